From an optimization exercise on the open Yosys and OpenROAD flow, aimed at small area and few clock cycles per item; shortcuts taken in it are not production practice. In this exercise RTL edits were held to simulation tests only and were not proved equivalent to the original. Runs are listed by start time; runs that overlapped did not see each other's results, and the first one shown may already differ from the original design. Not every run is shown, and edits may drop behaviour that the tests do not exercise. The flow treats the clock pin as an ideal source, which a real chip does not have. No activity file was given, so power comes from the tool's default toggle rates.

==> flow/design.v <==
module MUX16 (in0, in1, select, out);
    input[15:0] in0;
    input[15:0] in1;
    input select;
    output reg[15:0] out;
    always @(in0 or in1 or select)
        begin
        case(select)
        0 : out = in0;
        1 : out = in1;
        default: out = in0;
        endcase
        end
endmodule
module MUX4 (in0, in1, select, out);
    input[3:0] in0;
    input[3:0] in1;
    input select;
    output reg[3:0] out;
    always @(in0 or in1 or select)
        begin
        case(select)
        0 : out = in0;
        1 : out = in1;
        default: out = in0;
        endcase
        end
endmodule
module MUX16_3_input (in0, in1, in2, select, out);
    input[15:0] in0;
    input[15:0] in1;
    input [15:0] in2;
    input [1:0] select;
    output reg[15:0] out;
    always @(in0 or in1 or in2 or select)
        begin
        case(select)
        2'b00 : out = in0;
        2'b01 : out = in1;
        2'b10 : out = in2;
        default: out = in0;
        endcase
        end
endmodule
module adder( pc_add, imm, shiftout);
  input [15:0] pc_add;
  input [15:0] imm;
  output [15:0] shiftout;
  assign shiftout = pc_add + imm;
endmodule
module sign_ext_4_16(
  imm_4, imm_16);
  input [3:0] imm_4;
  output[15:0] imm_16;
  assign imm_16 = {{12{imm_4[3]}}, imm_4};
endmodule  
module sign_ext_8_16(
  imm_8, imm_16);
  input [7:0] imm_8;
  output[15:0] imm_16;
  assign imm_16 = {{8{imm_8[7]}}, imm_8};
endmodule  
module sign_ext_12_16(
  imm_12, imm_16);
  input [11:0] imm_12;
  output[15:0] imm_16;
  assign imm_16 = {{4{imm_12[11]}}, imm_12};
endmodule  
module control(
    opcode,
    dmem_wen,
    rf_wen,
    alu_op,
    alusrc,
    regdest,
    branch,
    mem2reg,
    lhb_llb_con1,
    s5,
    s6,
    s7,
    jal,
    jr,
    exec, 
    lw
  );
 input[3:0] opcode;
 output reg dmem_wen;
 output reg rf_wen;
 output reg[2:0] alu_op;
 output reg alusrc;
 output reg regdest;
 output reg branch;
 output reg mem2reg;
 output reg lhb_llb_con1;
 output reg s5;
 output reg s6;
 output reg s7;
 output reg jal;
 output reg jr;
 output reg exec;
 output reg lw; 
always @ (*)
begin
  dmem_wen=1;
  rf_wen=0;
  alu_op=3'b000;
  alusrc=0;
  regdest=1;
  branch=0;
  mem2reg=0;
  lhb_llb_con1 = 0;
  s5 = 0;
  s6 = 1;
  s7 = 0;
  jal = 0;
  jr = 0;
  exec = 0;
  lw = 0;
  if ( (opcode==4'b0000) || (opcode==4'b0001) || (opcode==4'b0010) || (opcode==4'b0011) )
  begin
    dmem_wen=1;
    rf_wen=1;
    alu_op=opcode[2:0];
    alusrc=0;
    regdest=1;
    branch=0;
    mem2reg=0;
    lhb_llb_con1 = 0;
    s5 = 0;
    s6 = 1;
    s7 = 0; 
    jal = 0; 
    jr = 0;
    exec = 0;
    lw=0;
  end
  if ( (opcode==4'b0100) || (opcode==4'b0101) || (opcode==4'b0110) || (opcode==4'b0111) )
  begin
    dmem_wen=1;
    rf_wen=1;
    alu_op=opcode[2:0];
    alusrc=1;
    regdest=1;
    branch=0;
    mem2reg=0;
    lhb_llb_con1 = 0;
    s5 = 0;
    s6 = 1;
    s7 = 0;
    jal=0;
    jr = 0;
    exec = 0;
    lw=0;
  end
  if (opcode==4'b1000)
  begin
    dmem_wen=1;
    rf_wen=1;
    alu_op=3'b000;
    alusrc=1;
    regdest=1;
    branch=0;
    mem2reg=1;
    lhb_llb_con1 = 0;
    s5 = 0;
    s6 = 1;
    s7 = 0;
    jal=0;
    jr = 0;
    exec =0;
    lw=1;
  end
  if (opcode==4'b1001)
  begin
    dmem_wen=0;
    rf_wen=0;
    alu_op=3'b000;
    alusrc=1;
    regdest=0;
    branch=0;
    lhb_llb_con1 = 1;
    s5 = 0;
    s6 = 1;
    jal=0;
    jr = 0;
    exec = 0;
    lw=0;
    mem2reg=0;
  end
  if((opcode == 4'b1010)) 
  begin
    dmem_wen = 1;
    alu_op = 3'b010;
    rf_wen = 1;
    regdest = 1;
    branch = 0;
    lhb_llb_con1 = 1;
    mem2reg=0;
    alusrc = 0;
    s5 = 1;
    s6 = 0;
    s7 = 0;
    jal=0;
    jr = 0;
    exec = 0;
    lw=0;
  end
  if(opcode == 4'b1011)
  begin
    dmem_wen = 1;
    rf_wen = 1;
    regdest = 1;
    mem2reg=0;
    s7 = 1;
    branch = 0;
    jal=0;
    jr = 0;
    exec = 0;
    lw=0;
  end 
  if(opcode == 4'b1101)
  begin
    dmem_wen=1;
    rf_wen=1;
    alu_op=3'b000;  
    branch=0;
    jal = 1;
    mem2reg=0;
    lhb_llb_con1 = 0;
    s5 = 0;
    s6 = 1;
    s7 = 0;
    jr = 0;
    exec = 0;
    lw=0;
  end
  if(opcode == 4'b1110)
  begin
    dmem_wen = 1;
    rf_wen = 0;
    branch = 0;
    lhb_llb_con1 = 1;
    mem2reg=0;
    jal = 0;
    s5 = 0;
    s6 = 1;
    s7 = 0;
    jr = 1;
    exec = 0;
    lw=0;
  end
  if(opcode == 4'b1111)
  begin
    dmem_wen = 1;
    rf_wen = 0;
    branch = 0;
    mem2reg=0;
    lhb_llb_con1 = 1;
    jal = 0;
    s5 = 0;
    s6 = 1;
    s7 = 0;
    jr = 0;
    exec = 1;
    lw=0;
  end
  if((opcode == 4'b1100))
  begin
    s7 = 0;
    dmem_wen=1;
    rf_wen=0;
    branch=1;
    jal=0;
    jr = 0;
    mem2reg=0;
  end
end
endmodule
module alu(
   a,    
   b,    
   op,    
   imm,    
   flag_in,  
   flag_out,  
   out    
   );
   parameter DSIZE = 16;
   input [DSIZE-1:0] a, b;
   input [2:0] op;
   input [3:0] imm;
   input [2:0] flag_in;
   output reg[DSIZE-1:0] out;
   output reg [2:0] flag_out;
always @(*)
  begin
   flag_out = flag_in;
   flag_out[1] = 1'b0;
   case(op)
      3'd0: 
        begin
          out = a + b;
          flag_out[1] = ((a[15] == b[15])&&(b[15] != out[15]))? 1'b1 : 1'b0;
          if (flag_out[1] == 0) 
            flag_out[0] = out[15];
        end
      3'd1: 
        begin
          out = a - b;
          flag_out[1] = ((a[15] != b[15])&&(a[15] != out[15]))? 1'b1 : 1'b0;
          if (flag_out[1] == 0)
            flag_out[0] = out[15];
        end
      3'd2:             
          out = a & b;
      3'd3:           
          out = a | b;
      3'd4: out = a << imm;
      3'd5: out = a >> imm;
      3'd6: out = $signed(a) >>> imm;
      3'd7: out = (a << imm) | (a >> (5'd16-{1'b0,imm}));
      default: out = 0;
  endcase
  flag_out[2] = (out == 16'h0000)? 1'b1 : 1'b0;
end
endmodule
module regfile (
	clk,
	rst,
	wen,
	raddr1, 
	raddr2, 
	waddr, 
	wdata, 
  	rdata1,
	rdata2
	);
        parameter DSIZE=16;
        parameter NREG=16;
        localparam RSIZE=4;
  	input clk;
	input rst;
	input wen;
	input [RSIZE-1:0] raddr1;
	input [RSIZE-1:0] raddr2; 
	input [RSIZE-1:0] waddr;
	input [DSIZE-1:0] wdata;
 	output [DSIZE-1:0] rdata1;
	output [DSIZE-1:0] rdata2;
	reg [DSIZE-1:0] regdata [0:NREG-1];
	reg wen_temp;
	always@(posedge clk)
		begin
			if(rst)
				begin
					regdata[0] <=0;
                                        regdata[1] <=0;
                                        regdata[2] <=0;
                                        regdata[3] <=0;
                                        regdata[4] <=0;
                                        regdata[5] <=0;
                                        regdata[6] <=0;
                                        regdata[7] <=0;
                                        regdata[8] <=0;
                                        regdata[9] <=0;
                                        regdata[10] <=0;
                                        regdata[11] <=0;
                                        regdata[12] <=0;
                                        regdata[13] <=0;
                                        regdata[14] <=0;
                                        regdata[15] <=0;
				end
			else
				regdata[waddr] <= ((wen == 1) && (waddr != 0)) ? wdata : regdata[waddr];
		end
  assign rdata1 = ((wen===1) && (waddr == raddr1) && (waddr != 0))? wdata : regdata[raddr1];
  assign rdata2 = ((wen===1) && (waddr == raddr2) && (waddr != 0)) ? wdata : regdata[raddr2];
endmodule 
module phase1_top(
    input clk,
    input rst,
    output [15:0] imem_addr,
    input  [15:0] imem_rdata,
    output [15:0] dmem_addr,
    output [15:0] dmem_wdata,
    output        dmem_we,
    input  [15:0] dmem_rdata
);
reg  [15:0] pc_curr;
reg         valid_ifid;
reg  [15:0] inst_curr_IDIF;
reg  [15:0] pc_added_IDIF;
reg         valid_idex;
reg  [15:0] inst_curr_IDEX;
reg  [15:0] pc_added_IDEX;
reg  [15:0] rdata1_idex, rdata2_idex;
reg  [3:0]  raddr2_idex;
reg         dmem_wen_idex, rf_wen_idex, alusrc_idex, branch_idex, mem2reg_idex;
reg  [2:0]  alu_op_idex;
reg         s5_idex, s6_idex, s7_idex, jal_idex, jr_idex, exec_idex, lw_idex;
reg         valid_exmem;
reg         branch2_exmem;
reg  [15:0] branch_target_exmem;
reg  [15:0] aluout_exmem;
reg  [15:0] rdata2_exmem;
reg  [3:0]  rf_waddr_exmem;
reg         rf_wen_exmem, mem2reg_exmem, sw_exmem;
reg         valid_memwb;
reg  [15:0] aluout_memwb;
reg  [3:0]  rf_waddr_memwb;
reg         rf_wen_memwb, mem2reg_memwb;
reg  [2:0]  flag;
reg         exec_pending;
reg  [15:0] execPCadded;
wire stall;
wire [15:0] pc_added = pc_curr + 16'd1;
wire [15:0] pc_seq, pc_mux_out;
MUX16 pcStallMUX (.in0(pc_added), .in1(pc_curr), .select(stall), .out(pc_seq));
MUX16 S9 (.in0(pc_seq), .in1(branch_target_exmem), .select(branch2_exmem), .out(pc_mux_out));
assign imem_addr = rst ? 16'h0000 : pc_mux_out;
always @(posedge clk) begin
  if (rst) pc_curr <= 16'h0000;
  else     pc_curr <= pc_mux_out;
end
always @(posedge clk) begin
  if (rst || branch2_exmem) valid_ifid <= 1'b0;
  else if (!stall) valid_ifid <= 1'b1;
  if (!stall) begin
    inst_curr_IDIF <= imem_rdata;
    pc_added_IDIF  <= pc_added;
  end
end
wire [3:0] opcode = inst_curr_IDIF[15:12];
wire dmem_wen, rf_wen, alusrc, regdest, branch, mem2reg, lhb_llb_regcon;
wire s5, s6, s7, jal, jr, exec, lw;
wire [2:0] alu_op;
control Ctrl(
    .opcode(opcode),
    .dmem_wen(dmem_wen),
    .rf_wen(rf_wen),
    .alu_op(alu_op),
    .alusrc(alusrc),
    .regdest(regdest),
    .branch(branch),
    .mem2reg(mem2reg),
    .lhb_llb_con1(lhb_llb_regcon),
    .s5(s5),
    .s6(s6),
    .s7(s7),
    .jal(jal),
    .jr(jr),
    .exec(exec),
    .lw(lw)
);
wire [3:0] inst_raddr1 = inst_curr_IDIF[7:4];
wire [3:0] inst_raddr2;
MUX4 S4 (.in0(inst_curr_IDIF[3:0]), .in1(inst_curr_IDIF[11:8]),
  .select(lhb_llb_regcon), .out(inst_raddr2));
wire [15:0] rdata1, rdata2;
wire [15:0] rf_wdata;
regfile RF(
  .clk(clk),
  .rst(rst),
  .wen(valid_memwb & rf_wen_memwb),
  .raddr1(inst_raddr1),
  .raddr2(inst_raddr2),
  .waddr(rf_waddr_memwb),
  .wdata(rf_wdata),
  .rdata1(rdata1),
  .rdata2(rdata2)
);
wire uses_r1 = ~opcode[3] | (opcode == 4'b1000) | (opcode == 4'b1001);
wire uses_r2 = (opcode == 4'b0000) | (opcode == 4'b0001) | (opcode == 4'b0010) | (opcode == 4'b0011) |
               (opcode == 4'b1001) | (opcode == 4'b1010) | (opcode == 4'b1110) | (opcode == 4'b1111);
wire [3:0] rd_idex = inst_curr_IDEX[11:8];
assign stall = valid_ifid & valid_idex & lw_idex & (rd_idex != 4'd0) &
               ((uses_r1 & (inst_raddr1 == rd_idex)) | (uses_r2 & (inst_raddr2 == rd_idex)));
always @(posedge clk) begin
  if (rst || branch2_exmem || stall) valid_idex <= 1'b0;
  else valid_idex <= valid_ifid;
  inst_curr_IDEX <= inst_curr_IDIF;
  pc_added_IDEX  <= pc_added_IDIF;
  rdata1_idex    <= rdata1;
  rdata2_idex    <= rdata2;
  raddr2_idex    <= inst_raddr2;
  dmem_wen_idex  <= dmem_wen;
  rf_wen_idex    <= rf_wen;
  alu_op_idex    <= alu_op;
  alusrc_idex    <= alusrc;
  branch_idex    <= branch;
  mem2reg_idex   <= mem2reg;
  s5_idex        <= s5;
  s6_idex        <= s6;
  s7_idex        <= s7;
  jal_idex       <= jal;
  jr_idex        <= jr;
  exec_idex      <= exec;
  lw_idex        <= lw;
end
wire valid_ex = valid_idex & ~branch2_exmem;
wire [3:0] rs_idex = inst_curr_IDEX[7:4];
wire fwd_em_ok = valid_exmem & rf_wen_exmem & ~mem2reg_exmem & (rf_waddr_exmem != 4'd0);
wire fwd_mw_ok = valid_memwb & rf_wen_memwb & (rf_waddr_memwb != 4'd0);
wire [1:0] forwardA = (fwd_em_ok & (rf_waddr_exmem == rs_idex)) ? 2'b10 :
                      (fwd_mw_ok & (rf_waddr_memwb == rs_idex)) ? 2'b01 : 2'b00;
wire [1:0] forwardB = (fwd_em_ok & (rf_waddr_exmem == raddr2_idex)) ? 2'b10 :
                      (fwd_mw_ok & (rf_waddr_memwb == raddr2_idex)) ? 2'b01 : 2'b00;
wire [15:0] rdata1_idex_final, rdata2_idex_final;
MUX16_3_input forward_a_alu(.in0(rdata1_idex), .in1(rf_wdata), .in2(aluout_exmem),
  .select(forwardA), .out(rdata1_idex_final));
MUX16_3_input forward_b_alu(.in0(rdata2_idex), .in1(rf_wdata), .in2(aluout_exmem),
  .select(forwardB), .out(rdata2_idex_final));
wire [15:0] extended_idex, imm_16_0_idex, imm_12_to_16_idex;
sign_ext_4_16  signext4_16 (.imm_4(inst_curr_IDEX[3:0]),   .imm_16(extended_idex));
sign_ext_8_16  signext8_16 (.imm_8(inst_curr_IDEX[7:0]),   .imm_16(imm_16_0_idex));
sign_ext_12_16 signext12_16(.imm_12(inst_curr_IDEX[11:0]), .imm_16(imm_12_to_16_idex));
wire [15:0] shifted81  = {inst_curr_IDEX[7:0], 8'hFF};
wire [15:0] changed8_1 = {8'hFF, rdata2_idex_final[7:0]};
wire [15:0] alu_first_input, alu_second_input, alu_second_input_final;
MUX16 S6(.in0(shifted81), .in1(rdata1_idex_final), .select(s6_idex), .out(alu_first_input));
MUX16 S5(.in0(rdata2_idex_final), .in1(changed8_1), .select(s5_idex), .out(alu_second_input));
MUX16 S1(.in0(alu_second_input), .in1(extended_idex), .select(alusrc_idex), .out(alu_second_input_final));
wire [15:0] aluout;
wire [2:0]  flag_next;
alu ALU(
  .a(alu_first_input),
  .b(alu_second_input_final),
  .op(alu_op_idex),
  .imm(inst_curr_IDEX[3:0]),
  .flag_in(flag),
  .flag_out(flag_next),
  .out(aluout)
);
wire is_alu_idex = ~inst_curr_IDEX[15];
always @(posedge clk) begin
  if (rst) flag <= 3'b000;
  else if (valid_ex & is_alu_idex) flag <= flag_next;
end
wire [3:0] cond_IDEX = inst_curr_IDEX[11:8];
reg canBranch;
always @(*) begin
  case (cond_IDEX)
    4'b0000: canBranch = flag[2];
    4'b0001: canBranch = ~flag[2];
    4'b0010: canBranch = ~flag[2] & ~flag[0];
    4'b0011: canBranch = flag[0];
    4'b0100: canBranch = flag[2] | ~flag[0];
    4'b0101: canBranch = flag[0] | flag[2];
    4'b0110: canBranch = flag[1];
    4'b0111: canBranch = 1'b1;
    default: canBranch = 1'b0;
  endcase
end
wire [15:0] adderToAdd = jal_idex ? imm_12_to_16_idex : imm_16_0_idex;
wire [15:0] branch_target_idex;
adder branch_adder(.pc_add(pc_added_IDEX), .imm(adderToAdd), .shiftout(branch_target_idex));
wire is_ctrl_idex = branch_idex | jal_idex | jr_idex | exec_idex;
wire [15:0] branch_target_final = (jr_idex | exec_idex) ? rdata2_idex_final : branch_target_idex;
wire [15:0] branch_target_final_muxout;
MUX16 branch_target_final_or_exec(.in0(branch_target_final), .in1(execPCadded),
  .select(exec_pending), .out(branch_target_final_muxout));
wire branch2_idex = valid_ex & (exec_pending |
                    (branch_idex & canBranch) | jal_idex | jr_idex | exec_idex);
always @(posedge clk) begin
  if (rst) exec_pending <= 1'b0;
  else if (valid_ex) exec_pending <= ~exec_pending & exec_idex;
  if (valid_ex & ~exec_pending & exec_idex) execPCadded <= pc_added_IDEX;
end
wire [15:0] ex_result = jal_idex ? pc_added_IDEX : (s7_idex ? imm_16_0_idex : aluout);
wire [3:0]  rf_waddr  = jal_idex ? 4'b1111 : inst_curr_IDEX[11:8];
wire        rf_wen_ex = rf_wen_idex & ~(exec_pending & is_ctrl_idex);
always @(posedge clk) begin
  if (rst) begin
    valid_exmem   <= 1'b0;
    branch2_exmem <= 1'b0;
  end else begin
    valid_exmem   <= valid_ex;
    branch2_exmem <= branch2_idex;
  end
  branch_target_exmem <= branch_target_final_muxout;
  aluout_exmem   <= ex_result;
  rdata2_exmem   <= rdata2_idex_final;
  rf_waddr_exmem <= rf_waddr;
  rf_wen_exmem   <= rf_wen_ex;
  mem2reg_exmem  <= mem2reg_idex;
  sw_exmem       <= ~dmem_wen_idex;
end
assign dmem_addr  = aluout_exmem;
assign dmem_wdata = rdata2_exmem;
assign dmem_we    = valid_exmem & sw_exmem & ~rst;
always @(posedge clk) begin
  if (rst) valid_memwb <= 1'b0;
  else     valid_memwb <= valid_exmem;
  aluout_memwb   <= aluout_exmem;
  rf_waddr_memwb <= rf_waddr_exmem;
  rf_wen_memwb   <= rf_wen_exmem;
  mem2reg_memwb  <= mem2reg_exmem;
end
MUX16 mem2regMUX(.in0(aluout_memwb), .in1(dmem_rdata), .select(mem2reg_memwb), .out(rf_wdata));
endmodule
==> flow/run.sh <==
#!/bin/bash
# synth_recipe.tcl (not shown) runs the flow's synth.tcl, then flattens the netlist and writes it again
# the make line also repeats each setting of config.mk as NAME=value (left out here)
make -C /OpenROAD-flow-scripts/flow DESIGN_CONFIG=/design/flow/config.mk WORK_HOME=/design/flow/orfs CLKGATE_MAP_FILE= SYNTH_SCRIPT=/design/flow/synth_recipe.tcl finish
==> flow/config.mk <==
export PLATFORM = sky130hd
export DESIGN_NAME = phase1_top
export DESIGN_NICKNAME = phase1_top
export VERILOG_FILES = /design/flow/design.v
export SDC_FILE = /design/flow/constraint.sdc
export NUM_CORES = 4
export LEC_CHECK = 0
export CAP_MARGIN = 20
export CORE_MARGIN = 2
export CORE_UTILIZATION = 40
export SLEW_MARGIN = 20
==> flow/constraint.sdc <==
create_clock -name core_clock -period 8.0 [get_ports {clk}]
set_input_delay 1.6000 -clock core_clock [delete_from_list [all_inputs] [get_ports {clk}]]
set_output_delay 1.6000 -clock core_clock [all_outputs]
set_load 0.01 [all_outputs]
==> results of run 1 <==
## synthesized netlist by cell type, types with 6 or more instances
cell type and count:
o21a_1 11, inv_1 74, o22ai_1 18, a211oi_1 26
mux4_2 105, dfxtp_1 186, a32o_1 9, o311ai_0 6
a21oi_1 88, xnor2_1 47, o22a_1 6, a32oi_1 7
a221oi_1 20, and2_1 15, buf_2 8, a21o_1 11
and3_1 51, nand3_1 52, buf_1 23, edfxtp_1 304
mux2_2 28, o21ai_0 137, a22oi_1 9, a311oi_1 34
buf_6 7, nand3b_1 7, or2_2 15, or3_1 7
xor2_1 46, mux2i_1 133, a2111oi_0 7, nor2_1 395
nor3b_1 8, nand2b_1 36, o211ai_1 13, ha_1 64
nor2b_1 22, nand2_1 335, o31ai_1 24, a31oi_1 17
nor4_1 8, clkbuf_1 162, nor3_1 32
## area by class of cell
type | count | area [sq um] | area share [%]
multi-input cells | 1954 | 13800 | 43.9
repair buffers | 181 | 1560 | 4.96
inverters | 76 | 288 | 0.915
well taps | 882 | 1100 | 3.51
flip-flops and latches | 490 | 12900 | 40.9
clock inverters | 33 | 353 | 1.12
clock buffers | 67 | 1480 | 4.71
## cell families (layout without fill, tap and decap cells)
group	Yosys count	count (layout)	synth area share (%)
AOI/OAI and AO/OA	513	513	12.7
xor gates and xnor gates	94	94	3.01
adders and majority gates	67	67	3.12
buffers and inverters	277	357	4.01
DFF	490	490	46.6
muxes	266	266	14.5
other	1	16	0.0136
and+or+nand+nor	998	998	15.9
## placed cells by master (no fill, tap or decap), types with 18 or more instances in the layout
cell / netlist / layout
nand2_1: 335 / 335
xor2_1: 46 / 46
edfxtp_1: 304 / 304
o21ai_0: 137 / 137
nand3_1: 52 / 52
nor2_1: 395 / 394
mux2i_1: 133 / 113
ha_1: 64 / 64
nor2b_1: 22 / 22
and3_1: 51 / 51
inv_1: 74 / 74
mux4_2: 105 / 105
o22ai_1: 18 / 18
mux2_2: 28 / 28
a211oi_1: 26 / 26
clkbuf_16: 0 / 56
a311oi_1: 34 / 34
clkdlybuf4s50_1: 0 / 81
nor3_1: 32 / 32
xnor2_1: 47 / 47
a21oi_1: 88 / 88
buf_4: 1 / 99
o31ai_1: 24 / 24
dfxtp_1: 186 / 183
a221oi_1: 20 / 20
nand2b_1: 36 / 34
## final timing paths
kind | startpoint | to | slack [ns] | cells past startpoint
worst min register to register | mem2reg_idex$_SDFF_PP0_ | mem2reg_exmem$_DFF_P_ | 0.33 | 0
worst max-delay path | inst_curr_IDEX[7]$_DFF_P_ | flag[2]$_SDFFE_PP0P_ | 1.16 | 18
worst max register to register | inst_curr_IDEX[7]$_DFF_P_ | flag[2]$_SDFFE_PP0P_ | 1.16 | 18
worst min-delay path | mem2reg_idex$_SDFF_PP0_ | mem2reg_exmem$_DFF_P_ | 0.33 | 0
## critical path: cells and delay by family (launching register included)
family                   cells  cell delay [ns]
AND/OR/NAND/NOR              8             3.10
AO/OA/AOI/OAI                7             2.16
flip-flops                   1             0.66
adder cells (fa/ha/maj)      1             0.45
XOR/XNOR                     2             0.35
## report_power, final
part	leakage, nW	switching (mW)	total (mW)	internal, mW
registers	4.69	0.198	3.07	2.87
logic	6.35	1.20	1.88	0.679
clock network	0.909	1.09	2.58	1.49
## metal layers
| layer | track usage [%] | up-vias | wire length (microns) |
|---|---|---|---|
| li1 | - | 9954 | - |
| met3 | 6.26 | 232 | 10500 |
| met1 | 40.5 | 11300 | 43400 |
| met2 | 43.4 | 1312 | 44900 |
| met4 | 11.6 | 2 | 4600 |
| met5 | 0 | - | 17 |
## flip-flops by register name, summed over array words and instances, names as in the netlist, 13 cells and up, named ones only
signal               flops
RF.regdata             256
aluout_exmem            16
aluout_memwb            16
branch_target_exmem     16
execPCadded             16
inst_curr_IDEX          13
inst_curr_IDIF          16
pc_added_IDEX           16
pc_added_IDIF           16
pc_curr                 16
rdata1_idex             16
rdata2_exmem            16
rdata2_idex             16
## metrics by stage
stage                     util (%)  hold slack (ns)  area (sq um)  std cells  setup WS [ns]
after floorplan                  -            0.310         27600       2721           1.97
after global placement        43.2            0.316         29600       3583          0.912
after detailed placement      43.2            0.315         29600       3583          0.919
after CTS                     45.9            0.326         31400       3683           1.18
after global routing          45.9            0.332         31400       3683          0.896
final                         45.9            0.325         31400       3683           1.16
==> results.txt, run 1 <==
Total die area = 0.0710 sq mm
Post-synth EDFFs = 304
Yosys warns = 7
Nets = 2857
Total grt overflow = 0
Share of Yosys cell area claimed by the top area cell type = 33.1%
Pwr per Cell Area = 239 mW/mm^2
Run status = timing/DRC/antenna clean
Final setup viols = 0
CORE AREA = 0.0685 sq mm
Synth area leader = edfxtp_1
Initial antenna violation count = 3
Setup Skew = 0.0419 ns
Pre-antenna DRT Iters = 8
Share of layout cells above drive strength 1 = 13.5%
Min-Delay Path Class = flip-flop to flip-flop
Post-CTS Setup Bufs = 0
Iteration-0 DRC Markers = 2916
Total GRT Usage = 28.9%
First-pass GRT wire length = 150 mm
Max Root-Sink Buffers = 3
Worst setup EP type = flip-flop
Post-synthesis sequential area ratio = 46.6%
Final worst path period share = 85.5%
ANT nets after route = 0
Cts hold-fix bufs = 0
Crit Path Max Fanout = 15
Total Power = 7.53 mW
Root Driver = clkbuf_16
Vias in the first global route = 22100
CP Class = flip-flop to flip-flop
Die width = 267 microns
Final Hold Fails = 0
Critical Path RT = 8.50 ns
Post-synth ARST share = 0%
Die Height = 267 microns
IO Count = 83
IO Port Bufs = 82
Worst-margin pin slew = 1.14 ns
Max Slew Vio Count = 0
Fillcell total = 6342
GPL Wtd Cong = 1.04
Clk slew on worst S/H paths = 0.06 ns
Wire per inst = 28.1 microns
Routed WL = 103 mm
N_diodes = 0
VDD IR max = 163 uV
Type of origin of the critical path = flip-flop
Max Fclk = 146 MHz
Fin Setup TNS = 0 ns
Static leakage = 11.9 nW
Slowest library cell on the worst path = nor4_4
Total CTS buffers = 53
Final HPWL DP = 71.6 mm
Dominant synthesized flop cell = edfxtp_1
Critical path, cell by cell = xor2_2 -> nor4_4 -> and2_1 -> o31a_1 -> nand2_1 -> ha_1 -> or2_2 -> a221oi_1 -> nor4_1 -> nor2_1 -> nand3_1 -> a31oi_1 -> a2111oi_0 -> a2111oi_0 -> xnor2_1 -> o21ai_0 -> or4_1 -> o41ai_2
Ranking of synthesized cells by area = edfxtp_1, dfxtp_1, mux4_2
# rows = 96
CTS tree = built
Critical Path AT = 7.34 ns
Initial core utilization = 40.3%
Drc violations = 0
Clk latency of the worst-skew pair = 0.65 ns
CP dominant cell by count = a2111oi_0
Max cap viols = 0
RSZ-0062 raised after global routing = false
Largest net degree at the start of global routing = 67
Via count = 22800
Resized cells post-CTS = 0
Cell variety after synth = 81
Syn avg cell area = 10.2 sq um
Slowest cell delay on critical path = 0.92 ns
Synth-to-Final Area Change = 14.0%
Via density = 6.19
H-Tree Depth = 2
Cells after Synth = 2706
Clock sink count = 490
Synthesized cell area = 0.0276 sq mm
Synth Register Bits = 490
Tmin final = 6.84 ns
Worst rel slew slack = 24.3%
Testbench counts, summed over its fixed seeds: cycles 15,020, instructions 10,191.
==> run 2: changes to the inputs <==
==> flow/design.v (replaced) <==
module MUX16 (in0, in1, select, out);
    input[15:0] in0;
    input[15:0] in1;
    input select;
    output reg[15:0] out;
    always @(in0 or in1 or select)
        begin
        case(select)
        0 : out = in0;
        1 : out = in1;
        default: out = in0;
        endcase
        end
endmodule
module MUX4 (in0, in1, select, out);
    input[3:0] in0;
    input[3:0] in1;
    input select;
    output reg[3:0] out;
    always @(in0 or in1 or select)
        begin
        case(select)
        0 : out = in0;
        1 : out = in1;
        default: out = in0;
        endcase
        end
endmodule
module MUX16_3_input (in0, in1, in2, select, out);
    input[15:0] in0;
    input[15:0] in1;
    input [15:0] in2;
    input [1:0] select;
    output reg[15:0] out;
    always @(in0 or in1 or in2 or select)
        begin
        case(select)
        2'b00 : out = in0;
        2'b01 : out = in1;
        2'b10 : out = in2;
        default: out = in0;
        endcase
        end
endmodule
module adder( pc_add, imm, shiftout);
  input [15:0] pc_add;
  input [15:0] imm;
  output [15:0] shiftout;
  assign shiftout = pc_add + imm;
endmodule
module sign_ext_4_16(
  imm_4, imm_16);
  input [3:0] imm_4;
  output[15:0] imm_16;
  assign imm_16 = {{12{imm_4[3]}}, imm_4};
endmodule  
module sign_ext_8_16(
  imm_8, imm_16);
  input [7:0] imm_8;
  output[15:0] imm_16;
  assign imm_16 = {{8{imm_8[7]}}, imm_8};
endmodule  
module sign_ext_12_16(
  imm_12, imm_16);
  input [11:0] imm_12;
  output[15:0] imm_16;
  assign imm_16 = {{4{imm_12[11]}}, imm_12};
endmodule  
module control(
    opcode,
    dmem_wen,
    rf_wen,
    alu_op,
    alusrc,
    regdest,
    branch,
    mem2reg,
    lhb_llb_con1,
    s5,
    s6,
    s7,
    jal,
    jr,
    exec, 
    lw
  );
 input[3:0] opcode;
 output reg dmem_wen;
 output reg rf_wen;
 output reg[2:0] alu_op;
 output reg alusrc;
 output reg regdest;
 output reg branch;
 output reg mem2reg;
 output reg lhb_llb_con1;
 output reg s5;
 output reg s6;
 output reg s7;
 output reg jal;
 output reg jr;
 output reg exec;
 output reg lw; 
always @ (*)
begin
  dmem_wen=1;
  rf_wen=0;
  alu_op=3'b000;
  alusrc=0;
  regdest=1;
  branch=0;
  mem2reg=0;
  lhb_llb_con1 = 0;
  s5 = 0;
  s6 = 1;
  s7 = 0;
  jal = 0;
  jr = 0;
  exec = 0;
  lw = 0;
  if ( (opcode==4'b0000) || (opcode==4'b0001) || (opcode==4'b0010) || (opcode==4'b0011) )
  begin
    dmem_wen=1;
    rf_wen=1;
    alu_op=opcode[2:0];
    alusrc=0;
    regdest=1;
    branch=0;
    mem2reg=0;
    lhb_llb_con1 = 0;
    s5 = 0;
    s6 = 1;
    s7 = 0; 
    jal = 0; 
    jr = 0;
    exec = 0;
    lw=0;
  end
  if ( (opcode==4'b0100) || (opcode==4'b0101) || (opcode==4'b0110) || (opcode==4'b0111) )
  begin
    dmem_wen=1;
    rf_wen=1;
    alu_op=opcode[2:0];
    alusrc=1;
    regdest=1;
    branch=0;
    mem2reg=0;
    lhb_llb_con1 = 0;
    s5 = 0;
    s6 = 1;
    s7 = 0;
    jal=0;
    jr = 0;
    exec = 0;
    lw=0;
  end
  if (opcode==4'b1000)
  begin
    dmem_wen=1;
    rf_wen=1;
    alu_op=3'b000;
    alusrc=1;
    regdest=1;
    branch=0;
    mem2reg=1;
    lhb_llb_con1 = 0;
    s5 = 0;
    s6 = 1;
    s7 = 0;
    jal=0;
    jr = 0;
    exec =0;
    lw=1;
  end
  if (opcode==4'b1001)
  begin
    dmem_wen=0;
    rf_wen=0;
    alu_op=3'b000;
    alusrc=1;
    regdest=0;
    branch=0;
    lhb_llb_con1 = 1;
    s5 = 0;
    s6 = 1;
    jal=0;
    jr = 0;
    exec = 0;
    lw=0;
    mem2reg=0;
  end
  if((opcode == 4'b1010)) 
  begin
    dmem_wen = 1;
    alu_op = 3'b010;
    rf_wen = 1;
    regdest = 1;
    branch = 0;
    lhb_llb_con1 = 1;
    mem2reg=0;
    alusrc = 0;
    s5 = 1;
    s6 = 0;
    s7 = 0;
    jal=0;
    jr = 0;
    exec = 0;
    lw=0;
  end
  if(opcode == 4'b1011)
  begin
    dmem_wen = 1;
    rf_wen = 1;
    regdest = 1;
    mem2reg=0;
    s7 = 1;
    branch = 0;
    jal=0;
    jr = 0;
    exec = 0;
    lw=0;
  end 
  if(opcode == 4'b1101)
  begin
    dmem_wen=1;
    rf_wen=1;
    alu_op=3'b000;  
    branch=0;
    jal = 1;
    mem2reg=0;
    lhb_llb_con1 = 0;
    s5 = 0;
    s6 = 1;
    s7 = 0;
    jr = 0;
    exec = 0;
    lw=0;
  end
  if(opcode == 4'b1110)
  begin
    dmem_wen = 1;
    rf_wen = 0;
    branch = 0;
    lhb_llb_con1 = 1;
    mem2reg=0;
    jal = 0;
    s5 = 0;
    s6 = 1;
    s7 = 0;
    jr = 1;
    exec = 0;
    lw=0;
  end
  if(opcode == 4'b1111)
  begin
    dmem_wen = 1;
    rf_wen = 0;
    branch = 0;
    mem2reg=0;
    lhb_llb_con1 = 1;
    jal = 0;
    s5 = 0;
    s6 = 1;
    s7 = 0;
    jr = 0;
    exec = 1;
    lw=0;
  end
  if((opcode == 4'b1100))
  begin
    s7 = 0;
    dmem_wen=1;
    rf_wen=0;
    branch=1;
    jal=0;
    jr = 0;
    mem2reg=0;
  end
end
endmodule
module alu(
   a,    
   b,    
   op,    
   imm,    
   flag_in,  
   flag_out,  
   out    
   );
   parameter DSIZE = 16;
   input [DSIZE-1:0] a, b;
   input [2:0] op;
   input [3:0] imm;
   input [2:0] flag_in;
   output reg[DSIZE-1:0] out;
   output reg [2:0] flag_out;
always @(*)
  begin
   flag_out = flag_in;
   flag_out[1] = 1'b0;
   case(op)
      3'd0: 
        begin
          out = a + b;
          flag_out[1] = ((a[15] == b[15])&&(b[15] != out[15]))? 1'b1 : 1'b0;
          if (flag_out[1] == 0) 
            flag_out[0] = out[15];
        end
      3'd1: 
        begin
          out = a - b;
          flag_out[1] = ((a[15] != b[15])&&(a[15] != out[15]))? 1'b1 : 1'b0;
          if (flag_out[1] == 0)
            flag_out[0] = out[15];
        end
      3'd2:             
          out = a & b;
      3'd3:           
          out = a | b;
      3'd4: out = a << imm;
      3'd5: out = a >> imm;
      3'd6: out = $signed(a) >>> imm;
      3'd7: out = (a << imm) | (a >> (5'd16-{1'b0,imm}));
      default: out = 0;
  endcase
  flag_out[2] = (out == 16'h0000)? 1'b1 : 1'b0;
end
endmodule
module regfile (
	clk,
	rst,
	wen,
	raddr1, 
	raddr2, 
	waddr, 
	wdata, 
  	rdata1,
	rdata2
	);
        parameter DSIZE=16;
        parameter NREG=16;
        localparam RSIZE=4;
  	input clk;
	input rst;
	input wen;
	input [RSIZE-1:0] raddr1;
	input [RSIZE-1:0] raddr2; 
	input [RSIZE-1:0] waddr;
	input [DSIZE-1:0] wdata;
 	output [DSIZE-1:0] rdata1;
	output [DSIZE-1:0] rdata2;
	reg [DSIZE-1:0] regdata [0:NREG-1];
	reg wen_temp;
	always@(posedge clk)
		begin
			if(rst)
				begin
					regdata[0] <=0;
                                        regdata[1] <=0;
                                        regdata[2] <=0;
                                        regdata[3] <=0;
                                        regdata[4] <=0;
                                        regdata[5] <=0;
                                        regdata[6] <=0;
                                        regdata[7] <=0;
                                        regdata[8] <=0;
                                        regdata[9] <=0;
                                        regdata[10] <=0;
                                        regdata[11] <=0;
                                        regdata[12] <=0;
                                        regdata[13] <=0;
                                        regdata[14] <=0;
                                        regdata[15] <=0;
				end
			else
				regdata[waddr] <= ((wen == 1) && (waddr != 0)) ? wdata : regdata[waddr];
		end
  assign rdata1 = ((wen===1) && (waddr == raddr1) && (waddr != 0))? wdata : regdata[raddr1];
  assign rdata2 = ((wen===1) && (waddr == raddr2) && (waddr != 0)) ? wdata : regdata[raddr2];
endmodule 
module phase1_top(
    input clk,
    input rst,
    output [15:0] imem_addr,
    input  [15:0] imem_rdata,
    output [15:0] dmem_addr,
    output [15:0] dmem_wdata,
    output        dmem_we,
    input  [15:0] dmem_rdata
);
reg  [15:0] pc;     
reg         xm;     
reg         lwb;    
reg  [3:0]  lrd;    
reg         fz, fv, fn;
wire [15:0] ir = imem_rdata;
wire [3:0]  op = ir[15:12];
wire [3:0]  ra = ir[11:8];
wire [3:0]  rb = ir[7:4];
wire [3:0]  rc = ir[3:0];
wire exe    = ~lwb;                      
wire is_alu = ~op[3];
wire is_lw  = op == 4'b1000;
wire is_sw  = op == 4'b1001;
wire is_lhb = op == 4'b1010;
wire is_llb = op == 4'b1011;
wire is_br  = op == 4'b1100;
wire is_jal = op == 4'b1101;
wire is_jr  = op == 4'b1110;
wire is_ex  = op == 4'b1111;
wire [3:0]  addr_b = (op[3] | op[2]) ? ra : rc;
reg  [15:0] R [1:15];
reg  [15:0] rda, rdb;
integer i;
always @(*) begin
  rda = 16'h0000;
  rdb = 16'h0000;
  for (i = 1; i < 16; i = i + 1) begin
    if (rb == i)     rda = rda | R[i];
    if (addr_b == i) rdb = rdb | R[i];
  end
end
wire [15:0] sext4 = {{12{rc[3]}}, rc};
wire        sub   = op == 4'b0001;
wire [15:0] add_b = op[3] ? sext4 : (sub ? ~rdb : rdb);
wire [15:0] sum   = rda + add_b + {15'd0, sub};
reg  [15:0] shres;
always @(*) begin
  case (op[1:0])
    2'd0: shres = rda << rc;
    2'd1: shres = rda >> rc;
    2'd2: shres = $signed(rda) >>> rc;
    default: shres = (rda << rc) | (rda >> (5'd16 - {1'b0, rc}));
  endcase
end
wire [15:0] pc_inc = pc + 16'd1;
reg [15:0] res;
always @(*) begin
  case (op)
    4'd0, 4'd1: res = sum;
    4'd2:       res = rda & rdb;
    4'd3:       res = rda | rdb;
    4'b1010:       res = {ir[7:0], rdb[7:0]};
    4'b1011:       res = {{8{ir[7]}}, ir[7:0]};
    4'b1101:       res = pc_inc;
    default:    res = shres;
  endcase
end
wire v_new = ~op[2] & ~op[1] & (rda[15] == add_b[15]) & (sum[15] != rda[15]);
wire z_new = res == 16'h0000;
wire n_new = (~op[2] & ~op[1] & ~v_new) ? sum[15] : fn;
reg cond;
always @(*) begin
  case (ra)
    4'd0: cond = fz;
    4'd1: cond = ~fz;
    4'd2: cond = ~fz & ~fn;
    4'd3: cond = fn;
    4'd4: cond = fz | ~fn;
    4'd5: cond = fn | fz;
    4'd6: cond = fv;
    4'd7: cond = 1'b1;
    default: cond = 1'b0;
  endcase
end
wire ctl     = exe & ~xm;                  
wire taken   = ctl & ((is_br & cond) | is_jal);
wire [15:0] off = is_jal ? {{4{ir[11]}}, ir[11:0]} : {{8{ir[7]}}, ir[7:0]};
wire [15:0] tgt = pc_inc + (taken ? off : 16'd0);
wire to_reg  = ctl & (is_jr | is_ex);
wire [15:0] npc = lwb ? pc : (to_reg ? rdb : tgt);
assign imem_addr = rst ? 16'h0000 : npc;
wire lw_go = exe & is_lw & (ra != 4'd0);
always @(posedge clk) begin
  if (rst) begin
    pc  <= 16'h0000;
    xm  <= 1'b0;
    lwb <= 1'b0;
    fz  <= 1'b0;
    fv  <= 1'b0;
    fn  <= 1'b0;
  end else begin
    if (!(ctl & is_ex)) pc <= npc;
    xm  <= ctl & is_ex;
    lwb <= lw_go;
    if (exe & is_alu) begin
      fz <= z_new;
      fv <= v_new;
      fn <= n_new;
    end
  end
  if (lw_go) lrd <= ra;
end
wire        wen   = lwb | (exe & (is_alu | is_lhb | is_llb | (is_jal & ~xm)));
wire [3:0]  waddr = lwb ? lrd : ((is_jal & ~xm) ? 4'd15 : ra);
wire [15:0] wdata = lwb ? dmem_rdata : res;
wire [15:0] wd    = rst ? 16'h0000 : wdata;
integer k;
always @(posedge clk) begin
  for (k = 1; k < 16; k = k + 1)
    if (rst | (wen & (waddr == k))) R[k] <= wd;
end
assign dmem_addr  = sum;
assign dmem_wdata = rdb;
assign dmem_we    = ~rst & exe & is_sw;
endmodule
==> results.txt, run 2 <==
Critical Path AT = 6.27 ns (-1.07 ns)
Initial antenna violation count = 2 (-1)
Yosys warns = 2 (-5)
Post-synth ARST share = 0% (unchanged)
Pwr per Cell Area = 209 mW/mm^2 (-13%)
Slowest cell delay on critical path = 0.60 ns (-0.32 ns)
Via count = 18700 (-18%)
IO Port Bufs = 82 (unchanged)
Max cap viols = 0 (unchanged)
CP dominant cell by count = buf_4
Largest net degree at the start of global routing = 50 (-25%)
Slowest library cell on the worst path = clkdlybuf4s50_1
Buf+Inv Stages, Crit Path = 7 (+7)
Post-route insts no fill = 2762 (-25%)
Pre-antenna DRT Iters = 9 (+1)
Synthesized cell area = 0.0183 sq mm (-34%)
Worst-margin pin slew = 1.17 ns (+0.0393 ns)
Post-synth EDFFs = 244 (-20%)
Setup Skew = 0.0217 ns (-0.0202 ns)
Static leakage = 9.02 nW (-25%)
CTS tree = built
Max Slew Vio Count = 0 (unchanged)
CORE AREA = 0.0453 sq mm (-34%)
Cell variety after synth = 100 (+23%)
Cells after Synth = 1837 (-32%)
Final Hold Fails = 0 (unchanged)
First-pass GRT wire length = 128 mm (-15%)
Share of Yosys cell area claimed by the top area cell type = 40.1% (+7.0 points)
IO Count = 83 (unchanged)
GPL Wtd Cong = 1.03 (-0.47%)
Layout Utilization = 51.1% (+5.1 points)
Die width = 218 microns (-18%)
Post-synthesis sequential area ratio = 42.4% (-4.3 points)
Max Root-Sink Buffers = 3 (unchanged)
Tmin final = 7.87 ns (+1.04 ns)
Final WS setup = 0.125 ns (-1.04 ns)
Post-DP Area = 0.0217 sq mm (-27%)
Total GRT Usage = 37.5% (+8.6 points)
Final worst path period share = 98.4% (+13 points)
Syn avg cell area = 9.96 sq um (-2.3%)
Critical path, cell by cell = clkdlybuf4s50_1 -> buf_4 -> nand2b_1 -> mux2i_2 -> and2_1 -> buf_4 -> a222oi_1 -> nand2_1 -> a2111o_1 -> xnor2_1 -> o21ai_0 -> ha_1 -> buf_4 -> a211oi_2 -> nor2_2 -> o21ai_1 -> buf_4 -> a311oi_2 -> buf_4 -> xor2_2 -> dlygate4sd2_1
Vias in the first global route = 17700 (-20%)
Worst rel slew slack = 21.4% (-2.9 points)
Fin Setup TNS = 0 ns (unchanged)
Clock sink count = 265 (-46%)
Routed WL = 91.7 mm (-11%)
Run status = timing/DRC/antenna clean
Setup WS pre-CTS = -0.677 ns (-1.60 ns)
Final HPWL DP = 67.1 mm (-6.3%)
Most frequent cell after synthesis = edfxtp_1
Top cells by count, synth = edfxtp_1, nor2_1, nand2_1, mux2i_1, clkbuf_1
Die Height = 218 microns (-18%)
Cts hold-fix bufs = 0 (unchanged)
Commonest non-fill, non-tap cell in the layout = buf_4
H-Tree Depth = 1 (-1)
Max Fclk = 127 MHz (-13%)
Root Driver = clkbuf_16
Synth-to-Final Area Change = 26.4%
Delay-heaviest family, CP = buffers and inverters
Total die area = 0.0474 sq mm (-33%)
Cell count after placement = 2682 (-25%)
Total grt overflow = 0 (unchanged)
Top reg by flops = R
Final setup viols = 0 (unchanged)
Initial core utilization = 40.4% (+0.12 points)
CP Class = primary input to primary output
Dominant synthesized flop cell = edfxtp_1
Commonest cells after routing, fill and taps aside = buf_4, edfxtp_1, nand2_1
Iteration-0 DRC Markers = 3021 (+3.6%)
Ranking of synthesized cells by area = edfxtp_1, mux2i_1, a22oi_1
ANT nets after route = 0 (unchanged)
Wire per inst = 33.2 microns (+18%)
Min-Delay Path Class = flip-flop to flip-flop
Total CTS buffers = 29 (-45%)
Crit Path Max Fanout = 4 (-11)
Fin area = 0.0231 sq mm (-26%)
Fillcell total = 4198 (-34%)
# rows = 78 (-19%)
Via density = 6.76 (+9.2%)
Max reg flops = 240 (-6.3%)
Critical Path RT = 6.40 ns (-2.10 ns)
Synth Register Bits = 265 (-46%)
Hold WS = 0.516 ns (+0.191 ns)
Drc violations = 0 (unchanged)
Clk slew on worst S/H paths = 0.06 ns (about the same)
Type of origin of the critical path = primary input
Total Power = 4.84 mW (-36%)
Worst setup EP type = primary output
Clk latency of the worst-skew pair = 0.58 ns (-0.07 ns)
Largest regs = R x240, pc x16, lrd x4
Synth area leader = edfxtp_1
Share of layout cells above drive strength 1 = 24.0% (+10 points)
VDD IR max = 203 uV (+25%)
Nets = 2207 (-23%)
-- run 2: changes by cell type in the layout (fill, tap and decap cells not counted), sizes merged, moves of 32 or more --
cell    change
nor2      -250
a22oi      +73
clkbuf     -32
edfxtp     -60
mux4       -91
dfxtp     -165
nand2     -192
ha         -33
a222oi     +36
and3       -44
inv        -35
o21ai      -57
buf       +233
o22ai      +32
-- run 2: path summary, 6_finish.rpt --
check / startpoint / to / slack [ns] / cells past startpoint
max: imem_rdata[2] / dmem_addr[12] / 0.13 / 21
min: pc[10]$_SDFFE_PP0N_ / pc[10]$_SDFFE_PP0N_ / 0.52 / 1
min reg2reg: pc[10]$_SDFFE_PP0N_ / pc[10]$_SDFFE_PP0N_ / 0.52 / 1
max reg2reg: R[4][0]$_DFFE_PP_ / fz$_SDFFE_PP0P_ / 2.44 / 23
-- run 2: final cells by class --
cell class                      count  area [sq um]  share of cell area, %
Clock inverter                     21           178                  0.768
Inverter                           45           169                  0.731
Multi-Input combinational cell   1388         10100                   43.8
Antenna cell                        1          2.50                 0.0108
Tap cell                          600           751                   3.25
Timing Repair Buffer              410          3400                   14.7
Clock buffer                       32           737                   3.19
Sequential cell                   265          7750                   33.5
-- run 2: logic make-up (layout without fill, tap and decap cells) --
family                     count (synthesis)  count (layout)  synth area share, %
muxes                                    127             127                 8.01
and+or+nand+nor                          541             541                 14.8
buffers and inverters                    184             508                 4.28
DFF                                      265             265                 42.4
adders and majority gates                 34              34                 2.45
other                                      0               1                    0
AOI/OAI and AO/OA                        627             627                 25.2
xor gates and xnor gates                  59              59                 2.91
-- run 2: metal layers --
layer	share of wire (%)	up-vias	routed length (microns)	GRT usage, %
li1	-	7879	-	-
met1	39	9137	35600	49.7
met2	44	1356	40300	58.5
met3	11	298	9920	6.67
met4	6.4	0	5850	20.2
met5	0	-	0	0
-- run 2: power by group --
part	leakage (nW)	total [mW]	internal, mW	switching (mW)
registers	2.68	1.80	1.70	0.0941
clock network	0.439	1.30	0.732	0.572
logic	5.90	1.74	0.710	1.03
-- run 2: repair_timing --
action	4_1_cts	5_1_grt
setup buffers	6	19
pin swaps	12	30
endpoints found under the setup margin	19	17
resized for setup	54	57
cloned	0	1
Testbench counts for the RTL of run 2, summed over its fixed seeds: cycles 11,209, instructions 10,191.
==> run 3: changes to the inputs <==
==> flow/design.v (replaced) <==
module MUX16 (in0, in1, select, out);
    input[15:0] in0;
    input[15:0] in1;
    input select;
    output reg[15:0] out;
    always @(in0 or in1 or select)
        begin
        case(select)
        0 : out = in0;
        1 : out = in1;
        default: out = in0;
        endcase
        end
endmodule
module MUX4 (in0, in1, select, out);
    input[3:0] in0;
    input[3:0] in1;
    input select;
    output reg[3:0] out;
    always @(in0 or in1 or select)
        begin
        case(select)
        0 : out = in0;
        1 : out = in1;
        default: out = in0;
        endcase
        end
endmodule
module MUX16_3_input (in0, in1, in2, select, out);
    input[15:0] in0;
    input[15:0] in1;
    input [15:0] in2;
    input [1:0] select;
    output reg[15:0] out;
    always @(in0 or in1 or in2 or select)
        begin
        case(select)
        2'b00 : out = in0;
        2'b01 : out = in1;
        2'b10 : out = in2;
        default: out = in0;
        endcase
        end
endmodule
module adder( pc_add, imm, shiftout);
  input [15:0] pc_add;
  input [15:0] imm;
  output [15:0] shiftout;
  assign shiftout = pc_add + imm;
endmodule
module sign_ext_4_16(
  imm_4, imm_16);
  input [3:0] imm_4;
  output[15:0] imm_16;
  assign imm_16 = {{12{imm_4[3]}}, imm_4};
endmodule  
module sign_ext_8_16(
  imm_8, imm_16);
  input [7:0] imm_8;
  output[15:0] imm_16;
  assign imm_16 = {{8{imm_8[7]}}, imm_8};
endmodule  
module sign_ext_12_16(
  imm_12, imm_16);
  input [11:0] imm_12;
  output[15:0] imm_16;
  assign imm_16 = {{4{imm_12[11]}}, imm_12};
endmodule  
module control(
    opcode,
    dmem_wen,
    rf_wen,
    alu_op,
    alusrc,
    regdest,
    branch,
    mem2reg,
    lhb_llb_con1,
    s5,
    s6,
    s7,
    jal,
    jr,
    exec, 
    lw
  );
 input[3:0] opcode;
 output reg dmem_wen;
 output reg rf_wen;
 output reg[2:0] alu_op;
 output reg alusrc;
 output reg regdest;
 output reg branch;
 output reg mem2reg;
 output reg lhb_llb_con1;
 output reg s5;
 output reg s6;
 output reg s7;
 output reg jal;
 output reg jr;
 output reg exec;
 output reg lw; 
always @ (*)
begin
  dmem_wen=1;
  rf_wen=0;
  alu_op=3'b000;
  alusrc=0;
  regdest=1;
  branch=0;
  mem2reg=0;
  lhb_llb_con1 = 0;
  s5 = 0;
  s6 = 1;
  s7 = 0;
  jal = 0;
  jr = 0;
  exec = 0;
  lw = 0;
  if ( (opcode==4'b0000) || (opcode==4'b0001) || (opcode==4'b0010) || (opcode==4'b0011) )
  begin
    dmem_wen=1;
    rf_wen=1;
    alu_op=opcode[2:0];
    alusrc=0;
    regdest=1;
    branch=0;
    mem2reg=0;
    lhb_llb_con1 = 0;
    s5 = 0;
    s6 = 1;
    s7 = 0; 
    jal = 0; 
    jr = 0;
    exec = 0;
    lw=0;
  end
  if ( (opcode==4'b0100) || (opcode==4'b0101) || (opcode==4'b0110) || (opcode==4'b0111) )
  begin
    dmem_wen=1;
    rf_wen=1;
    alu_op=opcode[2:0];
    alusrc=1;
    regdest=1;
    branch=0;
    mem2reg=0;
    lhb_llb_con1 = 0;
    s5 = 0;
    s6 = 1;
    s7 = 0;
    jal=0;
    jr = 0;
    exec = 0;
    lw=0;
  end
  if (opcode==4'b1000)
  begin
    dmem_wen=1;
    rf_wen=1;
    alu_op=3'b000;
    alusrc=1;
    regdest=1;
    branch=0;
    mem2reg=1;
    lhb_llb_con1 = 0;
    s5 = 0;
    s6 = 1;
    s7 = 0;
    jal=0;
    jr = 0;
    exec =0;
    lw=1;
  end
  if (opcode==4'b1001)
  begin
    dmem_wen=0;
    rf_wen=0;
    alu_op=3'b000;
    alusrc=1;
    regdest=0;
    branch=0;
    lhb_llb_con1 = 1;
    s5 = 0;
    s6 = 1;
    jal=0;
    jr = 0;
    exec = 0;
    lw=0;
    mem2reg=0;
  end
  if((opcode == 4'b1010)) 
  begin
    dmem_wen = 1;
    alu_op = 3'b010;
    rf_wen = 1;
    regdest = 1;
    branch = 0;
    lhb_llb_con1 = 1;
    mem2reg=0;
    alusrc = 0;
    s5 = 1;
    s6 = 0;
    s7 = 0;
    jal=0;
    jr = 0;
    exec = 0;
    lw=0;
  end
  if(opcode == 4'b1011)
  begin
    dmem_wen = 1;
    rf_wen = 1;
    regdest = 1;
    mem2reg=0;
    s7 = 1;
    branch = 0;
    jal=0;
    jr = 0;
    exec = 0;
    lw=0;
  end 
  if(opcode == 4'b1101)
  begin
    dmem_wen=1;
    rf_wen=1;
    alu_op=3'b000;  
    branch=0;
    jal = 1;
    mem2reg=0;
    lhb_llb_con1 = 0;
    s5 = 0;
    s6 = 1;
    s7 = 0;
    jr = 0;
    exec = 0;
    lw=0;
  end
  if(opcode == 4'b1110)
  begin
    dmem_wen = 1;
    rf_wen = 0;
    branch = 0;
    lhb_llb_con1 = 1;
    mem2reg=0;
    jal = 0;
    s5 = 0;
    s6 = 1;
    s7 = 0;
    jr = 1;
    exec = 0;
    lw=0;
  end
  if(opcode == 4'b1111)
  begin
    dmem_wen = 1;
    rf_wen = 0;
    branch = 0;
    mem2reg=0;
    lhb_llb_con1 = 1;
    jal = 0;
    s5 = 0;
    s6 = 1;
    s7 = 0;
    jr = 0;
    exec = 1;
    lw=0;
  end
  if((opcode == 4'b1100))
  begin
    s7 = 0;
    dmem_wen=1;
    rf_wen=0;
    branch=1;
    jal=0;
    jr = 0;
    mem2reg=0;
  end
end
endmodule
module dp_mux2i(input a, input b, input s, output y);
  assign y = ~(s ? b : a);
endmodule
module dp_mux2(input a, input b, input s, output y);
  assign y = s ? b : a;
endmodule
module alu_shift(
  input         en,       
  input  [1:0]  op,       
  input  [3:0]  k,
  input  [15:0] a,
  output [15:0] rot,
  output [15:0] sk,
  output [15:0] sfn
);
  wire        right = op[0] ^ op[1];          
  wire        rl    = op[0] & op[1];
  wire [3:1]  m     = k[3:1] ^ {3{right}};
  wire        sel0  = ~right & ~k[0];
  wire        sel1  = k[0];
  wire        sel2  = right & ~k[0];
  wire [15:0] s1, s2, s3;
  genvar i;
  generate for (i = 0; i < 16; i = i + 1) begin : st
    c_aoi222  m1(.a1(sel0), .a2(a[i]), .b1(sel1), .b2(a[(i+15)%16]), .c1(sel2), .c2(a[(i+14)%16]),
                 .y(s1[i]));                                                
    dp_mux2i  m2(.a(s1[i]), .b(s1[(i+14)%16]), .s(m[1]), .y(s2[i]));        
    dp_mux2i  m3(.a(s2[i]), .b(s2[(i+12)%16]), .s(m[2]), .y(s3[i]));        
    dp_mux2i  m4(.a(s3[i]), .b(s3[(i+8)%16]),  .s(m[3]), .y(rot[i]));       
  end endgenerate
  wire [15:0] lo;
  dp_therm th(.force1(rl), .k(k), .lo(lo));
  wire el = en & ~right;
  wire er = en & right;
  wire ef = en & op[1] & ~op[0] & a[15];
  generate for (i = 0; i < 16; i = i + 1) begin : mk
    dp_ao2  u(.s1(el), .d1(lo[i]), .s2(er), .d2(lo[15-i]), .y(sk[i]));
    dp_ornot f(.a(lo[15-i]), .b(ef), .y(sfn[i]));
  end endgenerate
endmodule
module dp_therm(input force1, input [3:0] k, output [15:0] lo);
  assign lo = {16{force1}} | (16'hFFFF << k);
endmodule
module dp_ao2(input s1, d1, s2, d2, output y);
  assign y = (s1 & d1) | (s2 & d2);
endmodule
module dp_ornot(input a, b, output y);
  assign y = a | ~b;
endmodule
module c_aoi222(input a1, a2, b1, b2, c1, c2, output y);
  assign y = ~((a1 & a2) | (b1 & b2) | (c1 & c2));
endmodule
module c_aoi21(input a1, a2, b, output y);
  assign y = ~((a1 & a2) | b);
endmodule
module c_nand2(input a, b, output y);
  assign y = ~(a & b);
endmodule
module c_nand3(input a, b, c, output y);
  assign y = ~(a & b & c);
endmodule
module c_nand4(input a, b, c, d, output y);
  assign y = ~(a & b & c & d);
endmodule
module c_nand5(input a, b, c, d, e, output y);
  assign y = ~(a & b & c & d & e);
endmodule
module c_nand6(input a, b, c, d, e, f, output y);
  assign y = ~(a & b & c & d & e & f);
endmodule
module c_inv(input a, output y);
  assign y = ~a;
endmodule
module dp_ao7(input s1, d1, s2, d2, s3, d3, s4, d4, s5, d5, s6, d6, s7, d7, output y);
  wire n1, n2, n3;
  c_aoi222 u1(.a1(s1), .a2(d1), .b1(s2), .b2(d2), .c1(s3), .c2(d3), .y(n1));
  c_aoi222 u2(.a1(s4), .a2(d4), .b1(s5), .b2(d5), .c1(s6), .c2(d6), .y(n2));
  c_nand2  u3(.a(s7), .b(d7), .y(n3));
  c_nand3  o(.a(n1), .b(n2), .c(n3), .y(y));
endmodule
module dp_ao8(input s1, d1, s2, d2, s3, d3, s4, d4, s5, d5, s6, d6, s7, d7, s8n, output y);
  wire n1, n2, n3;
  c_aoi222 u1(.a1(s1), .a2(d1), .b1(s2), .b2(d2), .c1(s3), .c2(d3), .y(n1));
  c_aoi222 u2(.a1(s4), .a2(d4), .b1(s5), .b2(d5), .c1(s6), .c2(d6), .y(n2));
  c_nand2  u3(.a(s7), .b(d7), .y(n3));
  c_nand4  o(.a(n1), .b(n2), .c(n3), .d(s8n), .y(y));
endmodule
module dp_ao4(input s1, d1, s2, d2, s3, d3, s4, d4, output y);
  wire n1, n2;
  c_aoi222 u1(.a1(s1), .a2(d1), .b1(s2), .b2(d2), .c1(s3), .c2(d3), .y(n1));
  c_nand2  u2(.a(s4), .b(d4), .y(n2));
  c_nand2  o(.a(n1), .b(n2), .y(y));
endmodule
module dp_ao3(input s1, d1, s2, d2, s3, d3, output y);
  wire n1;
  c_aoi222 u1(.a1(s1), .a2(d1), .b1(s2), .b2(d2), .c1(s3), .c2(d3), .y(n1));
  c_inv    o(.a(n1), .y(y));
endmodule
module dp_add(input [15:0] a, input [15:0] b, input cin,
              output [15:0] s, output [15:0] g, output [15:0] p);
  assign s = a + b + {15'd0, cin};
  assign g = a & b;
  assign p = a ^ b;
endmodule
module rf_bit(input [15:1] s, input [15:1] r, output y);
  wire [4:0] n;
  genvar g;
  generate for (g = 0; g < 5; g = g + 1) begin : grp
    c_aoi222 u(.a1(s[3*g+1]), .a2(r[3*g+1]), .b1(s[3*g+2]), .b2(r[3*g+2]),
               .c1(s[3*g+3]), .c2(r[3*g+3]), .y(n[g]));
  end endgenerate
  c_nand5 o(.a(n[0]), .b(n[1]), .c(n[2]), .d(n[3]), .e(n[4]), .y(y));
endmodule
module rf_bit_x(input [15:1] s, input [15:1] r, input xs, input x, output y);
  wire [5:0] n;
  genvar g;
  generate for (g = 0; g < 5; g = g + 1) begin : grp
    c_aoi222 u(.a1(s[3*g+1]), .a2(r[3*g+1]), .b1(s[3*g+2]), .b2(r[3*g+2]),
               .c1(s[3*g+3]), .c2(r[3*g+3]), .y(n[g]));
  end endgenerate
  c_nand2 x5(.a(xs), .b(x), .y(n[5]));
  c_nand6 o(.a(n[0]), .b(n[1]), .c(n[2]), .d(n[3]), .e(n[4]), .f(n[5]), .y(y));
endmodule
module rf_read(
  input  [3:0]  addr,
  input  [15:0] r1, r2, r3, r4, r5, r6, r7, r8, r9, r10, r11, r12, r13, r14, r15,
  output [15:0] q
);
  wire [15:1] s;
  genvar g, b;
  generate for (g = 1; g < 16; g = g + 1) begin : dec
    assign s[g] = addr == g;
  end endgenerate
  wire [16*15-1:0] all = {r15, r14, r13, r12, r11, r10, r9, r8, r7, r6, r5, r4, r3, r2, r1};
  generate for (b = 0; b < 16; b = b + 1) begin : bits
    wire [15:1] col;
    for (g = 1; g < 16; g = g + 1) begin : c
      assign col[g] = all[16*(g-1) + b];
    end
    rf_bit u(.s(s), .r(col), .y(q[b]));
  end endgenerate
endmodule
module rf_read_x(
  input         en,
  input  [3:0]  addr,
  input         xs,
  input  [15:0] x,
  input  [15:0] r1, r2, r3, r4, r5, r6, r7, r8, r9, r10, r11, r12, r13, r14, r15,
  output [15:0] q
);
  wire [15:1] s;
  genvar g, b;
  generate for (g = 1; g < 16; g = g + 1) begin : dec
    assign s[g] = en & (addr == g);
  end endgenerate
  wire [16*15-1:0] all = {r15, r14, r13, r12, r11, r10, r9, r8, r7, r6, r5, r4, r3, r2, r1};
  generate for (b = 0; b < 16; b = b + 1) begin : bits
    wire [15:1] col;
    for (g = 1; g < 16; g = g + 1) begin : c
      assign col[g] = all[16*(g-1) + b];
    end
    rf_bit_x u(.s(s), .r(col), .xs(xs), .x(x[b]), .y(q[b]));
  end endgenerate
endmodule
module phase1_top(
    input clk,
    input rst,
    output [15:0] imem_addr,
    input  [15:0] imem_rdata,
    output [15:0] dmem_addr,
    output [15:0] dmem_wdata,
    output        dmem_we,
    input  [15:0] dmem_rdata
);
reg  [15:0] pc;     
reg         xm;     
reg         boot;   
reg         pend;   
reg         lwb;    
reg  [3:0]  pr;
reg  [15:0] lb;
reg         fz, fv, fn;
reg  [15:0] R [1:15];
wire [15:0] ir = imem_rdata;
wire [3:0]  op = ir[15:12];
wire [3:0]  ra = ir[11:8];
wire [3:0]  rb = ir[7:4];
wire [3:0]  rc = ir[3:0];
wire is_alu = ~op[3];
wire is_lw  = op == 4'b1000;
wire is_sw  = op == 4'b1001;
wire is_lhb = op == 4'b1010;
wire is_llb = op == 4'b1011;
wire is_br  = op == 4'b1100;
wire is_jal = op == 4'b1101;
wire is_jr  = op == 4'b1110;
wire is_ex  = op == 4'b1111;
wire is_rel = is_br | is_jal;              
wire is_as  = ~op[3] & ~op[2] & ~op[1];    
wire sub    = op == 4'b0001;
wire [3:0]  addr_b = (op[3] | op[2]) ? ra : rc;
wire use_a = is_alu | is_lw | is_sw;
wire use_b = (~op[3] & ~op[2]) | is_sw | is_lhb | ((is_jr | is_ex) & ~xm);
wire hazard = pend & ((use_a & (rb == pr)) | (use_b & (addr_b == pr)) | (is_ex & ~xm));
wire hold   = boot | hazard;
wire exe    = ~hold;                       
wire ctl    = exe & ~xm;                   
wire [15:0] pc_inc = pc + 16'd1;
wire [15:0] rda, rdb;
rf_read_x RA(.en(~is_rel), .addr(rb), .xs(is_rel), .x(pc_inc),
           .r1(R[1]), .r2(R[2]), .r3(R[3]), .r4(R[4]), .r5(R[5]),
           .r6(R[6]), .r7(R[7]), .r8(R[8]), .r9(R[9]), .r10(R[10]), .r11(R[11]),
           .r12(R[12]), .r13(R[13]), .r14(R[14]), .r15(R[15]), .q(rda));
rf_read RB(.addr(addr_b),
           .r1(R[1]), .r2(R[2]), .r3(R[3]), .r4(R[4]), .r5(R[5]),
           .r6(R[6]), .r7(R[7]), .r8(R[8]), .r9(R[9]), .r10(R[10]), .r11(R[11]),
           .r12(R[12]), .r13(R[13]), .r14(R[14]), .r15(R[15]), .q(rdb));
wire s_sh   = ~op[3] & op[2];            
wire [15:0] imm = is_jal ? {{4{ir[11]}}, ir[11:0]} :
                  is_br  ? {{8{ir[7]}}, ir[7:0]} : {{12{rc[3]}}, rc};
wire [15:0] add_b = op[3] ? imm : (rdb ^ {16{sub}});
wire [15:0] sum, g, p;
dp_add ADD(.a(rda), .b(add_b), .cin(sub), .s(sum), .g(g), .p(p));
wire [15:0] rot, sk, sfn;
alu_shift SH(.en(s_sh), .op(op[1:0]), .k(rc), .a(rda), .rot(rot), .sk(sk), .sfn(sfn));
wire s_sum  = is_as;
wire s_g    = op[3:1] == 3'b001;           
wire s_p    = op == 4'b0011;
wire s_lo   = is_lhb;                       
wire s_llb_lo = is_llb;                     
wire s_lhb_hi = is_lhb;                     
wire s_sx   = is_llb;                       
wire s_link = is_jal;
wire [15:0] res;
genvar gi;
generate for (gi = 0; gi < 16; gi = gi + 1) begin : rs
  if (gi < 8) begin : lo
    dp_ao8 u(.s1(s_sum), .d1(sum[gi]), .s2(s_g), .d2(g[gi]), .s3(s_p), .d3(p[gi]),
             .s4(sk[gi]), .d4(rot[gi]), .s5(s_lo), .d5(rdb[gi]), .s6(s_llb_lo), .d6(ir[gi]),
             .s7(s_link), .d7(pc_inc[gi]), .s8n(sfn[gi]), .y(res[gi]));
  end else begin : hi
    dp_ao8 u(.s1(s_sum), .d1(sum[gi]), .s2(s_g), .d2(g[gi]), .s3(s_p), .d3(p[gi]),
             .s4(sk[gi]), .d4(rot[gi]), .s5(s_lhb_hi), .d5(ir[gi-8]), .s6(s_sx), .d6(ir[7]),
             .s7(s_link), .d7(pc_inc[gi]), .s8n(sfn[gi]), .y(res[gi]));
  end
end endgenerate
wire v_new = is_as & (rda[15] == add_b[15]) & (sum[15] != rda[15]);
wire z_new = res == 16'h0000;
wire n_new = (is_as & ~v_new) ? sum[15] : fn;
reg cond;
always @(*) begin
  case (ra)
    4'd0: cond = fz;
    4'd1: cond = ~fz;
    4'd2: cond = ~fz & ~fn;
    4'd3: cond = fn;
    4'd4: cond = fz | ~fn;
    4'd5: cond = fn | fz;
    4'd6: cond = fv;
    4'd7: cond = 1'b1;
    default: cond = 1'b0;
  endcase
end
wire taken  = ctl & ((is_br & cond) | is_jal);
wire to_reg = ctl & (is_jr | is_ex);
wire n_hold = hold;
wire n_reg  = to_reg;
wire n_tk   = taken;
wire n_inc  = exe & ~to_reg & ~taken;
wire [15:0] npc;
generate for (gi = 0; gi < 16; gi = gi + 1) begin : np
  dp_ao4 u(.s1(n_hold), .d1(pc[gi]), .s2(n_reg), .d2(rdb[gi]), .s3(n_tk), .d3(sum[gi]),
           .s4(n_inc), .d4(pc_inc[gi]), .y(npc[gi]));
end endgenerate
assign imem_addr = npc;
wire        iwen  = exe & (is_alu | is_lhb | is_llb | (is_jal & ~xm));
wire [3:0]  iwa   = (is_jal & ~xm) ? 4'd15 : ra;
wire        pwr   = pend & ~iwen;          
wire        wen   = iwen | pwr;
wire [3:0]  waddr = pwr ? pr : iwa;
wire        w_res = ~rst & ~pwr;
wire        w_dm  = ~rst & pwr & lwb;
wire        w_lb  = ~rst & pwr & ~lwb;
wire [15:0] wd;
generate for (gi = 0; gi < 16; gi = gi + 1) begin : wb
  dp_ao3 u(.s1(w_res), .d1(res[gi]), .s2(w_dm), .d2(dmem_rdata[gi]), .s3(w_lb), .d3(lb[gi]),
           .y(wd[gi]));
end endgenerate
integer k;
always @(posedge clk) begin
  for (k = 1; k < 16; k = k + 1)
    if (rst | (wen & (waddr == k))) R[k] <= wd;
end
wire lw_go = exe & is_lw & (ra != 4'd0);
always @(posedge clk) begin
  if (rst) begin
    pc   <= 16'h0000;
    xm   <= 1'b0;
    boot <= 1'b1;
    pend <= 1'b0;
    fz   <= 1'b0;
    fv   <= 1'b0;
    fn   <= 1'b0;
  end else begin
    if (!(ctl & is_ex)) pc <= npc;
    if (exe) xm <= ~xm & is_ex;
    boot <= 1'b0;
    pend <= lw_go | (pend & iwen & (iwa != pr));
    if (exe & is_alu) begin
      fz <= z_new;
      fv <= v_new;
      fn <= n_new;
    end
  end
  lwb <= lw_go;
  if (lw_go) pr <= ra;
  if (lwb) lb <= dmem_rdata;
end
assign dmem_addr  = sum;
assign dmem_wdata = rdb;
assign dmem_we    = ~rst & exe & is_sw;
endmodule
==> flow/flow/run.sh (new file) <==
#!/bin/bash
# Layout flow: the standard flow (standard.sh, unchanged synthesis and
# steps) with the port buffers made from sky130_fd_sc_hd__buf_2 instead of
# the cell buffer_ports picks by default. Each tool's output goes to
# orfs/logs (ORFS's own logs); make's output to flow.log here.
set -euo pipefail
export BUFFER_PORTS_ARGS="-buffer_cell sky130_fd_sc_hd__buf_2"
bash standard.sh finish > flow.log 2>&1
==> flow/standard.sh (new file) <==
#!/bin/bash
# synth_recipe.tcl (not shown) runs the flow's synth.tcl, then flattens the netlist and writes it again
# the make line also repeats each setting of config.mk as NAME=value (left out here)
make -C /OpenROAD-flow-scripts/flow DESIGN_CONFIG=/design/flow/config.mk WORK_HOME=/design/flow/orfs CLKGATE_MAP_FILE= SYNTH_SCRIPT=/design/flow/synth_recipe.tcl "${@:-finish}"
--- a/flow/config.mk
+++ b/flow/config.mk
@@ -7,5 +7,7 @@
 export LEC_CHECK = 0
 export CAP_MARGIN = 20
 export CORE_MARGIN = 2
-export CORE_UTILIZATION = 40
+export CORE_UTILIZATION = 60
+export SETUP_SLACK_MARGIN = 0.2
 export SLEW_MARGIN = 20
+export SYNTH_HIERARCHICAL = 1
removed: flow/run.sh
==> results.txt, run 3 <==
Commonest cells after routing, fill and taps aside = edfxtp_1, a222oi_1, buf_4
Vias in the first global route = 13200 (-26%)
Die Height = 165 microns (-24%)
Synth Register Bits = 283 (+6.8%)
Root Driver = clkbuf_16
# rows = 59 (-24%)
Cts hold-fix bufs = 0 (unchanged)
Yosys warns = 9 (+7)
Dominant synthesized flop cell = edfxtp_1
Post-synth ARST share = 0% (unchanged)
Worst rel slew slack = 23.9% (+2.5 points)
Max Fclk = 129 MHz (+1.5%)
Final WS setup = 0.240 ns (+0.115 ns)
Min-Delay Path Class = flip-flop to flip-flop
Nets = 1586 (-28%)
Total grt overflow = 0 (unchanged)
IO Count = 83 (unchanged)
Type of origin of the critical path = primary input
Max Slew Vio Count = 0 (unchanged)
Final worst path period share = 97.0% (-1.4 points)
Pre-antenna DRT Iters = 12 (+3)
Largest regs = R x240, lb x16, pc x16
Setup Skew = 0.0405 ns (+0.0188 ns)
Initial antenna violation count = 4 (+2)
ANT nets after route = 0 (unchanged)
RSZ-0062 raised after global routing = false
Top cells by count, synth = edfxtp_1, a222oi_1, nand2_1, mux2i_1, nor2_1
Final Hold Fails = 0 (unchanged)
CTS tree = built
Max cap viols = 0 (unchanged)
Critical Path RT = 6.40 ns (about the same)
Total CTS buffers = 29 (unchanged)
GPL Wtd Cong = 1.15 (+11%)
Commonest non-fill, non-tap cell in the layout = edfxtp_1
Top reg by flops = R
Via count = 15000 (-20%)
Final setup viols = 0 (unchanged)
Synthesized cell area = 0.0156 sq mm (-15%)
Cell variety after synth = 75 (-25%)
Worst-margin pin slew = 1.14 ns (-0.0384 ns)
Max Root-Sink Buffers = 3 (unchanged)
Via density = 7.92 (+17%)
Largest net degree at the start of global routing = 45 (-10%)
Most frequent cell after synthesis = edfxtp_1
Critical Path AT = 6.16 ns (-0.11 ns)
Share of Yosys cell area claimed by the top area cell type = 50.0% (+9.9 points)
CORE AREA = 0.0258 sq mm (-43%)
Share of layout cells above drive strength 1 = 25.4% (+1.4 points)
Max reg flops = 240 (unchanged)
Setup WS pre-CTS = -0.0902 ns (+0.587 ns)
Post-synthesis sequential area ratio = 52.9% (+11 points)
First-pass GRT wire length = 86.9 mm (-32%)
Synth area leader = edfxtp_1
VDD IR max = 231 uV (+14%)
Total die area = 0.0274 sq mm (-42%)
Routed WL = 63.7 mm (-31%)
Total Power = 4.51 mW (-6.8%)
Run status = timing/DRC/antenna clean
Ranking of synthesized cells by area = edfxtp_1, a222oi_1, mux2i_1
Post-synth EDFFs = 260 (+6.6%)
Iteration-0 DRC Markers = 4013 (+33%)
Pwr per Cell Area = 236 mW/mm^2 (+13%)
Synth-to-Final Area Change = 22.3%
Clock sink count = 283 (+6.8%)
Clk latency of the worst-skew pair = 0.61 ns (+0.03 ns)
Wire per inst = 33.7 microns (+1.4%)
IO Port Bufs = 82 (unchanged)
Crit Path Max Fanout = 10 (+6)
H-Tree Depth = 1 (unchanged)
Total GRT Usage = 44.5% (+7.0 points)
Cells after Synth = 1270 (-31%)
Clk slew on worst S/H paths = 0.06 ns (about the same)
Die width = 165 microns (-24%)
Tmin final = 7.76 ns (-0.115 ns)
Worst setup EP type = primary output
Syn avg cell area = 12.3 sq um (+24%)
Final HPWL DP = 43.8 mm (-35%)
Drc violations = 0 (unchanged)
CP Class = primary input to primary output
Static leakage = 7.43 nW (-18%)
Initial core utilization = 60.5% (+20 points)
-- run 3: area by class of cell --
cell class | count | area (sq um)
fillers | 1754 | 6720
well taps | 335 | 419
repair buffers | 266 | 1970
inverters | 34 | 128
flip-flops and latches | 283 | 8270
clock inverters | 21 | 168
clock buffers | 33 | 741
diodes | 2 | 5.00
multi-input cells | 918 | 7410
-- run 3: final timing paths --
check	slack, ns	to	start	cells past startpoint
setup / recovery	0.24	imem_addr[12]	imem_rdata[14]	21
hold / removal	0.49	fv$_SDFFE_PP0P_	fv$_SDFFE_PP0P_	2
setup reg to reg	2.11	R[14][14]$_DFFE_PP_	pc[0]$_SDFFE_PP0N_	25
hold reg to reg	0.49	fv$_SDFFE_PP0P_	fv$_SDFFE_PP0P_	2
-- run 3: kinds of logic after synthesis --
group | after synthesis | share of synthesized area, %
and+or+nand+nor | 396 | 14.2
AOI/OAI and AO/OA | 379 | 21.8
DFF | 283 | 52.9
buffers and inverters | 71 | 2.07
muxes | 68 | 4.36
xor gates and xnor gates | 52 | 2.91
adders and majority gates | 20 | 1.70
other | 1 | 0.0240
-- run 3: per-module statistics from Yosys (local to each module, per instance), excerpt --
| module | cells inside | flops+latches | times used | cell area, sq um |
|---|---|---|---|---|
| c_nand2 | 1 | 0 | 64 | 3.75 |
| c_nand5 | 2 | 0 | 16 | 11.3 |
| dp_ornot | 1 | 0 | 16 | 6.26 |
| rf_read | 19 | 0 | 1 | 264 |
| dp_ao2 | 1 | 0 | 16 | 8.76 |
| c_inv | 1 | 0 | 16 | 3.75 |
| dp_therm | 25 | 0 | 1 | 165 |
| rf_read_x | 22 | 0 | 1 | 105 |
| dp_add | 90 | 0 | 1 | 712 |
-- run 3: timing repair --
action,CTS,global route
cloned,0,5
buffers inserted,9,35
pin swaps,7,73
gates resized for setup,23,65
setup endpoints to repair,12,15
-- run 3: metal layers --
metal | track usage [%] | routed length (microns) | share of wire, %
met1 | 55.4 | 20200 | 32
met2 | 66.5 | 27300 | 43
met3 | 14.6 | 10400 | 16
met4 | 29.3 | 5860 | 9.2
met5 | 0 | 0 | 0
-- run 3: where the power goes --
group | internal (mW) | total (mW) | switching, mW
Sequential | 1.80 | 1.88 | 0.0805
Combinational | 0.500 | 1.31 | 0.807
Clock | 0.709 | 1.32 | 0.614
-- run 3: critical path: stages --
cell      delay [ns]
buf_6           0.13
o21a_1          0.21
or2_4           0.28
buf_6           0.14
and4bb_4        0.23
buf_12          0.16
a222oi_1        0.59
and3_1          0.35
nand3_2         0.16
xor2_1          0.19
nor2_1          0.11
a31oi_1         0.05
ha_1            0.34
buf_6           0.14
a221oi_4        0.32
o21ai_4         0.12
a311oi_2        0.25
xnor2_1         0.14
a222oi_1        0.31
nand2_1         0.14
buf_2           0.17
-- run 3: through the flow --
step | utilization, % | cells | cell area [sq um] | TNS (ns) | hold WS [ns]
after floorplan | - | 1270 | 15600 | 0 | 0.445
after global placement | 67.5 | 1786 | 17400 | -0.0610 | 0.467
after detailed placement | 67.5 | 1786 | 17400 | -0.186 | 0.474
after CTS | 71.6 | 1849 | 18500 | 0 | 0.488
after global routing | 74.0 | 1890 | 19100 | 0 | 0.516
final | 74.0 | 1892 | 19100 | 0 | 0.488
Testbench counts for the RTL of run 3, summed over its fixed seeds: cycles 10,347, instructions 10,191.
==> run 4: changes to the inputs <==
--- a/flow/config.mk
+++ b/flow/config.mk
@@ -8,6 +8,7 @@
 export CAP_MARGIN = 20
 export CORE_MARGIN = 2
 export CORE_UTILIZATION = 60
+export CTS_BUF_LIST = sky130_fd_sc_hd__clkbuf_4
 export SETUP_SLACK_MARGIN = 0.2
 export SLEW_MARGIN = 20
 export SYNTH_HIERARCHICAL = 1
==> results.txt, run 4 <==
Critical path, cell by cell = buf_6 -> buf_4 -> nor2b_2 -> nand2_2 -> nand3b_1 -> buf_4 -> nor2_1 -> a222oi_1 -> nand3_1 -> inv_1 -> fa_2 -> inv_1 -> fa_2 -> a21o_1 -> a221oi_4 -> o21ai_4 -> a311oi_2 -> xnor2_1 -> a222oi_1 -> nand2_1 -> buf_2
First-pass GRT wire length = 87.4 mm (+0.52%)
Crit Path Max Fanout = 11 (+1)
RSZ-0062 raised after global routing = true
Setup Skew = 0.0823 ns (+0.0418 ns)
Post-DP Area = 0.0174 sq mm (unchanged)
Slowest library cell on the worst path = nor2_1
Slowest cell delay on critical path = 0.87 ns (+0.28 ns)
Synth Register Bits = 283 (unchanged)
Pre-antenna DRT Iters = 14 (+2)
IO Count = 83 (unchanged)
Total die area = 0.0274 sq mm (unchanged)
Worst-margin pin slew = 1.23 ns (+0.0919 ns)
Top reg by flops = R
Max cap viols = 0 (unchanged)
ANT nets after route = 0 (unchanged)
Dominant synthesized flop cell = edfxtp_1
Commonest cells after routing, fill and taps aside = edfxtp_1, a222oi_1, buf_4
Synth area leader = edfxtp_1
Die Height = 165 microns (unchanged)
Initial antenna violation count = 1 (-3)
Final Hold Fails = 0 (unchanged)
Ranking of synthesized cells by area = edfxtp_1, a222oi_1, mux2i_1
Hold WS = 0.487 ns (-0.000740 ns)
IO Port Bufs = 82 (unchanged)
GPL Wtd Cong = 1.15 (unchanged)
Final worst path period share = 97.8% (+0.78 points)
Synth-to-Final Area Change = 21.4%
Syn avg cell area = 12.3 sq um (unchanged)
Critical Path RT = 6.40 ns (about the same)
Worst setup EP type = primary output
Total GRT Usage = 44.8% (+0.33 points)
Pwr per Cell Area = 233 mW/mm^2 (-1.2%)
Largest net degree at the start of global routing = 45 (unchanged)
Clock sink count = 283 (unchanged)
Vias in the first global route = 13600 (+3.0%)
CORE AREA = 0.0258 sq mm (unchanged)
H-Tree Depth = 3 (+2)
Post-synthesis sequential area ratio = 52.9% (unchanged)
Type of origin of the critical path = primary input
Post-synth EDFFs = 260 (unchanged)
Total CTS buffers = 73 (+150%)
Min-Delay Path Class = flip-flop to flip-flop
CTS tree = built
Worst reg-to-reg setup slack = 2.17 ns (+0.06 ns)
Static leakage = 7.43 nW (about the same)
CP Class = primary input to primary output
Via density = 7.75 (-2.1%)
Top cells by count, synth = edfxtp_1, a222oi_1, nand2_1, mux2i_1, nor2_1
Max reg flops = 240 (unchanged)
Clk slew on worst S/H paths = 0.06 ns (about the same)
Max Slew Vio Count = 0 (unchanged)
Most frequent cell after synthesis = edfxtp_1
Root Driver = clkbuf_4
Largest regs = R x240, lb x16, pc x16
Final HPWL DP = 43.8 mm (unchanged)
Via count = 15100 (+0.56%)
Share of Yosys cell area claimed by the top area cell type = 50.0% (unchanged)
Cts hold-fix bufs = 0 (unchanged)
Clk latency of the worst-skew pair = 0.76 ns (+0.15 ns)
Fin area = 0.0190 sq mm (-0.71%)
Nets = 1612 (+1.6%)
Post-route insts no fill = 1944 (+2.7%)
Post-synth ARST share = 0% (unchanged)
Max Fclk = 128 MHz (-0.80%)
Yosys warns = 9 (unchanged)
Cell variety after synth = 75 (unchanged)
Initial core utilization = 60.5% (unchanged)
Total grt overflow = 0 (unchanged)
Synthesized cell area = 0.0156 sq mm (unchanged)
Critical Path AT = 6.22 ns (+0.06 ns)
Cells after Synth = 1270 (unchanged)
VDD IR max = 179 uV (-23%)
Tmin final = 7.82 ns (+0.0622 ns)
Wire per inst = 32.4 microns (-3.9%)
Max Root-Sink Buffers = 3 (unchanged)
# rows = 59 (unchanged)
Cell count after placement = 1786 (unchanged)
Iteration-0 DRC Markers = 3822 (-4.8%)
Run status = timing/DRC/antenna clean
Die width = 165 microns (unchanged)
Worst rel slew slack = 17.8% (-6.1 points)
Routed WL = 62.9 mm (-1.2%)
Share of layout cells above drive strength 1 = 27.2% (+1.8 points)
Final setup viols = 0 (unchanged)
Drc violations = 0 (unchanged)
Commonest non-fill, non-tap cell in the layout = edfxtp_1
run 4: layout make-up:
type | instances | area (sq um)
flip-flops and latches | 283 | 8270
multi-input cells | 916 | 7400
fillers | 1803 | 6860
repair buffers | 250 | 1840
clock buffers | 100 | 751
well taps | 335 | 419
clock inverters | 25 | 174
inverters | 34 | 128
diodes | 1 | 2.50
run 4: cell families (layout without fill, tap and decap cells):
family	count (synthesis)	in the layout	synth area share (%)
flip-flops	283	283	52.9
adder cells (fa/ha/maj)	20	20	1.70
buffers and inverters	71	409	2.07
AND/OR/NAND/NOR	396	396	14.2
other	1	2	0.0240
AO/OA/AOI/OAI	379	379	21.8
XOR/XNOR	52	52	2.91
multiplexers	68	68	4.36
run 4: what timing repair did:
action                                  in CTS  in global routing
hold endpoints to repair                     0                  0
setup buffers                               10                 19
pin swaps                                   12                 65
cloned                                       0                  2
endpoints found under the setup margin      12                 16
gates resized for setup                     22                 64
run 4: path summary, 6_finish.rpt:
kind	startpoint	to	cells past startpoint
min	fv$_SDFFE_PP0P_	fv$_SDFFE_PP0P_	2
max	imem_rdata[14]	imem_addr[12]	21
min reg2reg	fv$_SDFFE_PP0P_	fv$_SDFFE_PP0P_	2
max reg2reg	pc[4]$_SDFFE_PP0N_	R[11][14]$_DFFE_PP_	22
run 4: per-layer routing:
layer / routed length [microns] / global-route usage [%] / up-vias / part of all wire [%]
met4: 5550 / 32.1 / 0 / 8.8
met2: 27200 / 66.9 / 1472 / 43
li1: - / - / 6198 / -
met1: 20200 / 54.4 / 7103 / 32
met3: 9980 / 15.4 / 296 / 16
met5: 0 / 0 / - / 0
run 4: critical path: cells and delay by family:
kind | cells | cell delay (ns)
AND/OR/NAND/NOR | 6 | 1.77
XOR/XNOR | 1 | 0.17
AO/OA/AOI/OAI | 6 | 1.19
buffers and inverters | 6 | 0.87
adder cells (fa/ha/maj) | 2 | 0.61
run 4: per-module statistics from Yosys (local to each module, per instance), excerpt:
module      flops+latches  area, sq um  cells  times used
dp_therm                0          165     25           1
dp_ornot                0         6.26      1          16
dp_add                  0          712     90           1
c_nand5                 0         11.3      2          16
dp_ao2                  0         8.76      1          16
phase1_top            283        10400    624           1
c_nand4                 0         6.26      1          16
c_nand2                 0         3.75      1          64
c_aoi222                0         10.0      1         240
c_inv                   0         3.75      1          16
rf_read_x               0          105     22           1
rf_read                 0          264     19           1
alu_shift               0         82.6     10           1
dp_mux2i                0         10.0      1          48
c_nand6                 0         13.8      2          16
run 4: stage by stage:
step / power (mW) / worst slack (ns) / TNS [ns] / util, %
5_1_grt: 4.55 / 0.116 / 0 / 73.5
6_report: 4.42 / 0.178 / 0 / 73.5
3_3_place_gp: 3.03 / -0.0500 / -0.0610 / 67.5
3_5_place_dp: 3.04 / -0.0902 / -0.186 / 67.5
4_1_cts: 4.29 / 0.190 / 0 / 71.7
2_1_floorplan: 2.49 / 0.413 / 0 / -
run 4: power breakdown:
group          total, mW  switching, mW  internal (mW)
sequential          1.88         0.0798           1.80
clock               1.27          0.618          0.650
combinational       1.27          0.791          0.484
==> run 5: changes to the inputs <==
--- a/flow/config.mk
+++ b/flow/config.mk
@@ -9,6 +9,7 @@
 export CORE_MARGIN = 2
 export CORE_UTILIZATION = 60
 export CTS_BUF_LIST = sky130_fd_sc_hd__clkbuf_4
+export GPL_TIMING_DRIVEN = 0
 export SETUP_SLACK_MARGIN = 0.2
 export SLEW_MARGIN = 20
 export SYNTH_HIERARCHICAL = 1
==> results.txt, run 5 <==
Tmin final = 8.31 ns (+0.492 ns)
Top reg by flops = R
Pwr per Cell Area = 232 mW/mm^2 (-0.26%)
Static leakage = 7.23 nW (-2.7%)
IO Count = 83 (unchanged)
Max Fclk = 120 MHz (-5.9%)
Critical Path RT = 6.40 ns (about the same)
Cell count after placement = 1701 (-4.8%)
Nets = 1573 (-2.4%)
Top cells by count, synth = edfxtp_1, a222oi_1, nand2_1, mux2i_1, nor2_1
Levels on crit path = 26 (+24%)
Max cap viols = 0 (unchanged)
Critical path launch point = imem_rdata[14]
Comb pwr share = 29.2% (+0.3 points)
Setup WS pre-CTS = -1.36 ns (-1.27 ns)
Register share of total power = 42.7% (+0.3 points)
Worst rel slew slack = 21.6% (+3.8 points)
Max reg flops = 240 (unchanged)
Final WS setup = -0.314 ns (-0.492 ns)
Yosys warns = 9 (unchanged)
RSZ-0062 raised after global routing = true
Crit Path Max Fanout = 6 (-5)
Synthesized cell area = 0.0156 sq mm (unchanged)
Worst reg-to-reg setup slack = 1.69 ns (-0.48 ns)
Clk latency of the worst-skew pair = 0.73 ns (-0.03 ns)
Hold Path Stages = 2 (unchanged)
Initial core utilization = 60.5% (unchanged)
Total GRT Usage = 45.4% (+0.59 points)
Final HPWL DP = 42.5 mm (-3.0%)
GPL Wtd Cong = 0.998 (-13%)
Initial antenna violation count = 1 (unchanged)
Most frequent cell after synthesis = edfxtp_1
Die width = 165 microns (unchanged)
Worst-margin pin slew = 1.17 ns (-0.0563 ns)
Total CTS buffers = 73 (unchanged)
Cell internal pwr = 2.91 mW (-0.84%)
Iteration-0 DRC Markers = 3762 (-1.6%)
Cell variety after synth = 75 (unchanged)
Largest regs = R x240, lb x16, pc x16
Type of origin of the critical path = primary input
Worst-case reg-to-reg path depth = 20 (-9.1%)
Reg2reg start = pc[0]$_SDFFE_PP0N_
Synth Register Bits = 283 (unchanged)
Buf+Inv Stages, Crit Path = 9 (+3)
Max Slew Vio Count = 0 (unchanged)
Worst setup path end = imem_addr[12]
Fail Reasons = negative setup slack
VDD IR max = 208 uV (+16%)
Syn avg cell area = 12.3 sq um (unchanged)
Share of layout cells above drive strength 1 = 27.1% (-0.056 points)
CP dominant cell by count = buf_6
CORE AREA = 0.0258 sq mm (unchanged)
Final setup viols = 8 (+8)
Pre-antenna DRT Iters = 22 (+8)
Via density = 7.96 (+2.7%)
H-Tree Depth = 3 (unchanged)
Commonest non-fill, non-tap cell in the layout = edfxtp_1
Run status = failed layout checks
CTS tree = built
Setup Skew = 0.0739 ns (-0.00841 ns)
Dominant synthesized flop cell = edfxtp_1
Commonest cells after routing, fill and taps aside = edfxtp_1, a222oi_1, clkbuf_4
Largest net degree at the start of global routing = 30 (-33%)
Slowest library cell on the worst path = ha_1
Critical Path AT = 6.71 ns (+0.49 ns)
Share of Yosys cell area claimed by the top area cell type = 50.0% (unchanged)
Post-synth ARST share = 0% (unchanged)
Synth-to-Final Area Change = 20.9%
Vias in the first global route = 13700 (+1.1%)
CP Class = primary input to primary output
Worst R2R End = R[3][15]$_DFFE_PP_
Clock power share = 28.0% (-0.7 points)
Total grt overflow = 0 (unchanged)
Delay-heaviest family, CP = compound AO/OA/AOI/OAI gates
Synth area leader = edfxtp_1
Final Hold Fails = 0 (unchanged)
Post-synth EDFFs = 260 (unchanged)
Slowest cell delay on critical path = 0.42 ns (-0.45 ns)
Via count = 15100 (-0.060%)
First-pass GRT wire length = 88.1 mm (+0.90%)
Root Driver = clkbuf_4
Drc violations = 0 (unchanged)
ANT nets after route = 0 (unchanged)
Min-Delay Path Class = flip-flop to flip-flop
Post-synthesis sequential area ratio = 52.9% (unchanged)
Cts hold-fix bufs = 0 (unchanged)
Worst setup EP type = primary output
Clk slew on worst S/H paths = 0.06 ns (about the same)
Routed WL = 63.3 mm (+0.59%)
Max Root-Sink Buffers = 3 (unchanged)
Hold WS = 0.483 ns (-0.00342 ns)
IO Port Bufs = 82 (unchanged)
Clock sink count = 283 (unchanged)
Wire per inst = 33.4 microns (+3.4%)
Total die area = 0.0274 sq mm (unchanged)
Final worst path period share = 104% (+6.1 points)
Fin Setup TNS = -1.31 ns (-1.31 ns)
Die Height = 165 microns (unchanged)
Cells after Synth = 1270 (unchanged)
Switch Pwr = 1.48 mW (-0.53%)
Ranking of synthesized cells by area = edfxtp_1, a222oi_1, mux2i_1
Switching Share = 33.8% (+0.069 points)
Post-route insts no fill = 1892 (-2.7%)
Layout Utilization = 73.1% (-0.35 points)
# rows = 59 (unchanged)
## run 5: cell counts after synthesis
No cell type changed its count.
## run 5: cell families (layout without fill, tap and decap cells)
logic type / count (synthesis) / after routing / synth area share, %
DFF: 283 / 283 / 52.9
xor gates and xnor gates: 52 / 52 / 2.91
adders and majority gates: 20 / 20 / 1.70
muxes: 68 / 68 / 4.36
AOI/OAI and AO/OA: 379 / 379 / 21.8
and+or+nand+nor: 396 / 396 / 14.2
other: 1 / 2 / 0.0240
buffers and inverters: 71 / 357 / 2.07
## run 5: cell type report
class,instances,area (sq um)
fill,1827,6950
clock inverter,17,156
sequential,283,8270
antenna,1,2.50
inverter,34,128
tap,335,419
multi-input combinational,916,7700
clock buffer,95,713
buffer,37,229
timing repair buffer,174,1270
## run 5: repair_timing
item	in CTS	in global routing
setup buffers	58	20
setup endpoints to repair	161	81
cloned	0	0
gates resized for setup	116	53
pin swaps	37	35
## run 5: per-stage QoR
stage	total power [mW]	cell area, sq um
after floorplan	2.49	15600
after global placement	2.90	16500
final	4.39	18900
after CTS	4.24	18500
after detailed placement	2.93	16700
after global routing	4.51	18900
## run 5: Yosys stat by module (local to each module, per instance), a selection
module,cells,times used,flip-flops and latches
rf_read_x,22,1,0
dp_ornot,1,16,0
c_nand5,2,16,0
c_inv,1,16,0
dp_mux2i,1,48,0
dp_therm,25,1,0
rf_read,19,1,0
## run 5: power by group through the flow
stage          Combinational (mW)  Clock, mW  Sequential, mW
2_1_floorplan               0.621          0            1.87
3_3_place_gp                 1.02          0            1.89
3_5_place_dp                 1.04          0            1.90
4_1_cts                      1.14       1.23            1.87
5_1_grt                      1.31       1.31            1.88
6_report                     1.28       1.23            1.87
## run 5: per-layer routing
metal	vias up	share of wire, %	GRT usage (%)
li1	6113	-	-
met1	7056	32	55.1
met2	1560	44	69.4
met3	331	15	13.5
met4	0	8.9	32.3
met5	-	0	0
## run 5: worst min path at each step
stage | endpoint | start | slack, ns
after CTS | fv$_SDFFE_PP0P_ | fv$_SDFFE_PP0P_ | 0.48
final | fv$_SDFFE_PP0P_ | fv$_SDFFE_PP0P_ | 0.48
after global placement | fv$_SDFFE_PP0P_ | fv$_SDFFE_PP0P_ | 0.46
after detailed placement | fv$_SDFFE_PP0P_ | fv$_SDFFE_PP0P_ | 0.46
after floorplan | fv$_SDFFE_PP0P_ | fv$_SDFFE_PP0P_ | 0.44
after global routing | fv$_SDFFE_PP0P_ | fv$_SDFFE_PP0P_ | 0.51
## run 5: worst min-delay path: cells and delay by family, from the launching register on
kind	cells	cell delay, ns
flip-flops	1	0.32
multiplexers	1	0.05
AND/OR/NAND/NOR	1	0.06
==> run 6: changes to the inputs <==
--- a/flow/design.v
+++ b/flow/design.v
@@ -375,12 +375,86 @@
   c_aoi222 u1(.a1(s1), .a2(d1), .b1(s2), .b2(d2), .c1(s3), .c2(d3), .y(n1));
   c_inv    o(.a(n1), .y(y));
 endmodule
-module dp_add(input [15:0] a, input [15:0] b, input cin,
-              output [15:0] s, output [15:0] g, output [15:0] p);
-  assign s = a + b + {15'd0, cin};
+module dp_gp(input a, b, output g, p);
   assign g = a & b;
   assign p = a ^ b;
 endmodule
+module dp_pfx(input gh, ph, gl, pl, output g, p);
+  assign g = gh | (ph & gl);
+  assign p = ph & pl;
+endmodule
+module dp_xor(input a, b, output y);
+  assign y = a ^ b;
+endmodule
+module dp_add(input [15:0] a, input [15:0] b, input cin,
+              output [15:0] s, output [15:0] g, output [15:0] p);
+  genvar i, l;
+  generate for (i = 0; i < 16; i = i + 1) begin : gp
+    dp_gp u(.a(a[i]), .b(b[i]), .g(g[i]), .p(p[i]));
+  end endgenerate
+  wire [15:0] G [0:4];
+  wire [15:0] P [0:4];
+  dp_a21o c0(.a1(p[0]), .a2(cin), .b(g[0]), .y(G[0][0]));
+  assign P[0][0] = 1'b0;                       
+  generate for (i = 1; i < 16; i = i + 1) begin : l0
+    assign G[0][i] = g[i];
+    assign P[0][i] = p[i];
+  end endgenerate
+  generate for (l = 0; l < 4; l = l + 1) begin : lv
+    for (i = 0; i < 16; i = i + 1) begin : n
+      if (i & (1 << l)) begin : c
+        localparam integer J = ((i >> l) << l) - 1;
+        if (J < (1 << l)) begin : grey            
+          dp_a21o u(.a1(P[l][i]), .a2(G[l][J]), .b(G[l][i]), .y(G[l+1][i]));
+          assign P[l+1][i] = 1'b0;
+        end else begin : black
+          dp_pfx u(.gh(G[l][i]), .ph(P[l][i]), .gl(G[l][J]), .pl(P[l][J]),
+                   .g(G[l+1][i]), .p(P[l+1][i]));
+        end
+      end else begin : w
+        assign G[l+1][i] = G[l][i];
+        assign P[l+1][i] = P[l][i];
+      end
+    end
+  end endgenerate
+  dp_xor x0(.a(p[0]), .b(cin), .y(s[0]));
+  generate for (i = 1; i < 16; i = i + 1) begin : sm
+    dp_xor x(.a(p[i]), .b(G[4][i-1]), .y(s[i]));
+  end endgenerate
+endmodule
+module dp_ha(input a, b, output s, c);
+  assign s = a ^ b;
+  assign c = a & b;
+endmodule
+module dp_inc(input [15:0] a, output [15:0] y);
+  wire [3:0] gc;                        
+  assign gc[0] = 1'b1;
+  assign gc[1] = &a[3:0];
+  assign gc[2] = gc[1] & (&a[7:4]);
+  assign gc[3] = gc[2] & (&a[11:8]);
+  genvar g, i;
+  generate for (g = 0; g < 4; g = g + 1) begin : grp
+    wire [4:0] c;
+    assign c[0] = gc[g];
+    for (i = 0; i < 4; i = i + 1) begin : b
+      dp_ha h(.a(a[4*g+i]), .b(c[i]), .s(y[4*g+i]), .c(c[i+1]));
+    end
+  end endgenerate
+endmodule
+module dp_wdec(input rst, input wen, input [3:0] waddr, output [15:1] we);
+  wire [3:0] hi, lo;
+  genvar k;
+  generate for (k = 0; k < 4; k = k + 1) begin : pd
+    assign hi[k] = wen & (waddr[3:2] == k);
+    assign lo[k] = waddr[1:0] == k;
+  end endgenerate
+  generate for (k = 1; k < 16; k = k + 1) begin : d
+    dp_a21o u(.a1(hi[k/4]), .a2(lo[k%4]), .b(rst), .y(we[k]));
+  end endgenerate
+endmodule
+module dp_a21o(input a1, a2, b, output y);
+  assign y = (a1 & a2) | b;
+endmodule
 module rf_bit(input [15:1] s, input [15:1] r, output y);
   wire [4:0] n;
   genvar g;
@@ -484,9 +558,10 @@
 wire hold   = boot | hazard;
 wire exe    = ~hold;                       
 wire ctl    = exe & ~xm;                   
-wire [15:0] pc_inc = pc + 16'd1;
+wire [15:0] pc_inc;
+dp_inc INC(.a(pc), .y(pc_inc));
 wire [15:0] rda, rdb;
-rf_read_x RA(.en(~is_rel), .addr(rb), .xs(is_rel), .x(pc_inc),
+rf_read_x RA(.en(~is_rel), .addr(rb), .xs(is_rel), .x(pc),
            .r1(R[1]), .r2(R[2]), .r3(R[3]), .r4(R[4]), .r5(R[5]),
            .r6(R[6]), .r7(R[7]), .r8(R[8]), .r9(R[9]), .r10(R[10]), .r11(R[11]),
            .r12(R[12]), .r13(R[13]), .r14(R[14]), .r15(R[15]), .q(rda));
@@ -499,7 +574,7 @@
                   is_br  ? {{8{ir[7]}}, ir[7:0]} : {{12{rc[3]}}, rc};
 wire [15:0] add_b = op[3] ? imm : (rdb ^ {16{sub}});
 wire [15:0] sum, g, p;
-dp_add ADD(.a(rda), .b(add_b), .cin(sub), .s(sum), .g(g), .p(p));
+dp_add ADD(.a(rda), .b(add_b), .cin(sub | is_rel), .s(sum), .g(g), .p(p));
 wire [15:0] rot, sk, sfn;
 alu_shift SH(.en(s_sh), .op(op[1:0]), .k(rc), .a(rda), .rot(rot), .sk(sk), .sfn(sfn));
 wire s_sum  = is_as;
@@ -548,8 +623,8 @@
 wire n_inc  = exe & ~to_reg & ~taken;
 wire [15:0] npc;
 generate for (gi = 0; gi < 16; gi = gi + 1) begin : np
-  dp_ao4 u(.s1(n_hold), .d1(pc[gi]), .s2(n_reg), .d2(rdb[gi]), .s3(n_tk), .d3(sum[gi]),
-           .s4(n_inc), .d4(pc_inc[gi]), .y(npc[gi]));
+  dp_ao4 u(.s1(n_hold), .d1(pc[gi]), .s2(n_reg), .d2(rdb[gi]), .s3(n_inc), .d3(pc_inc[gi]),
+           .s4(n_tk), .d4(sum[gi]), .y(npc[gi]));      
 end endgenerate
 assign imem_addr = npc;
 wire        iwen  = exe & (is_alu | is_lhb | is_llb | (is_jal & ~xm));
@@ -565,10 +640,12 @@
   dp_ao3 u(.s1(w_res), .d1(res[gi]), .s2(w_dm), .d2(dmem_rdata[gi]), .s3(w_lb), .d3(lb[gi]),
            .y(wd[gi]));
 end endgenerate
+wire [15:1] wek;
+dp_wdec WDEC(.rst(rst), .wen(wen), .waddr(waddr), .we(wek));
 integer k;
 always @(posedge clk) begin
   for (k = 1; k < 16; k = k + 1)
-    if (rst | (wen & (waddr == k))) R[k] <= wd;
+    if (wek[k]) R[k] <= wd;
 end
 wire lw_go = exe & is_lw & (ra != 4'd0);
 always @(posedge clk) begin
--- a/flow/config.mk
+++ b/flow/config.mk
@@ -9,7 +9,6 @@
 export CORE_MARGIN = 2
 export CORE_UTILIZATION = 60
 export CTS_BUF_LIST = sky130_fd_sc_hd__clkbuf_4
-export GPL_TIMING_DRIVEN = 0
 export SETUP_SLACK_MARGIN = 0.2
 export SLEW_MARGIN = 20
 export SYNTH_HIERARCHICAL = 1
==> results.txt, run 6 <==
Cts hold-fix bufs = 0 (unchanged)
Final setup viols = 0 (-8)
VDD IR max = 185 uV (-11%)
Setup Skew = 0.0865 ns (+0.0126 ns)
Pre-antenna DRT Iters = 12 (-45%)
Iteration-0 DRC Markers = 3241 (-14%)
Synth area leader = edfxtp_1
CORE AREA = 0.0258 sq mm (-0.29%)
Max reg flops = 240 (unchanged)
Post-synth ARST share = 0% (unchanged)
Run status = timing/DRC/antenna clean
First-pass GRT wire length = 81.1 mm (-7.9%)
CTS tree = built
ANT nets after route = 0 (unchanged)
CP Class = primary input to primary output
Crit Path Max Fanout = 12 (+6)
Clock sink count = 283 (unchanged)
Type of origin of the critical path = primary input
Static leakage = 7.21 nW (-0.23%)
Worst R2R End = R[14][9]$_DFFE_PP_
Worst rel slew slack = 23.9% (+2.4 points)
Total grt overflow = 0 (unchanged)
WHS Endpoint = fv$_SDFFE_PP0P_
GPL Wtd Cong = 1.08 (+8.3%)
Clk latency of the worst-skew pair = 0.76 ns (+0.03 ns)
Min-Delay Path Class = flip-flop to flip-flop
RSZ-0062 raised after global routing = false
Nets = 1525 (-3.1%)
Synth-to-Final Area Change = 15.4%
Gr busiest metal = met2
Clk slew on worst S/H paths = 0.06 ns (about the same)
Hold wc startpoint = fv$_SDFFE_PP0P_
Hold Path Stages = 2 (unchanged)
Total GRT Usage = 41.2% (-4.2 points)
Die Height = 165 microns (about the same)
Worst reg-to-reg setup slack = 2.83 ns (+1.14 ns)
# rows = 59 (unchanged)
Drc violations = 0 (unchanged)
Post-synth EDFFs = 260 (unchanged)
Synthesized cell area = 0.0156 sq mm (-0.14%)
Initial antenna violation count = 2 (+1)
Routed WL = 57.2 mm (-9.6%)
Max Slew Vio Count = 0 (unchanged)
IO Port Bufs = 82 (unchanged)
M3 GR Usage = 12.2% (-1.3 points)
Hold WS = 0.490 ns (+0.00660 ns)
Final HPWL DP = 41.5 mm (-2.2%)
Largest net degree at the start of global routing = 32 (+6.7%)
Max Root-Sink Buffers = 3 (unchanged)
H-Tree Depth = 3 (unchanged)
GRT met2 Usage = 61.6% (-7.8 points)
Total CTS buffers = 74 (+1.4%)
Share of layout cells above drive strength 1 = 23.7% (-3.4 points)
Met1 usage = 54.5% (-0.61 points)
Via density = 7.70 (-3.2%)
Die width = 165 microns (about the same)
Critical Path AT = 6.09 ns (-0.62 ns)
Fillcell total = 1913 (+4.7%)
Top reg by flops = R
Commonest cells after routing, fill and taps aside = edfxtp_1, a222oi_1, nand2_1
Syn avg cell area = 12.5 sq um (+1.7%)
Yosys warns = 10 (+1)
Vias in the first global route = 12600 (-7.9%)
Worst setup EP type = primary output
Wire per inst = 31.0 microns (-7.2%)
Commonest non-fill, non-tap cell in the layout = edfxtp_1
Max cap viols = 0 (unchanged)
Reg2reg start = R[10][5]$_DFFE_PP_
Ranking of synthesized cells by area = edfxtp_1, a222oi_1, mux2i_1
Tmin final = 7.69 ns (-0.621 ns)
Fin Setup TNS = 0 ns (+1.31 ns)
Worst-case reg-to-reg path depth = 17 (-15%)
Cells after Synth = 1247 (-1.8%)
Post-synthesis sequential area ratio = 53.0% (+0.076 points)
Via count = 14200 (-5.7%)
Total Power = 4.21 mW (-4.1%)
Worst-margin pin slew = 1.14 ns (-0.0353 ns)
Cell count after placement = 1701 (unchanged)
Top cells by count, synth = edfxtp_1, a222oi_1, nand2_1, mux2i_1, a21o_1
Total die area = 0.0273 sq mm (-0.14%)
Max Fclk = 130 MHz (+8.1%)
Post-route insts no fill = 1844 (-2.5%)
Most frequent cell after synthesis = edfxtp_1
Critical Path RT = 6.40 ns (about the same)
Pwr per Cell Area = 233 mW/mm^2 (+0.52%)
Share of Yosys cell area claimed by the top area cell type = 50.0% (+0.072 points)
IO Count = 83 (unchanged)
Largest regs = R x240, lb x16, pc x16
Synth Register Bits = 283 (unchanged)
Final worst path period share = 96.2% (-7.8 points)
Root Driver = clkbuf_4
Initial core utilization = 60.6% (+0.086 points)
Final Hold Fails = 0 (unchanged)
Dominant synthesized flop cell = edfxtp_1
Cell variety after synth = 66 (-12%)
==> run 6: per-module statistics from Yosys (local to each module, per instance), a selection <==
module / area, sq um / times used
c_nand5: 11.3 / 16
c_aoi222: 10.0 / 240
c_inv: 3.75 / 16
dp_inc: 46.3 / 1
c_nand2: 3.75 / 64
dp_mux2i: 10.0 / 48
dp_a21o: 7.51 / 30
c_nand4: 6.26 / 16
rf_read: 264 / 1
dp_therm: 165 / 1
dp_gp: 12.5 / 16
rf_read_x: 105 / 1
dp_ao2: 8.76 / 16
==> run 6: area by class of cell <==
class | count | area [sq um] | share of cell area [%]
flip-flops and latches | 283 | 8270 | 45.9
multi-input cells | 880 | 7020 | 39.0
repair buffers | 190 | 1290 | 7.16
clock buffers | 103 | 773 | 4.29
well taps | 335 | 419 | 2.33
clock inverters | 23 | 134 | 0.743
inverters | 29 | 109 | 0.604
diodes | 1 | 2.50 | 0.0139
==> run 6: layer usage <==
layer	share of wire, %	routed length, microns
met5	0	0
met4	5.8	3300
met3	14	8020
met2	44	25200
met1	36	20700
==> run 6: metrics by stage <==
stage,util (%),instance area (sq um),setup slack [ns]
floorplan,-,15600,0.768
global placement,65.4,16800,0.194
detailed placement,65.4,16800,0.120
CTS,69.1,17800,0.212
global route,69.9,18000,0.201
finish,69.9,18000,0.307
==> run 6: how the worst max path moves through the flow <==
stage / to / slack, ns / start / cells after the start
2_1_floorplan: imem_addr[15] / 0.77 / imem_rdata[15] / 19
3_3_place_gp: imem_addr[9] / 0.19 / imem_rdata[14] / 19
3_5_place_dp: imem_addr[9] / 0.12 / imem_rdata[14] / 19
4_1_cts: imem_addr[13] / 0.21 / imem_rdata[15] / 19
5_1_grt: imem_addr[14] / 0.20 / imem_rdata[14] / 20
6_report: imem_addr[11] / 0.31 / imem_rdata[14] / 20
==> run 6: repair_timing <==
action                     CTS  global route
buffers inserted             5            10
resized for setup            3            19
gates cloned                 0             0
pin swaps                    1            11
setup endpoints to repair    9            19
==> run 6: power by group <==
group          switching (mW)  internal (mW)
registers              0.0806           1.80
clock network           0.627          0.606
logic                   0.702          0.395
total                    1.41           2.80
==> run 6: cell families (layout without fill, tap and decap cells) <==
kind of cell,Yosys count,in the layout,share of synthesized area [%]
buffers and inverters,84,345,3.04
AOI/OAI and AO/OA,391,391,22.2
muxes,57,57,3.66
and+or+nand+nor,356,356,13.2
adders and majority gates,33,33,2.65
xor gates and xnor gates,41,41,2.30
DFF,283,283,53.0
other,2,3,0.0481
==> run 6: critical path, cell delays in order <==
cell and delay (ns):
clkbuf_4 0.22, buf_4 0.22, nor2b_1 0.23, nand2_2 0.17
nand3b_1 0.15, buf_4 0.17, nor2_2 0.13, buf_4 0.20
a222oi_1 0.55, and4_1 0.34, nand3_2 0.20, ha_1 0.42
and2_1 0.15, a21o_1 0.25, a21o_2 0.29, a21o_1 0.19
xor2_1 0.26, nand2_1 0.09, nand2_1 0.09, buf_2 0.13
Testbench counts for the RTL of run 6, summed over its fixed seeds: cycles 10,347, instructions 10,191.
==> run 7: changes to the inputs <==
==> flow/flow/run.sh (replaced) <==
#!/bin/bash
# Layout flow: the standard flow (standard.sh: unchanged synthesis and
# steps) with two changes: the port buffers are sky130_fd_sc_hd__buf_2
# instead of the cell buffer_ports picks by default, and clock tree
# synthesis inserts no dummy loads. ORFS writes each tool's output to
# orfs/logs; make's own output goes to flow.log here.
set -euo pipefail
export BUFFER_PORTS_ARGS="-buffer_cell sky130_fd_sc_hd__buf_2"
export CTS_ARGS="-sink_clustering_enable -repair_clock_nets -buf_list sky130_fd_sc_hd__clkbuf_4 -dont_use_dummy_load"
bash standard.sh finish > flow.log 2>&1
==> results.txt, run 7 <==
Wire per inst = 31.8 microns (+2.6%)
Layout Utilization = 68.8% (-1.2 points)
Clock sink count = 283 (unchanged)
Root Driver = clkbuf_4
Min-Delay Path Class = flip-flop to flip-flop
Critical Path AT = 6.16 ns (+0.07 ns)
Clk latency of the worst-skew pair = 0.72 ns (-0.04 ns)
ANT nets after route = 0 (unchanged)
Most frequent cell after synthesis = edfxtp_1
Crit Path Max Fanout = 31 (+19)
Synthesized cell area = 0.0156 sq mm (unchanged)
Clock power share = 24.0% (-5.3 points)
Via count = 14100 (-0.90%)
Setup Skew = 0.148 ns (+0.0615 ns)
Register share of total power = 47.8% (+3.2 points)
GPL Wtd Cong = 1.08 (unchanged)
Final setup viols = 0 (unchanged)
Ranking of synthesized cells by area = edfxtp_1, a222oi_1, mux2i_1
Reg2reg start = R[10][5]$_DFFE_PP_
Vias in the first global route = 12600 (-0.39%)
Pre-antenna DRT Iters = 12 (unchanged)
Routed WL = 57.0 mm (-0.28%)
Fin area = 0.0177 sq mm (-1.6%)
Max cap viols = 0 (unchanged)
Total die area = 0.0273 sq mm (unchanged)
Total CTS buffers = 74 (unchanged)
Commonest cells after routing, fill and taps aside = edfxtp_1, a222oi_1, nand2_1
CTS tree = built
Worst R2R End = R[8][11]$_DFFE_PP_
Type of origin of the critical path = primary input
H-Tree Depth = 3 (unchanged)
VDD IR max = 169 uV (-8.6%)
Nets = 1523 (-0.13%)
Share of Yosys cell area claimed by the top area cell type = 50.0% (unchanged)
Final worst path period share = 97.0% (+0.81 points)
Drc violations = 0 (unchanged)
Synth-to-Final Area Change = 13.5%
Post-synth ARST share = 0% (unchanged)
Switching Share = 33.3% (-0.22 points)
Critical path, cell by cell = buf_2 -> buf_4 -> nand2_2 -> nand3b_1 -> nor2_4 -> buf_4 -> a222oi_1 -> and4_1 -> nand3_2 -> ha_4 -> and2_1 -> a21o_1 -> a21o_2 -> a21o_1 -> xor2_1 -> nand2_1 -> nand2_1 -> buf_2
Cells after Synth = 1247 (unchanged)
Syn avg cell area = 12.5 sq um (unchanged)
Hold wc startpoint = fv$_SDFFE_PP0P_
Max Fclk = 129 MHz (-0.84%)
Fin Setup TNS = 0 ns (unchanged)
Post-synth EDFFs = 260 (unchanged)
Total grt overflow = 0 (unchanged)
Worst setup EP type = primary output
Share of layout cells above drive strength 1 = 21.9% (-1.7 points)
IO Port Bufs = 82 (unchanged)
Delay-heaviest family, CP = simple AND/OR/NAND/NOR gates
First-pass GRT wire length = 80.5 mm (-0.82%)
Total GRT Usage = 40.8% (-0.37 points)
RSZ-0062 raised after global routing = false
Die width = 165 microns (unchanged)
Worst-case reg-to-reg path depth = 17 (unchanged)
Comb pwr share = 28.1% (+2.0 points)
Slowest library cell on the worst path = a222oi_1
Post-DP Area = 0.0168 sq mm (unchanged)
Max Slew Vio Count = 0 (unchanged)
Dominant synthesized flop cell = edfxtp_1
Switch Pwr = 1.31 mW (-7.3%)
Top reg by flops = R
Cell variety after synth = 66 (unchanged)
Tmin final = 7.76 ns (+0.0648 ns)
Static leakage = 7.00 nW (-2.9%)
Hold WS = 0.490 ns (-0.000238 ns)
Final Hold Fails = 0 (unchanged)
Worst-margin pin slew = 1.14 ns (+0.00113 ns)
Cell internal pwr = 2.62 mW (-6.4%)
Synth area leader = edfxtp_1
IO Count = 83 (unchanged)
Worst rel slew slack = 23.8% (-0.076 points)
Run status = timing/DRC/antenna clean
# rows = 59 (unchanged)
Final HPWL DP = 41.5 mm (unchanged)
Yosys warns = 10 (unchanged)
Hold Path Stages = 2 (unchanged)
Critical Path RT = 6.40 ns (about the same)
CORE AREA = 0.0258 sq mm (unchanged)
Cts hold-fix bufs = 0 (unchanged)
CP Class = primary input to primary output
Largest net degree at the start of global routing = 32 (unchanged)
Slowest cell delay on critical path = 0.59 ns (+0.04 ns)
Pwr per Cell Area = 222 mW/mm^2 (-5.1%)
Top cells by count, synth = edfxtp_1, a222oi_1, nand2_1, mux2i_1, a21o_1
Initial antenna violation count = 3 (+1)
Max Root-Sink Buffers = 3 (unchanged)
Commonest non-fill, non-tap cell in the layout = edfxtp_1
Worst reg-to-reg setup slack = 2.73 ns (-0.10 ns)
Clk slew on worst S/H paths = 0.06 ns (about the same)
Max reg flops = 240 (unchanged)
Via density = 7.85 (+1.9%)
Largest regs = R x240, lb x16, pc x16
Buf+Inv Stages, Crit Path = 4 (-1)
Initial core utilization = 60.6% (unchanged)
Synth Register Bits = 283 (unchanged)
Iteration-0 DRC Markers = 3344 (+3.2%)
Die Height = 165 microns (unchanged)
WHS Endpoint = fv$_SDFFE_PP0P_
Post-synthesis sequential area ratio = 53.0% (unchanged)
-- run 7: cell counts after synthesis --
No cell type changed its count.
-- run 7: worst max path at each step --
stage	startpoint	end	slack (ns)	cells after the start
after floorplan	imem_rdata[15]	imem_addr[15]	0.77	19
after global placement	imem_rdata[14]	imem_addr[9]	0.19	19
after detailed placement	imem_rdata[14]	imem_addr[9]	0.12	19
after CTS	imem_rdata[15]	imem_addr[13]	0.21	19
after global routing	imem_rdata[14]	imem_addr[14]	0.15	19
final	imem_rdata[15]	imem_addr[11]	0.24	18
-- run 7: layout make-up --
class	instances	area (sq um)
tap	335	419
sequential	283	8270
inverter	29	109
multi-input combinational	880	7090
timing repair buffer	188	1270
antenna	4	10.0
clock buffer	74	556
fill	1929	8050
-- run 7: stage by stage --
step,std cells,worst slack [ns],total power [mW]
detailed placement,1701,0.120,2.93
CTS,1779,0.212,3.85
floorplan,1247,0.768,2.49
finish,1793,0.242,3.92
global route,1791,0.154,4.06
global placement,1700,0.194,2.91
-- run 7: per-layer routing --
metal | part of all wire, % | routed length [microns] | GRT usage [%]
met5 | 0.023 | 13 | 0
met4 | 5.8 | 3310 | 21.5
met3 | 14 | 8150 | 11.3
met2 | 44 | 25000 | 61.3
met1 | 36 | 20600 | 54.3
-- run 7: worst min-delay path, cell delays in order (launching register included) --
cell and delay, ns:
dfxtp_1 0.31, nand2b_1 0.07, mux2i_1 0.06
-- run 7: modules after synthesis, one instance, submodules excluded, a selection --
| module | flops+latches | area, sq um | cells |
|---|---|---|---|
| dp_gp | 0 | 12.5 | 1 |
| phase1_top | 283 | 9830 | 548 |
| dp_ha | 0 | 12.5 | 1 |
| dp_wdec | 0 | 62.6 | 8 |
| dp_ornot | 0 | 6.26 | 1 |
| dp_therm | 0 | 165 | 25 |
| c_nand4 | 0 | 6.26 | 1 |
| dp_inc | 0 | 46.3 | 7 |
| dp_a21o | 0 | 7.51 | 1 |
| dp_ao2 | 0 | 8.76 | 1 |
| dp_xor | 0 | 8.76 | 1 |
| c_nand5 | 0 | 11.3 | 2 |
| c_nand6 | 0 | 13.8 | 2 |
| rf_read_x | 0 | 105 | 22 |
| alu_shift | 0 | 82.6 | 10 |
| dp_mux2i | 0 | 10.0 | 1 |
-- run 7: cell families (layout without fill, tap and decap cells) --
group | count (synthesis) | in the layout | share of synthesized area [%]
AOI/OAI and AO/OA | 391 | 391 | 22.2
DFF | 283 | 283 | 53.0
muxes | 57 | 57 | 3.66
other | 2 | 6 | 0.0481
xor gates and xnor gates | 41 | 41 | 2.30
adders and majority gates | 33 | 33 | 2.65
buffers and inverters | 84 | 291 | 3.04
and+or+nand+nor | 356 | 356 | 13.2
-- run 7: power by group through the flow --
stage	combinational [mW]	sequential, mW	clock, mW
2_1_floorplan	0.620	1.87	0
3_3_place_gp	1.02	1.90	0
3_5_place_dp	1.03	1.90	0
4_1_cts	1.03	1.87	0.947
5_1_grt	1.15	1.89	1.02
6_report	1.10	1.88	0.943
-- run 7: repair_timing --
| action | in CTS | in global routing |
|---|---|---|
| setup buffers | 4 | 10 |
| pin swaps | 0 | 13 |
| gates cloned | 0 | 0 |
| resized for setup | 3 | 26 |
| setup endpoints to repair | 9 | 19 |
==> run 8: changes to the inputs <==
==> flow/flow/run.sh (replaced) <==
#!/bin/bash
# Layout flow: the standard flow (standard.sh: unchanged synthesis and
# steps) with three changes: the port buffers are sky130_fd_sc_hd__buf_2
# instead of the cell buffer_ports picks by default, clock tree synthesis
# inserts no dummy loads, and after clock tree synthesis cells on paths
# with slack to spare are downsized (recover.tcl). ORFS writes each tool's
# output to orfs/logs; make's own output goes to flow.log here.
set -euo pipefail
here=$(cd "$(dirname "$0")" && pwd)
export BUFFER_PORTS_ARGS="-buffer_cell sky130_fd_sc_hd__buf_2"
export CTS_ARGS="-sink_clustering_enable -repair_clock_nets -buf_list sky130_fd_sc_hd__clkbuf_4 -dont_use_dummy_load"
export POST_CTS_TCL="$here/recover.tcl"
bash standard.sh finish > flow.log 2>&1
==> flow/flow/recover.tcl (new file) <==
# After clock tree synthesis and its timing repair: downsize cells on paths
# with slack to spare, then legalize the placement again.
repair_timing -recover_power 100 -setup_margin 0.2 -verbose
detailed_placement
check_placement -verbose
==> results.txt, run 8 <==
CP Class = primary input to primary output
Switching Share = 33.7% (+0.38 points)
Die Height = 165 microns (unchanged)
Final WS setup = 0.195 ns (-0.0479 ns)
Iteration-0 DRC Markers = 3266 (-2.3%)
Run status = timing/DRC/antenna clean
Hold wc startpoint = fv$_SDFFE_PP0P_
Type of origin of the critical path = primary input
Wire per inst = 31.9 microns (+0.28%)
Synth-to-Final Area Change = 12.4%
Final setup viols = 0 (unchanged)
Register share of total power = 48.2% (+0.4 points)
Top cells by count, synth = edfxtp_1, a222oi_1, nand2_1, mux2i_1, a21o_1
Critical path launch point = imem_rdata[14]
GPL Wtd Cong = 1.08 (unchanged)
Worst-margin pin slew = 1.14 ns (+0.00603 ns)
Clock power share = 24.3% (+0.3 points)
Setup WS pre-CTS = 0.120 ns (unchanged)
Crit Path Max Fanout = 12 (-61%)
Syn avg cell area = 12.5 sq um (unchanged)
Initial core utilization = 60.6% (unchanged)
Worst-case reg-to-reg path depth = 18 (+1)
Cell count after placement = 1701 (unchanged)
Final Hold Fails = 0 (unchanged)
First-pass GRT wire length = 80.8 mm (+0.40%)
Via density = 7.95 (+1.2%)
Switch Pwr = 1.31 mW (+0.38%)
ANT nets after route = 0 (unchanged)
Clk slew on worst S/H paths = 0.06 ns (about the same)
Total Power = 3.90 mW (-0.75%)
Ranking of synthesized cells by area = edfxtp_1, a222oi_1, mux2i_1
Yosys warns = 10 (unchanged)
Min-Delay Path Class = flip-flop to flip-flop
CORE AREA = 0.0258 sq mm (unchanged)
Cell variety after synth = 66 (unchanged)
Initial antenna violation count = 2 (-1)
Nets = 1524 (+0.066%)
Synthesized cell area = 0.0156 sq mm (unchanged)
Layout Utilization = 68.1% (-0.67 points)
Critical Path RT = 6.40 ns (about the same)
Synth area leader = edfxtp_1
Setup Skew = 0.145 ns (-0.00305 ns)
Max Fclk = 128 MHz (-0.61%)
Post-synthesis sequential area ratio = 53.0% (unchanged)
CTS tree = built
Synth Register Bits = 283 (unchanged)
Total grt overflow = 0 (unchanged)
Top reg by flops = R
Max Slew Vio Count = 0 (unchanged)
Max reg flops = 240 (unchanged)
Post-DP Area = 0.0168 sq mm (unchanged)
Die width = 165 microns (unchanged)
Hold Path Stages = 2 (unchanged)
VDD IR max = 169 uV (-0.38%)
Critical Path AT = 6.21 ns (+0.05 ns)
Vias in the first global route = 12600 (+0.29%)
Drc violations = 0 (unchanged)
Share of Yosys cell area claimed by the top area cell type = 50.0% (unchanged)
Max cap viols = 0 (unchanged)
IO Port Bufs = 82 (unchanged)
Clock sink count = 283 (unchanged)
Static leakage = 6.75 nW (-3.5%)
Via count = 14300 (+1.4%)
Pwr per Cell Area = 222 mW/mm^2 (+0.22%)
Post-synth EDFFs = 260 (unchanged)
Worst setup EP type = primary output
# rows = 59 (unchanged)
Clk latency of the worst-skew pair = 0.73 ns (about the same)
Post-route insts no fill = 1796 (+0.17%)
Final HPWL DP = 41.5 mm (unchanged)
Largest regs = R x240, lb x16, pc x16
Cells after Synth = 1247 (unchanged)
Fin area = 0.0175 sq mm (-0.97%)
Tmin final = 7.81 ns (+0.0479 ns)
Largest net degree at the start of global routing = 32 (unchanged)
Reg2reg start = R[10][5]$_DFFE_PP_
Routed WL = 57.3 mm (+0.45%)
Most frequent cell after synthesis = edfxtp_1
Total GRT Usage = 41.0% (+0.14 points)
Dominant synthesized flop cell = edfxtp_1
Pre-antenna DRT Iters = 12 (unchanged)
Commonest non-fill, non-tap cell in the layout = edfxtp_1
Cell internal pwr = 2.58 mW (-1.3%)
Comb pwr share = 27.5% (-0.6 points)
Total die area = 0.0273 sq mm (unchanged)
Fin Setup TNS = 0 ns (unchanged)
RSZ-0062 raised after global routing = false
Hold WS = 0.490 ns (+0.000228 ns)
Final worst path period share = 97.6% (+0.60 points)
Commonest cells after routing, fill and taps aside = edfxtp_1, a222oi_1, nand2_1
Share of layout cells above drive strength 1 = 16.9% (-5.0 points)
IO Count = 83 (unchanged)
Worst rel slew slack = 23.4% (-0.46 points)
Post-synth ARST share = 0% (unchanged)
-- run 8: cell counts after synthesis --
Identical to the previous run, type by type.
-- run 8: cell type report --
cell class	instances	area [sq um]
sequential	283	8270
fill	1982	8220
multi-input combinational	880	7090
timing repair buffer	189	1090
clock buffer	74	556
tap	335	419
inverter	29	109
antenna	6	15.0
-- run 8: power groups by stage --
stage / registers [mW] / logic, mW / clock network, mW
after detailed placement: 1.90 / 1.03 / 0
final: 1.88 / 1.07 / 0.946
after floorplan: 1.87 / 0.620 / 0
after global routing: 1.89 / 1.12 / 1.02
after global placement: 1.90 / 1.02 / 0
-- run 8: logic make-up after synthesis --
logic type / synth area share (%)
flip-flops: 53.0
buffers and inverters: 3.04
AND/OR/NAND/NOR: 13.2
adder cells (fa/ha/maj): 2.65
XOR/XNOR: 2.30
multiplexers: 3.66
AO/OA/AOI/OAI: 22.2
other: 0.0481
-- run 8: modules after synthesis (local to each module, per instance), a selection --
module     cell area (sq um)  cells  copies in the design  flops+latches
dp_mux2i                10.0      1                    48              0
c_nand2                 3.75      1                    64              0
dp_pfx                  13.8      2                    14              0
dp_inc                  46.3      7                     1              0
dp_add                   165     22                     1              0
c_nand4                 6.26      1                    16              0
rf_read_x                105     22                     1              0
alu_shift               82.6     10                     1              0
rf_read                  264     19                     1              0
dp_therm                 165     25                     1              0
dp_a21o                 7.51      1                    30              0
-- run 8: worst max-delay path, cell delays in order --
cell and delay [ns]:
clkbuf_4 0.22, buf_4 0.22, nor2b_1 0.22, nand2_2 0.18, nand3b_1 0.39, nor2_4 0.16
buf_4 0.20, a222oi_1 0.54, and4_1 0.28, nand3_1 0.28, ha_4 0.37, and2_1 0.15
a21o_1 0.25, a21o_2 0.29, a21o_1 0.19, xor2_1 0.29, nand2_1 0.09, nand2_1 0.10
buf_2 0.15
-- run 8: path summary, 6_finish.rpt --
path	endpoint	slack (ns)
min	fv$_SDFFE_PP0P_	0.49
min reg2reg	fv$_SDFFE_PP0P_	0.49
max reg2reg	R[15][14]$_DFFE_PP_	2.09
max	imem_addr[9]	0.19
-- run 8: metal layers --
metal	global-route usage, %	up-vias	part of all wire [%]
met2	61.1	1315	44
met4	21.6	0	6.0
li1	-	5850	-
met1	54.4	6897	36
met5	0	-	0
met3	12.0	210	14
==> run 9: changes to the inputs <==
==> flow/flow/run.sh (replaced) <==
#!/bin/bash
# Layout flow: the standard flow (standard.sh: unchanged synthesis and
# steps) with two changes: the port buffers are sky130_fd_sc_hd__buf_2
# instead of the cell buffer_ports picks by default, and clock tree
# synthesis inserts no dummy loads and clusters up to 10 sinks per buffer. ORFS writes each tool's output to
# orfs/logs; make's own output goes to flow.log here.
set -euo pipefail
export BUFFER_PORTS_ARGS="-buffer_cell sky130_fd_sc_hd__buf_2"
export CTS_ARGS="-sink_clustering_enable -repair_clock_nets -buf_list sky130_fd_sc_hd__clkbuf_4 -sink_clustering_size 10 -sink_clustering_max_diameter 60 -dont_use_dummy_load"
bash standard.sh finish > flow.log 2>&1
removed: flow/flow/recover.tcl
==> results.txt, run 9 <==
Tmin final = 7.77 ns (-0.0370 ns)
Largest net degree at the start of global routing = 32 (unchanged)
# rows = 59 (unchanged)
Total Power = 3.65 mW (-6.2%)
Worst-margin pin slew = 1.11 ns (-0.0333 ns)
Post-synth EDFFs = 260 (unchanged)
GPL Wtd Cong = 1.08 (unchanged)
Type of origin of the critical path = primary input
Final HPWL DP = 41.5 mm (unchanged)
Delay-heaviest family, CP = simple AND/OR/NAND/NOR gates
Wire per inst = 32.4 microns (+1.5%)
Initial antenna violation count = 4 (+2)
Slowest cell delay on critical path = 0.56 ns (+0.02 ns)
Critical Path RT = 6.40 ns (about the same)
Comb pwr share = 30.2% (+2.7 points)
Worst rel slew slack = 25.6% (+2.2 points)
Run status = timing/DRC/antenna clean
Drc violations = 0 (unchanged)
Max cap viols = 0 (unchanged)
Sequential cell area = 0.00827 sq mm (unchanged)
Register share of total power = 51.3% (+3.1 points)
Syn avg cell area = 12.5 sq um (unchanged)
Synth Register Bits = 283 (unchanged)
Clock sink count = 283 (unchanged)
Most frequent cell after synthesis = edfxtp_1
Worst setup EP type = primary output
Commonest non-fill, non-tap cell in the layout = edfxtp_1
Max Slew Vio Count = 0 (unchanged)
Synthesized cell area = 0.0156 sq mm (unchanged)
Iteration-0 DRC Markers = 3414 (+4.5%)
Total GRT Usage = 40.8% (-0.16 points)
Max reg flops = 240 (unchanged)
Via density = 7.91 (-0.46%)
Cts hold-fix bufs = 0
Post-synthesis sequential area ratio = 53.0% (unchanged)
Switching Share = 34.3% (+0.58 points)
Dominant synthesized flop cell = edfxtp_1
Clk slew on worst S/H paths = 0.10 ns (+0.04 ns)
ANT nets after route = 0 (unchanged)
Clock power share = 18.5% (-5.8 points)
IO Port Bufs = 82 (unchanged)
Fillcell total = 1962 (-1.0%)
RSZ-0062 raised after global routing = false
Pre-antenna DRT Iters = 11 (-1)
CP Class = primary input to primary output
Crit Path Max Fanout = 31 (+19)
Top reg by flops = R
Setup Skew = 0.0818 ns (-0.0632 ns)
CORE AREA = 0.0258 sq mm (unchanged)
Yosys warns = 10 (unchanged)
Final Hold Fails = 0 (unchanged)
Cell variety after synth = 66 (unchanged)
Total CTS buffers = 36
Critical path, cell by cell = buf_2 -> buf_4 -> nand2_2 -> nand3b_1 -> nor2_4 -> buf_4 -> a222oi_1 -> and4_1 -> nand3_1 -> ha_4 -> and2_1 -> a21o_1 -> a21o_2 -> a21o_1 -> xor2_1 -> nand2_1 -> nand2_1 -> buf_2
Top cells by count, synth = edfxtp_1, a222oi_1, nand2_1, mux2i_1, a21o_1
Share of Yosys cell area claimed by the top area cell type = 50.0% (unchanged)
Routed WL = 56.8 mm (-0.85%)
Critical Path AT = 6.17 ns (-0.04 ns)
Ranking of synthesized cells by area = edfxtp_1, a222oi_1, mux2i_1
Die width = 165 microns (unchanged)
Slowest library cell on the worst path = a222oi_1
Clk latency of the worst-skew pair = 0.68 ns (-0.05 ns)
Root Driver = clkbuf_4
CTS tree = built
IO Count = 83 (unchanged)
Via count = 13900 (-2.7%)
Commonest cells after routing, fill and taps aside = edfxtp_1, a222oi_1, nand2_1
Buf+Inv Stages, Crit Path = 4 (unchanged)
Nets = 1485 (-2.6%)
Largest regs = R x240, lb x16, pc x16
Total grt overflow = 0 (unchanged)
Cell internal pwr = 2.40 mW (-7.0%)
Die Height = 165 microns (unchanged)
Final worst path period share = 97.1% (-0.46 points)
Total die area = 0.0273 sq mm (unchanged)
Switch Pwr = 1.25 mW (-4.6%)
Max Root-Sink Buffers = 3
First-pass GRT wire length = 80.6 mm (-0.26%)
Initial core utilization = 60.6% (unchanged)
Post-synth ARST share = 0% (unchanged)
Fin Setup TNS = 0 ns (unchanged)
Min-Delay Path Class = flip-flop to flip-flop
Cells after Synth = 1247 (unchanged)
Synth area leader = edfxtp_1
Max Fclk = 129 MHz (+0.48%)
Multi-input logic area = 0.00710 sq mm (+0.12%)
Static leakage = 6.84 nW (+1.2%)
VDD IR max = 179 uV (+6.0%)
Vias in the first global route = 12300 (-2.8%)
Pwr per Cell Area = 209 mW/mm^2 (-5.6%)
H-Tree Depth = 2
Synth-to-Final Area Change = 11.8%
Final setup viols = 0 (unchanged)
Share of layout cells above drive strength 1 = 20.1% (+3.1 points)
## run 9: cell count changes in the layout (fill, tap and decap cells not counted), moves of 29 or more
cell      before  now
buf_2         38   81
buf_4         72  101
clkbuf_1      71    0
clkbuf_4      77   37
## run 9: cell type report
class / instances / area share (%)
flip-flops and latches: 283 / 47.4
clock buffers: 36 / 1.55
inverters: 29 / 0.624
multi-input cells: 880 / 40.7
well taps: 335 / 2.40
repair buffers: 188 / 7.29
diodes: 4 / 0.0574
## run 9: metal layers
| layer | GRT usage (%) | vias up | wire length (microns) |
|---|---|---|---|
| met3 | 10.6 | 206 | 7970 |
| met4 | 20.1 | 4 | 3330 |
| li1 | - | 5756 | - |
| met1 | 55.2 | 6660 | 20400 |
| met5 | 0 | - | 27 |
| met2 | 61.4 | 1256 | 25100 |
## run 9: per-module statistics from Yosys (local to each module, per instance), a selection
module	flops+latches	copies in the design	cells inside	cell area, sq um
dp_mux2i	0	48	1	10.0
dp_ao2	0	16	1	8.76
alu_shift	0	1	10	82.6
dp_gp	0	16	1	12.5
dp_a21o	0	30	1	7.51
c_inv	0	16	1	3.75
c_nand5	0	16	2	11.3
dp_therm	0	1	25	165
rf_read	0	1	19	264
dp_add	0	1	22	165
c_nand2	0	64	1	3.75
phase1_top	283	1	548	9830
## run 9: logic make-up (layout without fill, tap and decap cells)
family,Yosys count,after routing,synth area share [%]
compound gates,391,391,22.2
simple gates,356,356,13.2
flops,283,283,53.0
buf+inv,84,253,3.04
mux,57,57,3.66
xor+xnor,41,41,2.30
fa+ha+maj,33,33,2.65
other cells,2,6,0.0481
## run 9: power groups by stage
| stage | registers (mW) | clock network (mW) | logic [mW] |
|---|---|---|---|
| after global routing | 1.88 | 0.726 | 1.16 |
| after detailed placement | 1.90 | 0 | 1.03 |
| after global placement | 1.90 | 0 | 1.02 |
| after floorplan | 1.87 | 0 | 0.620 |
| after CTS | 1.87 | 0.673 | 1.03 |
| final | 1.87 | 0.675 | 1.10 |
## run 9: path summary, 6_finish.rpt
path | depth (start not counted) | to | start | slack (ns)
min reg2reg | 2 | fv$_SDFFE_PP0P_ | fv$_SDFFE_PP0P_ | 0.50
max reg2reg | 18 | R[7][15]$_DFFE_PP_ | R[10][8]$_DFFE_PP_ | 2.83
max | 18 | imem_addr[11] | imem_rdata[15] | 0.23
min | 2 | fv$_SDFFE_PP0P_ | fv$_SDFFE_PP0P_ | 0.50
## run 9: what timing repair did
| item | in CTS | in global routing |
|---|---|---|
| endpoints found under the setup margin | 9 | 20 |
| pin swaps | 0 | 13 |
| buffers inserted | 4 | 10 |
| resized for setup | 3 | 29 |
## run 9: worst register-to-register path, delay by kind of cell (launching register included)
kind	cells	cell delay (ns)
XOR/XNOR	2	0.37
buffers and inverters	4	0.78
AO/OA/AOI/OAI	5	1.72
flip-flops	1	0.41
AND/OR/NAND/NOR	6	1.26
adder cells (fa/ha/maj)	1	0.35
## run 9: through the flow
step                      utilization (%)  instance area, sq um  setup slack (ns)  instances  hold slack, ns
after floorplan                         -                 15600             0.768       1247           0.450
after global placement               65.4                 16800             0.194       1700           0.467
after detailed placement             65.4                 16800             0.120       1701           0.469
after CTS                            66.6                 17200             0.215       1741           0.493
after global routing                 67.7                 17400             0.133       1753           0.545
final                                67.7                 17400             0.232       1755           0.496
==> run 10: changes to the inputs <==
--- a/flow/design.v
+++ b/flow/design.v
@@ -364,6 +364,14 @@
   c_nand2  u3(.a(s7), .b(d7), .y(n3));
   c_nand4  o(.a(n1), .b(n2), .c(n3), .d(s8n), .y(y));
 endmodule
+module dp_ao10(input s1, d1, s2, d2, s3, d3, s4, d4, s5, d5, s6, d6, s7, d7, s8, d8, s9, d9,
+               input s10n, output y);
+  wire n1, n2, n3;
+  c_aoi222 u1(.a1(s1), .a2(d1), .b1(s2), .b2(d2), .c1(s3), .c2(d3), .y(n1));
+  c_aoi222 u2(.a1(s4), .a2(d4), .b1(s5), .b2(d5), .c1(s6), .c2(d6), .y(n2));
+  c_aoi222 u3(.a1(s7), .a2(d7), .b1(s8), .b2(d8), .c1(s9), .c2(d9), .y(n3));
+  c_nand4  o(.a(n1), .b(n2), .c(n3), .d(s10n), .y(y));
+endmodule
 module dp_ao4(input s1, d1, s2, d2, s3, d3, s4, d4, output y);
   wire n1, n2;
   c_aoi222 u1(.a1(s1), .a2(d1), .b1(s2), .b2(d2), .c1(s3), .c2(d3), .y(n1));
@@ -558,6 +566,14 @@
 wire hold   = boot | hazard;
 wire exe    = ~hold;                       
 wire ctl    = exe & ~xm;                   
+wire        iwen  = exe & (is_alu | is_lhb | is_llb | (is_jal & ~xm));
+wire [3:0]  iwa   = (is_jal & ~xm) ? 4'd15 : ra;
+wire        pwr   = pend & ~iwen;          
+wire        wen   = iwen | pwr;
+wire [3:0]  waddr = pwr ? pr : iwa;
+wire        w_res = ~rst & ~pwr;
+wire        w_dm  = ~rst & pwr & lwb;
+wire        w_lb  = ~rst & pwr & ~lwb;
 wire [15:0] pc_inc;
 dp_inc INC(.a(pc), .y(pc_inc));
 wire [15:0] rda, rdb;
@@ -576,26 +592,28 @@
 wire [15:0] sum, g, p;
 dp_add ADD(.a(rda), .b(add_b), .cin(sub | is_rel), .s(sum), .g(g), .p(p));
 wire [15:0] rot, sk, sfn;
-alu_shift SH(.en(s_sh), .op(op[1:0]), .k(rc), .a(rda), .rot(rot), .sk(sk), .sfn(sfn));
-wire s_sum  = is_as;
-wire s_g    = op[3:1] == 3'b001;           
-wire s_p    = op == 4'b0011;
-wire s_lo   = is_lhb;                       
-wire s_llb_lo = is_llb;                     
-wire s_lhb_hi = is_lhb;                     
-wire s_sx   = is_llb;                       
-wire s_link = is_jal;
+alu_shift SH(.en(w_res & s_sh), .op(op[1:0]), .k(rc), .a(rda), .rot(rot), .sk(sk), .sfn(sfn));
+wire s_sum  = w_res & is_as;
+wire s_g    = w_res & (op[3:1] == 3'b001);    
+wire s_p    = w_res & (op == 4'b0011);
+wire s_lo   = w_res & is_lhb;                 
+wire s_llb_lo = w_res & is_llb;               
+wire s_lhb_hi = w_res & is_lhb;               
+wire s_sx   = w_res & is_llb;                 
+wire s_link = w_res & is_jal;
 wire [15:0] res;
 genvar gi;
 generate for (gi = 0; gi < 16; gi = gi + 1) begin : rs
   if (gi < 8) begin : lo
-    dp_ao8 u(.s1(s_sum), .d1(sum[gi]), .s2(s_g), .d2(g[gi]), .s3(s_p), .d3(p[gi]),
-             .s4(sk[gi]), .d4(rot[gi]), .s5(s_lo), .d5(rdb[gi]), .s6(s_llb_lo), .d6(ir[gi]),
-             .s7(s_link), .d7(pc_inc[gi]), .s8n(sfn[gi]), .y(res[gi]));
+    dp_ao10 u(.s1(s_sum), .d1(sum[gi]), .s2(s_g), .d2(g[gi]), .s3(s_p), .d3(p[gi]),
+              .s4(sk[gi]), .d4(rot[gi]), .s5(s_lo), .d5(rdb[gi]), .s6(s_llb_lo), .d6(ir[gi]),
+              .s7(s_link), .d7(pc_inc[gi]), .s8(w_dm), .d8(dmem_rdata[gi]), .s9(w_lb), .d9(lb[gi]),
+              .s10n(sfn[gi]), .y(res[gi]));
   end else begin : hi
-    dp_ao8 u(.s1(s_sum), .d1(sum[gi]), .s2(s_g), .d2(g[gi]), .s3(s_p), .d3(p[gi]),
-             .s4(sk[gi]), .d4(rot[gi]), .s5(s_lhb_hi), .d5(ir[gi-8]), .s6(s_sx), .d6(ir[7]),
-             .s7(s_link), .d7(pc_inc[gi]), .s8n(sfn[gi]), .y(res[gi]));
+    dp_ao10 u(.s1(s_sum), .d1(sum[gi]), .s2(s_g), .d2(g[gi]), .s3(s_p), .d3(p[gi]),
+              .s4(sk[gi]), .d4(rot[gi]), .s5(s_lhb_hi), .d5(ir[gi-8]), .s6(s_sx), .d6(ir[7]),
+              .s7(s_link), .d7(pc_inc[gi]), .s8(w_dm), .d8(dmem_rdata[gi]), .s9(w_lb), .d9(lb[gi]),
+              .s10n(sfn[gi]), .y(res[gi]));
   end
 end endgenerate
 wire v_new = is_as & (rda[15] == add_b[15]) & (sum[15] != rda[15]);
@@ -627,19 +645,7 @@
            .s4(n_tk), .d4(sum[gi]), .y(npc[gi]));      
 end endgenerate
 assign imem_addr = npc;
-wire        iwen  = exe & (is_alu | is_lhb | is_llb | (is_jal & ~xm));
-wire [3:0]  iwa   = (is_jal & ~xm) ? 4'd15 : ra;
-wire        pwr   = pend & ~iwen;          
-wire        wen   = iwen | pwr;
-wire [3:0]  waddr = pwr ? pr : iwa;
-wire        w_res = ~rst & ~pwr;
-wire        w_dm  = ~rst & pwr & lwb;
-wire        w_lb  = ~rst & pwr & ~lwb;
-wire [15:0] wd;
-generate for (gi = 0; gi < 16; gi = gi + 1) begin : wb
-  dp_ao3 u(.s1(w_res), .d1(res[gi]), .s2(w_dm), .d2(dmem_rdata[gi]), .s3(w_lb), .d3(lb[gi]),
-           .y(wd[gi]));
-end endgenerate
+wire [15:0] wd = res;
 wire [15:1] wek;
 dp_wdec WDEC(.rst(rst), .wen(wen), .waddr(waddr), .we(wek));
 integer k;
==> flow/flow/run.sh (replaced) <==
#!/bin/bash
# Layout flow: the standard flow (standard.sh: unchanged synthesis and
# steps) with three changes: the port buffers are sky130_fd_sc_hd__buf_2
# instead of the cell buffer_ports picks by default, clock tree synthesis
# inserts no dummy loads and puts at most 8 flip-flops on a leaf buffer, and after clock tree synthesis cells on paths
# with slack to spare are downsized (recover.tcl). ORFS writes each tool's
# output to orfs/logs; make's own output goes to flow.log here.
set -euo pipefail
here=$(cd "$(dirname "$0")" && pwd)
export BUFFER_PORTS_ARGS="-buffer_cell sky130_fd_sc_hd__buf_2"
export CTS_ARGS="-sink_clustering_enable -repair_clock_nets -buf_list sky130_fd_sc_hd__clkbuf_4 -sink_clustering_size 8 -sink_clustering_max_diameter 50 -dont_use_dummy_load"
export POST_CTS_TCL="$here/recover.tcl"
bash standard.sh finish > flow.log 2>&1
==> flow/flow/recover.tcl (new file) <==
# After clock tree synthesis and its timing repair: downsize cells on paths
# with slack to spare, then legalize the placement again.
repair_timing -recover_power 100 -setup_margin 0.2 -verbose
detailed_placement
check_placement -verbose
==> results.txt, run 10 <==
Run status = timing/DRC/antenna clean
Total Power = 3.79 mW (+3.7%)
Worst setup EP type = primary output
Final setup viols = 0 (unchanged)
Die Height = 165 microns (-0.22%)
IO Port Bufs = 82 (unchanged)
First-pass GRT wire length = 82.3 mm (+2.1%)
Syn avg cell area = 12.7 sq um (+1.7%)
Vias in the first global route = 12700 (+3.9%)
Type of origin of the critical path = primary input
Largest regs = R x240, lb x16, pc x16
Final WS setup = 0.155 ns (-0.0766 ns)
Synth Register Bits = 283 (unchanged)
CTS tree = built
Most frequent cell after synthesis = edfxtp_1
Top cells by count, synth = edfxtp_1, a222oi_1, nand2_1, mux2i_1, a21o_1
Total die area = 0.0272 sq mm (-0.44%)
Total grt overflow = 0 (unchanged)
Crit Path Max Fanout = 16 (-48%)
Share of layout cells above drive strength 1 = 18.2% (-1.8 points)
Worst-margin pin slew = 1.14 ns (+0.0295 ns)
Layout Utilization = 69.0% (+1.3 points)
Reg2reg start = pr[2]$_DFFE_PP_
Max reg flops = 240 (unchanged)
Buf+Inv Stages, Crit Path = 4 (unchanged)
IO Count = 83 (unchanged)
Dominant synthesized flop cell = edfxtp_1
Yosys warns = 10 (unchanged)
Tmin final = 7.85 ns (+0.0766 ns)
GPL Wtd Cong = 1.04 (-4.2%)
Cell variety after synth = 67 (+1.5%)
ANT nets after route = 0 (unchanged)
Clk slew on worst S/H paths = 0.09 ns (about the same)
RSZ-0062 raised after global routing = true
Max Slew Vio Count = 0 (unchanged)
Ranking of synthesized cells by area = edfxtp_1, a222oi_1, mux2i_1
VDD IR max = 162 uV (-9.2%)
Hold WS = 0.512 ns (+0.0154 ns)
Static leakage = 6.57 nW (-3.9%)
CP Class = primary input to primary output
Critical path, cell by cell = buf_2 -> buf_4 -> nor2b_1 -> nand2_2 -> nand3b_1 -> nor2_2 -> a222oi_1 -> and4_1 -> nand3_1 -> ha_1 -> and2_1 -> a21o_1 -> clkbuf_1 -> a21o_1 -> xor2_1 -> nand2_1 -> nand2_1 -> clkbuf_1
Final HPWL DP = 42.5 mm (+2.5%)
Critical path launch point = imem_rdata[14]
Post-synthesis sequential area ratio = 53.2% (+0.24 points)
Worst rel slew slack = 24.0% (-1.7 points)
Top reg by flops = R
Post-synth ARST share = 0% (unchanged)
Pwr per Cell Area = 217 mW/mm^2 (+3.4%)
Synth-to-Final Area Change = 12.5%
Drc violations = 0 (unchanged)
Min-Delay Path Class = flip-flop to flip-flop
Synth area leader = edfxtp_1
Hold wc startpoint = fv$_SDFFE_PP0P_
Delay-heaviest family, CP = simple AND/OR/NAND/NOR gates
Die width = 165 microns (-0.22%)
Critical Path AT = 6.25 ns (+0.08 ns)
Commonest cells after routing, fill and taps aside = edfxtp_1, a222oi_1, nand2_1
Initial antenna violation count = 2 (-2)
Final worst path period share = 98.1% (+0.96 points)
Synthesized cell area = 0.0155 sq mm (-0.45%)
CORE AREA = 0.0253 sq mm (-1.7%)
# rows = 58 (-1.7%)
Share of Yosys cell area claimed by the top area cell type = 50.3% (+0.23 points)
Max Fclk = 127 MHz (-0.98%)
Post-synth EDFFs = 260 (unchanged)
Critical Path RT = 6.40 ns (about the same)
Total GRT Usage = 42.6% (+1.8 points)
Cells after Synth = 1221 (-2.1%)
Largest net degree at the start of global routing = 47 (+47%)
Initial core utilization = 61.3% (+0.77 points)
Commonest non-fill, non-tap cell in the layout = edfxtp_1
Final Hold Fails = 0 (unchanged)
Slowest library cell on the worst path = a222oi_1
Max cap viols = 0 (unchanged)
Setup Skew = 0.0641 ns (-0.0177 ns)
Via density = 8.03 (+1.5%)
Clk latency of the worst-skew pair = 0.72 ns (+0.04 ns)
Nets = 1497 (+0.81%)
Slowest cell delay on critical path = 0.59 ns (+0.03 ns)
Iteration-0 DRC Markers = 3401 (-0.38%)
Via count = 14100 (+1.8%)
Wire per inst = 33.6 microns (+3.9%)
Routed WL = 59.2 mm (+4.2%)
Pre-antenna DRT Iters = 11 (unchanged)
Setup WS pre-CTS = -0.174 ns (-0.294 ns)
Clock sink count = 283 (unchanged)
## run 10: cells by family after synthesis
logic type / after synthesis / synth area share [%]
AOI/OAI and AO/OA: 392 / 22.3
xor gates and xnor gates: 41 / 2.31
other: 2 / 0.0483
buffers and inverters: 68 / 2.78
adders and majority gates: 33 / 2.66
and+or+nand+nor: 347 / 13.2
muxes: 55 / 3.54
DFF: 283 / 53.2
## run 10: layout make-up
cell class,instances,area (sq um)
Sequential cell,283,8270
Timing Repair Buffer,220,1310
Clock buffer,43,323
Multi-Input combinational cell,871,7120
Fill cell,1903,7840
Inverter,11,41.3
Tap cell,330,413
Antenna cell,2,5.00
## run 10: report_power, final
part	switching (mW)	internal [mW]	leakage, nW
clock	0.474	0.246	0.198
sequential	0.0832	1.81	2.84
combinational	0.765	0.414	3.53
total	1.32	2.47	6.57
## run 10: Yosys stat by module, one instance, submodules excluded, a selection
module	times used	cells	cell area, sq um	flip-flops and latches
alu_shift	1	10	82.6	0
dp_pfx	14	2	13.8	0
c_nand6	16	2	13.8	0
dp_ha	16	1	12.5	0
c_nand5	16	2	11.3	0
dp_a21o	30	1	7.51	0
c_nand4	16	1	6.26	0
dp_ornot	16	1	6.26	0
## run 10: per-layer routing
layer | vias to the layer above | share of wire, % | global-route usage [%] | routed length, microns
li1 | 5781 | - | - | -
met1 | 6660 | 33 | 54.6 | 19700
met2 | 1425 | 44 | 65.6 | 25800
met3 | 266 | 15 | 9.09 | 8660
met4 | 2 | 8.5 | 28.0 | 5030
met5 | - | 0.022 | 0 | 13
## run 10: path summary, 6_finish.rpt
kind	to	slack, ns	cells after the start
worst max-delay path	imem_addr[5]	0.15	18
worst min-delay path	fv$_SDFFE_PP0P_	0.51	2
worst max register to register	fz$_SDFFE_PP0P_	2.54	14
worst min register to register	fv$_SDFFE_PP0P_	0.51	2
## run 10: tightest hold or removal path: stages (launching register included)
cell and delay, ns:
dfxtp_1 0.33, inv_1 0.06, o32ai_2 0.08
## run 10: stage by stage
stage	setup TNS [ns]	std cells	cell area (sq um)
after floorplan	0	1221	15500
after global placement	-0.812	1697	16900
after detailed placement	-1.05	1698	17000
after global routing	0	1759	17500
final	0	1760	17500
Testbench counts for the RTL of run 10, summed over its fixed seeds: cycles 10,347, instructions 10,191.
==> run 11: changes to the inputs <==
--- a/flow/design.v
+++ b/flow/design.v
@@ -535,7 +535,6 @@
 );
 reg  [15:0] pc;     
 reg         xm;     
-reg         boot;   
 reg         pend;   
 reg         lwb;    
 reg  [3:0]  pr;
@@ -563,7 +562,7 @@
 wire use_a = is_alu | is_lw | is_sw;
 wire use_b = (~op[3] & ~op[2]) | is_sw | is_lhb | ((is_jr | is_ex) & ~xm);
 wire hazard = pend & ((use_a & (rb == pr)) | (use_b & (addr_b == pr)) | (is_ex & ~xm));
-wire hold   = boot | hazard;
+wire hold   = hazard;
 wire exe    = ~hold;                       
 wire ctl    = exe & ~xm;                   
 wire        iwen  = exe & (is_alu | is_lhb | is_llb | (is_jal & ~xm));
@@ -635,10 +634,10 @@
 end
 wire taken  = ctl & ((is_br & cond) | is_jal);
 wire to_reg = ctl & (is_jr | is_ex);
-wire n_hold = hold;
-wire n_reg  = to_reg;
-wire n_tk   = taken;
-wire n_inc  = exe & ~to_reg & ~taken;
+wire n_hold = ~rst & hold;
+wire n_reg  = ~rst & to_reg;
+wire n_tk   = ~rst & taken;
+wire n_inc  = ~rst & exe & ~to_reg & ~taken;
 wire [15:0] npc;
 generate for (gi = 0; gi < 16; gi = gi + 1) begin : np
   dp_ao4 u(.s1(n_hold), .d1(pc[gi]), .s2(n_reg), .d2(rdb[gi]), .s3(n_inc), .d3(pc_inc[gi]),
@@ -658,7 +657,6 @@
   if (rst) begin
     pc   <= 16'h0000;
     xm   <= 1'b0;
-    boot <= 1'b1;
     pend <= 1'b0;
     fz   <= 1'b0;
     fv   <= 1'b0;
@@ -666,7 +664,6 @@
   end else begin
     if (!(ctl & is_ex)) pc <= npc;
     if (exe) xm <= ~xm & is_ex;
-    boot <= 1'b0;
     pend <= lw_go | (pend & iwen & (iwa != pr));
     if (exe & is_alu) begin
       fz <= z_new;
==> results.txt, run 11 <==
VDD IR max = 169 uV (+4.0%)
Nets = 1449 (-3.2%)
Via density = 7.93 (-1.2%)
Initial core utilization = 61.3% (about the same)
Total die area = 0.0272 sq mm (about the same)
Total grt overflow = 0 (unchanged)
Critical Path AT = 6.07 ns (-0.18 ns)
ANT nets after route = 0 (unchanged)
Final HPWL DP = 39.8 mm (-6.3%)
Register share of total power = 52.4% (+2.5 points)
Synth-to-Final Area Change = 9.06%
Run status = timing/DRC/antenna clean
Slowest cell delay on critical path = 0.48 ns (-0.11 ns)
Cell variety after synth = 69 (+3.0%)
Slowest library cell on the worst path = ha_1
Fillcell total = 1976 (+3.8%)
Top cells by count, synth = edfxtp_1, a222oi_1, nand2_1, mux2i_1, a21o_1
Post-synthesis sequential area ratio = 53.1% (-0.11 points)
Crit Path Max Fanout = 19 (+3)
Min-Delay Path Class = flip-flop to flip-flop
Setup Skew = 0.0770 ns (+0.0129 ns)
Final Hold Fails = 0 (unchanged)
Iteration-0 DRC Markers = 3376 (-0.74%)
Max Fclk = 130 MHz (+2.2%)
Commonest non-fill, non-tap cell in the layout = edfxtp_1
Final worst path period share = 95.9% (-2.1 points)
Top reg by flops = R
Comb pwr share = 27.6% (-3.5 points)
Dominant synthesized flop cell = edfxtp_1
Routed WL = 54.6 mm (-7.8%)
Sequential cell area = 0.00825 sq mm (-0.24%)
Critical path, cell by cell = buf_2 -> nor2b_4 -> nand2_1 -> nand3b_1 -> buf_4 -> nor2_1 -> buf_4 -> a222oi_1 -> and4_1 -> nand3_1 -> ha_1 -> a21o_1 -> a21o_1 -> a21o_1 -> a21o_1 -> xor2_1 -> nand2_1 -> nand2_1 -> buf_2
Ranking of synthesized cells by area = edfxtp_1, a222oi_1, mux2i_1
Drc violations = 0 (unchanged)
Largest net degree at the start of global routing = 52 (+11%)
IO Port Bufs = 82 (unchanged)
Post-synth ARST share = 0% (unchanged)
Synthesized cell area = 0.0155 sq mm (about the same)
Wire per inst = 31.9 microns (-5.1%)
Switch Pwr = 1.23 mW (-7.0%)
Clock sink count = 282 (-0.35%)
Via count = 13600 (-4.0%)
Critical Path RT = 6.40 ns (about the same)
GPL Wtd Cong = 1.01 (-2.7%)
Die width = 165 microns (about the same)
Worst rel slew slack = 26.4% (+2.4 points)
Fin area = 0.0169 sq mm (-3.1%)
CP dominant cell by count = a21o_1
Total GRT Usage = 39.6% (-3.0 points)
Switching Share = 34.0% (-0.89 points)
Most frequent cell after synthesis = edfxtp_1
Pre-antenna DRT Iters = 22 (+11)
# rows = 58 (unchanged)
Vias in the first global route = 12600 (-1.2%)
IO Count = 83 (unchanged)
Cells after Synth = 1219 (-0.16%)
CP Class = primary input to primary output
Worst setup EP type = primary output
Initial antenna violation count = 4 (+2)
Clk slew on worst S/H paths = 0.05 ns (-0.04 ns)
Syn avg cell area = 12.7 sq um (+0.12%)
Type of origin of the critical path = primary input
Multi-input logic area = 0.00696 sq mm (-2.3%)
Pwr per Cell Area = 214 mW/mm^2 (-1.5%)
Clock power share = 20.0% (+1.0 points)
Max cap viols = 0 (unchanged)
RSZ-0062 raised after global routing = true
Die Height = 165 microns (about the same)
Share of Yosys cell area claimed by the top area cell type = 50.3% (about the same)
Synth Register Bits = 282 (-0.35%)
First-pass GRT wire length = 78.9 mm (-4.2%)
Clk latency of the worst-skew pair = 0.72 ns (about the same)
Largest regs = R x240, lb x16, pc x16
Fin Setup TNS = 0 ns (unchanged)
Share of layout cells above drive strength 1 = 14.0% (-4.2 points)
Tmin final = 7.67 ns (-0.171 ns)
Synth area leader = edfxtp_1
Post-DP Area = 0.0167 sq mm (-1.7%)
Final setup viols = 0 (unchanged)
Static leakage = 6.38 nW (-2.9%)
Commonest cells after routing, fill and taps aside = edfxtp_1, a222oi_1, nand2_1
Max Slew Vio Count = 0 (unchanged)
CTS tree = built
Max reg flops = 240 (unchanged)
Cell internal pwr = 2.39 mW (-3.2%)
Worst-margin pin slew = 1.10 ns (-0.0360 ns)
Yosys warns = 10 (unchanged)
Post-synth EDFFs = 260 (unchanged)
CORE AREA = 0.0253 sq mm (unchanged)
==> run 11: path summary, 6_finish.rpt <==
check	end	cells after the start	from	slack (ns)
min	fv$_SDFFE_PP0P_	2	fv$_SDFFE_PP0P_	0.49
max	imem_addr[14]	19	imem_rdata[14]	0.33
min reg2reg	fv$_SDFFE_PP0P_	2	fv$_SDFFE_PP0P_	0.49
max reg2reg	fz$_SDFFE_PP0P_	16	xm$_SDFFE_PP0N_	2.83
==> run 11: metrics by stage <==
| step | instances | hold WS (ns) | total power, mW | worst slack [ns] | util [%] |
|---|---|---|---|---|---|
| finish | 1711 | 0.487 | 3.62 | 0.326 | 66.9 |
| global route | 1711 | 0.518 | 3.74 | 0.138 | 66.9 |
| detailed placement | 1659 | 0.476 | 2.90 | 0.298 | 65.8 |
| global placement | 1659 | 0.474 | 2.89 | 0.412 | 65.8 |
| floorplan | 1219 | 0.432 | 2.49 | 0.652 | - |
==> run 11: final cells by class <==
cell class	instances	share of cell area, %
inverters	12	0.266
multi-input cells	868	41.1
flip-flops and latches	282	48.7
repair buffers	175	5.56
clock buffers	43	1.91
diodes	1	0.0148
well taps	330	2.44
==> run 11: power groups by stage <==
stage / logic (mW) / clock network (mW) / registers, mW
6_report: 0.997 / 0.724 / 1.90
5_1_grt: 1.05 / 0.783 / 1.91
3_5_place_dp: 0.982 / 0 / 1.92
3_3_place_gp: 0.979 / 0 / 1.91
2_1_floorplan: 0.602 / 0 / 1.89
==> run 11: layer usage <==
layer,track usage (%),up-vias,part of all wire (%)
met4,14.8,6,4.2
li1,-,5694,-
met5,0,-,0.064
met3,9.54,180,13
met2,62.0,1143,45
met1,54.0,6549,38
==> run 11: cell families after synthesis <==
logic type | synth area share, %
AO/OA/AOI/OAI | 22.1
adder cells (fa/ha/maj) | 2.66
flip-flops | 53.1
AND/OR/NAND/NOR | 13.5
other | 0.0484
buffers and inverters | 2.85
multiplexers | 3.61
XOR/XNOR | 2.09
==> run 11: modules after synthesis, one instance, submodules excluded, a selection <==
module     cell area (sq um)  flops+latches
rf_read                  264              0
rf_read_x                105              0
dp_inc                  46.3              0
dp_pfx                  13.8              0
c_nand6                 13.8              0
c_aoi222                10.0              0
dp_a21o                 7.51              0
c_nand2                 3.75              0
==> run 11: worst max-delay path, delay by kind of cell <==
family,cells,cell delay (ns)
AO/OA/AOI/OAI,5,1.29
XOR/XNOR,1,0.27
adder cells (fa/ha/maj),1,0.48
buffers and inverters,4,0.86
AND/OR/NAND/NOR,8,1.56
Testbench counts for the RTL of run 11, summed over its fixed seeds: cycles 10,331, instructions 10,191.
==> run 12: changes to the inputs <==
==> flow/flow/run.sh (replaced) <==
#!/bin/bash
# Layout flow: the standard flow (standard.sh: unchanged synthesis and
# steps) with three changes: the port buffers are sky130_fd_sc_hd__buf_2
# instead of the cell buffer_ports picks by default, clock tree synthesis
# inserts no dummy loads and puts at most 8 flip-flops on a leaf buffer, and after clock tree synthesis cells on paths
# with slack to spare are downsized (recover.tcl). Timing-driven global
# placement keeps none of its trial buffering (GPL_KEEP_OVERFLOW=0); the
# timing repair after clock tree synthesis does that work. ORFS writes each tool's
# output to orfs/logs; make's own output goes to flow.log here.
set -euo pipefail
here=$(cd "$(dirname "$0")" && pwd)
export BUFFER_PORTS_ARGS="-buffer_cell sky130_fd_sc_hd__buf_2"
export CTS_ARGS="-sink_clustering_enable -repair_clock_nets -buf_list sky130_fd_sc_hd__clkbuf_4 -sink_clustering_size 8 -sink_clustering_max_diameter 50 -dont_use_dummy_load"
export POST_CTS_TCL="$here/recover.tcl"
export GPL_KEEP_OVERFLOW=0
bash standard.sh finish > flow.log 2>&1
==> results.txt, run 12 <==
Critical path, cell by cell = buf_2 -> nor2b_4 -> nand2_1 -> or3b_1 -> nor2_2 -> buf_6 -> a222oi_1 -> nand3_1 -> ha_1 -> a21o_1 -> a21o_1 -> a21o_1 -> a21o_2 -> a21o_1 -> xor2_1 -> a222oi_1 -> nand4_1 -> nor3_1 -> nand3_1 -> nor3_1 -> mux2i_1 -> nor2_1
Critical Path RT = 8.59 ns (+2.19 ns)
Syn avg cell area = 12.7 sq um (unchanged)
Min-Delay Path Class = flip-flop to flip-flop
Iteration-0 DRC Markers = 3165 (-6.3%)
Commonest cells after routing, fill and taps aside = edfxtp_1, a222oi_1, nand2_1
Die Height = 165 microns (unchanged)
CP Class = primary input to flip-flop
Worst R2R End = fz$_SDFFE_PP0P_
CP dominant cell by count = a21o_1
VDD IR max = 202 uV (+20%)
Synth Register Bits = 282 (unchanged)
Via count = 13800 (+1.4%)
Synthesized cell area = 0.0155 sq mm (unchanged)
Cells after Synth = 1219 (unchanged)
Final HPWL DP = 39.7 mm (-0.37%)
Drc violations = 0 (unchanged)
Max Slew Vio Count = 0 (unchanged)
Commonest non-fill, non-tap cell in the layout = edfxtp_1
Total grt overflow = 0 (unchanged)
Wire per inst = 35.3 microns (+11%)
Total Power = 3.61 mW (about the same)
Worst-margin pin slew = 1.15 ns (+0.0466 ns)
# rows = 58 (unchanged)
GPL Wtd Cong = 0.989 (-2.0%)
Tmin final = 7.68 ns (+0.00481 ns)
Final WS setup = 0.321 ns (-0.00481 ns)
Initial core utilization = 61.3% (unchanged)
Top reg by flops = R
Worst rel slew slack = 23.3% (-3.1 points)
Pwr per Cell Area = 213 mW/mm^2 (-0.46%)
Pre-antenna DRT Iters = 13 (-41%)
Ranking of synthesized cells by area = edfxtp_1, a222oi_1, mux2i_1
Max cap viols = 0 (unchanged)
Type of origin of the critical path = primary input
Critical Path AT = 8.27 ns (+2.20 ns)
Static leakage = 6.35 nW (-0.55%)
ANT nets after route = 0 (unchanged)
Final setup viols = 0 (unchanged)
Synth area leader = edfxtp_1
Cell variety after synth = 69 (unchanged)
Slowest library cell on the worst path = nand4_1
Die width = 165 microns (unchanged)
Hold wc startpoint = fv$_SDFFE_PP0P_
Routed WL = 58.9 mm (+7.8%)
Crit Path Max Fanout = 19 (unchanged)
Largest net degree at the start of global routing = 52 (unchanged)
Worst reg-to-reg setup slack = 2.12 ns (-0.71 ns)
Max reg flops = 240 (unchanged)
Most frequent cell after synthesis = edfxtp_1
Run status = timing/DRC/antenna clean
Max Fclk = 130 MHz (about the same)
Total GRT Usage = 43.0% (+3.4 points)
Share of Yosys cell area claimed by the top area cell type = 50.3% (unchanged)
WHS Endpoint = fv$_SDFFE_PP0P_
Reg2reg start = R[4][3]$_DFFE_PP_
RSZ-0062 raised after global routing = true
Worst-case reg-to-reg path depth = 18 (+2)
Synth-to-Final Area Change = 9.52%
Via density = 8.25 (+4.0%)
Layout Utilization = 67.2% (+0.28 points)
Initial antenna violation count = 2 (-2)
Vias in the first global route = 13000 (+3.7%)
Top cells by count, synth = edfxtp_1, a222oi_1, nand2_1, mux2i_1, a21o_1
CTS tree = built
First-pass GRT wire length = 83.7 mm (+6.2%)
Post-synth ARST share = 0% (unchanged)
Hold Path Stages = 2 (unchanged)
Dominant synthesized flop cell = edfxtp_1
Share of layout cells above drive strength 1 = 15.2% (+1.2 points)
Final worst path period share = 96.0% (about the same)
Worst setup EP type = flip-flop
Post-DP Area = 0.0164 sq mm (-1.6%)
Post-synth EDFFs = 260 (unchanged)
CORE AREA = 0.0253 sq mm (unchanged)
Fin area = 0.0170 sq mm (+0.42%)
Clk latency of the worst-skew pair = 0.72 ns (about the same)
Yosys warns = 10 (unchanged)
IO Count = 83 (unchanged)
Largest regs = R x240, lb x16, pc x16
Clock sink count = 282 (unchanged)
Setup WS pre-CTS = -1.30 ns (-1.59 ns)
Total die area = 0.0272 sq mm (unchanged)
Clk slew on worst S/H paths = 0.10 ns (+0.05 ns)
Nets = 1406 (-3.0%)
Post-synthesis sequential area ratio = 53.1% (unchanged)
Setup Skew = 0.118 ns (+0.0411 ns)
Slowest cell delay on critical path = 0.76 ns (+0.28 ns)
Final Hold Fails = 0 (unchanged)
IO Port Bufs = 82 (unchanged)
run 12: cell types whose count changed in the layout (fill, tap and decap cells not counted), sizes merged:
cell | previous run | this run
buf | 97 | 76
diode | 1 | 2
or2 | 5 | 6
clkbuf | 121 | 98
run 12: logic make-up (layout without fill, tap and decap cells):
group                    Yosys count  after routing  synth area share [%]
AO/OA/AOI/OAI                    386            386                  22.1
AND/OR/NAND/NOR                  354            355                  13.5
flip-flops                       282            282                  53.1
buffers and inverters             69            186                  2.85
multiplexers                      56             56                  3.61
XOR/XNOR                          37             37                  2.09
adder cells (fa/ha/maj)           33             33                  2.66
other                              2              4                0.0484
run 12: how the worst max path moves through the flow:
stage | end | from
final | fz$_SDFFE_PP0P_ | imem_rdata[13]
after global routing | fz$_SDFFE_PP0P_ | imem_rdata[14]
after detailed placement | fz$_SDFFE_PP0P_ | imem_rdata[15]
after global placement | fz$_SDFFE_PP0P_ | imem_rdata[13]
after floorplan | imem_addr[15] | imem_rdata[14]
run 12: layer usage:
metal  wire [microns]  vias up  GRT usage [%]
met5                0        -              0
met4             3800        0           23.8
met3             9880      257           13.5
met2            25100     1300           64.3
met1            20100     6606           56.0
li1                 -     5603              -
run 12: modules after synthesis (local to each module, per instance), excerpt:
module,flops+latches,cell area [sq um],times used
alu_shift,0,82.6,1
c_aoi222,0,10.0,240
c_nand2,0,3.75,48
c_nand4,0,6.26,16
dp_a21o,0,7.51,30
dp_mux2i,0,10.0,48
dp_xor,0,8.76,16
phase1_top,282,9880,1
rf_read_x,0,105,1
run 12: report_power, final:
part	internal, mW	switching [mW]
Combinational	0.314	0.675
Sequential	1.81	0.0843
Clock	0.257	0.474
run 12: final cells by class:
type	count	area (sq um)
repair buffers	129	827
fillers	1949	8320
diodes	2	5.00
well taps	330	413
inverters	12	45.0
clock buffers	45	338
flip-flops and latches	282	8250
multi-input cells	869	7130
run 12: worst max-delay path, delay by kind of cell:
| kind | cells | cell delay [ns] |
|---|---|---|
| AND/OR/NAND/NOR | 10 | 3.68 |
| AO/OA/AOI/OAI | 7 | 1.70 |
| buffers and inverters | 2 | 0.62 |
| adder cells (fa/ha/maj) | 1 | 0.31 |
| XOR/XNOR | 1 | 0.19 |
| multiplexers | 1 | 0.15 |
run 12: through the flow:
step | std cells | hold slack, ns | TNS [ns]
2_1_floorplan | 1219 | 0.432 | 0
3_5_place_dp | 1607 | 0.468 | -21.22
6_report | 1669 | 0.482 | 0
3_3_place_gp | 1574 | 0.454 | -75.51
5_1_grt | 1668 | 0.505 | 0
==> run 13: changes to the inputs <==
==> flow/flow/run.sh (replaced) <==
#!/bin/bash
# Layout flow: the standard flow (standard.sh: unchanged synthesis and
# steps) with three changes: the port buffers are sky130_fd_sc_hd__buf_1
# instead of the cell buffer_ports picks by default, clock tree synthesis
# inserts no dummy loads and puts at most 8 flip-flops on a leaf buffer, and after clock tree synthesis cells on paths
# with slack to spare are downsized (recover.tcl). ORFS writes each tool's
# output to orfs/logs; make's own output goes to flow.log here.
set -euo pipefail
here=$(cd "$(dirname "$0")" && pwd)
export BUFFER_PORTS_ARGS="-buffer_cell sky130_fd_sc_hd__buf_1"
export CTS_ARGS="-sink_clustering_enable -repair_clock_nets -buf_list sky130_fd_sc_hd__clkbuf_4 -sink_clustering_size 8 -sink_clustering_max_diameter 50 -dont_use_dummy_load"
export POST_CTS_TCL="$here/recover.tcl"
bash standard.sh finish > flow.log 2>&1
==> results.txt, run 13 <==
Run status = timing/DRC/antenna clean
Cells after Synth = 1219 (unchanged)
CTS tree = built
Drc violations = 0 (unchanged)
Final HPWL DP = 40.5 mm (+2.0%)
Final WS setup = 0.322 ns (+0.00107 ns)
Max reg flops = 240 (unchanged)
CP Class = primary input to primary output
Most frequent cell after synthesis = edfxtp_1
Syn avg cell area = 12.7 sq um (unchanged)
Max cap viols = 0 (unchanged)
Commonest cells after routing, fill and taps aside = edfxtp_1, a222oi_1, nand2_1
Final setup viols = 0 (unchanged)
Die width = 165 microns (unchanged)
Iteration-0 DRC Markers = 3299 (+4.2%)
Cell variety after synth = 69 (unchanged)
Worst-case reg-to-reg path depth = 20 (+2)
First-pass GRT wire length = 79.1 mm (-5.5%)
Multi-input logic area = 0.00702 sq mm (-1.6%)
Synth area leader = edfxtp_1
Hold WS = 0.467 ns (-0.0148 ns)
Max Slew Vio Count = 0 (unchanged)
Commonest non-fill, non-tap cell in the layout = edfxtp_1
Fin Setup TNS = 0 ns (unchanged)
Slowest cell delay on critical path = 0.35 ns (-0.41 ns)
Sequential cell area = 0.00825 sq mm (unchanged)
Wire per inst = 31.4 microns (-11%)
Top reg by flops = R
Die Height = 165 microns (unchanged)
Total die area = 0.0272 sq mm (unchanged)
Slowest library cell on the worst path = a211o_1
Largest net degree at the start of global routing = 29 (-44%)
Pre-antenna DRT Iters = 13 (unchanged)
Fin area = 0.0170 sq mm (about the same)
Clk slew on worst S/H paths = 0.07 ns (-0.03 ns)
Layout Utilization = 67.1% (about the same)
Share of layout cells above drive strength 1 = 12.1% (-3.0 points)
Crit Path Max Fanout = 9 (-10)
Via count = 13500 (-1.6%)
Setup Skew = 0.0783 ns (-0.0398 ns)
CORE AREA = 0.0253 sq mm (unchanged)
Synth-to-Final Area Change = 9.52% (about the same)
Type of origin of the critical path = primary input
Worst R2R End = fz$_SDFFE_PP0P_
Via density = 7.85 (-4.8%)
Largest regs = R x240, lb x16, pc x16
Max Fclk = 130 MHz (about the same)
Final Hold Fails = 0 (unchanged)
Top cells by count, synth = edfxtp_1, a222oi_1, nand2_1, mux2i_1, a21o_1
Dominant synthesized flop cell = edfxtp_1
Setup WS pre-CTS = 0.191 ns (+1.49 ns)
Post-synth EDFFs = 260 (unchanged)
Critical Path AT = 6.08 ns (-2.19 ns)
GPL Wtd Cong = 0.997 (+0.83%)
Min-Delay Path Class = flip-flop to flip-flop
IO Port Bufs = 82 (unchanged)
Routed WL = 54.1 mm (-8.1%)
Post-synth ARST share = 0% (unchanged)
Worst-margin pin slew = 1.25 ns (+0.0998 ns)
Tmin final = 7.68 ns (-0.00107 ns)
# rows = 58 (unchanged)
Synthesized cell area = 0.0155 sq mm (unchanged)
Fillcell total = 2003 (+2.8%)
CP dominant cell by count = a21o_1
Critical path, cell by cell = clkbuf_2 -> buf_2 -> o21a_1 -> or2_4 -> buf_4 -> and4b_2 -> buf_4 -> a222oi_1 -> and3_1 -> nand3_2 -> a211o_1 -> ha_1 -> and2_1 -> a21o_1 -> a21o_1 -> a21o_1 -> xor2_2 -> nand2_1 -> nand2_1 -> buf_1
RSZ-0062 raised after global routing = true
VDD IR max = 164 uV (-19%)
Share of Yosys cell area claimed by the top area cell type = 50.3% (unchanged)
Final worst path period share = 96.0% (about the same)
Post-synthesis sequential area ratio = 53.1% (unchanged)
Initial antenna violation count = 2 (unchanged)
Yosys warns = 10 (unchanged)
Clk latency of the worst-skew pair = 0.71 ns (about the same)
Critical path launch point = imem_rdata[14]
ANT nets after route = 0 (unchanged)
Post-DP Area = 0.0167 sq mm (+1.8%)
Critical Path RT = 6.40 ns (-2.19 ns)
Worst setup EP type = primary output
Ranking of synthesized cells by area = edfxtp_1, a222oi_1, mux2i_1
Clock sink count = 282 (unchanged)
Synth Register Bits = 282 (unchanged)
Initial core utilization = 61.3% (unchanged)
Pwr per Cell Area = 213 mW/mm^2 (+0.30%)
Hold wc startpoint = fv$_SDFFE_PP0P_
Total grt overflow = 0 (unchanged)
Hold Path Stages = 2 (unchanged)
Total GRT Usage = 39.6% (-3.4 points)
Static leakage = 6.31 nW (-0.59%)
Worst reg-to-reg setup slack = 2.79 ns (+0.67 ns)
Nets = 1461 (+3.9%)
Reg2reg start = R[4][3]$_DFFE_PP_
WHS Endpoint = fv$_SDFFE_PP0P_
IO Count = 83 (unchanged)
Vias in the first global route = 12600 (-3.7%)
Worst rel slew slack = 16.2% (-7.1 points)
## run 13: final cells by class
class,instances,share of cell area (%)
flip-flops and latches,282,48.5
well taps,330,2.43
repair buffers,186,5.58
clock buffers,44,1.94
diodes,2,0.0294
inverters,12,0.265
multi-input cells,868,41.3
## run 13: worst max-delay path, delay by kind of cell
kind	cells	cell delay, ns
compound gates	6	1.40
xor+xnor	1	0.21
simple gates	7	1.58
buf+inv	5	0.93
fa+ha+maj	1	0.35
## run 13: routing by layer
metal | wire (microns) | GRT usage (%) | part of all wire, % | vias up
met1 | 20500 | 54.4 | 38 | 6555
met3 | 7260 | 9.62 | 13 | 162
met5 | 0 | 0 | 0 | -
met2 | 24300 | 61.4 | 45 | 1126
met4 | 2100 | 14.8 | 3.9 | 0
li1 | - | - | - | 5699
## run 13: power by group
| part | internal, mW | total (mW) | leakage [nW] | switching (mW) |
|---|---|---|---|---|
| logic | 0.333 | 0.999 | 3.27 | 0.666 |
| registers | 1.81 | 1.90 | 2.84 | 0.0877 |
| clock network | 0.252 | 0.731 | 0.202 | 0.479 |
## run 13: how the worst max path moves through the flow
stage	slack, ns	endpoint	cells past startpoint
floorplan	0.65	imem_addr[15]	20
global placement	0.20	fz$_SDFFE_PP0P_	26
detailed placement	0.19	imem_addr[14]	19
global route	0.17	imem_addr[14]	18
finish	0.32	imem_addr[14]	20
## run 13: cells by family after synthesis
| logic type | after synthesis | synth area share (%) |
|---|---|---|
| xor+xnor | 37 | 2.09 |
| other cells | 2 | 0.0484 |
| mux | 56 | 3.61 |
| flops | 282 | 53.1 |
| fa+ha+maj | 33 | 2.66 |
| buf+inv | 69 | 2.85 |
| simple gates | 354 | 13.5 |
| compound gates | 386 | 22.1 |
## run 13: modules after synthesis (local to each module, per instance), a selection
| module | cells inside | area (sq um) |
|---|---|---|
| dp_add | 22 | 165 |
| dp_inc | 7 | 46.3 |
| c_nand5 | 2 | 11.3 |
| dp_mux2i | 1 | 10.0 |
| dp_therm | 25 | 165 |
| dp_ornot | 1 | 6.26 |
| c_nand2 | 1 | 3.75 |
| phase1_top | 552 | 9880 |
| alu_shift | 10 | 82.6 |
| c_nand6 | 2 | 13.8 |
| dp_ha | 1 | 12.5 |
| dp_a21o | 1 | 7.51 |
| c_aoi222 | 1 | 10.0 |
| dp_xor | 1 | 8.76 |
## run 13: through the flow
stage                     instances  power (mW)
after detailed placement       1675        2.89
after global placement         1675        2.88
after global routing           1724        3.75
final                          1724        3.63
after floorplan                1219        2.49
==> run 14: changes to the inputs <==
==> flow/flow/run.sh (replaced) <==
#!/bin/bash
# Layout flow: the standard flow (standard.sh: unchanged synthesis and
# steps) with three changes: the port buffers are sky130_fd_sc_hd__buf_2
# instead of the cell buffer_ports picks by default, clock tree synthesis
# inserts no dummy loads and puts at most 8 flip-flops on a leaf buffer, and after clock tree synthesis cells on paths
# with slack to spare are downsized (recover.tcl). ORFS writes each tool's
# output to orfs/logs; make's own output goes to flow.log here.
set -euo pipefail
here=$(cd "$(dirname "$0")" && pwd)
export BUFFER_PORTS_ARGS="-buffer_cell sky130_fd_sc_hd__buf_2"
export CTS_ARGS="-sink_clustering_enable -repair_clock_nets -buf_list sky130_fd_sc_hd__clkbuf_4 -sink_clustering_size 8 -sink_clustering_max_diameter 50 -dont_use_dummy_load"
export POST_CTS_TCL="$here/recover.tcl"
bash standard.sh finish > flow.log 2>&1
--- a/flow/config.mk
+++ b/flow/config.mk
@@ -9,6 +9,6 @@
 export CORE_MARGIN = 2
 export CORE_UTILIZATION = 60
 export CTS_BUF_LIST = sky130_fd_sc_hd__clkbuf_4
-export SETUP_SLACK_MARGIN = 0.2
+export SETUP_SLACK_MARGIN = 0.15
 export SLEW_MARGIN = 20
 export SYNTH_HIERARCHICAL = 1
==> results.txt, run 14 <==
Tmin final = 7.67 ns (-0.00374 ns)
Top reg by flops = R
Largest regs = R x240, lb x16, pc x16
IO Port Bufs = 82 (unchanged)
CP Class = primary input to primary output
Worst rel slew slack = 26.4% (+10 points)
Vias in the first global route = 12600 (+0.15%)
Levels on crit path = 19 (-5.0%)
Share of Yosys cell area claimed by the top area cell type = 50.3% (unchanged)
Share of layout cells above drive strength 1 = 14.0% (+1.8 points)
Worst-case reg-to-reg path depth = 16 (-20%)
Yosys warns = 10 (unchanged)
CORE AREA = 0.0253 sq mm (unchanged)
Post-route insts no fill = 1711 (-0.75%)
Drc violations = 0 (unchanged)
VDD IR max = 169 uV (+3.3%)
Routed WL = 54.6 mm (+0.97%)
Delay-heaviest family, CP = simple AND/OR/NAND/NOR gates
Post-synth ARST share = 0% (unchanged)
Run status = timing/DRC/antenna clean
Fin Setup TNS = 0 ns (unchanged)
First-pass GRT wire length = 78.9 mm (-0.36%)
Initial antenna violation count = 4 (+2)
RSZ-0062 raised after global routing = true
CP dominant cell by count = a21o_1
Synthesized cell area = 0.0155 sq mm (unchanged)
Dominant synthesized flop cell = edfxtp_1
Slowest library cell on the worst path = ha_1
Iteration-0 DRC Markers = 3376 (+2.3%)
Cell count after placement = 1659 (-0.96%)
Buf+Inv Stages, Crit Path = 4 (-1)
Post-synthesis mux area share = 3.61% (unchanged)
ANT nets after route = 0 (unchanged)
Critical Path AT = 6.07 ns (about the same)
XOR/XNOR share of the synthesized area = 2.09% (unchanged)
Die Height = 165 microns (unchanged)
Syn avg cell area = 12.7 sq um (unchanged)
Hold Path Stages = 2 (unchanged)
Final setup viols = 0 (unchanged)
GPL Wtd Cong = 1.01 (+1.2%)
Cell variety after synth = 69 (unchanged)
Compound-Gate Fraction of Synth Area = 22.1% (unchanged)
Switch Pwr = 1.23 mW (-0.22%)
Synth-to-Final Area Change = 9.06%
Layout Utilization = 66.9% (-0.28 points)
Slowest cell delay on critical path = 0.48 ns (+0.13 ns)
Total GRT Usage = 39.6% (about the same)
Max reg flops = 240 (unchanged)
Type of origin of the critical path = primary input
Cells after Synth = 1219 (unchanged)
Ranking of synthesized cells by area = edfxtp_1, a222oi_1, mux2i_1
Critical path, cell by cell = buf_2 -> nor2b_4 -> nand2_1 -> nand3b_1 -> buf_4 -> nor2_1 -> buf_4 -> a222oi_1 -> and4_1 -> nand3_1 -> ha_1 -> a21o_1 -> a21o_1 -> a21o_1 -> a21o_1 -> xor2_1 -> nand2_1 -> nand2_1 -> buf_2
Total Power = 3.62 mW (-0.25%)
Post-synthesis sequential area ratio = 53.1% (unchanged)
Largest net degree at the start of global routing = 52 (+79%)
Total grt overflow = 0 (unchanged)
Static leakage = 6.38 nW (+1.1%)
Max cap viols = 0 (unchanged)
Wire per inst = 31.9 microns (+1.7%)
CTS tree = built
Most frequent cell after synthesis = edfxtp_1
Via count = 13600 (+0.22%)
Final worst path period share = 95.9% (about the same)
Die width = 165 microns (unchanged)
Hold WS = 0.487 ns (+0.0206 ns)
Pwr per Cell Area = 214 mW/mm^2 (+0.17%)
Final HPWL DP = 39.8 mm (-1.6%)
Initial core utilization = 61.3% (unchanged)
Clock sink count = 282 (unchanged)
Worst-margin pin slew = 1.10 ns (-0.146 ns)
Crit Path Max Fanout = 19 (+10)
Post-Synth Simple-Gate Area = 13.5% (unchanged)
Post-synth EDFFs = 260 (unchanged)
Total die area = 0.0272 sq mm (unchanged)
Critical Path RT = 6.40 ns (about the same)
Pre-antenna DRT Iters = 22 (+9)
Synth area leader = edfxtp_1
Min-Delay Path Class = flip-flop to flip-flop
Top cells by count, synth = edfxtp_1, a222oi_1, nand2_1, mux2i_1, a21o_1
Via density = 7.93 (+0.98%)
Worst setup EP type = primary output
Register share of total power = 52.4% (about the same)
Commonest cells after routing, fill and taps aside = edfxtp_1, a222oi_1, nand2_1
Cell internal pwr = 2.39 mW (-0.26%)
Commonest non-fill, non-tap cell in the layout = edfxtp_1
Switching Share = 34.0% (about the same)
# rows = 58 (unchanged)
Max Slew Vio Count = 0 (unchanged)
Max Fclk = 130 MHz (about the same)
Adder-cell share of the synthesized area = 2.66% (unchanged)
Clk latency of the worst-skew pair = 0.72 ns (about the same)
Clk slew on worst S/H paths = 0.05 ns (-0.02 ns)
Clock power share = 20.0% (-0.2 points)
Synth Register Bits = 282 (unchanged)
Setup Skew = 0.0770 ns (-0.00135 ns)
Largest family of logic cells by synthesized area = compound AO/OA/AOI/OAI gates
Final Hold Fails = 0 (unchanged)
IO Count = 83 (unchanged)
Comb pwr share = 27.6% (about the same)
Nets = 1449 (-0.82%)
[run 14: cell counts after synthesis]
No cell type changed its count.
[run 14: path summary, 6_finish.rpt]
check	start	to	slack, ns
max	imem_rdata[14]	imem_addr[14]	0.33
min	fv$_SDFFE_PP0P_	fv$_SDFFE_PP0P_	0.49
max reg2reg	xm$_SDFFE_PP0N_	fz$_SDFFE_PP0P_	2.83
min reg2reg	fv$_SDFFE_PP0P_	fv$_SDFFE_PP0P_	0.49
[run 14: layout make-up]
| type | instances | area, sq um |
|---|---|---|
| Clock buffer | 43 | 323 |
| Inverter | 12 | 45.0 |
| Timing Repair Buffer | 175 | 942 |
| Multi-Input combinational cell | 868 | 6960 |
| Sequential cell | 282 | 8250 |
| Tap cell | 330 | 413 |
| Antenna cell | 1 | 2.50 |
| Fill cell | 1976 | 8390 |
[run 14: logic make-up after synthesis]
group | Yosys count
AO/OA/AOI/OAI | 386
AND/OR/NAND/NOR | 354
flip-flops | 282
buffers and inverters | 69
multiplexers | 56
XOR/XNOR | 37
adder cells (fa/ha/maj) | 33
other | 2
[run 14: power by group through the flow]
stage | Sequential (mW) | Combinational (mW) | Clock, mW
2_1_floorplan | 1.89 | 0.602 | 0
3_3_place_gp | 1.91 | 0.979 | 0
3_5_place_dp | 1.92 | 0.982 | 0
5_1_grt | 1.91 | 1.05 | 0.783
6_report | 1.90 | 0.997 | 0.724
[run 14: per-stage QoR]
stage,area [sq um],worst slack (ns)
floorplan,15500,0.652
global placement,16700,0.412
detailed placement,16700,0.298
global route,16900,0.138
finish,16900,0.326
[run 14: Yosys stat by module, one instance, submodules excluded, a selection]
| module | cells inside | area (sq um) |
|---|---|---|
| dp_pfx | 2 | 13.8 |
| dp_inc | 7 | 46.3 |
| dp_mux2i | 1 | 10.0 |
| dp_ao2 | 1 | 8.76 |
| rf_read | 19 | 264 |
| dp_gp | 1 | 12.5 |
| rf_read_x | 22 | 105 |
| alu_shift | 10 | 82.6 |
[run 14: routing by layer]
metal  vias up  GRT usage (%)  routed length, microns
met3       180           9.54                    7360
met5         -              0                      35
met2      1143           62.0                   24400
li1       5694              -                       -
met4         6           14.8                    2300
met1      6549           54.0                   20500
[run 14: worst reg2reg max path: cells and delay by family (launching register included)]
family | cells | cell delay [ns]
buffers and inverters | 3 | 0.90
flip-flops | 1 | 0.33
multiplexers | 1 | 0.12
AO/OA/AOI/OAI | 3 | 0.60
AND/OR/NAND/NOR | 9 | 3.06
==> run 15: changes to the inputs <==
--- a/flow/design.v
+++ b/flow/design.v
@@ -332,6 +332,9 @@
 module c_aoi21(input a1, a2, b, output y);
   assign y = ~((a1 & a2) | b);
 endmodule
+module c_nor2(input a, b, output y);
+  assign y = ~(a | b);
+endmodule
 module c_nand2(input a, b, output y);
   assign y = ~(a & b);
 endmodule
@@ -501,6 +504,9 @@
     rf_bit u(.s(s), .r(col), .y(q[b]));
   end endgenerate
 endmodule
+module rf_ndec #(parameter K = 1) (input [3:0] a, output y);
+  assign y = ~(a == K);
+endmodule
 module rf_read_x(
   input         en,
   input  [3:0]  addr,
@@ -512,7 +518,9 @@
   wire [15:1] s;
   genvar g, b;
   generate for (g = 1; g < 16; g = g + 1) begin : dec
-    assign s[g] = en & (addr == g);
+    wire nd;
+    rf_ndec #(.K(g)) d(.a(addr), .y(nd));
+    c_nor2 o(.a(nd), .b(~en), .y(s[g]));
   end endgenerate
   wire [16*15-1:0] all = {r15, r14, r13, r12, r11, r10, r9, r8, r7, r6, r5, r4, r3, r2, r1};
   generate for (b = 0; b < 16; b = b + 1) begin : bits
--- a/flow/config.mk
+++ b/flow/config.mk
@@ -9,6 +9,6 @@
 export CORE_MARGIN = 2
 export CORE_UTILIZATION = 60
 export CTS_BUF_LIST = sky130_fd_sc_hd__clkbuf_4
-export SETUP_SLACK_MARGIN = 0.15
+export SETUP_SLACK_MARGIN = 0.2
 export SLEW_MARGIN = 20
 export SYNTH_HIERARCHICAL = 1
==> results.txt, run 15 <==
Run status = timing/DRC/antenna clean
Type of origin of the critical path = primary input
Final Hold Fails = 0 (unchanged)
Vias in the first global route = 12500 (-0.73%)
Routed WL = 55.4 mm (+1.4%)
Post-synthesis mux area share = 3.59% (-0.024 points)
Clock sink count = 282 (unchanged)
IO Count = 83 (unchanged)
Buf+Inv Stages, Crit Path = 4 (unchanged)
Setup WS pre-CTS = 0.244 ns (-0.0543 ns)
Top Metal Used = met4
Worst-margin pin slew = 1.08 ns (-0.0250 ns)
Largest net degree at the start of global routing = 35 (-33%)
Total GRT Usage = 39.7% (+0.12 points)
Final HPWL DP = 40.7 mm (+2.0%)
Final worst path period share = 96.3% (+0.33 points)
Hold wc startpoint = fv$_SDFFE_PP0P_
Post-synthesis sequential area ratio = 52.8% (-0.35 points)
Commonest cells after routing, fill and taps aside = edfxtp_1, a222oi_1, nand2_1
Die Height = 165 microns (+0.32%)
Synthesized cell area = 0.0156 sq mm (+0.67%)
Total Power = 3.66 mW (+1.2%)
Crit Path Max Fanout = 19 (unchanged)
Critical path launch point = imem_rdata[14]
CTS tree = built
GPL Wtd Cong = 1.03 (+1.6%)
Syn avg cell area = 12.7 sq um (about the same)
VDD IR max = 160 uV (-5.3%)
Yosys warns = 10 (unchanged)
Post-route insts no fill = 1734 (+1.3%)
Share of Yosys cell area claimed by the top area cell type = 49.9% (-0.33 points)
XOR/XNOR share of the synthesized area = 2.07% (-0.014 points)
RSZ-0062 raised after global routing = true
DR WL met2 = 24.6 mm (+0.72%)
Max reg flops = 240 (unchanged)
ANT nets after route = 0 (unchanged)
Die width = 165 microns (+0.32%)
Clk slew on worst S/H paths = 0.10 ns (+0.05 ns)
Slowest cell delay on critical path = 0.53 ns (+0.05 ns)
Ranking of synthesized cells by area = edfxtp_1, a222oi_1, mux2i_1
Met3 WL post-DR = 7.70 mm (+4.7%)
Min-Delay Path Class = flip-flop to flip-flop
Max cap viols = 0 (unchanged)
Clk latency of the worst-skew pair = 0.74 ns (+0.02 ns)
Drc violations = 0 (unchanged)
Via density = 7.90 (-0.36%)
Post-Synth Simple-Gate Area = 14.0% (+0.55 points)
Critical Path AT = 6.10 ns (+0.03 ns)
Largest family of logic cells by synthesized area = compound AO/OA/AOI/OAI gates
Dominant synthesized flop cell = edfxtp_1
CORE AREA = 0.0258 sq mm (+2.0%)
Top reg by flops = R
Nets = 1466 (+1.2%)
First-pass GRT wire length = 79.3 mm (+0.58%)
Initial core utilization = 60.5% (-0.81 points)
Synth-to-Final Area Change = 9.48%
Post-synth EDFFs = 260 (unchanged)
Slowest library cell on the worst path = ha_1
Compound-Gate Fraction of Synth Area = 22.0% (-0.15 points)
Setup Skew = 0.102 ns (+0.0248 ns)
Critical path, cell by cell = buf_2 -> nor2b_4 -> nand2_1 -> clkinvlp_4 -> nor2_1 -> clkbuf_1 -> a222oi_1 -> and4_1 -> nand3_1 -> ha_1 -> a21o_1 -> a21o_1 -> a21o_1 -> a21o_1 -> xor2_1 -> nand2_1 -> nand2_1 -> buf_2
Critical Path RT = 6.40 ns (about the same)
Via count = 13700 (+0.98%)
Commonest non-fill, non-tap cell in the layout = edfxtp_1
Reg2reg start = R[4][0]$_DFFE_PP_
Pre-antenna DRT Iters = 14 (-36%)
Max Slew Vio Count = 0 (unchanged)
Max Fclk = 130 MHz (-0.34%)
Metal-1 WL = 20.4 mm (-0.62%)
Top cells by count, synth = edfxtp_1, a222oi_1, nand2_1, mux2i_1, a21o_1
Pwr per Cell Area = 214 mW/mm^2 (+0.15%)
Wire per inst = 31.9 microns (about the same)
Worst rel slew slack = 28.0% (+1.6 points)
Initial antenna violation count = 2 (-2)
Synth area leader = edfxtp_1
Most frequent cell after synthesis = edfxtp_1
Tmin final = 7.70 ns (+0.0265 ns)
Adder-cell share of the synthesized area = 2.64% (-0.018 points)
IO Port Bufs = 82 (unchanged)
Static leakage = 6.46 nW (+1.2%)
Iteration-0 DRC Markers = 3233 (-4.2%)
Cell count after placement = 1679 (+1.2%)
# rows = 59 (+1.7%)
CP Class = primary input to primary output
CP dominant cell by count = a21o_1
Total grt overflow = 0 (unchanged)
Fin Setup TNS = 0 ns (unchanged)
Fillcell total = 2079 (+5.2%)
Post-synth ARST share = 0% (unchanged)
Share of layout cells above drive strength 1 = 14.5% (+0.47 points)
Largest regs = R x240, lb x16, pc x16
Final setup viols = 0 (unchanged)
Delay-heaviest family, CP = simple AND/OR/NAND/NOR gates
Cell variety after synth = 70 (+1.4%)
Synth Register Bits = 282 (unchanged)
Total die area = 0.0274 sq mm (+0.65%)
Final WS setup = 0.299 ns (-0.0265 ns)
Cells after Synth = 1228 (+0.74%)
Worst setup EP type = primary output
==> run 15: metal layers <==
metal	up-vias	global-route usage [%]
met5	-	0
met1	6625	53.1
li1	5758	-
met4	0	17.4
met2	1140	61.1
met3	182	10.9
==> run 15: cell type report <==
type                    count  area [sq um]  area share, %
clock buffers              43           323           1.89
repair buffers            182           973           5.69
flip-flops and latches    282          8250           48.2
inverters                  13          52.6          0.307
diodes                      2          5.00         0.0292
well taps                 335           419           2.45
multi-input cells         877          7090           41.5
==> run 15: final timing paths <==
kind | endpoint | cells past startpoint | slack [ns]
worst max-delay path | imem_addr[15] | 18 | 0.30
worst min-delay path | fv$_SDFFE_PP0P_ | 2 | 0.46
worst max register to register | fz$_SDFFE_PP0P_ | 21 | 2.87
worst min register to register | fv$_SDFFE_PP0P_ | 2 | 0.46
==> run 15: per-stage QoR <==
step	util (%)	instance area, sq um	hold WS [ns]
6_report	66.2	17100	0.463
5_1_grt	66.2	17100	0.486
3_3_place_gp	65.1	16800	0.441
2_1_floorplan	-	15600	0.432
3_5_place_dp	65.1	16800	0.453
==> run 15: cells by family (layout without fill, tap and decap cells) <==
group,Yosys count,in the layout
AOI/OAI and AO/OA,386,386
xor gates and xnor gates,37,37
adders and majority gates,33,33
buffers and inverters,70,238
DFF,282,282
muxes,56,56
other,2,4
and+or+nand+nor,362,363
==> run 15: tightest hold or removal path, cell delays in order, from the launching register on <==
cell and delay, ns:
dfxtp_1 0.32, nand2_1 0.05, a21oi_1 0.05
==> run 15: power by group <==
part	leakage [nW]	internal (mW)	switching, mW
Clock	0.198	0.246	0.485
Sequential	2.84	1.81	0.0830
Combinational	3.42	0.347	0.692
Total	6.46	2.40	1.26
==> run 15: Yosys stat by module, one instance, submodules excluded, a selection <==
module,flip-flops and latches,cells
phase1_top,282,552
rf_read,0,19
dp_therm,0,25
dp_add,0,22
alu_shift,0,10
dp_inc,0,7
c_nand6,0,2
c_nand5,0,2
c_aoi222,0,1
c_nand4,0,1
c_nor2,0,1
rf_read_x,0,1
Testbench counts for the RTL of run 15, summed over its fixed seeds: cycles 10,331, instructions 10,191.

-- re-timing with driven ports --
How much do the figures lean on ideal ports? The routed layouts below were timed once more, with nothing changed but the port constraints.
Step 1 (the two cells are an assumption about what drives the block):
set clk [get_ports {clk}]
set_driving_cell -lib_cell sky130_fd_sc_hd__clkbuf_16 $clk
set_driving_cell -lib_cell sky130_fd_sc_hd__buf_2 [delete_from_list [all_inputs] $clk]
Step 2 moves the port delays by t, midway between the first and last clock arrival at a register: inputs arrive t later, outputs are due t later. That takes back most of the time a late clock gives input paths.
Three values: no drivers, after step 1, after step 2; two values: the first two.
| run | t (ns) | setup slack, ns | worst setup path at the end |
|---|---|---|---|
| run 1 | 0.692 | 1.163 / 1.126 / 0.701 | input to register |
| run 2 | 0.629 | 0.125 / 0.098 / 0.098 | input to output |
| run 3 | 0.647 | 0.240 / 0.208 / 0.176 | input to register |
| run 4 | 0.768 | 0.178 / 0.146 / -0.109 | input to register |
| run 5 | 0.743 | -0.314 / -0.363 / -0.617 | input to register |
| run 6 | 0.760 | 0.307 / 0.272 / 0.237 | input to register |
| run 7 | 0.693 | 0.242 / 0.208 / 0.135 | input to register |
| run 8 | 0.700 | 0.195 / 0.159 / -0.446 | input to register |
| run 9 | 0.684 | 0.232 / 0.202 / 0.202 | input to output |
| run 10 | 0.735 | 0.155 / 0.130 / 0.044 | input to register |
| run 11 | 0.728 | 0.326 / 0.293 / 0.255 | input to register |
| run 12 | 0.708 | 0.321 / 0.305 / -0.363 | input to register |
| run 13 | 0.722 | 0.322 / 0.301 / 0.135 | input to register |
| run 14 | 0.728 | 0.326 / 0.293 / 0.255 | input to register |
| run 15 | 0.737 | 0.299 / 0.264 / 0.157 | input to register |
Met with ideal ports but missed after step 2: setup timing in run 4, run 8 and run 12. The setup slack of run 12, which loses most, moves by -0.016 ns with the drivers and by -0.684 ns with both steps.
